This is an optimization exercise on Yosys and OpenROAD, whose aim is small area, a short achievable clock period and few clock cycles, not a production implementation. At most, simulation tests tie the RTL to the original design; equivalence was not proved. Runs are listed by start time; runs that overlapped did not see each other's results, and the first one shown may already differ from the original design. Some runs may be left out. An edit can pass the tests and still lose a function that they never use. The RTL of runs 2, 4 and 13 was laid out without a check of its function. Power is estimated from default activity; no workload was simulated.

==> run.sh <==
#!/bin/bash
# synth_recipe.tcl (not shown) runs the flow's synth.tcl, then flattens the netlist and writes it again
# the make line also repeats each setting of config.mk as NAME=value (left out here)
make -C /OpenROAD-flow-scripts/flow DESIGN_CONFIG=/design/flow/config.mk WORK_HOME=/design/flow/orfs CLKGATE_MAP_FILE= SYNTH_SCRIPT=/design/flow/synth_recipe.tcl finish
==> config.mk <==
export PLATFORM = sky130hd
export DESIGN_NAME = ysyx_22050058_top
export DESIGN_NICKNAME = ysyx_22050058_top
export VERILOG_FILES = /design/flow/design.v
export SDC_FILE = /design/flow/constraint.sdc
export NUM_CORES = 8
export LEC_CHECK = 0
export CAP_MARGIN = 40
export CELL_PAD_IN_SITES_DETAIL_PLACEMENT = 1
export CELL_PAD_IN_SITES_GLOBAL_PLACEMENT = 1
export CORE_MARGIN = 2
export CORE_UTILIZATION = 30
export PLACE_DENSITY = 0.5
export SLEW_MARGIN = 40
==> constraint.sdc <==
create_clock -name core_clock -period 15.0 [get_ports {clk}]
set_input_delay 3.0000 -clock core_clock [delete_from_list [all_inputs] [get_ports {clk}]]
set_output_delay 3.0000 -clock core_clock [all_outputs]
set_load 0.01 [all_outputs]
==> design.v <==
module ysyx_22050058_mdu #(parameter MK = 4, parameter DK = 2) (
    input  wire        clk,
    input  wire        rst,
    input  wire        start,
    input  wire [2:0]  f3,
    input  wire        w,
    input  wire [63:0] a,
    input  wire [63:0] b,
    output wire        done,
    output wire [63:0] result
);
    reg        act;
    reg [6:0]  cnt;
    reg [65:0] acc;      
    reg [63:0] q;        
    wire is_div = f3[2];
    wire a_sgn_m = (f3[1:0] == 2'b01) | (f3[1:0] == 2'b10);    
    wire b_sgn_m = (f3[1:0] == 2'b01);                          
    wire        d_sgn = ~f3[0];
    wire        d_rem = f3[1];
    wire [63:0] a_d   = w ? {{32{d_sgn & a[31]}}, a[31:0]} : a;
    wire [63:0] b_d   = w ? {{32{d_sgn & b[31]}}, b[31:0]} : b;
    wire        a_neg = d_sgn & a_d[63];
    wire        b_neg = d_sgn & b_d[63];
    wire        b_nz  = |b_d;
    wire [6:0] nsteps = is_div ? (w ? 7'd32 / DK : 7'd64 / DK)
                               : (w ? 7'd32 / MK : 7'd64 / MK);
    wire last = (cnt == nsteps - 7'd1);
    assign done = act & (cnt == nsteps);
    wire signed [64:0] m65 = {a_sgn_m & a[63], a};
    wire negrow = b_sgn_m & ~w & last;
    reg signed [65+MK:0] ms;
    integer j;
    always @(*) begin
        ms = {{MK{acc[65]}}, acc};
        for (j = 0; j < MK; j = j + 1) begin
            if (q[j]) begin
                if (negrow && j == MK - 1) ms = ms - ($signed({{(MK+1){m65[64]}}, m65}) <<< j);
                else                       ms = ms + ($signed({{(MK+1){m65[64]}}, m65}) <<< j);
            end
        end
    end
    wire [65:0] dsub = {2'b11, b_neg ? b_d : ~b_d};
    reg  [63:0] dr;
    reg  [63:0] dq;
    reg  [65:0] dt;
    reg  [64:0] dx;
    integer k;
    always @(*) begin
        dr = acc[63:0];
        dq = q;
        for (k = 0; k < DK; k = k + 1) begin
            dx = {dr, dq[63]};
            dt = {1'b0, dx} + dsub + {65'd0, ~b_neg};
            if (!dt[65]) dr = dt[63:0];
            else         dr = dx[63:0];
            dq = {dq[62:0], ~dt[65]};
        end
    end
    wire [63:0] val = is_div ? (d_rem ? acc[63:0] : q)
                             : (w ? {32'd0, q[63:32]} : ((f3[1:0] == 2'b00) ? q : acc[63:0]));
    wire        neg_res = is_div & (d_rem ? a_neg : ((a_neg ^ b_neg) & b_nz));
    wire [63:0] neg_in  = act ? val : a_d;
    wire [63:0] neg_out = ~neg_in + 64'd1;
    wire [63:0] a_mag   = a_neg ? neg_out : a_d;
    assign result = neg_res ? neg_out : val;
    always @(posedge clk) begin
        if (rst) begin
            act <= 1'b0;
        end else if (start && !act) begin
            act <= 1'b1;
        end else if (done) begin
            act <= 1'b0;
        end
    end
    always @(posedge clk) begin
        if (start && !act) begin
            cnt <= 7'd0;
            acc <= 66'd0;
            q   <= is_div ? (w ? {a_mag[31:0], 32'd0} : a_mag) : b;
        end else if (act && !done) begin
            cnt <= cnt + 7'd1;
            if (is_div) begin
                acc <= {2'b00, dr};
                q   <= dq;
            end else begin
                acc <= ms[65+MK:MK];
                q   <= {ms[MK-1:0], q[63:MK]};
            end
        end
    end
endmodule
module ysyx_22050058_regfile (
    input  wire        clk,
    input  wire        we,
    input  wire [4:0]  waddr,
    input  wire [63:0] wdata,
    input  wire [4:0]  raddr1,
    output wire [63:0] rdata1,
    input  wire [4:0]  raddr2,
    output wire [63:0] rdata2
);
    reg [63:0] gpr [1:31];
    always @(posedge clk) begin
        if (we && waddr != 5'd0)
            gpr[waddr] <= wdata;
    end
    assign rdata1 = (raddr1 == 5'd0) ? 64'd0 : gpr[raddr1];
    assign rdata2 = (raddr2 == 5'd0) ? 64'd0 : gpr[raddr2];
endmodule
module ysyx_22050058_top(
    input   wire            clk,
    input   wire            rst,
    output  wire [63:0]     imem_addr,
    input   wire [63:0]     imem_rdata,
    output  wire            dmem_ren,
    output  wire [63:0]     dmem_raddr,
    input   wire [63:0]     dmem_rdata,
    output  wire            dmem_wen,
    output  wire [63:0]     dmem_waddr,
    output  wire [63:0]     dmem_wdata,
    output  wire [7:0]      dmem_wmask,
    output  wire            halt
);
    localparam [47:0] PC_HI = 48'h0000_0000_8000;
    localparam R_SUM = 4'd0, R_SLT = 4'd1, R_SLTU = 4'd2, R_XOR = 4'd3, R_OR = 4'd4,
               R_AND = 4'd5, R_SLL = 4'd6, R_SRL = 4'd7, R_SRA = 4'd8, R_LOAD = 4'd9,
               R_LINK = 4'd10, R_MDU = 4'd11;
    reg  [15:2] pc_q;
    reg         x_valid;
    reg  [63:0] x_opa, x_opb, x_rs2;
    reg  [15:2] x_alt;
    reg  [4:0]  x_rd;
    reg         x_wen;
    reg  [3:0]  x_res;
    reg         x_w, x_sub, x_ld, x_st, x_br, x_pred, x_jalr, x_md, x_ebreak;
    reg  [2:0]  x_f3;
    wire        x_stall;
    wire        x_redirect;
    wire [15:2] x_target;
    wire [63:0] x_result;
    assign imem_addr = {PC_HI, pc_q, 2'b00};
    wire [31:0] inst = pc_q[2] ? imem_rdata[63:32] : imem_rdata[31:0];
    wire [6:0] opc = inst[6:0];
    wire [4:0] f_rd  = inst[11:7];
    wire [2:0] f_f3  = inst[14:12];
    wire [4:0] f_rs1 = inst[19:15];
    wire [4:0] f_rs2 = inst[24:20];
    wire op_lui   = opc[6:2] == 5'b01101;
    wire op_auipc = opc[6:2] == 5'b00101;
    wire op_jal   = opc[6:2] == 5'b11011;
    wire op_jalr  = opc[6:2] == 5'b11001;
    wire op_br    = opc[6:2] == 5'b11000;
    wire op_ld    = opc[6:2] == 5'b00000;
    wire op_st    = opc[6:2] == 5'b01000;
    wire op_imm   = opc[6:2] == 5'b00100;
    wire op_imm32 = opc[6:2] == 5'b00110;
    wire op_reg   = opc[6:2] == 5'b01100;
    wire op_reg32 = opc[6:2] == 5'b01110;
    wire op_sys   = opc[6:2] == 5'b11100;
    wire [63:0] imm_i = {{52{inst[31]}}, inst[31:20]};
    wire [63:0] imm_s = {{52{inst[31]}}, inst[31:25], inst[11:7]};
    wire [63:0] imm_u = {{32{inst[31]}}, inst[31:12], 12'b0};
    wire [15:2] imm_b = {{4{inst[31]}}, inst[7], inst[30:25], inst[11:9]};
    wire [15:2] imm_j = {inst[15:12], inst[20], inst[30:22]};
    wire [63:0] rf_rdata1, rf_rdata2;
    wire        rf_we = x_valid & x_wen & ~x_stall;
    ysyx_22050058_regfile u_rf (
        .clk(clk),
        .we(rf_we), .waddr(x_rd), .wdata(x_result),
        .raddr1(f_rs1), .rdata1(rf_rdata1),
        .raddr2(f_rs2), .rdata2(rf_rdata2)
    );
    wire byp1 = x_valid & x_wen & (x_rd == f_rs1);
    wire byp2 = x_valid & x_wen & (x_rd == f_rs2);
    wire [63:0] rs1v = byp1 ? x_result : rf_rdata1;
    wire [63:0] rs2v = byp2 ? x_result : rf_rdata2;
    wire        f_take = op_jal | (op_br & inst[31]);
    wire [15:2] f_seq  = pc_q + 14'd1;
    wire [15:2] f_tgt  = pc_q + (op_jal ? imm_j : imm_b);
    wire [15:2] f_next = f_take ? f_tgt : f_seq;
    wire f_md   = (op_reg | op_reg32) & inst[25];
    wire f_wen  = (op_lui | op_auipc | op_jal | op_jalr | op_ld | op_imm | op_imm32 |
                   op_reg | op_reg32) & (f_rd != 5'd0);
    wire f_isub = (op_reg | op_reg32) & ~inst[25] & inst[30] & (f_f3 == 3'b000);
    wire f_slt  = (op_reg & ~inst[25] | op_imm) & (f_f3[2:1] == 2'b01);
    wire f_sub  = f_isub | f_slt | op_br;
    reg [3:0] f_res;
    always @(*) begin
        f_res = R_SUM;
        if (op_jal | op_jalr)            f_res = R_LINK;
        else if (op_ld)                  f_res = R_LOAD;
        else if (f_md)                   f_res = R_MDU;
        else if (op_imm | op_imm32 | op_reg | op_reg32) begin
            case (f_f3)
                3'b001: f_res = R_SLL;
                3'b010: f_res = R_SLT;
                3'b011: f_res = R_SLTU;
                3'b100: f_res = R_XOR;
                3'b101: f_res = inst[30] ? R_SRA : R_SRL;
                3'b110: f_res = R_OR;
                3'b111: f_res = R_AND;
                default: f_res = R_SUM;
            endcase
        end
    end
    wire [63:0] f_opa = op_lui ? 64'd0 : op_auipc ? {PC_HI, pc_q, 2'b00} : rs1v;
    wire [63:0] f_opb = (op_reg | op_reg32 | op_br) ? rs2v :
                        (op_lui | op_auipc)          ? imm_u :
                        op_st                        ? imm_s : imm_i;
    always @(posedge clk) begin
        if (rst) begin
            pc_q    <= 14'd0;
            x_valid <= 1'b0;
        end else if (!x_stall) begin
            pc_q    <= x_redirect ? x_target : f_next;
            x_valid <= ~x_redirect;
        end
    end
    always @(posedge clk) begin
        if (!x_stall) begin
            x_opa    <= f_opa;
            x_opb    <= f_opb;
            x_rs2    <= rs2v;
            x_alt    <= (op_br & ~f_take) ? f_tgt : f_seq;
            x_rd     <= f_rd;
            x_wen    <= f_wen;
            x_res    <= f_res;
            x_w      <= op_imm32 | op_reg32;
            x_sub    <= f_sub;
            x_ld     <= op_ld;
            x_st     <= op_st;
            x_br     <= op_br;
            x_pred   <= f_take;
            x_jalr   <= op_jalr;
            x_md     <= f_md;
            x_ebreak <= op_sys;
            x_f3     <= f_f3;
        end
    end
    wire [63:0] opb_x = x_opb ^ {64{x_sub}};
    wire [64:0] sum65 = {1'b0, x_opa} + {1'b0, opb_x} + {64'd0, x_sub};
    wire [63:0] sum   = sum65[63:0];
    wire        ltu   = ~sum65[64];
    wire        lts   = (x_opa[63] ^ x_opb[63]) ? x_opa[63] : sum[63];
    wire        eq    = (x_opa == x_opb);
    reg br_cond;
    always @(*) begin
        case (x_f3)
            3'b000: br_cond = eq;
            3'b001: br_cond = ~eq;
            3'b100: br_cond = lts;
            3'b101: br_cond = ~lts;
            3'b110: br_cond = ltu;
            default: br_cond = ~ltu;
        endcase
    end
    assign x_redirect = x_valid & ((x_br & (br_cond ^ x_pred)) | x_jalr);
    assign x_target   = x_jalr ? sum[15:2] : x_alt;
    wire        sh_left = (x_res == R_SLL);
    wire [5:0]  shamt   = {x_opb[5] & ~x_w, x_opb[4:0]};
    reg  [63:0] a_rev;
    integer i;
    always @(*) for (i = 0; i < 64; i = i + 1) a_rev[i] = x_opa[63-i];
    wire [63:0] sh_in   = sh_left ? a_rev :
                          x_w ? {{32{(x_res == R_SRA) & x_opa[31]}}, x_opa[31:0]} : x_opa;
    wire        sh_fill = (x_res == R_SRA) & sh_in[63];
    wire [127:0] sh_ext = {{64{sh_fill}}, sh_in};
    wire [63:0] sh_out  = sh_ext >> shamt;
    reg  [63:0] sh_rev;
    always @(*) for (i = 0; i < 64; i = i + 1) sh_rev[i] = sh_out[63-i];
    wire [2:0]  boff  = sum[2:0];
    wire [63:0] ldw   = dmem_rdata >> {boff, 3'b000};
    reg  [63:0] ld_val;
    always @(*) begin
        case (x_f3)
            3'b000: ld_val = {{56{ldw[7]}},  ldw[7:0]};
            3'b001: ld_val = {{48{ldw[15]}}, ldw[15:0]};
            3'b010: ld_val = {{32{ldw[31]}}, ldw[31:0]};
            3'b100: ld_val = {56'd0, ldw[7:0]};
            3'b101: ld_val = {48'd0, ldw[15:0]};
            3'b110: ld_val = {32'd0, ldw[31:0]};
            default: ld_val = ldw;
        endcase
    end
    wire        md_done;
    wire [63:0] md_result;
    ysyx_22050058_mdu u_mdu (
        .clk(clk), .rst(rst),
        .start(x_valid & x_md),
        .f3(x_f3), .w(x_w),
        .a(x_opa), .b(x_opb),
        .done(md_done), .result(md_result)
    );
    reg [63:0] res;
    always @(*) begin
        case (x_res)
            R_SUM:  res = sum;
            R_SLT:  res = {63'd0, lts};
            R_SLTU: res = {63'd0, ltu};
            R_XOR:  res = x_opa ^ x_opb;
            R_OR:   res = x_opa | x_opb;
            R_AND:  res = x_opa & x_opb;
            R_SLL:  res = sh_rev;
            R_SRL, R_SRA: res = sh_out;
            R_LOAD: res = ld_val;
            R_LINK: res = {PC_HI, x_alt, 2'b00};
            default: res = md_result;
        endcase
    end
    assign x_result = x_w ? {{32{res[31]}}, res[31:0]} : res;
    assign x_stall = x_valid & ((x_md & ~md_done) | x_ebreak);
    assign dmem_ren   = x_valid & x_ld;
    assign dmem_raddr = sum;
    assign dmem_wen   = x_valid & x_st;
    assign dmem_waddr = sum;
    assign dmem_wdata = x_rs2;
    assign dmem_wmask = (x_f3[1:0] == 2'b00) ? (8'h01 << boff) :
                        (x_f3[1:0] == 2'b01) ? (8'h03 << boff) :
                        (x_f3[1:0] == 2'b10) ? (8'h0f << boff) : 8'hff;
    assign halt = x_valid & x_ebreak;
endmodule
==> impl_metrics.toml, run 1 <==
[sta]
tns_ns = 0
worst_slack_ns = 1.76
setup_viol = 0
min_period_ns = 13.24
tightest_slew_ns = 1.08
slew-limit-headroom = 0.278
grt_setup_unrepaired = "no"
finalMaxSlewViolations = 0
hold_viol_final = 0
fmax_mhz = 75.5
finalCritPeriodShare = 0.883
fin_worst_skew_ns = 0.108

[setup_path]
cpMostUsedCell = "nand2_1"
crit_path_end_kind = "flip-flop"
cp-start-kind = "flip-flop"
worst_ep_arrival_time_ns = 14.14
r2r_setup_slack_ns = 1.76
crit_required_ns = 15.90
worstSetupPathType = "flip-flop to flip-flop"
cp_max_fo = 7
max_stage_delay_ns = 0.59
crit_path_top_delay_cell = "nor2_1"

[clock_tree]
worstSkewPairLatency_ns = 1.02
post_cts_resized = 0
numCtsBuffers = 303
cts_tree = "done"
cts_setup_buffers = 0
clockBufferDepth = 4
clk_pin_slew_ns = 0.06
clock_sinks = 2365
cts-root-buf = "clkbuf_16"
cts_htree_levels = 5
hold_buffers = 0

[logic_synthesis]
syn-cell-area_um2 = 167000
seq_area_frac_synth = 0.420
synth.distinct_cells = 105
yosysWarningCount = 3
avgSynthCellArea_um2 = 9.03
syn-instance-count = 18511
synth_edf_count = 2276
ys_top_cells_by_area = "edfxtp_1 (41%), nand2_1 (9.5%), nand3_1 (4.9%)"
synthFlopType = "edfxtp_1"
synth_largest_area_cell = "edfxtp_1"
synth_top_area_share = 0.409
synth_seq_cells = 2365
async_flop_share = 0

[die]
core_um2 = 556000
die_w_um = 750
dieArea_um2 = 563000
io_pins = 397
rows = 274
die_h_um = 750
initial_core_util = 0.301

[route]
post_drt_via_cell_ratio = 6.15
vias = 160930
ant_nets = 0
drc = 0
wl_per_cell_um = 38.9
initialDrtViolationCount = 17740
wl_um = 1020000
firstDrtPassIters = 6

[grt]
grt_max_degree = 142
grt-ovfl-total = 0
grt_use_total = 0.349
grt_pass1_wl_um = 1370000
grt_pass1_vias = 157087
antenna_found_initial = 113

[placement]
portBuffers = 342
place_congestion = 1.06
hpwl_um = 713000
dp.cells = 25566
place_ws_ns = 2.09

[cells_and_area]
syn_to_final_growth_pct = 15.3
layoutNonFillerInstCount = 26172
layout.cells.most_common_list = "nand2_1 (4202), edfxtp_1 (2276), nand3_1 (1622), a21oi_1 (1047), nor2_1 (785)"
final_nets = 19183
fill_cells = 63313
layout-drive-gt1-share = 0.111
final_common_cell = "nand2_1"

[worst_hold_path]
hp-class = "flip-flop to flip-flop"

[run]
drv_cap = 0

[status]
status = "timing/DRC/antenna clean"
==> metal layers <==
metal  global-route usage  routed length, um
met5             0.000680                193
met1                0.448             417000
met3               0.0669              75300
met4                0.230              80500
met2                0.536             446000
==> final timing paths <==
path	start	cells past startpoint	to
hold / removal	u_mdu.cnt[1]	2	u_mdu.cnt[1]
setup / recovery	x_opa[11]	45	u_mdu.acc[63]
setup reg to reg	x_opa[11]	45	u_mdu.acc[63]
hold reg to reg	u_mdu.cnt[1]	2	u_mdu.cnt[1]
==> through the flow <==
step / area [um2] / utilization / hold slack, ns
final: 193000 / 0.346 / 0.521
after global routing: 193000 / 0.346 / 0.566
after CTS: 192000 / 0.346 / 0.532
after detailed placement: 183000 / 0.328 / 0.517
after global placement: 181000 / 0.325 / 0.503
after floorplan: 167000 / - / 0.446
==> registers in the layout, indices dropped and copies added, names as in the netlist, 3 cells and up <==
register	cells
x_rd	5
u_mdu.cnt	7
x_alt	14
x_res	4
x_f3	3
u_mdu.acc	66
pc_q	14
x_opa	64
x_rs2	64
u_rf.gpr	1984
u_mdu.q	64
x_opb	64
==> area by class of cell <==
type	instances	area (um2)	area share
multi-input cells	14300	91600	0.475
well taps	7452	9320	0.0484
inverters	357	1360	0.00707
diodes	48	120	0.000623
flip-flops and latches	2365	70100	0.364
clock inverters	178	1770	0.00916
clock buffers	372	7960	0.0413
repair buffers	1100	10400	0.0540
==> critical path, delay by kind of cell, from the launching register on <==
kind	cells	cell delay [ns]
multiplexers	2	0.65
buffers and inverters	1	0.25
flip-flops	1	0.58
AO/OA/AOI/OAI	19	5.56
AND/OR/NAND/NOR	15	3.75
adder cells (fa/ha/maj)	4	1.60
XOR/XNOR	4	0.68
==> cells by family after synthesis <==
logic type,share of synthesized area
xor gates and xnor gates,0.0365
buffers and inverters,0.0458
other,0.0000449
AOI/OAI and AO/OA,0.179
and+or+nand+nor,0.200
muxes,0.0717
DFF,0.420
adders and majority gates,0.0472
==> synthesized netlist by cell type, types with 206 or more instances <==
| cell | number |
|---|---|
| nand2_1 | 4209 |
| edfxtp_1 | 2276 |
| nand3_1 | 1624 |
| clkbuf_1 | 1084 |
| a21oi_1 | 1081 |
| nor2_1 | 844 |
| o21ai_0 | 709 |
| a311oi_1 | 620 |
| ha_1 | 618 |
| xnor2_1 | 422 |
| inv_1 | 343 |
| a21o_1 | 333 |
| mux2i_1 | 326 |
| and3_1 | 290 |
| mux4_2 | 290 |
| a31oi_1 | 284 |
| buf_1 | 276 |
| xor2_1 | 274 |
| a211oi_1 | 208 |
| o211ai_1 | 206 |
Testbench counts, summed over its fixed seeds: cycles 271,989.
Power of run 1 is not shown: default switching activity piles up to over one toggle a cycle in this logic, so the estimate is an artifact.
==> inputs of run 2 (changes only) <==
==> design.v (replaced) <==
module ysyx_22050058_mdu (
    input  wire        clk,
    input  wire        rst,
    input  wire        start,
    input  wire [2:0]  f3_in,
    input  wire        w_in,
    input  wire [4:0]  rd_in,
    input  wire [63:0] a,
    input  wire [63:0] b,
    output wire        busy,
    output wire [4:0]  rd,
    output wire        xhold,
    output wire        sh_req,
    output reg  [63:0] sh_hi,
    output reg  [63:0] sh_lo,
    output reg  [5:0]  sh_amt,
    output wire        sh_rev,
    input  wire [63:0] sh_out,
    output wire        wb,
    output wire [63:0] result
);
    localparam S_IDLE = 3'd0, S_MSTEP = 3'd1, S_DPRE = 3'd2, S_DSTEP = 3'd3, S_DONE = 3'd4;
    reg [2:0]  st;
    reg [4:0]  cnt;      
    reg [3:0]  nst;      
    reg [64:0] acc;      
    reg [63:0] q;        
    reg [64:0] dv;       
    reg [2:0]  f3;
    reg        w;
    reg [4:0]  rd_r;
    reg        an_r, bn_r, bnz_r;
    wire is_div = f3[2];
    wire ld_div = f3_in[2];
    wire sa = ld_div ? ~f3_in[0] : (f3_in[1:0] != 2'b11);
    wire sb = ld_div ? ~f3_in[0] : (f3_in[1:0] == 2'b00) | (f3_in[1:0] == 2'b01);
    wire [63:0] a1 = w_in ? {{32{sa & a[31]}}, a[31:0]} : a;
    wire [63:0] b1 = w_in ? {{32{sb & b[31]}}, b[31:0]} : b;
    wire        an = sa & a1[63];
    wire        bn = sb & b1[63];
    wire [63:0] dval;
    wire [63:0] na_in = (st == S_IDLE) ? a1 : dval;   
    wire [63:0] a_ng  = ~na_in + 64'd1;
    wire [63:0] b_ng  = ~b1 + 64'd1;
    function [4:0] ndig;
        input [63:0] v;
        input        sgn;
        reg [63:0] d;
        integer n;
        begin
            d = sgn ? {v[62:0] ^ {63{v[63]}}, 1'b0} : v;
            ndig = 5'd1;
            for (n = 1; n < 16; n = n + 1)
                if (d[n*4 +: 4] != 4'd0) ndig = n + 1;
        end
    endfunction
    wire [4:0] nda  = ndig(a1, sa);
    wire [4:0] ndb  = ndig(b1, sb);
    wire       swap = (nda < ndb);                
    wire [4:0] ndm  = swap ? nda : ndb;
    wire       mneg = swap ? an : bn;             
    wire [63:0] mc  = swap ? b1 : a1;
    wire        mcs = swap ? sb : sa;
    wire [63:0] mcn = swap ? b_ng : a_ng;
    wire [64:0] mc65 = mneg ? {~(mcs & mc[63]) ^ (mc == 64'd0), mcn} : {mcs & mc[63], mc};
    wire [63:0] mq   = mneg ? (swap ? a_ng : b_ng) : (swap ? a1 : b1);
    wire [68:0] x0 = {{4{acc[64]}}, acc};
    wire [68:0] mx = {{4{dv[64]}}, dv};
    wire [68:0] x1 = q[0] ? mx : 69'd0;
    wire [68:0] x2 = q[1] ? {mx[67:0], 1'b0} : 69'd0;
    wire [68:0] x3 = q[2] ? {mx[66:0], 2'b0} : 69'd0;
    wire [68:0] x4 = q[3] ? {mx[65:0], 3'b0} : 69'd0;
    wire [68:0] s1 = x0 ^ x1 ^ x2;
    wire [68:0] c1 = {(x0[67:0] & x1[67:0]) | (x0[67:0] & x2[67:0]) | (x1[67:0] & x2[67:0]), 1'b0};
    wire [68:0] s2 = s1 ^ c1 ^ x3;
    wire [68:0] c2 = {(s1[67:0] & c1[67:0]) | (s1[67:0] & x3[67:0]) | (c1[67:0] & x3[67:0]), 1'b0};
    wire [68:0] s3 = s2 ^ c2 ^ x4;
    wire [68:0] c3 = {(s2[67:0] & c2[67:0]) | (s2[67:0] & x4[67:0]) | (c2[67:0] & x4[67:0]), 1'b0};
    wire [68:0] ms = s3 + c3;
    function [6:0] clz;
        input [63:0] v;
        integer n;
        begin
            clz = 7'd64;
            for (n = 0; n < 64; n = n + 1)
                if (v[n]) clz = 7'd63 - n[6:0];
        end
    endfunction
    wire [6:0] clz_r  = clz(acc[63:0]);
    wire [6:0] clz_d  = clz(dv[63:0]);
    wire       d_zero = (dv[63:0] == 64'd0);
    wire       d_big  = (clz_d < clz_r);                  
    wire [6:0] nq     = clz_d - clz_r + 7'd1;            
    wire [6:0] nq2    = nq + {6'd0, nq[0]};               
    reg  [63:0] dlow;                                      
    integer m;
    always @(*) begin
        dlow[63] = 1'b0;
        for (m = 62; m >= 0; m = m - 1) dlow[m] = dlow[m+1] | dv[m+1];
    end
    wire       d_pow2 = ~d_zero & ((dv[63:0] & dlow) == 64'd0);
    wire [65:0] t1 = {2'b00, acc[63:0]} - {1'b0, dv};
    wire [63:0] r1 = t1[65] ? acc[63:0] : t1[63:0];
    wire [65:0] t2 = {2'b00, r1} - {2'b00, dv[64:1]};
    wire [63:0] r2 = t2[65] ? r1 : t2[63:0];
    wire mhi = (f3[1:0] != 2'b00);     
    assign sh_req = ((st == S_DPRE) & ~d_zero & ~d_big) | ((st == S_DONE) & ~is_div);
    assign sh_rev = (st == S_DPRE) & ~d_pow2;
    always @(*) begin
        if (st == S_DPRE) begin
            sh_hi  = 64'd0;
            sh_lo  = d_pow2 ? acc[63:0] : dv[63:0];
            sh_amt = d_pow2 ? 6'd63 - clz_d[5:0] : nq2[5:0] - 6'd2;
        end else begin
            sh_hi  = mhi ? {64{acc[64]}} : acc[63:0];
            sh_lo  = mhi ? acc[63:0] : q;
            sh_amt = ~{nst, 2'b11};            
        end
    end
    wire d_rem   = f3[1];
    assign dval  = d_rem ? acc[63:0] : q;
    wire neg_res = d_rem ? an_r : ((an_r ^ bn_r) & bnz_r);
    wire [63:0] res = is_div ? (neg_res ? a_ng : dval) : sh_out;
    assign result = w ? {{32{res[31]}}, res[31:0]} : res;
    assign busy   = (st != S_IDLE);
    assign rd     = rd_r;
    assign wb     = (st == S_DONE) & (rd_r != 5'd0);
    assign xhold  = (st == S_DONE) | ((st == S_DPRE) & ~d_zero & ~d_big);
    always @(posedge clk) begin
        if (rst) begin
            st <= S_IDLE;
        end else begin
            case (st)
                S_IDLE:  if (start) st <= ld_div ? S_DPRE : S_MSTEP;
                S_MSTEP: if (cnt == 5'd1) st <= S_DONE;
                S_DPRE:  st <= (d_zero | d_big | d_pow2) ? S_DONE : S_DSTEP;
                S_DSTEP: if (cnt == 5'd1) st <= S_DONE;
                default: st <= S_IDLE;
            endcase
        end
    end
    always @(posedge clk) begin
        case (st)
            S_IDLE: begin
                f3    <= f3_in;
                w     <= w_in;
                rd_r  <= rd_in;
                an_r  <= an;
                bn_r  <= bn;
                bnz_r <= (b1 != 64'd0);
                if (ld_div) begin
                    acc <= {1'b0, an ? a_ng : a1};
                    dv  <= {1'b0, bn ? b_ng : b1};
                end else begin
                    acc <= 65'd0;
                    dv  <= mc65;
                    q   <= mq;
                    nst <= ndm[3:0] - 4'd1;
                    cnt <= ndm;
                end
            end
            S_MSTEP: begin
                acc <= ms[68:4];
                q   <= {ms[3:0], q[63:4]};
                cnt <= cnt - 5'd1;
            end
            S_DPRE: begin
                q   <= d_zero ? 64'hffff_ffff_ffff_ffff : (d_pow2 & ~d_big) ? sh_out : 64'd0;
                if (d_pow2 & ~d_big) acc <= {1'b0, acc[63:0] & dlow};
                dv  <= {sh_out, 1'b0};
                cnt <= nq2[5:1];
            end
            S_DSTEP: begin
                acc <= {1'b0, r2};
                q   <= {q[61:0], ~t1[65], ~t2[65]};
                dv  <= {2'b00, dv[64:2]};
                cnt <= cnt - 5'd1;
            end
            default: ;
        endcase
    end
endmodule
module ysyx_22050058_regfile (
    input  wire        clk,
    input  wire        we,
    input  wire [4:0]  waddr,
    input  wire [63:0] wdata,
    input  wire [4:0]  raddr1,
    output reg  [63:0] rdata1,
    input  wire [4:0]  raddr2,
    output reg  [63:0] rdata2
);
    reg [63:0] gpr [1:31];
    integer i;
    always @(posedge clk) begin
        if (we && waddr != 5'd0)
            gpr[waddr] <= wdata;
    end
    always @(*) begin
        rdata1 = 64'd0;
        rdata2 = 64'd0;
        for (i = 1; i < 32; i = i + 1) begin
            rdata1 = rdata1 | ({64{raddr1 == i}} & gpr[i]);
            rdata2 = rdata2 | ({64{raddr2 == i}} & gpr[i]);
        end
    end
endmodule
module ysyx_22050058_top(
    input   wire            clk,
    input   wire            rst,
    output  wire [63:0]     imem_addr,
    input   wire [63:0]     imem_rdata,
    output  wire            dmem_ren,
    output  wire [63:0]     dmem_raddr,
    input   wire [63:0]     dmem_rdata,
    output  wire            dmem_wen,
    output  wire [63:0]     dmem_waddr,
    output  wire [63:0]     dmem_wdata,
    output  wire [7:0]      dmem_wmask,
    output  wire            halt
);
    localparam [47:0] PC_HI = 48'h0000_0000_8000;
    localparam R_SUM = 4'd0, R_SLT = 4'd1, R_SLTU = 4'd2, R_XOR = 4'd3, R_OR = 4'd4,
               R_AND = 4'd5, R_SLL = 4'd6, R_SRL = 4'd7, R_SRA = 4'd8, R_LOAD = 4'd9,
               R_LINK = 4'd10;
    reg  [15:2] pc_q;
    reg         x_valid;
    reg  [63:0] x_opa, x_opb, x_rs2;
    reg  [15:2] x_alt;
    reg  [4:0]  x_rd;
    reg         x_wen;
    reg  [3:0]  x_res;
    reg         x_w, x_sub, x_ld, x_st, x_br, x_pred, x_jalr, x_md, x_ebreak, x_auipc;
    reg  [2:0]  x_f3;
    wire        x_stall;
    wire [63:0] sum;
    wire        x_redirect;
    wire [15:2] x_target;
    wire [63:0] x_result;
    assign imem_addr = {PC_HI, pc_q, 2'b00};
    wire [31:0] inst = pc_q[2] ? imem_rdata[63:32] : imem_rdata[31:0];
    wire [6:0] opc = inst[6:0];
    wire [4:0] f_rd  = inst[11:7];
    wire [2:0] f_f3  = inst[14:12];
    wire [4:0] f_rs1 = inst[19:15];
    wire [4:0] f_rs2 = inst[24:20];
    wire op_lui   = opc[6:2] == 5'b01101;
    wire op_auipc = opc[6:2] == 5'b00101;
    wire op_jal   = opc[6:2] == 5'b11011;
    wire op_jalr  = opc[6:2] == 5'b11001;
    wire op_br    = opc[6:2] == 5'b11000;
    wire op_ld    = opc[6:2] == 5'b00000;
    wire op_st    = opc[6:2] == 5'b01000;
    wire op_imm   = opc[6:2] == 5'b00100;
    wire op_imm32 = opc[6:2] == 5'b00110;
    wire op_reg   = opc[6:2] == 5'b01100;
    wire op_reg32 = opc[6:2] == 5'b01110;
    wire op_sys   = opc[6:2] == 5'b11100;
    wire [63:0] imm_i = {{52{inst[31]}}, inst[31:20]};
    wire [63:0] imm_s = {{52{inst[31]}}, inst[31:25], inst[11:7]};
    wire [63:0] imm_u = {{32{inst[31]}}, inst[31:12], 12'b0};
    wire [15:2] imm_b = {{4{inst[31]}}, inst[7], inst[30:25], inst[11:9]};
    wire [15:2] imm_j = {inst[15:12], inst[20], inst[30:22]};
    wire [63:0] rf_rdata1, rf_rdata2;
    wire        md_busy, md_xhold, md_wb;
    wire [4:0]  md_rd;
    wire [63:0] md_result;
    wire        rf_we = (x_valid & x_wen & ~x_stall) | md_wb;
    ysyx_22050058_regfile u_rf (
        .clk(clk),
        .we(rf_we), .waddr(md_wb ? md_rd : x_rd), .wdata(md_wb ? md_result : x_result),
        .raddr1(f_rs1), .rdata1(rf_rdata1),
        .raddr2(f_rs2), .rdata2(rf_rdata2)
    );
    wire byp1 = x_valid & x_wen & (x_rd == f_rs1);
    wire byp2 = x_valid & x_wen & (x_rd == f_rs2);
    wire [63:0] rs1v = byp1 ? x_result : rf_rdata1;
    wire [63:0] rs2v = byp2 ? x_result : rf_rdata2;
    wire        f_take = op_jal | (op_br & (inst[31] | f_f3[0]));
    wire [15:2] f_seq  = pc_q + 14'd1;
    wire [15:2] f_tgt  = pc_q + (op_jal ? imm_j : imm_b);
    wire        f_jpred = op_jalr & x_valid & x_auipc & (x_rd == f_rs1);
    wire [15:0] f_jtgt = sum[15:0] + inst[31:20];
    wire [15:2] f_next = f_jpred ? f_jtgt[15:2] : f_take ? f_tgt : f_seq;
    wire f_md   = (op_reg | op_reg32) & inst[25];
    wire f_wen  = (op_lui | op_auipc | op_jal | op_jalr | op_ld | op_imm | op_imm32 |
                   op_reg | op_reg32) & ~f_md & (f_rd != 5'd0);
    wire f_wr   = f_wen | f_md;
    wire hz_md  = md_busy & (md_rd != 5'd0) &
                  ((f_rs1 == md_rd) | (f_rs2 == md_rd) | (f_wr & (f_rd == md_rd)));
    wire hz_x   = x_valid & x_md & (x_rd != 5'd0) &
                  ((f_rs1 == x_rd) | (f_rs2 == x_rd) | (f_wr & (f_rd == x_rd)));
    wire f_hold = hz_md | hz_x;
    wire f_isub = (op_reg | op_reg32) & ~inst[25] & inst[30] & (f_f3 == 3'b000);
    wire f_slt  = (op_reg & ~inst[25] | op_imm) & (f_f3[2:1] == 2'b01);
    wire f_sub  = f_isub | f_slt | op_br;
    reg [3:0] f_res;
    always @(*) begin
        f_res = R_SUM;
        if (op_jal | op_jalr)            f_res = R_LINK;
        else if (op_ld)                  f_res = R_LOAD;
        else if (op_imm | op_imm32 | op_reg | op_reg32) begin
            case (f_f3)
                3'b001: f_res = R_SLL;
                3'b010: f_res = R_SLT;
                3'b011: f_res = R_SLTU;
                3'b100: f_res = R_XOR;
                3'b101: f_res = inst[30] ? R_SRA : R_SRL;
                3'b110: f_res = R_OR;
                3'b111: f_res = R_AND;
                default: f_res = R_SUM;
            endcase
        end
    end
    wire [63:0] f_opa = op_lui ? 64'd0 : op_auipc ? {PC_HI, pc_q, 2'b00} : rs1v;
    wire [63:0] f_opb = (op_reg | op_reg32 | op_br) ? rs2v :
                        (op_lui | op_auipc)          ? imm_u :
                        op_st                        ? imm_s : imm_i;
    always @(posedge clk) begin
        if (rst) begin
            pc_q    <= 14'd0;
            x_valid <= 1'b0;
        end else if (!x_stall) begin
            if (x_redirect)  pc_q <= x_target;
            else if (!f_hold) pc_q <= f_next;
            x_valid <= ~x_redirect & ~f_hold;
        end
    end
    always @(posedge clk) begin
        if (!x_stall) begin
            x_opa    <= f_opa;
            x_opb    <= f_opb;
            x_rs2    <= rs2v;
            x_alt    <= (op_br & ~f_take) ? f_tgt : f_seq;
            x_rd     <= f_rd;
            x_wen    <= f_wen;
            x_res    <= f_res;
            x_w      <= op_imm32 | op_reg32;
            x_sub    <= f_sub;
            x_ld     <= op_ld;
            x_st     <= op_st;
            x_br     <= op_br;
            x_pred   <= f_take;
            x_jalr   <= op_jalr & ~f_jpred;
            x_auipc  <= op_auipc;
            x_md     <= f_md;
            x_ebreak <= op_sys;
            x_f3     <= f_f3;
        end
    end
    wire [63:0] opb_x = x_opb ^ {64{x_sub}};
    wire [64:0] sum65 = {1'b0, x_opa} + {1'b0, opb_x} + {64'd0, x_sub};
    assign      sum   = sum65[63:0];
    wire        ltu   = ~sum65[64];
    wire        lts   = (x_opa[63] ^ x_opb[63]) ? x_opa[63] : sum[63];
    wire        eq    = (x_opa == x_opb);
    reg br_cond;
    always @(*) begin
        case (x_f3)
            3'b000: br_cond = eq;
            3'b001: br_cond = ~eq;
            3'b100: br_cond = lts;
            3'b101: br_cond = ~lts;
            3'b110: br_cond = ltu;
            default: br_cond = ~ltu;
        endcase
    end
    assign x_redirect = x_valid & ((x_br & (br_cond ^ x_pred)) | x_jalr);
    assign x_target   = x_jalr ? sum[15:2] : x_alt;
    wire        md_sh_req, md_sh_rev;
    wire [63:0] md_sh_hi, md_sh_lo;
    wire [5:0]  md_sh_amt;
    wire        sh_sra  = (x_res == R_SRA);
    wire        sh_rev  = md_sh_req ? md_sh_rev : (x_res == R_SLL);
    wire        sh_sign = sh_sra & (x_w ? x_opa[31] : x_opa[63]);
    wire [63:0] sh_lo0  = md_sh_req ? md_sh_lo :
                          x_w ? {{32{sh_sign}}, x_opa[31:0]} : x_opa;
    wire [63:0] sh_hi   = md_sh_req ? md_sh_hi : {64{sh_sign}};
    wire [5:0]  sh_amt  = md_sh_req ? md_sh_amt : {x_opb[5] & ~x_w, x_opb[4:0]};
    reg  [63:0] sh_lo;
    integer i;
    always @(*) for (i = 0; i < 64; i = i + 1) sh_lo[i] = sh_rev ? sh_lo0[63-i] : sh_lo0[i];
    wire [127:0] sh_cat = {sh_hi, sh_lo} >> sh_amt;
    reg  [63:0] sh_res;
    always @(*) for (i = 0; i < 64; i = i + 1) sh_res[i] = sh_rev ? sh_cat[63-i] : sh_cat[i];
    wire [2:0]  boff  = sum[2:0];
    wire [63:0] ldw   = dmem_rdata >> {boff, 3'b000};
    reg  [63:0] ld_val;
    always @(*) begin
        case (x_f3)
            3'b000: ld_val = {{56{ldw[7]}},  ldw[7:0]};
            3'b001: ld_val = {{48{ldw[15]}}, ldw[15:0]};
            3'b010: ld_val = {{32{ldw[31]}}, ldw[31:0]};
            3'b100: ld_val = {56'd0, ldw[7:0]};
            3'b101: ld_val = {48'd0, ldw[15:0]};
            3'b110: ld_val = {32'd0, ldw[31:0]};
            default: ld_val = ldw;
        endcase
    end
    ysyx_22050058_mdu u_mdu (
        .clk(clk), .rst(rst),
        .start(x_valid & x_md),
        .f3_in(x_f3), .w_in(x_w), .rd_in(x_rd),
        .a(x_opa), .b(x_opb),
        .busy(md_busy), .rd(md_rd), .xhold(md_xhold),
        .sh_req(md_sh_req), .sh_hi(md_sh_hi), .sh_lo(md_sh_lo), .sh_amt(md_sh_amt),
        .sh_rev(md_sh_rev), .sh_out(sh_res),
        .wb(md_wb), .result(md_result)
    );
    reg [63:0] res;
    always @(*) begin
        case (x_res)
            R_SUM:  res = sum;
            R_SLT:  res = {63'd0, lts};
            R_SLTU: res = {63'd0, ltu};
            R_XOR:  res = x_opa ^ x_opb;
            R_OR:   res = x_opa | x_opb;
            R_AND:  res = x_opa & x_opb;
            R_SLL, R_SRL, R_SRA: res = sh_res;
            R_LOAD: res = ld_val;
            default: res = {PC_HI, x_alt, 2'b00};
        endcase
    end
    assign x_result = x_w ? {{32{res[31]}}, res[31:0]} : res;
    assign x_stall = (x_valid & ((x_md & md_busy) | x_ebreak)) | md_xhold;
    assign dmem_ren   = x_valid & x_ld;
    assign dmem_raddr = sum;
    assign dmem_wen   = x_valid & x_st & ~md_xhold;
    assign dmem_waddr = sum;
    assign dmem_wdata = x_rs2;
    assign dmem_wmask = (x_f3[1:0] == 2'b00) ? (8'h01 << boff) :
                        (x_f3[1:0] == 2'b01) ? (8'h03 << boff) :
                        (x_f3[1:0] == 2'b10) ? (8'h0f << boff) : 8'hff;
    assign halt = x_valid & x_ebreak;
endmodule
--- a/config.mk
+++ b/config.mk
@@ -11,4 +11,5 @@
 export CORE_MARGIN = 2
 export CORE_UTILIZATION = 30
 export PLACE_DENSITY = 0.5
+export SETUP_SLACK_MARGIN = 5
 export SLEW_MARGIN = 40
==> impl_metrics.toml, run 2 <==
[sta]
fin_worst_skew_ns = 0.0789
hold_viol_final = 0
tns_ns = 0
finalMaxSlewViolations = 0
min_period_ns = 10.19
finalCritPeriodShare = 0.679
fmax_mhz = 98.2
slew-limit-headroom = 0.265
setup_viol = 0
tightest_slew_ns = 1.10
grt_setup_unrepaired = "yes"
whs_ns = 0.684

[status]
status = "timing/DRC/antenna clean"

[grt]
grt_max_degree = 122
grt_use_total = 0.418
grt-ovfl-total = 0
grt_pass1_wl_um = 1550000
antenna_found_initial = 107
grt_pass1_vias = 158459

[setup_path]
cp_max_fo = 31
cp-start-kind = "flip-flop"
reg2regPathDepth = 42
max_stage_delay_ns = 0.79
r2r_start = "u_mdu.acc[2]"
crit_path_end_kind = "flip-flop"
worst_ep_arrival_time_ns = 10.86
crit_path_top_delay_cell = "nor2_1"
worstSetupPathType = "flip-flop to flip-flop"
r2r_setup_slack_ns = 4.81
cpMostUsedCell = "buf_4"
reg2reg_to = "u_rf.gpr[19][22]"
crit_required_ns = 15.67

[clock_tree]
worstSkewPairLatency_ns = 1.03
cts_tree = "done"
numCtsBuffers = 300
clockBufferDepth = 4
hold_buffers = 0
cts_htree_levels = 5
clk_pin_slew_ns = 0.06
cts-root-buf = "clkbuf_16"
clock_sinks = 2446

[route]
ant_nets = 0
wl_um = 1200000
drc = 0
vias = 167094
wl_per_cell_um = 49.8
initialDrtViolationCount = 27649
post_drt_via_cell_ratio = 6.95
firstDrtPassIters = 10

[die]
core_um2 = 538000
initial_core_util = 0.301
die_w_um = 739
rows = 269
dieArea_um2 = 546000
io_pins = 397
die_h_um = 739

[cells_and_area]
largest_reg_flops = 1984
top_register = "u_rf.gpr"
layout-drive-gt1-share = 0.161
regArea_um2 = 73300
utilization = 0.366
layout.cells.most_common_list = "edfxtp_1 (2428), nand2_1 (1222), a22oi_1 (930), buf_4 (901), nor2_1 (900)"
final_common_cell = "edfxtp_1"
fill_cells = 58930
final_nets = 17336
largestRegisters = "u_rf.gpr (1984), u_mdu.acc (65), u_mdu.dv (65)"
postLayoutCellArea_um2 = 197000
syn_to_final_growth_pct = 21.6
multi_input_area_um2 = 86700

[logic_synthesis]
synth_top_area_share = 0.450
synth_edf_count = 2428
yosysMostFrequentCell = "edfxtp_1"
syn-instance-count = 16007
syn-cell-area_um2 = 162000
yosysWarningCount = 3
ys_top_cells_by_area = "edfxtp_1 (45%), a22oi_1 (4.4%), ha_1 (3.4%)"
synth.distinct_cells = 122
synth_largest_area_cell = "edfxtp_1"
async_flop_share = 0
synth_seq_cells = 2446
seq_area_frac_synth = 0.452
avgSynthCellArea_um2 = 10.1
synth_common_cells = "edfxtp_1 (2428), nand2_1 (1261), nor2_1 (1042)"
synthFlopType = "edfxtp_1"

[worst_hold_path]
hold_path_end = "pc_q[4]"
hp-class = "flip-flop to flip-flop"
min_from = "pc_q[4]"
worstHoldPathCells = 3

[run]
drv_cap = 0

[placement]
portBuffers = 342
place_congestion = 1.08
hpwl_um = 800000
place_area_um2 = 180000
## run 2: kinds of logic after synthesis
group           share of synthesized area
buf+inv                            0.0503
other cells                     0.0000463
mux                                0.0380
flops                               0.452
simple gates                        0.119
fa+ha+maj                          0.0595
xor+xnor                           0.0303
compound gates                      0.251
## run 2: final cells by class
cell class                 instances  area share
multi-input combinational      11643       0.440
sequential                      2446       0.372
timing repair buffer            1542      0.0795
tap                             7181      0.0456
clock buffer                     374      0.0400
inverter                         625      0.0120
clock inverter                   165     0.00956
antenna                           76    0.000966
## run 2: worst max path at each step
stage,from,to,cells after the start
after floorplan,u_mdu.acc[5],u_rf.gpr[17][0],35
after global placement,u_mdu.acc[1],u_rf.gpr[19][3],40
after detailed placement,u_mdu.acc[1],u_rf.gpr[18][12],43
after CTS,u_mdu.acc[2],u_rf.gpr[9][43],45
after global routing,u_mdu.acc[2],u_rf.gpr[19][22],42
final,u_mdu.acc[2],u_rf.gpr[19][22],42
## run 2: what timing repair did
| item | 4_1_cts | 5_1_grt |
|---|---|---|
| resized for setup | 486 | 305 |
| gates cloned | 12 | 11 |
| endpoints found under the setup margin | 3192 | 2257 |
| pin swaps | 111 | 89 |
| setup buffers | 175 | 105 |
## run 2: metrics by stage
step           cells  worst slack (ns)
2_1_floorplan  16055              4.44
5_1_grt        23991              4.83
3_5_place_dp   23122              2.25
6_report       24052              4.81
3_3_place_gp   23066              1.65
4_1_cts        23848              4.79
## run 2: worst max-delay path, delay by kind of cell, from the launching register on
kind / cells / cell delay (ns)
simple gates: 7 / 1.62
mux: 1 / 0.26
fa+ha+maj: 1 / 0.29
buf+inv: 8 / 1.46
flops: 1 / 0.41
compound gates: 25 / 5.67
## run 2: metal layers
metal,track usage,wire [um]
met4,0.341,120000
met5,0.0000874,379
met3,0.111,132000
met1,0.512,442000
met2,0.619,503000
Power of run 2 is left out for the same reason.
==> inputs of run 3 (changes only) <==
--- a/design.v
+++ b/design.v
@@ -19,9 +19,10 @@
     output wire        wb,
     output wire [63:0] result
 );
-    localparam S_IDLE = 3'd0, S_MSTEP = 3'd1, S_DPRE = 3'd2, S_DSTEP = 3'd3, S_DONE = 3'd4;
+    localparam S_IDLE = 3'd0, S_MSTEP = 3'd1, S_DPRE = 3'd2, S_DSH = 3'd3, S_DSTEP = 3'd4,
+               S_DFIN = 3'd5, S_DONE = 3'd6;
     reg [2:0]  st;
-    reg [4:0]  cnt;      
+    reg [6:0]  cnt;      
     reg [3:0]  nst;      
     reg [64:0] acc;      
     reg [63:0] q;        
@@ -30,6 +31,24 @@
     reg        w;
     reg [4:0]  rd_r;
     reg        an_r, bn_r, bnz_r;
+    reg        dpow;     
+    reg [5:0]  damt;     
+    function [63:0] below;
+        input [63:0] v;
+        integer k;
+        begin
+            below = {v[62:0], 1'b0};
+            for (k = 1; k < 64; k = k * 2) below = below | (below << k);
+        end
+    endfunction
+    function [63:0] above;
+        input [63:0] v;
+        integer k;
+        begin
+            above = {1'b0, v[63:1]};
+            for (k = 1; k < 64; k = k * 2) above = above | (above >> k);
+        end
+    endfunction
     wire is_div = f3[2];
     wire ld_div = f3_in[2];
     wire sa = ld_div ? ~f3_in[0] : (f3_in[1:0] != 2'b11);
@@ -40,8 +59,8 @@
     wire        bn = sb & b1[63];
     wire [63:0] dval;
     wire [63:0] na_in = (st == S_IDLE) ? a1 : dval;   
-    wire [63:0] a_ng  = ~na_in + 64'd1;
-    wire [63:0] b_ng  = ~b1 + 64'd1;
+    wire [63:0] a_ng  = na_in ^ below(na_in);
+    wire [63:0] b_ng  = b1 ^ below(b1);
     function [4:0] ndig;
         input [63:0] v;
         input        sgn;
@@ -62,7 +81,7 @@
     wire [63:0] mc  = swap ? b1 : a1;
     wire        mcs = swap ? sb : sa;
     wire [63:0] mcn = swap ? b_ng : a_ng;
-    wire [64:0] mc65 = mneg ? {~(mcs & mc[63]) ^ (mc == 64'd0), mcn} : {mcs & mc[63], mc};
+    wire [64:0] mc65 = mneg ? {(mcs & mc[63]) ^ (mc != 64'd0), mcn} : {mcs & mc[63], mc};
     wire [63:0] mq   = mneg ? (swap ? a_ng : b_ng) : (swap ? a1 : b1);
     wire [68:0] x0 = {{4{acc[64]}}, acc};
     wire [68:0] mx = {{4{dv[64]}}, dv};
@@ -92,25 +111,20 @@
     wire       d_big  = (clz_d < clz_r);                  
     wire [6:0] nq     = clz_d - clz_r + 7'd1;            
     wire [6:0] nq2    = nq + {6'd0, nq[0]};               
-    reg  [63:0] dlow;                                      
-    integer m;
-    always @(*) begin
-        dlow[63] = 1'b0;
-        for (m = 62; m >= 0; m = m - 1) dlow[m] = dlow[m+1] | dv[m+1];
-    end
-    wire       d_pow2 = ~d_zero & ((dv[63:0] & dlow) == 64'd0);
+    wire [63:0] dlow   = above(dv[63:0]);                  
+    wire        d_pow2 = ~d_zero & ((dv[63:0] & dlow) == 64'd0);
     wire [65:0] t1 = {2'b00, acc[63:0]} - {1'b0, dv};
     wire [63:0] r1 = t1[65] ? acc[63:0] : t1[63:0];
     wire [65:0] t2 = {2'b00, r1} - {2'b00, dv[64:1]};
     wire [63:0] r2 = t2[65] ? r1 : t2[63:0];
     wire mhi = (f3[1:0] != 2'b00);     
-    assign sh_req = ((st == S_DPRE) & ~d_zero & ~d_big) | ((st == S_DONE) & ~is_div);
-    assign sh_rev = (st == S_DPRE) & ~d_pow2;
+    assign sh_req = (st == S_DSH) | ((st == S_DONE) & ~is_div);
+    assign sh_rev = (st == S_DSH) & ~dpow;
     always @(*) begin
-        if (st == S_DPRE) begin
+        if (st == S_DSH) begin
             sh_hi  = 64'd0;
-            sh_lo  = d_pow2 ? acc[63:0] : dv[63:0];
-            sh_amt = d_pow2 ? 6'd63 - clz_d[5:0] : nq2[5:0] - 6'd2;
+            sh_lo  = dpow ? acc[63:0] : dv[63:0];
+            sh_amt = damt;
         end else begin
             sh_hi  = mhi ? {64{acc[64]}} : acc[63:0];
             sh_lo  = mhi ? acc[63:0] : q;
@@ -120,21 +134,23 @@
     wire d_rem   = f3[1];
     assign dval  = d_rem ? acc[63:0] : q;
     wire neg_res = d_rem ? an_r : ((an_r ^ bn_r) & bnz_r);
-    wire [63:0] res = is_div ? (neg_res ? a_ng : dval) : sh_out;
+    wire [63:0] res = is_div ? q : sh_out;
     assign result = w ? {{32{res[31]}}, res[31:0]} : res;
     assign busy   = (st != S_IDLE);
     assign rd     = rd_r;
     assign wb     = (st == S_DONE) & (rd_r != 5'd0);
-    assign xhold  = (st == S_DONE) | ((st == S_DPRE) & ~d_zero & ~d_big);
+    assign xhold  = (st == S_DONE) | (st == S_DSH);
     always @(posedge clk) begin
         if (rst) begin
             st <= S_IDLE;
         end else begin
             case (st)
                 S_IDLE:  if (start) st <= ld_div ? S_DPRE : S_MSTEP;
-                S_MSTEP: if (cnt == 5'd1) st <= S_DONE;
-                S_DPRE:  st <= (d_zero | d_big | d_pow2) ? S_DONE : S_DSTEP;
-                S_DSTEP: if (cnt == 5'd1) st <= S_DONE;
+                S_MSTEP: if (cnt == 7'd1) st <= S_DONE;
+                S_DPRE:  st <= (d_zero | d_big) ? S_DFIN : S_DSH;
+                S_DSH:   st <= dpow ? S_DFIN : S_DSTEP;
+                S_DSTEP: if (cnt == 7'd1) st <= S_DFIN;
+                S_DFIN:  st <= S_DONE;
                 default: st <= S_IDLE;
             endcase
         end
@@ -156,25 +172,35 @@
                     dv  <= mc65;
                     q   <= mq;
                     nst <= ndm[3:0] - 4'd1;
-                    cnt <= ndm;
+                    cnt <= {2'd0, ndm};
                 end
             end
             S_MSTEP: begin
                 acc <= ms[68:4];
                 q   <= {ms[3:0], q[63:4]};
-                cnt <= cnt - 5'd1;
+                cnt <= cnt - 7'd1;
             end
             S_DPRE: begin
-                q   <= d_zero ? 64'hffff_ffff_ffff_ffff : (d_pow2 & ~d_big) ? sh_out : 64'd0;
-                if (d_pow2 & ~d_big) acc <= {1'b0, acc[63:0] & dlow};
-                dv  <= {sh_out, 1'b0};
-                cnt <= nq2[5:1];
+                q    <= d_zero ? 64'hffff_ffff_ffff_ffff : 64'd0;
+                dpow <= d_pow2;
+                damt <= d_pow2 ? 6'd63 - clz_d[5:0] : nq[5:0] - 6'd1;
+                cnt  <= nq;
+            end
+            S_DSH: begin
+                if (dpow) begin
+                    q   <= sh_out;
+                    acc <= {1'b0, acc[63:0] & dlow};
+                end
+                dv  <= {1'b0, sh_out};
+            end
+            S_DFIN: begin
+                q   <= neg_res ? a_ng : dval;
             end
             S_DSTEP: begin
-                acc <= {1'b0, r2};
-                q   <= {q[61:0], ~t1[65], ~t2[65]};
-                dv  <= {2'b00, dv[64:2]};
-                cnt <= cnt - 5'd1;
+                acc <= {1'b0, r1};
+                q   <= {q[62:0], ~t1[65]};
+                dv  <= {1'b0, dv[64:1]};
+                cnt <= cnt - 7'd1;
             end
             default: ;
         endcase
==> flow/run.sh (new file) <==
#!/bin/bash
set -euo pipefail
bash standard.sh SETUP_SLACK_MARGIN=9 finish > standard_flow.log 2>&1
==> standard.sh (new file) <==
#!/bin/bash
# synth_recipe.tcl (not shown) runs the flow's synth.tcl, then flattens the netlist and writes it again
# the make line also repeats each setting of config.mk as NAME=value (left out here)
make -C /OpenROAD-flow-scripts/flow DESIGN_CONFIG=/design/flow/config.mk WORK_HOME=/design/flow/orfs CLKGATE_MAP_FILE= SYNTH_SCRIPT=/design/flow/synth_recipe.tcl "${@:-finish}"
--- a/config.mk
+++ b/config.mk
@@ -9,7 +9,6 @@
 export CELL_PAD_IN_SITES_DETAIL_PLACEMENT = 1
 export CELL_PAD_IN_SITES_GLOBAL_PLACEMENT = 1
 export CORE_MARGIN = 2
-export CORE_UTILIZATION = 30
-export PLACE_DENSITY = 0.5
-export SETUP_SLACK_MARGIN = 5
+export CORE_UTILIZATION = 50
+export PLACE_DENSITY = 0.65
 export SLEW_MARGIN = 40
removed: run.sh
==> impl_metrics.toml, run 3 <==
[status]
status = "aborted with a tool error"
stop_stage = "global routing"
error_line = "[ERROR GRT-0116] Global routing finished with congestion. Check the congestion regions in the DRC Viewer."

[die]
die_w_um = 567
io_pins = 397
initial_core_util = 0.503
die_h_um = 567
rows = 206

[logic_synthesis]
synth_seq_cells = 2455
synth_common_cells = "edfxtp_1 (2437), nand2_1 (1251), clkbuf_1 (944)"
yosysWarningCount = 3
ys_top_cells_by_area = "edfxtp_1 (46%), a221oi_1 (4.0%), a22o_1 (3.4%)"
synthFlopType = "edfxtp_1"
synth.distinct_cells = 121
yosysMostFrequentCell = "edfxtp_1"
syn-cell-area_um2 = 158000
synth_largest_area_cell = "edfxtp_1"
async_flop_share = 0
synth_edf_count = 2437
synth_top_area_share = 0.462
avgSynthCellArea_um2 = 10.4
seq_area_frac_synth = 0.464
syn-instance-count = 15297

[grt]
grt_max_degree = 108
grt_use_total = 0.794
grt_pass1_vias = 195330
grt-ovfl-total = 182
grt_pass1_wl_um = 1790000

[clock_tree]
cts_htree_levels = 5
cts-root-buf = "clkbuf_16"
clock_sinks = 2455
hold_buffers = 0
clockBufferDepth = 4
numCtsBuffers = 273

[placement]
place_area_um2 = 171000
hpwl_um = 718000
place_congestion = 1.19
portBuffers = 342
[run 3: changes by cell type after synthesis, moves of 47 or more]
cell / before / now
a21o_1: 217 / 160
nand3_1: 531 / 475
mux2i_1: 417 / 281
o221ai_1: 122 / 75
a21oi_1: 950 / 797
a22oi_1: 954 / 679
ha_1: 446 / 382
nor2_1: 1042 / 905
o21ai_0: 828 / 702
a22o_1: 481 / 622
a221oi_1: 551 / 726
[run 3: how the worst max path moves through the flow]
stage / start / end / slack [ns]
4_1_cts: x_sub / dmem_waddr[62] / 7.18
3_3_place_gp: x_f3[2] / u_mdu.q[31] / 6.10
3_5_place_dp: x_sub / dmem_waddr[57] / 6.13
2_1_floorplan: u_mdu.st[2] / u_rf.gpr[20][0] / 4.96
[run 3: repair_timing]
action / in CTS
endpoints found under the setup margin: 2781
pin swaps: 283
cloned: 78
setup buffers: 460
gates resized for setup: 1772
[run 3: kinds of logic after synthesis]
family / count (synthesis) / share of synthesized area
xor+xnor: 511 / 0.0283
compound gates: 5358 / 0.250
flops: 2455 / 0.464
other cells: 2 / 0.0000474
fa+ha+maj: 586 / 0.0558
mux: 426 / 0.0312
buf+inv: 1961 / 0.0506
simple gates: 3998 / 0.120
[run 3: stage by stage]
| step | hold slack, ns | std cells | setup WS (ns) | util |
|---|---|---|---|---|
| after floorplan | 0.421 | 15345 | 4.96 | - |
| after global placement | 0.604 | 19191 | 6.10 | 0.536 |
| after detailed placement | 0.625 | 19226 | 6.13 | 0.542 |
| after CTS | 0.634 | 20252 | 7.18 | 0.607 |
[run 3: layer usage]
metal	overflow	track usage
met1	3	0.807
met2	72	0.923
met3	10	0.679
met4	94	0.754
met5	3	0.404
Testbench counts for the RTL of run 3, summed over its fixed seeds: cycles 154,478.
==> inputs of run 4 (changes only) <==
--- a/design.v
+++ b/design.v
@@ -10,6 +10,8 @@
     output wire        busy,
     output wire [4:0]  rd,
     output wire        xhold,
+    input  wire        kill_in,      
+    output reg         killed,
     output wire        sh_req,
     output reg  [63:0] sh_hi,
     output reg  [63:0] sh_lo,
@@ -138,12 +140,15 @@
     assign result = w ? {{32{res[31]}}, res[31:0]} : res;
     assign busy   = (st != S_IDLE);
     assign rd     = rd_r;
-    assign wb     = (st == S_DONE) & (rd_r != 5'd0);
+    assign wb     = (st == S_DONE) & (rd_r != 5'd0) & ~killed;
     assign xhold  = (st == S_DONE) | (st == S_DSH);
     always @(posedge clk) begin
         if (rst) begin
-            st <= S_IDLE;
+            st     <= S_IDLE;
+            killed <= 1'b0;
         end else begin
+            if (st == S_IDLE) killed <= 1'b0;
+            else if (kill_in) killed <= 1'b1;
             case (st)
                 S_IDLE:  if (start) st <= ld_div ? S_DPRE : S_MSTEP;
                 S_MSTEP: if (cnt == 7'd1) st <= S_DONE;
@@ -288,7 +293,7 @@
     wire [15:2] imm_b = {{4{inst[31]}}, inst[7], inst[30:25], inst[11:9]};
     wire [15:2] imm_j = {inst[15:12], inst[20], inst[30:22]};
     wire [63:0] rf_rdata1, rf_rdata2;
-    wire        md_busy, md_xhold, md_wb;
+    wire        md_busy, md_xhold, md_wb, md_kill;
     wire [4:0]  md_rd;
     wire [63:0] md_result;
     wire        rf_we = (x_valid & x_wen & ~x_stall) | md_wb;
@@ -311,11 +316,13 @@
     wire f_md   = (op_reg | op_reg32) & inst[25];
     wire f_wen  = (op_lui | op_auipc | op_jal | op_jalr | op_ld | op_imm | op_imm32 |
                    op_reg | op_reg32) & ~f_md & (f_rd != 5'd0);
-    wire f_wr   = f_wen | f_md;
-    wire hz_md  = md_busy & (md_rd != 5'd0) &
-                  ((f_rs1 == md_rd) | (f_rs2 == md_rd) | (f_wr & (f_rd == md_rd)));
+    wire f_use1 = ~(op_lui | op_auipc | op_jal);
+    wire f_use2 = op_reg | op_reg32 | op_br | op_st;
+    wire x_wr_md = x_valid & x_wen & (x_rd == md_rd);      
+    wire hz_md  = md_busy & ~md_kill & ~x_wr_md & (md_rd != 5'd0) &
+                  ((f_use1 & (f_rs1 == md_rd)) | (f_use2 & (f_rs2 == md_rd)));
     wire hz_x   = x_valid & x_md & (x_rd != 5'd0) &
-                  ((f_rs1 == x_rd) | (f_rs2 == x_rd) | (f_wr & (f_rd == x_rd)));
+                  ((f_use1 & (f_rs1 == x_rd)) | (f_use2 & (f_rs2 == x_rd)));
     wire f_hold = hz_md | hz_x;
     wire f_isub = (op_reg | op_reg32) & ~inst[25] & inst[30] & (f_f3 == 3'b000);
     wire f_slt  = (op_reg & ~inst[25] | op_imm) & (f_f3[2:1] == 2'b01);
@@ -429,6 +436,7 @@
         .f3_in(x_f3), .w_in(x_w), .rd_in(x_rd),
         .a(x_opa), .b(x_opb),
         .busy(md_busy), .rd(md_rd), .xhold(md_xhold),
+        .kill_in(x_wr_md & ~x_stall), .killed(md_kill),
         .sh_req(md_sh_req), .sh_hi(md_sh_hi), .sh_lo(md_sh_lo), .sh_amt(md_sh_amt),
         .sh_rev(md_sh_rev), .sh_out(sh_res),
         .wb(md_wb), .result(md_result)
==> impl_metrics.toml, run 4 <==
[status]
status = "aborted with a tool error"
stop_stage = "global routing"
error_line = "[ERROR GRT-0116] Global routing finished with congestion. Check the congestion regions in the DRC Viewer."

[logic_synthesis]
synth_top_area_share = 0.457
ys_top_cells_by_area = "edfxtp_1 (46%), a221oi_1 (4.0%), a22oi_1 (3.7%)"
synth_seq_cells = 2456
synth_largest_area_cell = "edfxtp_1"
async_flop_share = 0
synth.distinct_cells = 128
yosysWarningCount = 3
syn-instance-count = 15590
syn-cell-area_um2 = 160000
yosysMostFrequentCell = "edfxtp_1"
synthFlopType = "edfxtp_1"
synth_common_cells = "edfxtp_1 (2437), nand2_1 (1174), nor2_1 (982)"
synth_edf_count = 2437
seq_area_frac_synth = 0.459
avgSynthCellArea_um2 = 10.3

[die]
io_pins = 397
die_w_um = 570
rows = 207
initial_core_util = 0.503
die_h_um = 570

[placement]
hpwl_um = 763000
portBuffers = 342
dp.cells = 19600
place_area_um2 = 173000
place_congestion = 1.17

[grt]
grt-ovfl-total = 4641
grt_max_degree = 93
grt_pass1_wl_um = 2120000
grt_use_total = 0.931
grt_pass1_vias = 221115

[clock_tree]
hold_buffers = 0
numCtsBuffers = 272
clockBufferDepth = 4
cts_htree_levels = 5
cts-root-buf = "clkbuf_16"
clock_sinks = 2456
## run 4: cell types whose count changed after synthesis, moves of 35 or more
cell      delta
a22oi_1    +104
mux2i_1     +86
nand2_1     -77
nor2_1      +77
o21ai_0     +71
a21oi_1     +57
o211ai_1    -56
nand3_1     -52
a22o_1      -42
a211oi_1    +39
o22ai_1     +37
o21a_1      +35
## run 4: cell families after synthesis
kind of cell / count (synthesis) / synth area share
buf+inv: 1983 / 0.0516
mux: 505 / 0.0337
compound gates: 5578 / 0.253
flops: 2456 / 0.459
fa+ha+maj: 585 / 0.0552
simple gates: 3996 / 0.120
xor+xnor: 485 / 0.0265
other cells: 2 / 0.0000469
## run 4: worst max-delay path by stage
stage | to | cells past startpoint | slack (ns) | from
2_1_floorplan | u_rf.gpr[25][0] | 8 | 5.21 | u_mdu.st[1]
4_1_cts | dmem_raddr[57] | 17 | 7.09 | x_sub
3_3_place_gp | dmem_raddr[61] | 17 | 5.60 | x_sub
3_5_place_dp | dmem_raddr[61] | 17 | 5.67 | x_sub
## run 4: through the flow
stage,hold slack [ns],worst slack (ns),utilization
global placement,0.543,5.60,0.537
detailed placement,0.526,5.67,0.542
floorplan,0.421,5.21,-
CTS,0.558,7.09,0.612
## run 4: timing repair
action / in CTS
buffers inserted: 523
setup endpoints to repair: 3015
pin swaps: 310
gates cloned: 91
resized for setup: 1938
## run 4: per-layer routing
| layer | overflow | track usage |
|---|---|---|
| met5 | 121 | 0.779 |
| met4 | 1355 | 0.944 |
| met3 | 676 | 0.870 |
| met2 | 1905 | 1.00 |
| met1 | 584 | 0.918 |
==> inputs of run 5 (changes only) <==
==> design.v (replaced) <==
module ysyx_22050058_mdu #(parameter MK = 4) (
    input  wire        clk,
    input  wire        rst,
    input  wire        start,
    input  wire [2:0]  f3_in,
    input  wire        w_in,
    input  wire [4:0]  rd_in,
    input  wire [63:0] a,
    input  wire [63:0] b,
    output wire        busy,
    output wire [4:0]  rd,
    output wire        xhold_sh,     
    output wire        xhold_wb,     
    input  wire        kill_in,      
    output reg         killed,
    output reg         sh_req,
    output reg         sh_rev,
    output reg  [5:0]  sh_amt,
    output reg         sh_lo_acc,
    output reg         sh_lo_q,
    output reg         sh_lo_dv,
    output reg         sh_hi_acc,
    output reg         sh_hi_sgn,
    output wire [64:0] acc_o,
    output wire [63:0] q_o,
    output wire [63:0] dv_o,
    input  wire [63:0] sh_out,
    output wire        wb,
    output wire [63:0] result
);
    localparam S_IDLE = 3'd0, S_MSTEP = 3'd1, S_DPRE = 3'd2, S_DSH = 3'd3, S_DSTEP = 3'd4,
               S_FIN = 3'd5, S_DONE = 3'd6;
    reg [2:0]  st;
    reg [6:0]  cnt;      
    localparam ND = 64 / MK;           
    reg [5:0]  nst;      
    reg [64:0] acc;      
    reg [63:0] q;        
    reg [64:0] dv;       
    reg [2:0]  f3;
    reg        w;
    reg [4:0]  rd_r;
    reg        an_r, bn_r, bnz_r;
    reg        dpow;     
    function [63:0] below;
        input [63:0] v;
        integer k;
        begin
            below = {v[62:0], 1'b0};
            for (k = 1; k < 64; k = k * 2) below = below | (below << k);
        end
    endfunction
    function [63:0] above;
        input [63:0] v;
        integer k;
        begin
            above = {1'b0, v[63:1]};
            for (k = 1; k < 64; k = k * 2) above = above | (above >> k);
        end
    endfunction
    wire is_div = f3[2];
    wire ld_div = f3_in[2];
    wire sa = ld_div ? ~f3_in[0] : (f3_in[1:0] != 2'b11);
    wire sb = ld_div ? ~f3_in[0] : (f3_in[1:0] == 2'b00) | (f3_in[1:0] == 2'b01);
    wire [63:0] a1 = w_in ? {{32{sa & a[31]}}, a[31:0]} : a;
    wire [63:0] b1 = w_in ? {{32{sb & b[31]}}, b[31:0]} : b;
    wire        an = sa & a1[63];
    wire        bn = sb & b1[63];
    wire [63:0] dval;
    wire [63:0] na_in = (st == S_IDLE) ? a1 : dval;   
    wire [63:0] a_ng  = na_in ^ below(na_in);
    wire [63:0] b_ng  = b1 ^ below(b1);
    function [6:0] ndig;
        input [63:0] v;
        input        sgn;
        reg [63:0] d;
        integer n;
        begin
            d = sgn ? {v[62:0] ^ {63{v[63]}}, 1'b0} : v;
            ndig = 7'd1;
            for (n = 1; n < ND; n = n + 1)
                if (d[n*MK +: MK] != {MK{1'b0}}) ndig = n + 1;
        end
    endfunction
    wire [6:0] nda  = ndig(a1, sa);
    wire [6:0] ndb  = ndig(b1, sb);
    wire       swap = (nda < ndb);                
    wire [6:0] ndm  = swap ? nda : ndb;
    wire       mneg = swap ? an : bn;             
    wire [63:0] mc  = swap ? b1 : a1;
    wire        mcs = swap ? sb : sa;
    wire [63:0] mcn = swap ? b_ng : a_ng;
    wire [64:0] mc65 = mneg ? {(mcs & mc[63]) ^ (mc != 64'd0), mcn} : {mcs & mc[63], mc};
    wire [63:0] mq   = mneg ? (swap ? a_ng : b_ng) : (swap ? a1 : b1);
    localparam MW = 65 + MK;
    reg [MW-1:0] cs_s, cs_c, cs_x, cs_t;
    integer j;
    always @(*) begin
        cs_s = {{MK{acc[64]}}, acc};
        cs_c = {MW{1'b0}};
        for (j = 0; j < MK; j = j + 1) begin
            cs_x = q[j] ? ({{MK{dv[64]}}, dv} << j) : {MW{1'b0}};
            cs_t = cs_s ^ cs_c ^ cs_x;
            cs_c = ((cs_s & cs_c) | (cs_s & cs_x) | (cs_c & cs_x)) << 1;
            cs_s = cs_t;
        end
    end
    wire          mstep = (st == S_MSTEP);
    wire [MW-1:0] ad_a  = mstep ? cs_s : {{(MW-64){1'b0}}, acc[63:0]};
    wire [MW-1:0] ad_b  = mstep ? cs_c : ~{{(MW-65){1'b0}}, dv};
    wire [MW-1:0] ms    = ad_a + ad_b + {{(MW-1){1'b0}}, ~mstep};
    function [6:0] clz;
        input [63:0] v;
        integer n;
        begin
            clz = 7'd64;
            for (n = 0; n < 64; n = n + 1)
                if (v[n]) clz = 7'd63 - n[6:0];
        end
    endfunction
    wire [6:0] clz_r  = clz(acc[63:0]);
    wire [6:0] clz_d  = clz(dv[63:0]);
    wire       d_zero = (dv[63:0] == 64'd0);
    wire       d_big  = (clz_d < clz_r);                  
    wire [6:0] nq     = clz_d - clz_r + 7'd1;            
    wire [63:0] dlow   = above(dv[63:0]);                  
    wire        d_pow2 = ~d_zero & ((dv[63:0] & dlow) == 64'd0);
    wire        t1n = ms[MW-1];                           
    wire [63:0] r1 = t1n ? acc[63:0] : ms[63:0];
    wire mhi = (f3[1:0] != 2'b00);     
    assign acc_o = acc;
    assign q_o   = q;
    assign dv_o  = dv[63:0];
    wire d_rem   = f3[1];
    assign dval  = d_rem ? acc[63:0] : q;
    wire neg_res = d_rem ? an_r : ((an_r ^ bn_r) & bnz_r);
    assign result = w ? {{32{q[31]}}, q[31:0]} : q;
    assign busy   = (st != S_IDLE);
    assign rd     = rd_r;
    assign wb     = (st == S_DONE) & (rd_r != 5'd0) & ~killed;
    assign xhold_sh = sh_req;
    assign xhold_wb = (st == S_DONE);
    wire m_fin = (st == S_MSTEP) & (cnt == 7'd1);             
    wire d_sh  = (st == S_DPRE) & ~d_zero & ~d_big;           
    always @(posedge clk) begin
        if (m_fin) sh_amt <= 6'd0 - MK * (nst + 6'd1);         
        else       sh_amt <= d_pow2 ? 6'd63 - clz_d[5:0] : nq[5:0] - 6'd1;
    end
    always @(posedge clk) begin
        if (rst) begin
            st     <= S_IDLE;
            killed <= 1'b0;
            sh_req    <= 1'b0;
            sh_rev    <= 1'b0;
            sh_lo_acc <= 1'b0;
            sh_lo_q   <= 1'b0;
            sh_lo_dv  <= 1'b0;
            sh_hi_acc <= 1'b0;
            sh_hi_sgn <= 1'b0;
        end else begin
            sh_req    <= m_fin | d_sh;
            sh_rev    <= d_sh & ~d_pow2;
            sh_lo_acc <= (m_fin & mhi) | (d_sh & d_pow2);
            sh_lo_q   <= m_fin & ~mhi;
            sh_lo_dv  <= d_sh & ~d_pow2;
            sh_hi_acc <= m_fin & ~mhi;
            sh_hi_sgn <= m_fin & mhi;
            if (st == S_IDLE) killed <= 1'b0;
            else if (kill_in) killed <= 1'b1;
            case (st)
                S_IDLE:  if (start) st <= ld_div ? S_DPRE : S_MSTEP;
                S_MSTEP: if (cnt == 7'd1) st <= S_FIN;
                S_DPRE:  st <= (d_zero | d_big) ? S_FIN : S_DSH;
                S_DSH:   st <= dpow ? S_FIN : S_DSTEP;
                S_DSTEP: if (cnt == 7'd1) st <= S_FIN;
                S_FIN:  st <= S_DONE;
                default: st <= S_IDLE;
            endcase
        end
    end
    always @(posedge clk) begin
        case (st)
            S_IDLE: begin
                f3    <= f3_in;
                w     <= w_in;
                rd_r  <= rd_in;
                an_r  <= an;
                bn_r  <= bn;
                bnz_r <= (b1 != 64'd0);
                if (ld_div) begin
                    acc <= {1'b0, an ? a_ng : a1};
                    dv  <= {1'b0, bn ? b_ng : b1};
                end else begin
                    acc <= 65'd0;
                    dv  <= mc65;
                    q   <= mq;
                    nst <= ndm[5:0] - 6'd1;
                    cnt <= ndm;
                end
            end
            S_MSTEP: begin
                acc <= ms[MW-1:MK];
                q   <= {ms[MK-1:0], q[63:MK]};
                cnt <= cnt - 7'd1;
            end
            S_DPRE: begin
                q    <= d_zero ? 64'hffff_ffff_ffff_ffff : 64'd0;
                dpow <= d_pow2;
                cnt  <= nq;
            end
            S_DSH: begin
                if (dpow) begin
                    q   <= sh_out;
                    acc <= {1'b0, acc[63:0] & dlow};
                end
                dv  <= {1'b0, sh_out};
            end
            S_FIN: begin
                q   <= is_div ? (neg_res ? a_ng : dval) : sh_out;
            end
            S_DSTEP: begin
                acc <= {1'b0, r1};
                q   <= {q[62:0], ~t1n};
                dv  <= {1'b0, dv[64:1]};
                cnt <= cnt - 7'd1;
            end
            default: ;
        endcase
    end
endmodule
module ysyx_22050058_regfile (
    input  wire        clk,
    input  wire        we,
    input  wire [4:0]  waddr,
    input  wire [63:0] wdata,
    input  wire [4:0]  raddr1,
    output reg  [63:0] rdata1,
    input  wire [4:0]  raddr2,
    output reg  [63:0] rdata2
);
    reg [63:0] gpr [1:31];
    integer i;
    always @(posedge clk) begin
        if (we && waddr != 5'd0)
            gpr[waddr] <= wdata;
    end
    always @(*) begin
        rdata1 = 64'd0;
        rdata2 = 64'd0;
        for (i = 1; i < 32; i = i + 1) begin
            rdata1 = rdata1 | ({64{raddr1 == i}} & gpr[i]);
            rdata2 = rdata2 | ({64{raddr2 == i}} & gpr[i]);
        end
    end
endmodule
module ysyx_22050058_ifu (
    input  wire [15:2] pc,
    input  wire [63:0] imem_rdata,
    input  wire        d_valid,
    input  wire [31:0] d_ir,
    input  wire [15:2] d_pc,
    input  wire        flip,      
    output wire [31:0] ir,
    output wire [15:2] next,
    output wire [15:2] alt,       
    output wire        take,
    output wire        hint,      
    output wire        jpred
);
    assign ir = pc[2] ? imem_rdata[63:32] : imem_rdata[31:0];
    wire is_jal  = ir[6:2] == 5'b11011;
    wire is_jalr = ir[6:2] == 5'b11001;
    wire is_br   = ir[6:2] == 5'b11000;
    wire [15:2] immb = {{4{ir[31]}}, ir[7], ir[30:25], ir[11:9]};
    wire [15:2] immj = {ir[15:12], ir[20], ir[30:22]};
    wire [15:2] seq  = pc + 14'd1;
    wire [15:2] tgtb = pc + immb;
    wire [15:2] tgtj = pc + immj;
    wire        d_auipc = d_ir[6:2] == 5'b00101;
    wire [15:0] tgtr = {d_pc, 2'b00} + {d_ir[15:12], 12'd0} + {{4{ir[31]}}, ir[31:20]};
    assign hint = ir[31] | ir[12];
    wire take_b = is_br & (hint ^ flip);
    assign take  = is_jal | take_b;
    assign jpred = is_jalr & d_valid & d_auipc & (d_ir[11:7] == ir[19:15]) & (d_ir[11:7] != 5'd0);
    assign next  = jpred ? tgtr[15:2] : is_jal ? tgtj : take_b ? tgtb : seq;
    assign alt   = (is_br & ~take_b) ? tgtb : seq;
endmodule
module ysyx_22050058_bht (
    input  wire        clk,
    input  wire        rst,
    input  wire [4:0]  ridx,
    output wire        flip,
    input  wire        upd,
    input  wire [4:0]  widx,
    input  wire        agree
);
    reg [1:0] cnt [0:31];
    integer i;
    always @(posedge clk) begin
        if (rst) begin
            for (i = 0; i < 32; i = i + 1) cnt[i] <= 2'b01;
        end else if (upd) begin
            if (agree) begin
                if (cnt[widx] != 2'b00) cnt[widx] <= cnt[widx] - 2'b01;
            end else begin
                if (cnt[widx] != 2'b11) cnt[widx] <= cnt[widx] + 2'b01;
            end
        end
    end
    assign flip = cnt[ridx][1];
endmodule
module ysyx_22050058_dec (
    input  wire [31:0] ir,
    output wire [4:0]  rd,
    output wire [4:0]  rs1,
    output wire [4:0]  rs2,
    output wire [2:0]  f3,
    output wire        wen,        
    output wire        md,
    output wire        use1,       
    output wire        use2,       
    output wire        sub,        
    output reg  [3:0]  res_sel,
    output wire        w,
    output wire        ld,
    output wire        st,
    output wire        br,
    output wire        jalr,
    output wire        ebreak,
    output wire        opa_zero,
    output wire        opa_pc,
    output wire        opb_rs2,
    output wire        mem,        
    output wire        shift,      
    output wire [63:0] imm
);
    localparam R_SUM = 4'd0, R_SLT = 4'd1, R_SLTU = 4'd2, R_XOR = 4'd3, R_OR = 4'd4,
               R_AND = 4'd5, R_SLL = 4'd6, R_SRL = 4'd7, R_SRA = 4'd8, R_LOAD = 4'd9,
               R_LINK = 4'd10;
    wire [4:0] op = ir[6:2];
    wire op_lui   = op == 5'b01101;
    wire op_auipc = op == 5'b00101;
    wire op_jal   = op == 5'b11011;
    wire op_jalr  = op == 5'b11001;
    wire op_br    = op == 5'b11000;
    wire op_ld    = op == 5'b00000;
    wire op_st    = op == 5'b01000;
    wire op_imm   = op == 5'b00100;
    wire op_imm32 = op == 5'b00110;
    wire op_reg   = op == 5'b01100;
    wire op_reg32 = op == 5'b01110;
    wire op_sys   = op == 5'b11100;
    assign rd  = ir[11:7];
    assign rs1 = ir[19:15];
    assign rs2 = ir[24:20];
    assign f3  = ir[14:12];
    assign md   = (op_reg | op_reg32) & ir[25];
    assign wen  = (op_lui | op_auipc | op_jal | op_jalr | op_ld | op_imm | op_imm32 |
                   op_reg | op_reg32) & ~md & (rd != 5'd0);
    assign use1 = ~(op_lui | op_auipc | op_jal);
    assign use2 = op_reg | op_reg32 | op_br | op_st;
    wire isub   = (op_reg | op_reg32) & ~ir[25] & ir[30] & (f3 == 3'b000);
    wire slt    = (op_reg & ~ir[25] | op_imm) & (f3[2:1] == 2'b01);
    assign sub  = isub | slt | op_br;
    assign w    = op_imm32 | op_reg32;
    assign ld   = op_ld;
    assign st   = op_st;
    assign br   = op_br;
    assign jalr = op_jalr;
    assign ebreak = op_sys;
    assign opa_zero = op_lui;
    assign opa_pc   = op_auipc;
    assign opb_rs2  = op_reg | op_reg32 | op_br | op_st;
    assign mem      = op_ld | op_st;
    assign shift    = (op_imm | op_imm32 | op_reg | op_reg32) & ~md & (f3[1:0] == 2'b01);
    assign imm = (op_lui | op_auipc) ? {{32{ir[31]}}, ir[31:12], 12'b0} :
                 op_st               ? {{52{ir[31]}}, ir[31:25], ir[11:7]} :
                                       {{52{ir[31]}}, ir[31:20]};
    always @(*) begin
        res_sel = R_SUM;
        if (op_jal | op_jalr)            res_sel = R_LINK;
        else if (op_ld)                  res_sel = R_LOAD;
        else if (op_imm | op_imm32 | op_reg | op_reg32) begin
            case (f3)
                3'b001: res_sel = R_SLL;
                3'b010: res_sel = R_SLT;
                3'b011: res_sel = R_SLTU;
                3'b100: res_sel = R_XOR;
                3'b101: res_sel = ir[30] ? R_SRA : R_SRL;
                3'b110: res_sel = R_OR;
                3'b111: res_sel = R_AND;
                default: res_sel = R_SUM;
            endcase
        end
    end
endmodule
module ysyx_22050058_opsel (
    input  wire [63:0] rf1,
    input  wire [63:0] rf2,
    input  wire [63:0] xres,
    input  wire        byp1,
    input  wire        byp2,
    input  wire        opa_zero,
    input  wire        opa_pc,
    input  wire [63:0] pcv,
    input  wire        opb_rs2,
    input  wire        mem,
    input  wire        sub,
    input  wire [63:0] imm,
    output wire [63:0] opa,
    output wire [63:0] opb
);
    wire [63:0] inv = {64{sub}};
    wire [63:0] addr = rf1 + imm;
    wire [63:0] opa_base = mem ? addr : opa_zero ? 64'd0 : opa_pc ? pcv : rf1;
    wire [63:0] opb_base = (opb_rs2 ? rf2 : imm) ^ inv;
    assign opa  = (byp1 & ~opa_zero & ~opa_pc & ~mem) ? xres : opa_base;
    assign opb  = (byp2 & opb_rs2) ? (xres ^ inv) : opb_base;
endmodule
module ysyx_22050058_alu (
    input  wire [63:0] opa,
    input  wire [63:0] opb,
    input  wire        cin,
    input  wire [3:0]  res_sel,
    input  wire        w,
    input  wire [2:0]  f3,
    input  wire [15:2] alt,
    input  wire        md_sh_req,
    input  wire        md_sh_rev,
    input  wire [5:0]  md_sh_amt,
    input  wire        md_lo_acc,
    input  wire        md_lo_q,
    input  wire        md_lo_dv,
    input  wire        md_hi_acc,
    input  wire        md_hi_sgn,
    input  wire [64:0] md_acc,
    input  wire [63:0] md_q,
    input  wire [63:0] md_dv,
    output wire [63:0] sum,
    output reg         br_cond,
    output wire [63:0] sh_res_o,
    output wire [63:0] alu_res
);
    localparam [47:0] PC_HI = 48'h0000_0000_8000;
    localparam R_SUM = 4'd0, R_SLT = 4'd1, R_SLTU = 4'd2, R_XOR = 4'd3, R_OR = 4'd4,
               R_AND = 4'd5, R_SLL = 4'd6, R_SRL = 4'd7, R_SRA = 4'd8, R_LOAD = 4'd9,
               R_LINK = 4'd10;
    wire [64:0] sum65 = {1'b0, opa} + {1'b0, opb} + {64'd0, cin};
    assign      sum   = sum65[63:0];
    wire        ltu   = ~sum65[64];
    wire        lts   = (opa[63] == opb[63]) ? opa[63] : sum[63];
    wire        eq    = &(opa ^ opb);
    always @(*) begin
        case (f3)
            3'b000: br_cond = eq;
            3'b001: br_cond = ~eq;
            3'b100: br_cond = lts;
            3'b101: br_cond = ~lts;
            3'b110: br_cond = ltu;
            default: br_cond = ~ltu;
        endcase
    end
    wire        own     = ~md_sh_req;
    wire        sh_sra  = (res_sel == R_SRA);
    wire        sh_rev  = md_sh_req ? md_sh_rev : (res_sel == R_SLL);
    wire        sh_sign = sh_sra & (w ? opa[31] : opa[63]);
    wire [63:0] sh_lo0  = ({64{own & ~w}} & opa) |
                          ({64{own & w}} & {{32{sh_sign}}, opa[31:0]}) |
                          ({64{md_lo_acc}} & md_acc[63:0]) |
                          ({64{md_lo_q}} & md_q) |
                          ({64{md_lo_dv}} & md_dv);
    wire [63:0] sh_hi   = ({64{own & sh_sign}}) |
                          ({64{md_hi_acc}} & md_acc[63:0]) |
                          ({64{md_hi_sgn & md_acc[64]}});
    wire [5:0]  sh_amt  = md_sh_req ? md_sh_amt : {opb[5] & ~w, opb[4:0]};
    reg  [63:0] sh_lo;
    integer i;
    always @(*) for (i = 0; i < 64; i = i + 1) sh_lo[i] = sh_rev ? sh_lo0[63-i] : sh_lo0[i];
    wire [127:0] sh_cat = {sh_hi, sh_lo} >> sh_amt;
    reg  [63:0] sh_res;
    always @(*) for (i = 0; i < 64; i = i + 1) sh_res[i] = sh_rev ? sh_cat[63-i] : sh_cat[i];
    assign sh_res_o = sh_res;
    reg [63:0] res;
    always @(*) begin
        case (res_sel)
            R_SUM:  res = sum;
            R_SLT:  res = {63'd0, lts};
            R_SLTU: res = {63'd0, ltu};
            R_XOR:  res = opa ^ opb;
            R_OR:   res = opa | opb;
            R_AND:  res = opa & opb;
            R_SLL, R_SRL, R_SRA: res = sh_res;
            default: res = {PC_HI, alt, 2'b00};
        endcase
    end
    assign alu_res = w ? {{32{res[31]}}, res[31:0]} : res;
endmodule
module ysyx_22050058_lsu (
    input  wire [63:0] dmem_rdata,
    input  wire [2:0]  boff,
    input  wire [2:0]  f3,
    input  wire        is_ld,
    input  wire [63:0] alu_res,
    output wire [63:0] result,
    output wire [7:0]  wmask
);
    wire [63:0] ldw = dmem_rdata >> {boff, 3'b000};
    reg  [63:0] ld_val;
    always @(*) begin
        case (f3)
            3'b000: ld_val = {{56{ldw[7]}},  ldw[7:0]};
            3'b001: ld_val = {{48{ldw[15]}}, ldw[15:0]};
            3'b010: ld_val = {{32{ldw[31]}}, ldw[31:0]};
            3'b100: ld_val = {56'd0, ldw[7:0]};
            3'b101: ld_val = {48'd0, ldw[15:0]};
            3'b110: ld_val = {32'd0, ldw[31:0]};
            default: ld_val = ldw;
        endcase
    end
    assign result = is_ld ? ld_val : alu_res;
    assign wmask  = (f3[1:0] == 2'b00) ? (8'h01 << boff) :
                    (f3[1:0] == 2'b01) ? (8'h03 << boff) :
                    (f3[1:0] == 2'b10) ? (8'h0f << boff) : 8'hff;
endmodule
module ysyx_22050058_top(
    input   wire            clk,
    input   wire            rst,
    output  wire [63:0]     imem_addr,
    input   wire [63:0]     imem_rdata,
    output  wire            dmem_ren,
    output  wire [63:0]     dmem_raddr,
    input   wire [63:0]     dmem_rdata,
    output  wire            dmem_wen,
    output  wire [63:0]     dmem_waddr,
    output  wire [63:0]     dmem_wdata,
    output  wire [7:0]      dmem_wmask,
    output  wire            halt
);
    localparam [47:0] PC_HI = 48'h0000_0000_8000;
    reg  [15:2] pc_q;
    reg         d_valid;
    reg  [31:0] d_ir;
    reg  [15:2] d_pc;
    reg  [15:2] d_alt;       
    reg         d_pred;      
    reg         d_jpred;     
    reg         d_hint;      
    reg  [4:0]  d_bidx;      
    reg         x_valid;
    reg  [63:0] x_opa, x_opb;      
    reg  [15:2] x_alt;
    reg  [4:0]  x_rd;
    reg         x_wen;
    reg  [3:0]  x_res;
    reg         x_w, x_sub, x_ld, x_st, x_br, x_pred, x_jalr, x_md, x_ebreak, x_sh;
    reg  [2:0]  x_f3;
    reg         x_hint;
    reg  [4:0]  x_bidx;
    wire        x_stall;
    wire        x_redirect;
    wire [15:2] x_target;
    wire [63:0] x_result;
    wire [31:0] f_ir;
    wire [15:2] f_next, f_alt;
    wire        f_take, f_jpred, f_hint, f_flip;
    assign imem_addr = {PC_HI, pc_q, 2'b00};
    ysyx_22050058_ifu u_ifu (
        .pc(pc_q), .imem_rdata(imem_rdata),
        .d_valid(d_valid), .d_ir(d_ir), .d_pc(d_pc), .flip(f_flip),
        .ir(f_ir), .next(f_next), .alt(f_alt), .take(f_take), .hint(f_hint), .jpred(f_jpred)
    );
    wire [4:0]  d_rd, d_rs1, d_rs2;
    wire [2:0]  d_f3;
    wire        d_wen, d_md, d_use1, d_use2, d_sub, d_w, d_ld, d_st, d_br, d_jalr, d_ebreak;
    wire        d_opa_zero, d_opa_pc, d_opb_rs2, d_mem, d_shift;
    wire [3:0]  d_res;
    wire [63:0] d_imm;
    ysyx_22050058_dec u_dec (
        .ir(d_ir), .rd(d_rd), .rs1(d_rs1), .rs2(d_rs2), .f3(d_f3),
        .wen(d_wen), .md(d_md), .use1(d_use1), .use2(d_use2), .sub(d_sub),
        .res_sel(d_res), .w(d_w), .ld(d_ld), .st(d_st), .br(d_br), .jalr(d_jalr),
        .ebreak(d_ebreak), .opa_zero(d_opa_zero), .opa_pc(d_opa_pc),
        .opb_rs2(d_opb_rs2), .mem(d_mem), .shift(d_shift), .imm(d_imm)
    );
    wire [63:0] rf_rdata1, rf_rdata2;
    wire        md_busy, md_xh_sh, md_xh_wb, md_wb, md_kill;
    wire [4:0]  md_rd;
    wire [63:0] md_result;
    wire        rf_we = (x_valid & x_wen & ~x_stall) | md_wb;
    ysyx_22050058_regfile u_rf (
        .clk(clk),
        .we(rf_we), .waddr(md_wb ? md_rd : x_rd), .wdata(md_wb ? md_result : x_result),
        .raddr1(d_rs1), .rdata1(rf_rdata1),
        .raddr2(d_rs2), .rdata2(rf_rdata2)
    );
    wire byp1 = x_valid & x_wen & (x_rd == d_rs1);
    wire byp2 = x_valid & x_wen & (x_rd == d_rs2);
    wire [63:0] d_opa, d_opb;
    ysyx_22050058_opsel u_opsel (
        .rf1(rf_rdata1), .rf2(rf_rdata2), .xres(x_result), .byp1(byp1), .byp2(byp2),
        .opa_zero(d_opa_zero), .opa_pc(d_opa_pc), .pcv({PC_HI, d_pc, 2'b00}),
        .opb_rs2(d_opb_rs2), .mem(d_mem), .sub(d_sub), .imm(d_imm),
        .opa(d_opa), .opb(d_opb)
    );
    wire x_wr_md = x_valid & x_wen & (x_rd == md_rd);      
    wire hz_md  = md_busy & ~md_kill & ~x_wr_md & (md_rd != 5'd0) &
                  ((d_use1 & (d_rs1 == md_rd)) | (d_use2 & (d_rs2 == md_rd)));
    wire hz_x   = x_valid & x_md & (x_rd != 5'd0) &
                  ((d_use1 & (d_rs1 == x_rd)) | (d_use2 & (d_rs2 == x_rd)));
    wire hz_agu = d_mem & x_valid & x_wen & (x_rd == d_rs1);
    wire d_hold = d_valid & (hz_md | hz_x | hz_agu);
    always @(posedge clk) begin
        if (rst) begin
            pc_q    <= 14'd0;
            d_valid <= 1'b0;
            x_valid <= 1'b0;
        end else if (!x_stall) begin
            if (x_redirect) begin
                pc_q    <= x_target;
                d_valid <= 1'b0;
                x_valid <= 1'b0;
            end else if (d_hold) begin
                x_valid <= 1'b0;
            end else begin
                pc_q    <= f_next;
                d_valid <= 1'b1;
                x_valid <= d_valid;
            end
        end
    end
    always @(posedge clk) begin
        if (!x_stall && !d_hold) begin
            d_ir    <= f_ir;
            d_pc    <= pc_q;
            d_alt   <= f_alt;
            d_pred  <= f_take;
            d_jpred <= f_jpred;
            d_hint  <= f_hint;
            d_bidx  <= pc_q[6:2];
        end
    end
    always @(posedge clk) begin
        if (!x_stall) begin
            x_opa    <= d_opa;
            x_opb    <= d_opb;
            x_alt    <= d_alt;
            x_rd     <= d_rd;
            x_wen    <= d_wen;
            x_res    <= d_res;
            x_w      <= d_w;
            x_sub    <= d_sub;
            x_ld     <= d_ld;
            x_st     <= d_st;
            x_br     <= d_br;
            x_pred   <= d_pred;
            x_jalr   <= d_jalr & ~d_jpred;
            x_md     <= d_md;
            x_ebreak <= d_ebreak;
            x_f3     <= d_f3;
            x_sh     <= d_shift;
            x_hint   <= d_hint;
            x_bidx   <= d_bidx;
        end
    end
    wire        md_sh_req, md_sh_rev, md_lo_acc, md_lo_q, md_lo_dv, md_hi_acc, md_hi_sgn;
    wire [5:0]  md_sh_amt;
    wire [64:0] md_acc;
    wire [63:0] md_q, md_dv;
    wire [63:0] sum, sh_res, alu_res;
    wire        br_cond;
    ysyx_22050058_alu u_alu (
        .opa(x_opa), .opb(x_opb), .cin(x_sub), .res_sel(x_res), .w(x_w), .f3(x_f3),
        .alt(x_alt),
        .md_sh_req(md_sh_req), .md_sh_rev(md_sh_rev), .md_sh_amt(md_sh_amt),
        .md_lo_acc(md_lo_acc), .md_lo_q(md_lo_q), .md_lo_dv(md_lo_dv),
        .md_hi_acc(md_hi_acc), .md_hi_sgn(md_hi_sgn),
        .md_acc(md_acc), .md_q(md_q), .md_dv(md_dv),
        .sum(sum), .br_cond(br_cond), .sh_res_o(sh_res), .alu_res(alu_res)
    );
    assign x_redirect = x_valid & ((x_br & (br_cond ^ x_pred)) | x_jalr);
    ysyx_22050058_bht u_bht (
        .clk(clk), .rst(rst),
        .ridx(pc_q[6:2]), .flip(f_flip),
        .upd(x_valid & x_br & ~x_stall), .widx(x_bidx), .agree(br_cond == x_hint)
    );
    assign x_target   = x_jalr ? sum[15:2] : x_alt;
    wire [7:0] wmask;
    ysyx_22050058_lsu u_lsu (
        .dmem_rdata(dmem_rdata), .boff(x_opa[2:0]), .f3(x_f3), .is_ld(x_ld),
        .alu_res(alu_res), .result(x_result), .wmask(wmask)
    );
    ysyx_22050058_mdu u_mdu (
        .clk(clk), .rst(rst),
        .start(x_valid & x_md),
        .f3_in(x_f3), .w_in(x_w), .rd_in(x_rd),
        .a(x_opa), .b(x_opb),
        .busy(md_busy), .rd(md_rd), .xhold_sh(md_xh_sh), .xhold_wb(md_xh_wb),
        .kill_in(x_wr_md & ~x_stall), .killed(md_kill),
        .sh_req(md_sh_req), .sh_rev(md_sh_rev), .sh_amt(md_sh_amt),
        .sh_lo_acc(md_lo_acc), .sh_lo_q(md_lo_q), .sh_lo_dv(md_lo_dv),
        .sh_hi_acc(md_hi_acc), .sh_hi_sgn(md_hi_sgn),
        .acc_o(md_acc), .q_o(md_q), .dv_o(md_dv), .sh_out(sh_res),
        .wb(md_wb), .result(md_result)
    );
    wire md_stall  = x_valid & ((md_xh_sh & x_sh) | (md_xh_wb & x_wen));
    assign x_stall = (x_valid & ((x_md & md_busy) | x_ebreak)) | md_stall;
    assign dmem_ren   = x_valid & x_ld;
    assign dmem_raddr = x_opa;
    assign dmem_wen   = x_valid & x_st;
    assign dmem_waddr = x_opa;
    assign dmem_wdata = x_opb;
    assign dmem_wmask = wmask;
    assign halt = x_valid & x_ebreak;
endmodule
==> run.sh (new file) <==
#!/bin/bash
# synth_recipe.tcl (not shown) runs the flow's synth.tcl, then flattens the netlist and writes it again
# the make line also repeats each setting of config.mk as NAME=value (left out here)
make -C /OpenROAD-flow-scripts/flow DESIGN_CONFIG=/design/flow/config.mk WORK_HOME=/design/flow/orfs CLKGATE_MAP_FILE= SYNTH_SCRIPT=/design/flow/synth_recipe.tcl finish
--- a/config.mk
+++ b/config.mk
@@ -9,6 +9,9 @@
 export CELL_PAD_IN_SITES_DETAIL_PLACEMENT = 1
 export CELL_PAD_IN_SITES_GLOBAL_PLACEMENT = 1
 export CORE_MARGIN = 2
-export CORE_UTILIZATION = 50
-export PLACE_DENSITY = 0.65
+export CORE_UTILIZATION = 35
+export PLACE_DENSITY = 0.55
+export SETUP_SLACK_MARGIN = 5
 export SLEW_MARGIN = 40
+export SYNTH_HIERARCHICAL = 1
+export SYNTH_MINIMUM_KEEP_SIZE = 0
removed: flow/run.sh
removed: standard.sh
==> impl_metrics.toml, run 5 <==
[cells_and_area]
final_nets = 18440
layout.cells.most_common_list = "edfxtp_1 (2498), nand2_1 (1480), nor2_1 (1205), a22oi_1 (1144), a21oi_1 (973)"
largest_reg_flops = 1984
largestRegisters = "u_rf.gpr (1984), u_mdu.acc (65), u_mdu.dv (65)"
syn_to_final_growth_pct = 13.6
top_register = "u_rf.gpr"
fill_cells = 55524
layout-drive-gt1-share = 0.127
final_common_cell = "edfxtp_1"

[setup_path]
crit_path_end_kind = "flip-flop"
crit_end = "u_mdu.dv[35]"
reg2reg_to = "u_mdu.dv[35]"
worst_ep_arrival_time_ns = 10.14
r2r_start = "x_w"
cp_max_fo = 92
startpoint = "x_w"
cp-start-kind = "flip-flop"
crit_required_ns = 15.69
worstSetupPathType = "flip-flop to flip-flop"
r2r_setup_slack_ns = 5.55
reg2regPathDepth = 22

[sta]
finalCritPeriodShare = 0.630
slew-limit-headroom = 0.246
finalMaxSlewViolations = 0
min_period_ns = 9.45
setup_viol = 0
grt_setup_unrepaired = "no"
tns_ns = 0
hold_viol_final = 0
tightest_slew_ns = 1.13
fin_worst_skew_ns = 0.0830
fmax_mhz = 106

[grt]
grt-ovfl-total = 0
grt_pass1_vias = 168279
grt_max_degree = 125
antenna_found_initial = 226
grt_use_total = 0.474
grt_pass1_wl_um = 1630000

[route]
ant_nets = 0
wl_um = 1260000
firstDrtPassIters = 10
drc = 0
initialDrtViolationCount = 31542
vias = 180536
post_drt_via_cell_ratio = 7.26
wl_per_cell_um = 50.5

[logic_synthesis]
syn-cell-area_um2 = 177000
syn-instance-count = 17730
yosysWarningCount = 13
avgSynthCellArea_um2 = 9.98

[clock_tree]
hold_buffers = 0
clk_pin_slew_ns = 0.07
clockBufferDepth = 4
worstSkewPairLatency_ns = 1.04
cts_htree_levels = 5
numCtsBuffers = 304
cts-root-buf = "clkbuf_16"
cts_setup_buffers = 0
post_cts_resized = 0
cts_tree = "done"
clock_sinks = 2529

[placement]
place_congestion = 1.07
portBuffers = 342
hpwl_um = 856000

[die]
core_um2 = 505000
rows = 261
io_pins = 397
die_h_um = 715
initial_core_util = 0.351
die_w_um = 715
dieArea_um2 = 511000

[run]
drv_cap = 0

[worst_hold_path]
hp-class = "flip-flop to flip-flop"

[status]
status = "timing/DRC/antenna clean"
==> run 5: metal layers <==
layer  track usage  vias up  part of all wire
li1              -    68177                 -
met1         0.554    91746              0.35
met2         0.674    15648              0.41
met3         0.171     4883              0.13
met4         0.439       82              0.11
met5       0.00255        -           0.00057
==> run 5: how the worst min path moves through the flow <==
stage              start   endpoint  slack, ns  cells past startpoint
3_5_place_dp   d_alt[15]  x_alt[15]       0.41                      0
4_1_cts           d_hint     x_hint       0.39                      0
5_1_grt           d_hint     x_hint       0.41                      0
2_1_floorplan  d_alt[10]  x_alt[10]       0.40                      0
6_report          d_hint     x_hint       0.38                      0
3_3_place_gp    d_alt[8]   x_alt[8]       0.40                      0
==> run 5: worst max-delay path, stage by stage (launching register included) <==
cell and delay [ns]:
edfxtp_1 0.37, buf_12 0.37, buf_4 0.63, and2_0 0.58, o21ai_4 0.10, buf_4 0.30, inv_2 0.53, buf_4 0.64
nand3_1 0.14, o31a_1 0.31, nor2_1 0.18, nand2_1 0.12, a31oi_1 0.19, o21ai_0 0.26, ha_1 0.33, or4_1 0.55
a2111o_1 0.61, nand3_2 0.15, buf_4 0.57, nand2_2 0.64, buf_6 0.47, mux2i_1 0.21, o221ai_1 0.57
==> run 5: layout make-up <==
| cell class | count | area (um2) | area share |
|---|---|---|---|
| clock inverters | 183 | 1970 | 0.00980 |
| multi-input cells | 12988 | 92900 | 0.462 |
| repair buffers | 1242 | 11300 | 0.0561 |
| diodes | 214 | 536 | 0.00266 |
| inverters | 631 | 2380 | 0.0119 |
| clock buffers | 368 | 7960 | 0.0396 |
| flip-flops and latches | 2529 | 75700 | 0.376 |
| well taps | 6706 | 8390 | 0.0417 |
==> run 5: metrics by stage <==
stage / hold WS [ns] / util / std cells / instance area, um2 / setup slack (ns)
2_1_floorplan: 0.400 / - / 17828 / 177000 / 6.64
3_3_place_gp: 0.402 / 0.374 / 24016 / 189000 / 5.58
3_5_place_dp: 0.406 / 0.377 / 24070 / 190000 / 5.62
4_1_cts: 0.391 / 0.396 / 24621 / 200000 / 5.54
5_1_grt: 0.406 / 0.398 / 24698 / 201000 / 5.42
6_report: 0.380 / 0.398 / 24861 / 201000 / 5.55
Testbench counts for the RTL of run 5, summed over its fixed seeds: cycles 152,103.
Power of run 5 is not shown: the default activity estimate is doubtful for this run.
==> inputs of run 6 (changes only) <==
--- a/design.v
+++ b/design.v
@@ -8,9 +8,11 @@
     input  wire [63:0] a,
     input  wire [63:0] b,
     output wire        busy,
+    output wire        accept,       
+    output wire        ready,        
     output wire [4:0]  rd,
     output wire        xhold_sh,     
-    output wire        xhold_wb,     
+    input  wire        port_free,    
     input  wire        kill_in,      
     output reg         killed,
     output reg         sh_req,
@@ -28,9 +30,9 @@
     output wire        wb,
     output wire [63:0] result
 );
-    localparam S_IDLE = 3'd0, S_MSTEP = 3'd1, S_DPRE = 3'd2, S_DSH = 3'd3, S_DSTEP = 3'd4,
-               S_FIN = 3'd5, S_DONE = 3'd6;
-    reg [2:0]  st;
+    localparam S_IDLE = 4'd0, S_MSTEP = 4'd1, S_MCOR = 4'd2, S_DNEG = 4'd3, S_DPRE = 4'd4,
+               S_DSH = 4'd5, S_DSTEP = 4'd6, S_FIN = 4'd7, S_DONE = 4'd8, S_DCOR = 4'd9;
+    reg [3:0]  st;
     reg [6:0]  cnt;      
     localparam ND = 64 / MK;           
     reg [5:0]  nst;      
@@ -41,6 +43,7 @@
     reg        w;
     reg [4:0]  rd_r;
     reg        an_r, bn_r, bnz_r;
+    reg        mneg_r;   
     reg        dpow;     
     function [63:0] below;
         input [63:0] v;
@@ -67,9 +70,8 @@
     wire        an = sa & a1[63];
     wire        bn = sb & b1[63];
     wire [63:0] dval;
-    wire [63:0] na_in = (st == S_IDLE) ? a1 : dval;   
-    wire [63:0] a_ng  = na_in ^ below(na_in);
-    wire [63:0] b_ng  = b1 ^ below(b1);
+    wire [63:0] ng_in = (st == S_FIN) ? dval : q;
+    wire [63:0] ng    = ng_in ^ below(ng_in);
     function [6:0] ndig;
         input [63:0] v;
         input        sgn;
@@ -86,12 +88,9 @@
     wire [6:0] ndb  = ndig(b1, sb);
     wire       swap = (nda < ndb);                
     wire [6:0] ndm  = swap ? nda : ndb;
-    wire       mneg = swap ? an : bn;             
+    wire       mneg = swap ? an : bn;
     wire [63:0] mc  = swap ? b1 : a1;
     wire        mcs = swap ? sb : sa;
-    wire [63:0] mcn = swap ? b_ng : a_ng;
-    wire [64:0] mc65 = mneg ? {(mcs & mc[63]) ^ (mc != 64'd0), mcn} : {mcs & mc[63], mc};
-    wire [63:0] mq   = mneg ? (swap ? a_ng : b_ng) : (swap ? a1 : b1);
     localparam MW = 65 + MK;
     reg [MW-1:0] cs_s, cs_c, cs_x, cs_t;
     integer j;
@@ -106,9 +105,10 @@
         end
     end
     wire          mstep = (st == S_MSTEP);
-    wire [MW-1:0] ad_a  = mstep ? cs_s : {{(MW-64){1'b0}}, acc[63:0]};
-    wire [MW-1:0] ad_b  = mstep ? cs_c : ~{{(MW-65){1'b0}}, dv};
-    wire [MW-1:0] ms    = ad_a + ad_b + {{(MW-1){1'b0}}, ~mstep};
+    wire          dadd  = acc[64] & ((st == S_DSTEP) | (st == S_DCOR));
+    wire [MW-1:0] ad_a  = mstep ? cs_s : {{MK{acc[64]}}, acc};
+    wire [MW-1:0] ad_b  = mstep ? cs_c : ({{MK{dv[64]}}, dv} ^ {MW{~dadd}});
+    wire [MW-1:0] ms    = ad_a + ad_b + {{(MW-1){1'b0}}, ~mstep & ~dadd};
     function [6:0] clz;
         input [63:0] v;
         integer n;
@@ -126,7 +126,6 @@
     wire [63:0] dlow   = above(dv[63:0]);                  
     wire        d_pow2 = ~d_zero & ((dv[63:0] & dlow) == 64'd0);
     wire        t1n = ms[MW-1];                           
-    wire [63:0] r1 = t1n ? acc[63:0] : ms[63:0];
     wire mhi = (f3[1:0] != 2'b00);     
     assign acc_o = acc;
     assign q_o   = q;
@@ -136,12 +135,15 @@
     wire neg_res = d_rem ? an_r : ((an_r ^ bn_r) & bnz_r);
     assign result = w ? {{32{q[31]}}, q[31:0]} : q;
     assign busy   = (st != S_IDLE);
+    assign accept = (st == S_IDLE) | (st == S_DONE);
+    wire   load   = start & accept;
+    assign ready  = (st == S_DONE);
     assign rd     = rd_r;
-    assign wb     = (st == S_DONE) & (rd_r != 5'd0) & ~killed;
+    assign wb     = (st == S_DONE) & (rd_r != 5'd0) & ~killed & port_free;
     assign xhold_sh = sh_req;
-    assign xhold_wb = (st == S_DONE);
-    wire m_fin = (st == S_MSTEP) & (cnt == 7'd1);             
-    wire d_sh  = (st == S_DPRE) & ~d_zero & ~d_big;           
+    wire m_last = (st == S_MSTEP) & (cnt == 7'd1);
+    wire m_fin  = (m_last & ~mneg_r) | (st == S_MCOR);       
+    wire d_sh   = (st == S_DPRE) & ~d_zero & ~d_big;         
     always @(posedge clk) begin
         if (m_fin) sh_amt <= 6'd0 - MK * (nst + 6'd1);         
         else       sh_amt <= d_pow2 ? 6'd63 - clz_d[5:0] : nq[5:0] - 6'd1;
@@ -165,44 +167,57 @@
             sh_lo_dv  <= d_sh & ~d_pow2;
             sh_hi_acc <= m_fin & ~mhi;
             sh_hi_sgn <= m_fin & mhi;
-            if (st == S_IDLE) killed <= 1'b0;
+            if (load) killed <= 1'b0;
             else if (kill_in) killed <= 1'b1;
-            case (st)
-                S_IDLE:  if (start) st <= ld_div ? S_DPRE : S_MSTEP;
-                S_MSTEP: if (cnt == 7'd1) st <= S_FIN;
+            if (load) st <= ld_div ? ((an | bn) ? S_DNEG : S_DPRE) : S_MSTEP;
+            else case (st)
+                S_IDLE:  ;
+                S_MSTEP: if (cnt == 7'd1) st <= mneg_r ? S_MCOR : S_FIN;
+                S_MCOR:  st <= S_FIN;
+                S_DNEG:  st <= S_DPRE;
                 S_DPRE:  st <= (d_zero | d_big) ? S_FIN : S_DSH;
                 S_DSH:   st <= dpow ? S_FIN : S_DSTEP;
-                S_DSTEP: if (cnt == 7'd1) st <= S_FIN;
-                S_FIN:  st <= S_DONE;
+                S_DSTEP: if (cnt == 7'd1) st <= t1n ? S_DCOR : S_FIN;
+                S_DCOR:  st <= S_FIN;
+                S_FIN:   st <= S_DONE;
+                S_DONE:  if (port_free | killed | (rd_r == 5'd0)) st <= S_IDLE;
                 default: st <= S_IDLE;
             endcase
         end
     end
     always @(posedge clk) begin
-        case (st)
-            S_IDLE: begin
-                f3    <= f3_in;
-                w     <= w_in;
-                rd_r  <= rd_in;
-                an_r  <= an;
-                bn_r  <= bn;
-                bnz_r <= (b1 != 64'd0);
-                if (ld_div) begin
-                    acc <= {1'b0, an ? a_ng : a1};
-                    dv  <= {1'b0, bn ? b_ng : b1};
-                end else begin
-                    acc <= 65'd0;
-                    dv  <= mc65;
-                    q   <= mq;
-                    nst <= ndm[5:0] - 6'd1;
-                    cnt <= ndm;
-                end
+        if (load) begin
+            f3    <= f3_in;
+            w     <= w_in;
+            rd_r  <= rd_in;
+            an_r  <= an;
+            bn_r  <= bn;
+            bnz_r <= (b1 != 64'd0);
+            if (ld_div) begin
+                acc <= (an | bn) ? 65'd0 : {1'b0, a1};
+                q   <= a1;
+                dv  <= {1'b0, b1};
+            end else begin
+                acc    <= 65'd0;
+                dv     <= {mcs & mc[63], mc};
+                q      <= swap ? a1 : b1;
+                mneg_r <= mneg;
+                nst    <= ndm[5:0] - 6'd1;
+                cnt    <= ndm;
             end
+        end else case (st)
             S_MSTEP: begin
                 acc <= ms[MW-1:MK];
                 q   <= {ms[MK-1:0], q[63:MK]};
                 cnt <= cnt - 7'd1;
             end
+            S_MCOR: begin
+                acc <= ms[64:0];
+            end
+            S_DNEG: begin
+                acc <= {1'b0, an_r ? ng : q};
+                if (bn_r) dv <= {1'b0, ms[63:0]};
+            end
             S_DPRE: begin
                 q    <= d_zero ? 64'hffff_ffff_ffff_ffff : 64'd0;
                 dpow <= d_pow2;
@@ -216,14 +231,17 @@
                 dv  <= {1'b0, sh_out};
             end
             S_FIN: begin
-                q   <= is_div ? (neg_res ? a_ng : dval) : sh_out;
+                q   <= is_div ? (neg_res ? ng : dval) : sh_out;
             end
             S_DSTEP: begin
-                acc <= {1'b0, r1};
+                acc <= ms[64:0];
                 q   <= {q[62:0], ~t1n};
-                dv  <= {1'b0, dv[64:1]};
+                if (cnt != 7'd1) dv <= {1'b0, dv[64:1]};
                 cnt <= cnt - 7'd1;
             end
+            S_DCOR: begin
+                acc <= ms[64:0];
+            end
             default: ;
         endcase
     end
@@ -233,9 +251,9 @@
     input  wire        we,
     input  wire [4:0]  waddr,
     input  wire [63:0] wdata,
-    input  wire [4:0]  raddr1,
+    input  wire [31:0] rsel1,
     output reg  [63:0] rdata1,
-    input  wire [4:0]  raddr2,
+    input  wire [31:0] rsel2,
     output reg  [63:0] rdata2
 );
     reg [63:0] gpr [1:31];
@@ -248,8 +266,8 @@
         rdata1 = 64'd0;
         rdata2 = 64'd0;
         for (i = 1; i < 32; i = i + 1) begin
-            rdata1 = rdata1 | ({64{raddr1 == i}} & gpr[i]);
-            rdata2 = rdata2 | ({64{raddr2 == i}} & gpr[i]);
+            rdata1 = rdata1 | ({64{rsel1[i]}} & gpr[i]);
+            rdata2 = rdata2 | ({64{rsel2[i]}} & gpr[i]);
         end
     end
 endmodule
@@ -400,20 +418,30 @@
     input  wire [63:0] xres,
     input  wire        byp1,
     input  wire        byp2,
+    input  wire [63:0] mdres,      
+    input  wire        mbyp1,
+    input  wire        mbyp2,
     input  wire        opa_zero,
     input  wire        opa_pc,
     input  wire [63:0] pcv,
     input  wire        opb_rs2,
     input  wire        mem,
     input  wire        sub,
+    input  wire [2:0]  f3,
     input  wire [63:0] imm,
     output wire [63:0] opa,
-    output wire [63:0] opb
+    output wire [63:0] opb,
+    output wire [7:0]  wmask       
 );
     wire [63:0] inv = {64{sub}};
     wire [63:0] addr = rf1 + imm;
-    wire [63:0] opa_base = mem ? addr : opa_zero ? 64'd0 : opa_pc ? pcv : rf1;
-    wire [63:0] opb_base = (opb_rs2 ? rf2 : imm) ^ inv;
+    assign wmask = (f3[1:0] == 2'b00) ? (8'h01 << addr[2:0]) :
+                   (f3[1:0] == 2'b01) ? (8'h03 << addr[2:0]) :
+                   (f3[1:0] == 2'b10) ? (8'h0f << addr[2:0]) : 8'hff;
+    wire [63:0] r1 = mbyp1 ? mdres : rf1;
+    wire [63:0] r2 = mbyp2 ? mdres : rf2;
+    wire [63:0] opa_base = mem ? addr : opa_zero ? 64'd0 : opa_pc ? pcv : r1;
+    wire [63:0] opb_base = (opb_rs2 ? r2 : imm) ^ inv;
     assign opa  = (byp1 & ~opa_zero & ~opa_pc & ~mem) ? xres : opa_base;
     assign opb  = (byp2 & opb_rs2) ? (xres ^ inv) : opb_base;
 endmodule
@@ -480,20 +508,21 @@
     reg  [63:0] sh_res;
     always @(*) for (i = 0; i < 64; i = i + 1) sh_res[i] = sh_rev ? sh_cat[63-i] : sh_cat[i];
     assign sh_res_o = sh_res;
+    wire        slt_bit = ((res_sel == R_SLT) & lts) | ((res_sel == R_SLTU) & ltu);
     reg [63:0] res;
     always @(*) begin
         case (res_sel)
             R_SUM:  res = sum;
-            R_SLT:  res = {63'd0, lts};
-            R_SLTU: res = {63'd0, ltu};
             R_XOR:  res = opa ^ opb;
             R_OR:   res = opa | opb;
             R_AND:  res = opa & opb;
             R_SLL, R_SRL, R_SRA: res = sh_res;
+            R_SLT, R_SLTU: res = 64'd0;
             default: res = {PC_HI, alt, 2'b00};
         endcase
     end
-    assign alu_res = w ? {{32{res[31]}}, res[31:0]} : res;
+    wire [63:0] res_w = w ? {{32{res[31]}}, res[31:0]} : res;
+    assign alu_res = {res_w[63:1], res_w[0] | slt_bit};
 endmodule
 module ysyx_22050058_lsu (
     input  wire [63:0] dmem_rdata,
@@ -501,8 +530,7 @@
     input  wire [2:0]  f3,
     input  wire        is_ld,
     input  wire [63:0] alu_res,
-    output wire [63:0] result,
-    output wire [7:0]  wmask
+    output wire [63:0] result
 );
     wire [63:0] ldw = dmem_rdata >> {boff, 3'b000};
     reg  [63:0] ld_val;
@@ -518,9 +546,6 @@
         endcase
     end
     assign result = is_ld ? ld_val : alu_res;
-    assign wmask  = (f3[1:0] == 2'b00) ? (8'h01 << boff) :
-                    (f3[1:0] == 2'b01) ? (8'h03 << boff) :
-                    (f3[1:0] == 2'b10) ? (8'h0f << boff) : 8'hff;
 endmodule
 module ysyx_22050058_top(
     input   wire            clk,
@@ -544,16 +569,19 @@
     reg  [15:2] d_alt;       
     reg         d_pred;      
     reg         d_jpred;     
+    reg  [31:0] d_rsel1, d_rsel2;    
     reg         d_hint;      
     reg  [4:0]  d_bidx;      
     reg         x_valid;
-    reg  [63:0] x_opa, x_opb;      
+    reg  [63:0] x_opa, x_opb;
+    reg  [63:0] x_addr, x_wdata;   
     reg  [15:2] x_alt;
     reg  [4:0]  x_rd;
     reg         x_wen;
     reg  [3:0]  x_res;
     reg         x_w, x_sub, x_ld, x_st, x_br, x_pred, x_jalr, x_md, x_ebreak, x_sh;
     reg  [2:0]  x_f3;
+    reg  [7:0]  x_wmask;
     reg         x_hint;
     reg  [4:0]  x_bidx;
     wire        x_stall;
@@ -583,28 +611,32 @@
         .opb_rs2(d_opb_rs2), .mem(d_mem), .shift(d_shift), .imm(d_imm)
     );
     wire [63:0] rf_rdata1, rf_rdata2;
-    wire        md_busy, md_xh_sh, md_xh_wb, md_wb, md_kill;
+    wire        md_busy, md_accept, md_ready, md_xh_sh, md_wb, md_kill;
     wire [4:0]  md_rd;
     wire [63:0] md_result;
     wire        rf_we = (x_valid & x_wen & ~x_stall) | md_wb;
     ysyx_22050058_regfile u_rf (
         .clk(clk),
         .we(rf_we), .waddr(md_wb ? md_rd : x_rd), .wdata(md_wb ? md_result : x_result),
-        .raddr1(d_rs1), .rdata1(rf_rdata1),
-        .raddr2(d_rs2), .rdata2(rf_rdata2)
+        .rsel1(d_rsel1), .rdata1(rf_rdata1),
+        .rsel2(d_rsel2), .rdata2(rf_rdata2)
     );
     wire byp1 = x_valid & x_wen & (x_rd == d_rs1);
     wire byp2 = x_valid & x_wen & (x_rd == d_rs2);
     wire [63:0] d_opa, d_opb;
+    wire [7:0]  d_wmask;
     ysyx_22050058_opsel u_opsel (
         .rf1(rf_rdata1), .rf2(rf_rdata2), .xres(x_result), .byp1(byp1), .byp2(byp2),
+        .mdres(md_result), .mbyp1(md_m1 & md_ready), .mbyp2(md_m2 & md_ready),
         .opa_zero(d_opa_zero), .opa_pc(d_opa_pc), .pcv({PC_HI, d_pc, 2'b00}),
-        .opb_rs2(d_opb_rs2), .mem(d_mem), .sub(d_sub), .imm(d_imm),
-        .opa(d_opa), .opb(d_opb)
+        .opb_rs2(d_opb_rs2), .mem(d_mem), .sub(d_sub), .f3(d_f3), .imm(d_imm),
+        .opa(d_opa), .opb(d_opb), .wmask(d_wmask)
     );
     wire x_wr_md = x_valid & x_wen & (x_rd == md_rd);      
-    wire hz_md  = md_busy & ~md_kill & ~x_wr_md & (md_rd != 5'd0) &
-                  ((d_use1 & (d_rs1 == md_rd)) | (d_use2 & (d_rs2 == md_rd)));
+    wire md_live = md_busy & ~md_kill & ~x_wr_md & (md_rd != 5'd0);
+    wire md_m1   = md_live & (d_rs1 == md_rd);
+    wire md_m2   = md_live & (d_rs2 == md_rd);
+    wire hz_md   = (d_use1 & md_m1 & (~md_ready | d_mem)) | (d_use2 & md_m2 & ~md_ready);
     wire hz_x   = x_valid & x_md & (x_rd != 5'd0) &
                   ((d_use1 & (d_rs1 == x_rd)) | (d_use2 & (d_rs2 == x_rd)));
     wire hz_agu = d_mem & x_valid & x_wen & (x_rd == d_rs1);
@@ -631,6 +663,8 @@
     always @(posedge clk) begin
         if (!x_stall && !d_hold) begin
             d_ir    <= f_ir;
+            d_rsel1 <= 32'd1 << f_ir[19:15];
+            d_rsel2 <= 32'd1 << f_ir[24:20];
             d_pc    <= pc_q;
             d_alt   <= f_alt;
             d_pred  <= f_take;
@@ -640,6 +674,10 @@
         end
     end
     always @(posedge clk) begin
+        if (!x_stall && d_mem) x_addr  <= d_opa;
+        if (!x_stall && d_st)  x_wdata <= d_opb;
+    end
+    always @(posedge clk) begin
         if (!x_stall) begin
             x_opa    <= d_opa;
             x_opb    <= d_opb;
@@ -657,6 +695,7 @@
             x_md     <= d_md;
             x_ebreak <= d_ebreak;
             x_f3     <= d_f3;
+            x_wmask  <= d_wmask;
             x_sh     <= d_shift;
             x_hint   <= d_hint;
             x_bidx   <= d_bidx;
@@ -684,17 +723,16 @@
         .upd(x_valid & x_br & ~x_stall), .widx(x_bidx), .agree(br_cond == x_hint)
     );
     assign x_target   = x_jalr ? sum[15:2] : x_alt;
-    wire [7:0] wmask;
     ysyx_22050058_lsu u_lsu (
-        .dmem_rdata(dmem_rdata), .boff(x_opa[2:0]), .f3(x_f3), .is_ld(x_ld),
-        .alu_res(alu_res), .result(x_result), .wmask(wmask)
+        .dmem_rdata(dmem_rdata), .boff(x_addr[2:0]), .f3(x_f3), .is_ld(x_ld),
+        .alu_res(alu_res), .result(x_result)
     );
     ysyx_22050058_mdu u_mdu (
         .clk(clk), .rst(rst),
         .start(x_valid & x_md),
         .f3_in(x_f3), .w_in(x_w), .rd_in(x_rd),
         .a(x_opa), .b(x_opb),
-        .busy(md_busy), .rd(md_rd), .xhold_sh(md_xh_sh), .xhold_wb(md_xh_wb),
+        .busy(md_busy), .accept(md_accept), .ready(md_ready), .rd(md_rd), .xhold_sh(md_xh_sh), .port_free(~(x_valid & x_wen) | x_stall),
         .kill_in(x_wr_md & ~x_stall), .killed(md_kill),
         .sh_req(md_sh_req), .sh_rev(md_sh_rev), .sh_amt(md_sh_amt),
         .sh_lo_acc(md_lo_acc), .sh_lo_q(md_lo_q), .sh_lo_dv(md_lo_dv),
@@ -702,13 +740,13 @@
         .acc_o(md_acc), .q_o(md_q), .dv_o(md_dv), .sh_out(sh_res),
         .wb(md_wb), .result(md_result)
     );
-    wire md_stall  = x_valid & ((md_xh_sh & x_sh) | (md_xh_wb & x_wen));
-    assign x_stall = (x_valid & ((x_md & md_busy) | x_ebreak)) | md_stall;
+    wire md_stall  = x_valid & md_xh_sh & x_sh;
+    assign x_stall = (x_valid & ((x_md & ~md_accept) | x_ebreak)) | md_stall;
     assign dmem_ren   = x_valid & x_ld;
-    assign dmem_raddr = x_opa;
+    assign dmem_raddr = x_addr;
     assign dmem_wen   = x_valid & x_st;
-    assign dmem_waddr = x_opa;
-    assign dmem_wdata = x_opb;
-    assign dmem_wmask = wmask;
+    assign dmem_waddr = x_addr;
+    assign dmem_wdata = x_wdata;
+    assign dmem_wmask = x_wmask;
     assign halt = x_valid & x_ebreak;
 endmodule
==> flow/run.sh (new file) <==
#!/bin/bash
set -euo pipefail
bash standard.sh SETUP_SLACK_MARGIN=12 finish > standard_flow.log 2>&1
==> standard.sh (new file) <==
#!/bin/bash
# synth_recipe.tcl (not shown) runs the flow's synth.tcl, then flattens the netlist and writes it again
# the make line also repeats each setting of config.mk as NAME=value (left out here)
make -C /OpenROAD-flow-scripts/flow DESIGN_CONFIG=/design/flow/config.mk WORK_HOME=/design/flow/orfs CLKGATE_MAP_FILE= SYNTH_SCRIPT=/design/flow/synth_recipe.tcl "${@:-finish}"
==> config.mk (replaced) <==
export PLATFORM = sky130hd
export DESIGN_NAME = ysyx_22050058_top
export DESIGN_NICKNAME = ysyx_22050058_top
export VERILOG_FILES = /design/flow/design.v
export SDC_FILE = /design/flow/constraint.sdc
export NUM_CORES = 8
export LEC_CHECK = 0
export CAP_MARGIN = 20
export CELL_PAD_IN_SITES_DETAIL_PLACEMENT = 1
export CELL_PAD_IN_SITES_GLOBAL_PLACEMENT = 1
export CORE_MARGIN = 2
export CORE_UTILIZATION = 40
export CTS_CLUSTER_DIAMETER = 60
export CTS_CLUSTER_SIZE = 20
export PLACE_DENSITY = 0.6
export SLEW_MARGIN = 20
export SYNTH_HIERARCHICAL = 1
export SYNTH_MINIMUM_KEEP_SIZE = 0
export TNS_END_PERCENT = 0
removed: run.sh
==> impl_metrics.toml, run 6 <==
[route]
wl_um = 1070000
initialDrtViolationCount = 26001
vias = 170066
post_drt_via_cell_ratio = 7.26
drc = 0
firstDrtPassIters = 10
ant_nets = 0
wl_per_cell_um = 45.7

[clock_tree]
clock_sinks = 2729
numCtsBuffers = 296
worstSkewPairLatency_ns = 1.03
cts_tree = "done"
cts-root-buf = "clkbuf_16"
clk_pin_slew_ns = 0.07
cts_htree_levels = 5
clockBufferDepth = 4

[cells_and_area]
layout.cells.most_common_list = "edfxtp_1 (2697), a22oi_1 (1631), nand2_1 (1408), nor2_1 (1085), a21oi_1 (850)"
final_common_cell = "edfxtp_1"
postLayoutCellArea_um2 = 203000
final_nets = 17946
largestRegisters = "u_rf.gpr (1984), u_mdu.acc (65), u_mdu.dv (65)"
syn_to_final_growth_pct = 14.0
largest_reg_flops = 1984
top_register = "u_rf.gpr"
layout-drive-gt1-share = 0.140

[power_and_ir_drop]
power_switching_mw = 19.8
sequentialPowerShare = 0.301
swShare = 0.489
vdd_drop_max_mv = 0.159
power.share.clock = 0.195
p_leak_nw = 70.1
p_per_area_nw_per_um2 = 200
p_int_mw = 20.7
power_frac_comb = 0.504

[grt]
grtUsageMet2 = 0.675
grt-ovfl-total = 0
antenna_found_initial = 90
grt_use_met1 = 0.551
grt-busiest-layer = "met2"
grt_pass1_vias = 163939
grt_use_met3 = 0.129
grt_use_total = 0.459
grt_pass1_wl_um = 1430000
grt_max_degree = 89

[setup_path]
worst-path-buf-inv = 4
cp_max_fo = 31
crit_chain = "buf_12, buf_12, clkbuf_16, buf_4, a22o_1, a221oi_2, a32oi_2, o22ai_1, nor2_1, o21ai_1, a21oi_1, o21ai_1, o211ai_1, a21o_1, nor2_1, a21oi_1, mux2_2"
reg2regPathDepth = 17
reg2reg_to = "u_rf.gpr[6][44]"
crit_required_ns = 15.60
cp-start-kind = "flip-flop"
cp_top_family = "compound AO/OA/AOI/OAI gates"
worst_ep_arrival_time_ns = 7.41
r2r_start = "u_mdu.q[0]"
crit_path_end_kind = "flip-flop"
crit_path_top_delay_cell = "o21ai_1"
crit_cells = 17
r2r_setup_slack_ns = 8.19
max_stage_delay_ns = 0.79
worstSetupPathType = "flip-flop to flip-flop"

[sta]
finalCritPeriodShare = 0.454
setup_viol = 0
slew-limit-headroom = 0.0947
finalMaxSlewViolations = 0
min_period_ns = 6.81
worst_slack_ns = 8.19
fmax_mhz = 147
fin_worst_skew_ns = 0.0950
tns_ns = 0
hold_viol_final = 0
grt_setup_unrepaired = "yes"
tightest_slew_ns = 1.34

[die]
die_w_um = 671
die_h_um = 671
rows = 244
io_pins = 397
dieArea_um2 = 450000
core_um2 = 442000
initial_core_util = 0.402

[placement]
place_area_um2 = 187000
portBuffers = 342
hpwl_um = 734000
place_congestion = 1.13
place_ws_ns = 6.54

[worst_hold_path]
min_from = "d_alt[6]"
worstHoldPathCells = 0
hold_path_end = "x_alt[6]"
hp-class = "flip-flop to flip-flop"

[logic_synthesis]
syn-instance-count = 17260
avgSynthCellArea_um2 = 10.3
syn-cell-area_um2 = 178000
yosysWarningCount = 13

[run]
drv_cap = 0

[status]
status = "timing/DRC/antenna clean"
-- run 6: changes by cell type in the layout (fill, tap and decap cells not counted), moves of 105 or more --
| cell | delta |
|---|---|
| a22oi_1 | +487 |
| mux2i_1 | -385 |
| and3_1 | -253 |
| edfxtp_1 | +199 |
| diode_2 | -147 |
| o22ai_1 | -143 |
| a21oi_1 | -123 |
| xor2_1 | -123 |
| nor2_1 | -120 |
| a221oi_2 | +115 |
| o221ai_1 | -114 |
| mux2_2 | -105 |
-- run 6: area by class of cell --
| type | count | area, um2 |
|---|---|---|
| well taps | 5904 | 7390 |
| inverters | 598 | 2250 |
| repair buffers | 1215 | 11100 |
| diodes | 67 | 168 |
| clock buffers | 327 | 7620 |
| multi-input cells | 12367 | 89800 |
| flip-flops and latches | 2729 | 81700 |
| clock inverters | 215 | 2680 |
| fillers | 47869 | 239000 |
-- run 6: timing repair --
item / CTS / global route
pin swaps: 89 / 45
endpoints found under the setup margin: 5453 / 5442
cloned: 11 / 2
hold buffers: 0 / 0
gates resized for setup: 558 / 52
endpoints found under the hold margin: 0 / 0
setup buffers: 134 / 43
-- run 6: power by group through the flow --
stage / combinational (mW) / sequential, mW / clock [mW]
after global placement: 17.7 / 12.3 / 0
after floorplan: 9.51 / 11.8 / 0
after CTS: 18.9 / 12.1 / 7.93
after detailed placement: 17.8 / 12.3 / 0
final: 20.5 / 12.2 / 7.92
after global routing: 20.5 / 12.2 / 8.20
-- run 6: worst max path at each step --
stage               slack, ns           start          endpoint
CTS                      8.85      u_mdu.q[0]        u_mdu.q[0]
finish                   8.19      u_mdu.q[0]   u_rf.gpr[6][44]
global placement         6.60    u_mdu.sh_req  u_rf.gpr[18][61]
global route             8.31      u_mdu.q[0]        u_mdu.q[0]
detailed placement       6.54    u_mdu.sh_req  u_rf.gpr[18][61]
floorplan                9.49  imem_rdata[22]          pc_q[14]
-- run 6: per-stage QoR --
stage,cells,power (mW),hold slack [ns],utilization
floorplan,17358,21.3,0.400,-
global placement,22605,30.0,0.403,0.424
detailed placement,22611,30.2,0.408,0.424
CTS,23298,39.0,0.358,0.456
global route,23364,40.9,0.381,0.458
finish,23422,40.6,0.380,0.458
-- run 6: layer usage --
| layer | part of all wire | routed length, um |
|---|---|---|
| met5 | 0.00043 | 461 |
| met4 | 0.11 | 115000 |
| met3 | 0.11 | 120000 |
| met2 | 0.42 | 453000 |
| met1 | 0.36 | 383000 |
Testbench counts for the RTL of run 6, summed over its fixed seeds: cycles 147,581.
==> inputs of run 7 (changes only) <==
--- a/config.mk
+++ b/config.mk
@@ -10,8 +10,6 @@
 export CELL_PAD_IN_SITES_GLOBAL_PLACEMENT = 1
 export CORE_MARGIN = 2
 export CORE_UTILIZATION = 40
-export CTS_CLUSTER_DIAMETER = 60
-export CTS_CLUSTER_SIZE = 20
 export PLACE_DENSITY = 0.6
 export SLEW_MARGIN = 20
 export SYNTH_HIERARCHICAL = 1
==> impl_metrics.toml, run 7 <==
[cells_and_area]
final_common_cell = "edfxtp_1"
top_register = "u_rf.gpr"
final_nets = 17991
layout-drive-gt1-share = 0.139
layoutNonFillerInstCount = 23475
largest_reg_flops = 1984
postLayoutCellArea_um2 = 203000
layout.cells.most_common_list = "edfxtp_1 (2697), a22oi_1 (1630), nand2_1 (1405), nor2_1 (1082), a21oi_1 (840)"
syn_to_final_growth_pct = 14.1
largestRegisters = "u_rf.gpr (1984), u_mdu.acc (65), u_mdu.dv (65)"

[clock_tree]
hold_buffers = 0
numCtsBuffers = 313
clk_pin_slew_ns = 0.07
cts_tree = "done"
clock_sinks = 2729
cts-root-buf = "clkbuf_16"
cts_htree_levels = 5
clockBufferDepth = 4
worstSkewPairLatency_ns = 1.01

[grt]
antenna_found_initial = 94
grt-ovfl-total = 0
grt_use_total = 0.459
grt_pass1_wl_um = 1430000
grt_pass1_vias = 164154
grt_max_degree = 89

[sta]
finalCritPeriodShare = 0.446
whs_ns = 0.415
fin_worst_skew_ns = 0.0871
hold_viol_final = 0
min_period_ns = 6.69
setup_viol = 0
tightest_slew_ns = 1.34
finalMaxSlewViolations = 0
tns_ns = 0
slew-limit-headroom = 0.0941
grt_setup_unrepaired = "yes"
fmax_mhz = 149

[power_and_ir_drop]
p_per_area_nw_per_um2 = 199
vdd_drop_max_mv = 0.151
p_leak_nw = 70.3
fin_total_pwr_mw = 40.5

[placement]
place_congestion = 1.13
portBuffers = 342
dp.cells = 22611
hpwl_um = 734000
place_area_um2 = 187000

[route]
wl_um = 1070000
drc = 0
firstDrtPassIters = 27
ant_nets = 0
post_drt_via_cell_ratio = 7.24
initialDrtViolationCount = 26237
wl_per_cell_um = 45.7
vias = 170067

[setup_path]
max_stage_delay_ns = 1.14
cp-start-kind = "flip-flop"
crit_path_end_kind = "flip-flop"
crit_path_top_delay_cell = "o31ai_2"
worst_ep_arrival_time_ns = 7.38
crit_chain = "buf_4, o31ai_2, mux2i_1, mux2i_1, mux2i_1, a211oi_2, a311oi_1, a221oi_2, nand2_1, nand2_2, a221oi_1, nor2_2, nor2_1, a21oi_1, mux2_2"
crit_required_ns = 15.69
worstSetupPathType = "flip-flop to flip-flop"
cpMostUsedCell = "mux2i_1"
cp_max_fo = 31

[die]
io_pins = 397
die_h_um = 671
core_um2 = 442000
rows = 244
initial_core_util = 0.402
die_w_um = 671
dieArea_um2 = 450000

[worst_hold_path]
hp-class = "flip-flop to flip-flop"

[logic_synthesis]
syn-instance-count = 17260
yosysWarningCount = 13
avgSynthCellArea_um2 = 10.3
syn-cell-area_um2 = 178000

[status]
status = "timing/DRC/antenna clean"

[run]
drv_cap = 0
## run 7: cell types whose count changed in the layout (fill, tap and decap cells not counted), sizes merged
cell      before  now
inv          676  611
buf          865  891
clkinvlp      27    8
bufinv        20   22
diode         67   70
clkbuf       331  401
clkinv        90  126
## run 7: worst max-delay path, delay by kind of cell, from the launching register on
kind / cells / cell delay [ns]
AO/OA/AOI/OAI: 6 / 2.82
buffers and inverters: 1 / 0.34
flip-flops: 1 / 0.46
multiplexers: 4 / 1.78
AND/OR/NAND/NOR: 4 / 0.91
## run 7: per-layer routing
metal  vias up  share of wire  GRT usage
li1      66937              -          -
met1     87090           0.36      0.552
met2     12434           0.42      0.676
met3      3557           0.11      0.127
met4        49           0.11      0.403
met5         -        0.00070    0.00330
## run 7: what timing repair did
item | 4_1_cts | 5_1_grt
pin swaps | 110 | 60
setup buffers | 160 | 42
endpoints found under the setup margin | 5449 | 5433
resized for setup | 606 | 92
cloned | 13 | 1
## run 7: where the power goes
part / switching (mW) / total (mW) / leakage [nW] / internal [mW]
clock network: 3.40 / 7.69 / 4.81 / 4.29
logic: 15.3 / 20.6 / 40.2 / 5.23
registers: 0.818 / 12.2 / 25.3 / 11.4
total: 19.6 / 40.5 / 70.3 / 20.9
## run 7: final timing paths
| path | from | to | slack (ns) | cells past startpoint |
|---|---|---|---|---|
| max | u_mdu.sh_req | u_rf.gpr[25][5] | 8.31 | 15 |
| max reg2reg | u_mdu.sh_req | u_rf.gpr[25][5] | 8.31 | 15 |
| min | d_alt[9] | x_alt[9] | 0.42 | 0 |
| min reg2reg | d_alt[9] | x_alt[9] | 0.42 | 0 |
## run 7: metrics by stage
step                      worst slack, ns  utilization
after global routing                 8.55        0.459
after global placement               6.60        0.424
final                                8.31        0.459
after detailed placement             6.54        0.424
after floorplan                      9.49            -
after CTS                            8.87        0.456
## run 7: final cells by class
| cell class | instances | area (um2) |
|---|---|---|
| Timing Repair Buffer | 1243 | 11500 |
| Antenna cell | 70 | 175 |
| Tap cell | 5904 | 7390 |
| Clock buffer | 395 | 8240 |
| Inverter | 598 | 2260 |
| Clock inverter | 169 | 1620 |
| Sequential cell | 2729 | 81600 |
| Multi-Input combinational cell | 12367 | 90100 |
| Fill cell | 47915 | 239000 |
==> inputs of run 8 (changes only) <==
--- a/design.v
+++ b/design.v
@@ -306,17 +306,17 @@
 module ysyx_22050058_bht (
     input  wire        clk,
     input  wire        rst,
-    input  wire [4:0]  ridx,
+    input  wire [3:0]  ridx,
     output wire        flip,
     input  wire        upd,
-    input  wire [4:0]  widx,
+    input  wire [3:0]  widx,
     input  wire        agree
 );
-    reg [1:0] cnt [0:31];
+    reg [1:0] cnt [0:15];
     integer i;
     always @(posedge clk) begin
         if (rst) begin
-            for (i = 0; i < 32; i = i + 1) cnt[i] <= 2'b01;
+            for (i = 0; i < 16; i = i + 1) cnt[i] <= 2'b01;
         end else if (upd) begin
             if (agree) begin
                 if (cnt[widx] != 2'b00) cnt[widx] <= cnt[widx] - 2'b01;
@@ -571,10 +571,9 @@
     reg         d_jpred;     
     reg  [31:0] d_rsel1, d_rsel2;    
     reg         d_hint;      
-    reg  [4:0]  d_bidx;      
+    reg  [3:0]  d_bidx;      
     reg         x_valid;
-    reg  [63:0] x_opa, x_opb;
-    reg  [63:0] x_addr, x_wdata;   
+    reg  [63:0] x_opa, x_opb;      
     reg  [15:2] x_alt;
     reg  [4:0]  x_rd;
     reg         x_wen;
@@ -583,7 +582,7 @@
     reg  [2:0]  x_f3;
     reg  [7:0]  x_wmask;
     reg         x_hint;
-    reg  [4:0]  x_bidx;
+    reg  [3:0]  x_bidx;
     wire        x_stall;
     wire        x_redirect;
     wire [15:2] x_target;
@@ -670,14 +669,10 @@
             d_pred  <= f_take;
             d_jpred <= f_jpred;
             d_hint  <= f_hint;
-            d_bidx  <= pc_q[6:2];
+            d_bidx  <= pc_q[5:2];
         end
     end
     always @(posedge clk) begin
-        if (!x_stall && d_mem) x_addr  <= d_opa;
-        if (!x_stall && d_st)  x_wdata <= d_opb;
-    end
-    always @(posedge clk) begin
         if (!x_stall) begin
             x_opa    <= d_opa;
             x_opb    <= d_opb;
@@ -719,12 +714,12 @@
     assign x_redirect = x_valid & ((x_br & (br_cond ^ x_pred)) | x_jalr);
     ysyx_22050058_bht u_bht (
         .clk(clk), .rst(rst),
-        .ridx(pc_q[6:2]), .flip(f_flip),
+        .ridx(pc_q[5:2]), .flip(f_flip),
         .upd(x_valid & x_br & ~x_stall), .widx(x_bidx), .agree(br_cond == x_hint)
     );
     assign x_target   = x_jalr ? sum[15:2] : x_alt;
     ysyx_22050058_lsu u_lsu (
-        .dmem_rdata(dmem_rdata), .boff(x_addr[2:0]), .f3(x_f3), .is_ld(x_ld),
+        .dmem_rdata(dmem_rdata), .boff(x_opa[2:0]), .f3(x_f3), .is_ld(x_ld),
         .alu_res(alu_res), .result(x_result)
     );
     ysyx_22050058_mdu u_mdu (
@@ -743,10 +738,10 @@
     wire md_stall  = x_valid & md_xh_sh & x_sh;
     assign x_stall = (x_valid & ((x_md & ~md_accept) | x_ebreak)) | md_stall;
     assign dmem_ren   = x_valid & x_ld;
-    assign dmem_raddr = x_addr;
+    assign dmem_raddr = x_opa;
     assign dmem_wen   = x_valid & x_st;
-    assign dmem_waddr = x_addr;
-    assign dmem_wdata = x_wdata;
+    assign dmem_waddr = x_opa;
+    assign dmem_wdata = x_opb;
     assign dmem_wmask = x_wmask;
     assign halt = x_valid & x_ebreak;
 endmodule
--- a/config.mk
+++ b/config.mk
@@ -10,6 +10,8 @@
 export CELL_PAD_IN_SITES_GLOBAL_PLACEMENT = 1
 export CORE_MARGIN = 2
 export CORE_UTILIZATION = 40
+export CTS_CLUSTER_DIAMETER = 60
+export CTS_CLUSTER_SIZE = 20
 export PLACE_DENSITY = 0.6
 export SLEW_MARGIN = 20
 export SYNTH_HIERARCHICAL = 1
==> impl_metrics.toml, run 8 <==
[status]
status = "timing/DRC/antenna clean"

[cells_and_area]
layout-drive-gt1-share = 0.136
final_nets = 17678
largest_reg_flops = 1984
top_register = "u_rf.gpr"
largestRegisters = "u_rf.gpr (1984), u_mdu.acc (65), u_mdu.dv (65)"
syn_to_final_growth_pct = 13.8
final_common_cell = "edfxtp_1"
layout.cells.most_common_list = "edfxtp_1 (2536), a22oi_1 (1630), nand2_1 (1424), nor2_1 (1086), a21oi_1 (844)"
postLayoutCellArea_um2 = 196000
utilization = 0.458

[sta]
tightest_slew_ns = 1.38
min_period_ns = 6.80
finalCritPeriodShare = 0.453
grt_setup_unrepaired = "yes"
finalMaxSlewViolations = 0
slew-limit-headroom = 0.0789
hold_viol_final = 0
fin_worst_skew_ns = 0.0886
setup_viol = 0
worst_slack_ns = 8.20
tns_ns = 0
fmax_mhz = 147

[power_and_ir_drop]
p_leak_nw = 68.3
power.share.clock = 0.186
fin_total_pwr_mw = 40.6
p_int_mw = 20.4
sequentialPowerShare = 0.281
swShare = 0.497
vdd_drop_max_mv = 0.221
power_switching_mw = 20.2
power_frac_comb = 0.533
p_per_area_nw_per_um2 = 207

[die]
core_um2 = 428000
die_h_um = 660
die_w_um = 660
initial_core_util = 0.402
rows = 240
io_pins = 397
dieArea_um2 = 436000

[clock_tree]
clockBufferDepth = 4
clock_sinks = 2568
cts_tree = "done"
cts-root-buf = "clkbuf_16"
cts_htree_levels = 5
numCtsBuffers = 282
worstSkewPairLatency_ns = 1.06
clk_pin_slew_ns = 0.07

[worst_hold_path]
worstHoldPathCells = 0
min_from = "d_pred"
hold_path_end = "x_pred"
hp-class = "flip-flop to flip-flop"

[setup_path]
cp-start-kind = "flip-flop"
cp_max_fo = 31
crit_path_end_kind = "flip-flop"
worstSetupPathType = "flip-flop to flip-flop"
r2r_start = "u_mdu.sh_lo_acc"
crit_chain = "buf_6, buf_6, a222oi_1, a21boi_2, a32oi_4, a22o_1, or2_1, nor2_1, o22ai_2, nand2b_1, a31oi_2, o21ai_1, a21o_1, nor2_1, a21oi_2, mux2_2"
r2r_setup_slack_ns = 8.20
reg2reg_to = "u_rf.gpr[12][22]"
worst_ep_arrival_time_ns = 7.52
max_stage_delay_ns = 1.12
crit_path_top_delay_cell = "o21ai_1"
crit_required_ns = 15.72
reg2regPathDepth = 16

[route]
post_drt_via_cell_ratio = 7.27
topRoutingLayerUsed = "met5"
wl_met2_um = 458000
ant_nets = 0
vias = 166903
initialDrtViolationCount = 25000
drc = 0
wl_per_cell_um = 46.6
firstDrtPassIters = 9
wl_um = 1070000
dr_wl_met3_um = 115000
wl_met1_um = 383000

[placement]
portBuffers = 342
hpwl_um = 747000
place_ws_ns = 6.46
place_area_um2 = 182000
place_congestion = 1.10

[grt]
grt_max_degree = 89
grt_pass1_vias = 160261
grt-ovfl-total = 0
grt_pass1_wl_um = 1420000
antenna_found_initial = 104
grt_use_total = 0.474

[logic_synthesis]
yosysWarningCount = 13
syn-cell-area_um2 = 172000
avgSynthCellArea_um2 = 10.1
syn-instance-count = 16992

[run]
drv_cap = 0
[run 8: routing by layer]
metal,global-route usage,vias up
li1,-,65849
met1,0.566,85070
met2,0.706,12331
met3,0.124,3625
met4,0.413,28
met5,0.000332,-
[run 8: what timing repair did]
action                     in CTS  in global routing
hold buffers                    0                  0
cloned                          5                  5
resized for setup             385                171
pin swaps                      44                 57
buffers inserted               99                 58
setup endpoints to repair    5143               5145
[run 8: layout make-up]
type | count | area (um2)
inverter | 598 | 2260
clock inverter | 211 | 2610
clock buffer | 307 | 7240
timing repair buffer | 1223 | 10900
antenna | 89 | 223
sequential | 2568 | 76800
tap | 5687 | 7120
fill | 46403 | 232000
multi-input combinational | 12266 | 88800
[run 8: how the worst max path moves through the flow]
stage | startpoint | to | slack [ns]
after floorplan | u_mdu.st[1] | d_alt[10] | 1.35
after global placement | u_mdu.sh_req | u_rf.gpr[24][54] | 6.44
after detailed placement | u_mdu.sh_req | u_rf.gpr[24][54] | 6.46
after CTS | u_mdu.q[0] | u_mdu.q[0] | 8.69
after global routing | u_mdu.q[0] | u_mdu.st[1] | 8.50
final | u_mdu.sh_lo_acc | u_rf.gpr[12][22] | 8.20
[run 8: through the flow]
step | hold slack (ns) | cells
finish | 0.423 | 22949
global placement | 0.401 | 22162
global route | 0.431 | 22887
CTS | 0.423 | 22789
detailed placement | 0.409 | 22167
floorplan | 0.400 | 17090
[run 8: power by group through the flow]
stage	Clock [mW]	Combinational [mW]	Sequential, mW
3_5_place_dp	0	19.1	11.7
2_1_floorplan	0	9.66	11.3
6_report	7.58	21.7	11.4
3_3_place_gp	0	18.9	11.7
4_1_cts	7.59	20.0	11.4
5_1_grt	7.84	21.7	11.4
[run 8: worst max-delay path: cells and delay by family, from the launching register on]
family | cells | cell delay [ns]
AOI/OAI and AO/OA | 9 | 3.84
buffers and inverters | 2 | 0.72
muxes | 1 | 0.68
DFF | 1 | 0.61
and+or+nand+nor | 4 | 0.54
Testbench counts for the RTL of run 8, summed over its fixed seeds: cycles 148,123.
==> inputs of run 9 (changes only) <==
--- a/config.mk
+++ b/config.mk
@@ -5,7 +5,7 @@
 export SDC_FILE = /design/flow/constraint.sdc
 export NUM_CORES = 8
 export LEC_CHECK = 0
-export CAP_MARGIN = 20
+export CAP_MARGIN = 10
 export CELL_PAD_IN_SITES_DETAIL_PLACEMENT = 1
 export CELL_PAD_IN_SITES_GLOBAL_PLACEMENT = 1
 export CORE_MARGIN = 2
@@ -13,7 +13,7 @@
 export CTS_CLUSTER_DIAMETER = 60
 export CTS_CLUSTER_SIZE = 20
 export PLACE_DENSITY = 0.6
-export SLEW_MARGIN = 20
+export SLEW_MARGIN = 10
 export SYNTH_HIERARCHICAL = 1
 export SYNTH_MINIMUM_KEEP_SIZE = 0
 export TNS_END_PERCENT = 0
==> impl_metrics.toml, run 9 <==
[die]
die_h_um = 660
io_pins = 397
core_um2 = 428000
dieArea_um2 = 436000
initial_core_util = 0.402
rows = 240
die_w_um = 660

[route]
drc = 0
firstDrtPassIters = 11
wl_per_cell_um = 46.7
wl_um = 1070000
initialDrtViolationCount = 25168
post_drt_via_cell_ratio = 7.30
ant_nets = 0
vias = 167421

[placement]
portBuffers = 342
place_congestion = 1.10
place_area_um2 = 182000
hpwl_um = 746000

[logic_synthesis]
yosysWarningCount = 13
avgSynthCellArea_um2 = 10.1
syn-instance-count = 16992
syn-cell-area_um2 = 172000

[clock_tree]
cts-root-buf = "clkbuf_16"
clk_pin_slew_ns = 0.07
hold_buffers = 0
numCtsBuffers = 284
worstSkewPairLatency_ns = 1.01
clock_sinks = 2568
cts_htree_levels = 5
cts_tree = "done"
clockBufferDepth = 4

[sta]
finalCritPeriodShare = 0.448
fin_worst_skew_ns = 0.0837
tns_ns = 0
grt_setup_unrepaired = "yes"
slew-limit-headroom = -0.872
tightest_slew_ns = 2.78
fmax_mhz = 149
finalMaxSlewViolations = 9
whs_ns = 0.424
hold_viol_final = 0
min_period_ns = 6.73
setup_viol = 0

[cells_and_area]
regArea_um2 = 76800
multi_input_area_um2 = 88800
final_nets = 17691
postLayoutCellArea_um2 = 196000
fill_cells = 46532
largest_reg_flops = 1984
largestRegisters = "u_rf.gpr (1984), u_mdu.acc (65), u_mdu.dv (65)"
layout-drive-gt1-share = 0.138
top_register = "u_rf.gpr"
syn_to_final_growth_pct = 13.9
layout.cells.most_common_list = "edfxtp_1 (2536), a22oi_1 (1630), nand2_1 (1422), nor2_1 (1087), a21oi_1 (840)"
final_common_cell = "edfxtp_1"

[setup_path]
worstSetupPathType = "flip-flop to flip-flop"
crit_required_ns = 15.71
worst_ep_arrival_time_ns = 7.43
cp-start-kind = "flip-flop"
cp_max_fo = 43
crit_path_end_kind = "flip-flop"

[power_and_ir_drop]
p_leak_nw = 68.4
p_per_area_nw_per_um2 = 207
vdd_drop_max_mv = 0.155

[grt]
grt_max_degree = 89
grt_pass1_wl_um = 1420000
grt_pass1_vias = 160435
antenna_found_initial = 102
grt-ovfl-total = 0
grt_use_total = 0.473

[status]
so_faults = "max-capacitance violations, max-slew violations"
status = "failed layout checks"

[worst_hold_path]
hp-class = "flip-flop to flip-flop"

[run]
drv_cap = 2
==> run 9: where the power goes <==
| part | internal (mW) | switching [mW] |
|---|---|---|
| clock | 3.93 | 3.61 |
| combinational | 5.63 | 16.1 |
| sequential | 10.8 | 0.650 |
==> run 9: worst paths after layout <==
kind | end | from | cells past startpoint | slack (ns)
min reg2reg | x_pred | d_pred | 0 | 0.42
max reg2reg | x_opb[8] | u_mdu.sh_req | 19 | 8.27
min | x_pred | d_pred | 0 | 0.42
max | x_opb[8] | u_mdu.sh_req | 19 | 8.27
==> run 9: through the flow <==
step            util  std cells  total power [mW]  worst slack [ns]
2_1_floorplan      -      17090              21.0              1.35
5_1_grt        0.458      22885              40.9              8.46
3_3_place_gp   0.424      22162              30.6              6.44
4_1_cts        0.454      22791              38.9              8.69
3_5_place_dp   0.424      22162              30.8              6.45
6_report       0.458      22940              40.7              8.27
==> run 9: layout make-up <==
| type | count | area share |
|---|---|---|
| diodes | 62 | 0.000791 |
| well taps | 5687 | 0.0363 |
| flip-flops and latches | 2568 | 0.392 |
| multi-input cells | 12267 | 0.453 |
| clock buffers | 302 | 0.0366 |
| clock inverters | 223 | 0.0140 |
| repair buffers | 1233 | 0.0564 |
| inverters | 598 | 0.0115 |
==> run 9: timing repair <==
item	in CTS	in global routing
setup endpoints to repair	5144	5149
gates resized for setup	377	218
buffers inserted	100	71
pin swaps	42	79
gates cloned	4	9
==> run 9: layer usage <==
layer / GRT usage / part of all wire
met1: 0.567 / 0.36
met2: 0.705 / 0.43
met3: 0.121 / 0.11
met4: 0.415 / 0.11
met5: 0.00144 / 0.00032
==> run 9: worst max-delay path, cell delays in order (launching register included) <==
cell	delay, ns
dfxtp_4	0.47
buf_6	0.38
mux2i_4	0.30
buf_6	0.36
buf_6	0.40
nand2_2	0.41
o22ai_1	0.42
a211oi_4	0.07
buf_4	0.22
a221oi_4	0.47
mux2i_1	0.30
o211ai_2	0.51
mux2_4	0.45
nand2_1	0.10
a31oi_1	0.48
o22a_1	0.39
nand2_1	0.08
o21ai_0	0.20
mux2i_1	0.17
xnor2_1	0.15
==> inputs of run 10 (changes only) <==
==> config.mk (replaced) <==
export PLATFORM = sky130hd
export DESIGN_NAME = ysyx_22050058_top
export DESIGN_NICKNAME = ysyx_22050058_top
export VERILOG_FILES = /design/flow/design.v
export SDC_FILE = /design/flow/constraint.sdc
export NUM_CORES = 8
export LEC_CHECK = 0
export CAP_MARGIN = 20
export CELL_PAD_IN_SITES_DETAIL_PLACEMENT = 1
export CELL_PAD_IN_SITES_GLOBAL_PLACEMENT = 1
export CORE_MARGIN = 2
export CORE_UTILIZATION = 35
export CTS_CLUSTER_DIAMETER = 60
export CTS_CLUSTER_SIZE = 20
export PLACE_DENSITY = 0.55
export SLEW_MARGIN = 20
export SYNTH_HIERARCHICAL = 1
export SYNTH_MINIMUM_KEEP_SIZE = 0
export TNS_END_PERCENT = 0
==> impl_metrics.toml, run 10 <==
[grt]
grt_pass1_vias = 159540
grt_use_total = 0.415
grt_pass1_wl_um = 1430000
antenna_found_initial = 100
grt-ovfl-total = 0
grt_max_degree = 147

[run]
drv_cap = 0

[placement]
hpwl_um = 744000
place_congestion = 1.05
portBuffers = 342

[route]
wl_um = 1070000
wl_per_cell_um = 45.3
drc = 0
firstDrtPassIters = 10
initialDrtViolationCount = 22679
post_drt_via_cell_ratio = 6.91
ant_nets = 0
vias = 163558

[sta]
grt_setup_unrepaired = "yes"
finalMaxSlewViolations = 0
setup_viol = 0
fin_worst_skew_ns = 0.0858
min_period_ns = 6.37
tns_ns = 0
finalCritPeriodShare = 0.425
hold_viol_final = 0
slew-limit-headroom = 0.101
fmax_mhz = 157
tightest_slew_ns = 1.31

[clock_tree]
cts_htree_levels = 5
numCtsBuffers = 280
clockBufferDepth = 4
clk_pin_slew_ns = 0.07
cts_tree = "done"
worstSkewPairLatency_ns = 1.02
clock_sinks = 2568
cts-root-buf = "clkbuf_16"
hold_buffers = 0

[cells_and_area]
top_register = "u_rf.gpr"
largestRegisters = "u_rf.gpr (1984), u_mdu.acc (65), u_mdu.dv (65)"
final_nets = 17676
utilization = 0.403
syn_to_final_growth_pct = 14.6
final_common_cell = "edfxtp_1"
layout-drive-gt1-share = 0.135
largest_reg_flops = 1984
layout.cells.most_common_list = "edfxtp_1 (2536), a22oi_1 (1627), nand2_1 (1433), nor2_1 (1087), a21oi_1 (844)"

[die]
die_h_um = 705
initial_core_util = 0.351
io_pins = 397
core_um2 = 490000
rows = 257
dieArea_um2 = 498000
die_w_um = 705

[power_and_ir_drop]
power_switching_mw = 20.3
vdd_drop_max_mv = 0.133
power.share.clock = 0.187
p_leak_nw = 68.5
swShare = 0.496
power_frac_comb = 0.538
p_per_area_nw_per_um2 = 208
p_int_mw = 20.7
sequentialPowerShare = 0.274

[setup_path]
r2r_start = "u_mdu.dv[4]"
crit_end = "u_mdu.sh_amt[5]"
crit_required_ns = 15.88
worst_ep_arrival_time_ns = 7.25
reg2regPathDepth = 20
cp_max_fo = 6
startpoint = "u_mdu.dv[4]"
cp-start-kind = "flip-flop"
r2r_setup_slack_ns = 8.63
crit_path_end_kind = "flip-flop"
reg2reg_to = "u_mdu.sh_amt[5]"
worstSetupPathType = "flip-flop to flip-flop"

[logic_synthesis]
syn-instance-count = 16992
yosysWarningCount = 13
avgSynthCellArea_um2 = 10.1
syn-cell-area_um2 = 172000

[status]
status = "timing/DRC/antenna clean"

[worst_hold_path]
hp-class = "flip-flop to flip-flop"
run 10: power by group through the flow:
| stage | logic (mW) | registers (mW) | clock network (mW) |
|---|---|---|---|
| after floorplan | 9.66 | 11.3 | 0 |
| after global placement | 19.5 | 11.5 | 0 |
| after detailed placement | 19.6 | 11.5 | 0 |
| after CTS | 20.8 | 11.2 | 7.74 |
| after global routing | 22.3 | 11.2 | 7.98 |
| final | 22.1 | 11.3 | 7.69 |
run 10: through the flow:
stage / total power, mW / setup slack, ns / cells / hold WS (ns) / cell area (um2)
after floorplan: 21.0 / 1.35 / 17090 / 0.400 / 173000
after detailed placement: 31.1 / 6.55 / 22933 / 0.406 / 183000
after global routing: 41.5 / 8.65 / 23647 / 0.427 / 197000
after global placement: 31.0 / 6.76 / 22925 / 0.404 / 182000
final: 41.0 / 8.63 / 23681 / 0.416 / 197000
after CTS: 39.8 / 8.91 / 23591 / 0.416 / 196000
run 10: final cells by class:
cell class	count	area [um2]
antenna	39	97.6
clock inverter	209	2740
clock buffer	303	7210
sequential	2568	76800
timing repair buffer	1226	11300
inverter	598	2260
fill	53628	293000
multi-input combinational	12263	88700
tap	6475	8100
run 10: how the worst min path moves through the flow:
stage | slack [ns] | endpoint | startpoint | cells past startpoint
after floorplan | 0.40 | x_alt[10] | d_alt[10] | 0
after global placement | 0.40 | x_hint | d_hint | 0
after detailed placement | 0.41 | x_pred | d_pred | 0
after CTS | 0.42 | x_alt[7] | d_alt[7] | 0
after global routing | 0.43 | x_alt[13] | d_alt[13] | 0
final | 0.42 | x_alt[7] | d_alt[7] | 0
run 10: critical path: stages (launching register included):
cell and delay, ns:
edfxtp_1 0.48, buf_4 0.24, buf_4 0.19, or4_1 0.59, a21oi_1 0.21, o21bai_1 0.14, a21boi_0 0.26, o21ai_0 0.27
a21boi_0 0.71, o21ai_0 0.31, a21oi_1 0.21, o21a_1 0.47, ha_1 0.37, ha_1 0.30, a21o_1 0.18, a21oi_1 0.25
xnor2_1 0.20, nor3b_1 0.30, xnor2_1 0.09, mux2_1 0.34, a21oi_1 0.17
run 10: per-layer routing:
layer,routed length [um],global-route usage,vias up
met5,434,0,-
li1,-,-,65764
met3,107000,0.107,2855
met4,100000,0.317,34
met2,469000,0.635,10042
met1,398000,0.500,84863
run 10: what timing repair did:
action / in CTS / in global routing
pin swaps: 86 / 50
setup buffers: 134 / 42
gates resized for setup: 503 / 99
gates cloned: 12 / 3
setup endpoints to repair: 5190 / 5194
==> inputs of run 11 (changes only) <==
--- a/config.mk
+++ b/config.mk
@@ -9,10 +9,10 @@
 export CELL_PAD_IN_SITES_DETAIL_PLACEMENT = 1
 export CELL_PAD_IN_SITES_GLOBAL_PLACEMENT = 1
 export CORE_MARGIN = 2
-export CORE_UTILIZATION = 35
+export CORE_UTILIZATION = 30
 export CTS_CLUSTER_DIAMETER = 60
 export CTS_CLUSTER_SIZE = 20
-export PLACE_DENSITY = 0.55
+export PLACE_DENSITY = 0.5
 export SLEW_MARGIN = 20
 export SYNTH_HIERARCHICAL = 1
 export SYNTH_MINIMUM_KEEP_SIZE = 0
==> impl_metrics.toml, run 11 <==
[grt]
grt_max_degree = 85
grt_pass1_vias = 159799
antenna_found_initial = 103
grt_pass1_wl_um = 1440000
grt_use_total = 0.359
grt-ovfl-total = 0

[sta]
fmax_mhz = 157
finalCritPeriodShare = 0.425
slew-limit-headroom = 0.0698
min_period_ns = 6.38
tns_ns = 0
grt_setup_unrepaired = "yes"
worst_slack_ns = 8.62
setup_viol = 0
tightest_slew_ns = 1.38
hold_viol_final = 0
fin_worst_skew_ns = 0.109
whs_ns = 0.403
finalMaxSlewViolations = 0

[cells_and_area]
layout.cells.most_common_list = "edfxtp_1 (2536), a22oi_1 (1627), nand2_1 (1428), nor2_1 (1082), a21oi_1 (841)"
layout-drive-gt1-share = 0.143
final_nets = 17772
syn_to_final_growth_pct = 16.2
final_common_cell = "edfxtp_1"
top_register = "u_rf.gpr"
layoutNonFillerInstCount = 24895
largest_reg_flops = 1984
largestRegisters = "u_rf.gpr (1984), u_mdu.acc (65), u_mdu.dv (65)"
fill_cells = 63157

[setup_path]
worst_ep_arrival_time_ns = 7.06
crit_path_top_delay_cell = "nor2_1"
crit_chain = "mux2i_4, buf_6, nand2_1, nor2_1, a22oi_1, o211ai_1, buf_4, nor2_1, a211oi_1, a31oi_1, mux2i_1, buf_4, nand2_1, a31oi_1, o22a_1, nand2_1, o21ai_0, mux2i_1, xnor2_1"
startpoint = "u_mdu.sh_req"
reg2regPathDepth = 19
r2r_start = "u_mdu.sh_req"
worst-path-buf-inv = 3
cp-start-kind = "flip-flop"
crit_path_end_kind = "flip-flop"
max_stage_delay_ns = 0.81
cp_max_fo = 40
worstSetupPathType = "flip-flop to flip-flop"
cp_top_family = "simple AND/OR/NAND/NOR gates"
reg2reg_to = "x_opb[10]"
r2r_setup_slack_ns = 8.62
cpMostUsedCell = "nand2_1"
crit_required_ns = 15.68

[clock_tree]
clk_pin_slew_ns = 0.07
cts_htree_levels = 5
cts-root-buf = "clkbuf_16"
hold_buffers = 0
worstSkewPairLatency_ns = 1.05
clock_sinks = 2568
clockBufferDepth = 4
numCtsBuffers = 306
cts_tree = "done"

[logic_synthesis]
syn-instance-count = 16992
yosysWarningCount = 13
avgSynthCellArea_um2 = 10.1
syn-cell-area_um2 = 172000

[die]
rows = 278
dieArea_um2 = 580000
core_um2 = 573000
io_pins = 397
die_w_um = 762
initial_core_util = 0.301
die_h_um = 762

[route]
initialDrtViolationCount = 21575
vias = 162304
wl_um = 1090000
ant_nets = 0
wl_per_cell_um = 43.7
drc = 0
firstDrtPassIters = 10
post_drt_via_cell_ratio = 6.52

[worst_hold_path]
hp-class = "flip-flop to flip-flop"
worstHoldPathCells = 0
min_from = "d_pred"
hold_path_end = "x_pred"

[placement]
place_ws_ns = 6.15
place_congestion = 1.01
portBuffers = 342
hpwl_um = 765000
dp.cells = 24052

[status]
status = "timing/DRC/antenna clean"

[power_and_ir_drop]
p_per_area_nw_per_um2 = 208
p_leak_nw = 69.2
vdd_drop_max_mv = 0.207

[run]
drv_cap = 0
-- run 11: area by class of cell --
| cell class | count | area, um2 | area share |
|---|---|---|---|
| diodes | 46 | 115 | 0.000575 |
| inverters | 598 | 2260 | 0.0113 |
| clock inverters | 228 | 2670 | 0.0133 |
| flip-flops and latches | 2568 | 76800 | 0.384 |
| repair buffers | 1288 | 11900 | 0.0596 |
| multi-input cells | 12271 | 89000 | 0.445 |
| well taps | 7560 | 9460 | 0.0473 |
| clock buffers | 336 | 7930 | 0.0396 |
-- run 11: power by group --
part	total (mW)	switching, mW	internal (mW)
Clock	8.02	3.64	4.38
Sequential	11.2	0.467	10.8
Combinational	22.4	16.6	5.85
-- run 11: metal layers --
metal  GRT usage  up-vias  routed length, um  part of all wire
li1            -    66008                  -                 -
met1       0.440    84637             418000              0.38
met2       0.562     9044             481000              0.44
met3      0.0811     2573              95500             0.088
met4       0.249       42              92100             0.085
met5           0        -                738           0.00068
-- run 11: worst max-delay path by stage --
stage	end	slack, ns	cells after the start
final	x_opb[10]	8.62	19
after global placement	u_rf.gpr[12][46]	6.00	16
after global routing	u_mdu.acc[64]	8.74	26
after detailed placement	u_rf.gpr[7][1]	6.15	16
after CTS	u_mdu.st[2]	9.00	26
after floorplan	d_alt[10]	1.35	5
-- run 11: stage by stage --
| step | util | instance area, um2 | power (mW) |
|---|---|---|---|
| 5_1_grt | 0.349 | 200000 | 42.3 |
| 3_3_place_gp | 0.321 | 184000 | 31.3 |
| 3_5_place_dp | 0.322 | 184000 | 31.4 |
| 6_report | 0.350 | 200000 | 41.7 |
| 2_1_floorplan | - | 173000 | 21.0 |
| 4_1_cts | 0.349 | 200000 | 40.6 |
-- run 11: what timing repair did --
action,CTS,global route
endpoints found under the hold margin,0,0
cloned,23,1
setup buffers,196,8
resized for setup,623,28
setup endpoints to repair,5171,5178
pin swaps,126,16
-- run 11: worst register-to-register path, stage by stage, from the launching register on --
cell and delay [ns]:
dfxtp_4 0.54, mux2i_4 0.30, buf_6 0.40, nand2_1 0.88, nor2_1 0.83, a22oi_1 0.22
o211ai_1 0.17, buf_4 0.25, nor2_1 0.07, a211oi_1 0.25, a31oi_1 0.15, mux2i_1 0.24
buf_4 0.32, nand2_1 0.12, a31oi_1 0.47, o22a_1 0.29, nand2_1 0.07, o21ai_0 0.10
mux2i_1 0.18, xnor2_1 0.22
==> inputs of run 12 (changes only) <==
--- a/config.mk
+++ b/config.mk
@@ -6,13 +6,13 @@
 export NUM_CORES = 8
 export LEC_CHECK = 0
 export CAP_MARGIN = 20
-export CELL_PAD_IN_SITES_DETAIL_PLACEMENT = 1
-export CELL_PAD_IN_SITES_GLOBAL_PLACEMENT = 1
+export CELL_PAD_IN_SITES_DETAIL_PLACEMENT = 0
+export CELL_PAD_IN_SITES_GLOBAL_PLACEMENT = 0
 export CORE_MARGIN = 2
-export CORE_UTILIZATION = 30
+export CORE_UTILIZATION = 35
 export CTS_CLUSTER_DIAMETER = 60
 export CTS_CLUSTER_SIZE = 20
-export PLACE_DENSITY = 0.5
+export PLACE_DENSITY = 0.55
 export SLEW_MARGIN = 20
 export SYNTH_HIERARCHICAL = 1
 export SYNTH_MINIMUM_KEEP_SIZE = 0
==> impl_metrics.toml, run 12 <==
[setup_path]
worst-path-buf-inv = 2
crit_path_end_kind = "flip-flop"
cp_top_family = "compound AO/OA/AOI/OAI gates"
crit_required_ns = 15.73
worst_ep_arrival_time_ns = 7.31
crit_chain = "buf_12, a222oi_1, a21boi_4, a32o_2, buf_4, o22ai_1, a221oi_4, a222oi_1, and2_1, a22oi_2, o21ai_0, nor2_1, nor2_2, a221o_1, nor2_1, a21oi_2, mux2_4"
cp_max_fo = 42
cp-start-kind = "flip-flop"
max_stage_delay_ns = 1.17
crit_path_top_delay_cell = "a222oi_1"
worstSetupPathType = "flip-flop to flip-flop"

[power_and_ir_drop]
power_frac_comb = 0.550
power.share.clock = 0.169
swShare = 0.499
vdd_drop_max_mv = 0.156
p_per_area_nw_per_um2 = 204
sequentialPowerShare = 0.280
p_int_mw = 20.1
p_leak_nw = 67.9
power_switching_mw = 20.0

[die]
core_um2 = 490000
rows = 257
die_h_um = 705
initial_core_util = 0.351
die_w_um = 705
dieArea_um2 = 498000
io_pins = 397

[sta]
finalCritPeriodShare = 0.439
fmax_mhz = 152
grt_setup_unrepaired = "yes"
hold_viol_final = 0
fin_worst_skew_ns = 0.0937
slew-limit-headroom = 0.0579
tns_ns = 0
min_period_ns = 6.59
finalMaxSlewViolations = 0
tightest_slew_ns = 1.40
worst_slack_ns = 8.41
setup_viol = 0

[cells_and_area]
largestRegisters = "u_rf.gpr (1984), u_mdu.acc (65), u_mdu.dv (65)"
utilization = 0.400
largest_reg_flops = 1984
postLayoutCellArea_um2 = 196000
top_register = "u_rf.gpr"
syn_to_final_growth_pct = 13.9
final_nets = 17672
final_common_cell = "edfxtp_1"
fill_cells = 48028
layout.cells.most_common_list = "edfxtp_1 (2536), a22oi_1 (1630), nand2_1 (1428), nor2_1 (1090), a21oi_1 (840)"
layout-drive-gt1-share = 0.136

[placement]
portBuffers = 342
hpwl_um = 694000
place_congestion = 1.07
place_area_um2 = 182000
place_ws_ns = 6.54

[clock_tree]
numCtsBuffers = 242
clockBufferDepth = 4
cts_htree_levels = 4
hold_buffers = 0
worstSkewPairLatency_ns = 1.05
clk_pin_slew_ns = 0.09
cts-root-buf = "clkbuf_16"
clock_sinks = 2568
cts_tree = "done"

[route]
vias = 162648
initialDrtViolationCount = 26292
post_drt_via_cell_ratio = 6.87
wl_um = 986000
firstDrtPassIters = 10
drc = 0
wl_per_cell_um = 41.6
ant_nets = 0

[logic_synthesis]
syn-cell-area_um2 = 172000
syn-instance-count = 16992
yosysWarningCount = 13
avgSynthCellArea_um2 = 10.1

[grt]
grt-busiest-layer = "met2"
grt_use_total = 0.378
grt-ovfl-total = 0
grtUsageMet2 = 0.556
antenna_found_initial = 109
grt_use_met3 = 0.137
grt_pass1_vias = 151209
grt_pass1_wl_um = 1310000
grt_use_met1 = 0.451
grt_max_degree = 110

[worst_hold_path]
hp-class = "flip-flop to flip-flop"

[status]
status = "timing/DRC/antenna clean"

[run]
drv_cap = 0
run 12: final timing paths:
kind,start,end,slack (ns),cells after the start
worst max-delay path,u_mdu.sh_lo_q,u_rf.gpr[20][29],8.41,17
worst min-delay path,d_alt[7],x_alt[7],0.42,0
worst max register to register,u_mdu.sh_lo_q,u_rf.gpr[20][29],8.41,17
worst min register to register,d_alt[7],x_alt[7],0.42,0
run 12: routing by layer:
layer / vias up / share of wire
met4: 64 / 0.093
met5: - / 0.00076
met2: 12260 / 0.42
met3: 3145 / 0.13
li1: 65795 / -
met1: 81384 / 0.36
run 12: timing repair:
item | 4_1_cts | 5_1_grt
setup buffers | 150 | 71
hold endpoints to repair | 0 | 0
pin swaps | 94 | 84
setup endpoints to repair | 5212 | 5233
resized for setup | 465 | 162
cloned | 13 | 4
run 12: layout make-up:
| type | instances | area (um2) | area share |
|---|---|---|---|
| Clock inverter | 198 | 2460 | 0.0126 |
| Timing Repair Buffer | 1258 | 11200 | 0.0573 |
| Multi-Input combinational cell | 12265 | 89000 | 0.454 |
| Antenna cell | 60 | 150 | 0.000766 |
| Tap cell | 6475 | 8100 | 0.0413 |
| Clock buffer | 254 | 6150 | 0.0314 |
| Sequential cell | 2568 | 76800 | 0.392 |
| Inverter | 598 | 2260 | 0.0115 |
run 12: worst register-to-register path: cells and delay by family, from the launching register on:
family | cells | cell delay, ns
mux | 1 | 0.48
simple gates | 4 | 0.76
flops | 1 | 0.42
buf+inv | 2 | 0.39
compound gates | 10 | 4.23
run 12: power groups by stage:
stage	registers [mW]	logic, mW	clock network, mW
6_report	11.2	22.0	6.79
5_1_grt	11.2	22.2	7.07
4_1_cts	11.2	20.3	6.82
3_5_place_dp	11.5	19.1	0
3_3_place_gp	11.5	19.1	0
2_1_floorplan	11.3	9.66	0
run 12: stage by stage:
step | power [mW] | instances | hold slack (ns)
after floorplan | 21.0 | 17090 | 0.400
after global placement | 30.6 | 22913 | 0.403
after detailed placement | 30.6 | 22915 | 0.405
after CTS | 38.4 | 23530 | 0.420
after global routing | 40.5 | 23631 | 0.427
final | 40.1 | 23676 | 0.421
==> inputs of run 13 (changes only) <==
--- a/design.v
+++ b/design.v
@@ -92,13 +92,17 @@
     wire [63:0] mc  = swap ? b1 : a1;
     wire        mcs = swap ? sb : sa;
     localparam MW = 65 + MK;
-    reg [MW-1:0] cs_s, cs_c, cs_x, cs_t;
+    reg [MW-1:0] cs_s, cs_c, cs_x, cs_t, cs_m;
     integer j;
     always @(*) begin
+        cs_m = {{MK{dv[64]}}, dv};
+        cs_x = q[0] ? cs_m : {MW{1'b0}};
+        cs_t = q[1] ? (cs_m << 1) : {MW{1'b0}};
         cs_s = {{MK{acc[64]}}, acc};
-        cs_c = {MW{1'b0}};
-        for (j = 0; j < MK; j = j + 1) begin
-            cs_x = q[j] ? ({{MK{dv[64]}}, dv} << j) : {MW{1'b0}};
+        cs_c = ((cs_s & cs_x) | (cs_s & cs_t) | (cs_x & cs_t)) << 1;
+        cs_s = cs_s ^ cs_x ^ cs_t;
+        for (j = 2; j < MK; j = j + 1) begin
+            cs_x = q[j] ? (cs_m << j) : {MW{1'b0}};
             cs_t = cs_s ^ cs_c ^ cs_x;
             cs_c = ((cs_s & cs_c) | (cs_s & cs_x) | (cs_c & cs_x)) << 1;
             cs_s = cs_t;
@@ -111,11 +115,23 @@
     wire [MW-1:0] ms    = ad_a + ad_b + {{(MW-1){1'b0}}, ~mstep & ~dadd};
     function [6:0] clz;
         input [63:0] v;
-        integer n;
+        reg [6:0] c [0:63];
+        reg       z [0:63];
+        integer lv, g;
         begin
-            clz = 7'd64;
-            for (n = 0; n < 64; n = n + 1)
-                if (v[n]) clz = 7'd63 - n[6:0];
+            for (g = 0; g < 64; g = g + 1) begin
+                z[g] = ~v[63-g];
+                c[g] = {6'd0, ~v[63-g]};
+            end
+            for (lv = 0; lv < 6; lv = lv + 1) begin
+                for (g = 0; g < 32; g = g + 1) begin
+                    if (g < (32 >> lv)) begin
+                        c[g] = z[2*g] ? ((7'd1 << lv) + c[2*g+1]) : c[2*g];
+                        z[g] = z[2*g] & z[2*g+1];
+                    end
+                end
+            end
+            clz = c[0];
         end
     endfunction
     wire [6:0] clz_r  = clz(acc[63:0]);
--- a/config.mk
+++ b/config.mk
@@ -6,8 +6,8 @@
 export NUM_CORES = 8
 export LEC_CHECK = 0
 export CAP_MARGIN = 20
-export CELL_PAD_IN_SITES_DETAIL_PLACEMENT = 0
-export CELL_PAD_IN_SITES_GLOBAL_PLACEMENT = 0
+export CELL_PAD_IN_SITES_DETAIL_PLACEMENT = 1
+export CELL_PAD_IN_SITES_GLOBAL_PLACEMENT = 1
 export CORE_MARGIN = 2
 export CORE_UTILIZATION = 35
 export CTS_CLUSTER_DIAMETER = 60
==> impl_metrics.toml, run 13 <==
[status]
status = "timing/DRC/antenna clean"

[die]
io_pins = 397
rows = 257
core_um2 = 489000
die_w_um = 704
die_h_um = 704
initial_core_util = 0.351
dieArea_um2 = 496000

[logic_synthesis]
yosysWarningCount = 17
avgSynthCellArea_um2 = 10.2
syn-instance-count = 16758
syn-cell-area_um2 = 172000

[sta]
slew-limit-headroom = 0.111
finalMaxSlewViolations = 0
finalCritPeriodShare = 0.421
setup_viol = 0
tns_ns = 0
min_period_ns = 6.31
hold_viol_final = 0
fin_worst_skew_ns = 0.0797
fmax_mhz = 158
tightest_slew_ns = 1.33
grt_setup_unrepaired = "yes"

[setup_path]
worst-path-buf-inv = 2
max_stage_delay_ns = 0.92
cp_max_fo = 26
r2r_setup_slack_ns = 8.69
cp_top_family = "compound AO/OA/AOI/OAI gates"
crit_chain = "buf_6, a222oi_1, o31ai_4, buf_12, mux2i_1, mux2i_1, mux2i_1, a211oi_1, a311oi_2, a221oi_4, nand2_1, nand2_4, a221oi_1, nor2_2, nor2_1, a21oi_1, nand2_1, o21ai_0, mux2i_1, xnor2_1"
cp-start-kind = "flip-flop"
reg2reg_to = "x_opb[5]"
crit_path_top_delay_cell = "a222oi_1"
worst_ep_arrival_time_ns = 7.03
cpMostUsedCell = "mux2i_1"
reg2regPathDepth = 20
crit_path_end_kind = "flip-flop"
r2r_start = "u_mdu.sh_lo_acc"
worstSetupPathType = "flip-flop to flip-flop"
crit_required_ns = 15.72

[power_and_ir_drop]
sequentialPowerShare = 0.232
swShare = 0.533
vdd_drop_max_mv = 0.172
power_frac_comb = 0.625
p_leak_nw = 68.9
power.share.clock = 0.143
p_per_area_nw_per_um2 = 269
fin_total_pwr_mw = 53.4
power_switching_mw = 28.4
p_int_mw = 24.9

[cells_and_area]
largestRegisters = "u_rf.gpr (1984), u_mdu.acc (65), u_mdu.dv (65)"
largest_reg_flops = 1984
top_register = "u_rf.gpr"
layout.cells.most_common_list = "edfxtp_1 (2536), a22oi_1 (1646), nand2_1 (1229), nor2_1 (1114), a21oi_1 (802)"
syn_to_final_growth_pct = 15.6
final_common_cell = "edfxtp_1"
layout-drive-gt1-share = 0.150
final_nets = 17457

[route]
ant_nets = 0
wl_per_cell_um = 45.3
vias = 162185
wl_um = 1070000
initialDrtViolationCount = 22564
firstDrtPassIters = 10
post_drt_via_cell_ratio = 6.88
drc = 0

[placement]
portBuffers = 342
place_congestion = 1.05
hpwl_um = 756000

[grt]
antenna_found_initial = 106
grt_pass1_wl_um = 1410000
grt_max_degree = 129
grt_pass1_vias = 156769
grt-ovfl-total = 0
grt_use_total = 0.412

[run]
drv_cap = 0

[worst_hold_path]
worstHoldPathCells = 0
min_from = "d_alt[5]"
hold_path_end = "x_alt[5]"
hp-class = "flip-flop to flip-flop"

[clock_tree]
cts_htree_levels = 5
clockBufferDepth = 4
cts-root-buf = "clkbuf_16"
worstSkewPairLatency_ns = 1.00
hold_buffers = 0
clock_sinks = 2568
clk_pin_slew_ns = 0.08
cts_tree = "done"
numCtsBuffers = 283
## run 13: routing by layer
layer | vias to the layer above | share of wire | track usage | routed length [um]
met4 | 38 | 0.097 | 0.325 | 103000
met2 | 10138 | 0.43 | 0.625 | 462000
li1 | 65301 | - | - | -
met5 | - | 0.00022 | 0 | 231
met1 | 83884 | 0.38 | 0.510 | 401000
met3 | 2824 | 0.094 | 0.0871 | 99900
## run 13: worst max path at each step
stage	start	end	slack, ns	depth (start not counted)
after global placement	u_mdu.sh_req	u_rf.gpr[2][61]	6.31	20
after floorplan	u_mdu.st[2]	d_alt[10]	1.35	5
after detailed placement	u_mdu.sh_req	u_rf.gpr[1][61]	6.34	20
after global routing	u_mdu.q[0]	u_mdu.q[0]	8.83	26
after CTS	u_mdu.q[0]	u_mdu.q[0]	8.98	26
final	u_mdu.sh_lo_acc	x_opb[5]	8.69	20
## run 13: stage by stage
step / cell area (um2) / worst slack (ns) / util / instances / hold slack [ns]
6_report: 198000 / 8.69 / 0.405 / 23561 / 0.403
5_1_grt: 198000 / 8.83 / 0.405 / 23520 / 0.417
4_1_cts: 196000 / 8.98 / 0.401 / 23422 / 0.403
3_5_place_dp: 182000 / 6.34 / 0.372 / 22738 / 0.408
3_3_place_gp: 182000 / 6.31 / 0.372 / 22736 / 0.401
2_1_floorplan: 172000 / 1.35 / - / 16856 / 0.400
## run 13: timing repair
item / 4_1_cts / 5_1_grt
cloned: 12 / 7
pin swaps: 88 / 85
gates resized for setup: 574 / 228
endpoints found under the setup margin: 5106 / 5111
buffers inserted: 150 / 61
## run 13: power groups by stage
stage	sequential [mW]	combinational, mW	clock, mW
4_1_cts	12.4	31.1	7.68
3_3_place_gp	12.7	29.1	0
3_5_place_dp	12.7	29.2	0
5_1_grt	12.4	33.9	7.92
6_report	12.4	33.3	7.63
2_1_floorplan	12.3	14.9	0
## run 13: final cells by class
type	instances	area, um2
fill	53211	291000
multi-input combinational	12105	89200
sequential	2568	76800
timing repair buffer	1280	12000
tap	6475	8100
clock buffer	299	7250
clock inverter	223	2710
inverter	542	2070
antenna	69	173
==> inputs of run 14 (changes only) <==
--- a/design.v
+++ b/design.v
@@ -329,15 +329,23 @@
     input  wire        agree
 );
     reg [1:0] cnt [0:15];
+    reg       upd_q, agree_q;
+    reg [3:0] widx_q;
     integer i;
     always @(posedge clk) begin
         if (rst) begin
+            upd_q <= 1'b0;
             for (i = 0; i < 16; i = i + 1) cnt[i] <= 2'b01;
-        end else if (upd) begin
-            if (agree) begin
-                if (cnt[widx] != 2'b00) cnt[widx] <= cnt[widx] - 2'b01;
-            end else begin
-                if (cnt[widx] != 2'b11) cnt[widx] <= cnt[widx] + 2'b01;
+        end else begin
+            upd_q   <= upd;
+            agree_q <= agree;
+            widx_q  <= widx;
+            if (upd_q) begin
+                if (agree_q) begin
+                    if (cnt[widx_q] != 2'b00) cnt[widx_q] <= cnt[widx_q] - 2'b01;
+                end else begin
+                    if (cnt[widx_q] != 2'b11) cnt[widx_q] <= cnt[widx_q] + 2'b01;
+                end
             end
         end
     end
==> impl_metrics.toml, run 14 <==
[worst_hold_path]
worstHoldPathCells = 0
min_from = "d_alt[14]"
hp-class = "flip-flop to flip-flop"

[sta]
slew-limit-headroom = 0.116
setup_viol = 0
min_period_ns = 6.25
tightest_slew_ns = 1.32
fmax_mhz = 160
finalMaxSlewViolations = 0
tns_ns = 0
grt_setup_unrepaired = "yes"
finalCritPeriodShare = 0.416
fin_worst_skew_ns = 0.0822
hold_viol_final = 0

[power_and_ir_drop]
p_per_area_nw_per_um2 = 266
sequentialPowerShare = 0.235
vdd_drop_max_mv = 0.186
power.share.clock = 0.144
power_switching_mw = 27.9
power_frac_comb = 0.620
p_int_mw = 24.8
swShare = 0.530
fin_total_pwr_mw = 52.7
p_leak_nw = 68.7

[cells_and_area]
top_register = "u_rf.gpr"
final_nets = 17453
syn_to_final_growth_pct = 15.1
layout.cells.most_common_list = "edfxtp_1 (2541), a22oi_1 (1643), nand2_1 (1219), nor2_1 (1136), a21oi_1 (806)"
largestRegisters = "u_rf.gpr (1984), u_mdu.acc (65), u_mdu.dv (65)"
layout-drive-gt1-share = 0.147
final_common_cell = "edfxtp_1"
largest_reg_flops = 1984

[grt]
grt_pass1_vias = 157403
grt_max_degree = 124
antenna_found_initial = 94
grt_pass1_wl_um = 1390000
grt_use_total = 0.404
grt-ovfl-total = 0

[setup_path]
r2r_setup_slack_ns = 8.75
worstSetupPathType = "flip-flop to flip-flop"
crit_required_ns = 15.71
crit_path_top_delay_cell = "a21oi_4"
reg2regPathDepth = 18
startpoint = "x_w"
cp_max_fo = 50
max_stage_delay_ns = 0.52
cp-start-kind = "flip-flop"
crit_path_end_kind = "flip-flop"
r2r_start = "x_w"
worst_ep_arrival_time_ns = 6.96
crit_chain = "clkbuf_8, buf_16, nand3b_2, o22ai_2, clkbuf_8, o32ai_2, buf_4, o21ai_2, o22ai_1, nor4_4, nand2_1, o21ai_1, o21ai_2, a21oi_4, a221o_1, nor2_1, a21oi_1, mux2_4"

[logic_synthesis]
yosysWarningCount = 17
avgSynthCellArea_um2 = 10.2
syn-instance-count = 16765
syn-cell-area_um2 = 172000

[clock_tree]
worstSkewPairLatency_ns = 1.01
numCtsBuffers = 284
cts_htree_levels = 5
clk_pin_slew_ns = 0.07
clock_sinks = 2578
clockBufferDepth = 4
cts-root-buf = "clkbuf_16"
cts_tree = "done"

[die]
die_h_um = 705
core_um2 = 489000
dieArea_um2 = 497000
io_pins = 397
rows = 257
die_w_um = 705
initial_core_util = 0.351

[run]
drv_cap = 0

[route]
post_drt_via_cell_ratio = 6.89
drc = 0
initialDrtViolationCount = 22164
vias = 162322
ant_nets = 0
wl_per_cell_um = 44.5
wl_um = 1050000
firstDrtPassIters = 9

[placement]
place_congestion = 1.08
hpwl_um = 731000
portBuffers = 342

[status]
status = "timing/DRC/antenna clean"
-- run 14: final timing paths --
check / end
setup / recovery: u_rf.gpr[9][1]
hold / removal: x_alt[14]
setup reg to reg: u_rf.gpr[9][1]
hold reg to reg: x_alt[14]
-- run 14: timing repair --
action                     in CTS  in global routing
resized for setup             629                113
hold buffers                    0                  0
pin swaps                     113                 62
buffers inserted              170                 40
gates cloned                   16                  8
setup endpoints to repair    5124               5130
-- run 14: layout make-up --
type / instances / area [um2]
clock inverter: 207 / 2500
clock buffer: 315 / 7410
inverter: 542 / 2050
multi-input combinational: 12104 / 88900
timing repair buffer: 1266 / 11700
sequential: 2578 / 77100
tap: 6475 / 8100
antenna: 59 / 148
fill: 53431 / 292000
-- run 14: worst max-delay path, delay by kind of cell (launching register included) --
family,cells,cell delay (ns)
AO/OA/AOI/OAI,9,2.66
buffers and inverters,4,1.26
AND/OR/NAND/NOR,4,1.01
multiplexers,1,0.51
flip-flops,1,0.35
-- run 14: power groups by stage --
| stage | logic (mW) | registers [mW] | clock network, mW |
|---|---|---|---|
| after global placement | 28.5 | 12.7 | 0 |
| after floorplan | 14.8 | 12.3 | 0 |
| after CTS | 30.5 | 12.4 | 7.66 |
| after global routing | 33.1 | 12.4 | 7.90 |
| final | 32.7 | 12.4 | 7.60 |
| after detailed placement | 28.6 | 12.7 | 0 |
-- run 14: metal layers --
metal  track usage  up-vias  routed length (um)
li1              -    65222                   -
met1         0.499    83561              397000
met2         0.609    10565              450000
met3         0.102     2916              106000
met4         0.303       58               95400
met5             0        -                 397
-- run 14: metrics by stage --
| stage | worst slack [ns] | utilization | instance area, um2 | hold WS [ns] | instances |
|---|---|---|---|---|---|
| 3_3_place_gp | 6.49 | 0.372 | 182000 | 0.402 | 22724 |
| 6_report | 8.75 | 0.404 | 198000 | 0.382 | 23546 |
| 3_5_place_dp | 6.46 | 0.372 | 182000 | 0.405 | 22727 |
| 2_1_floorplan | 1.35 | - | 172000 | 0.400 | 16863 |
| 4_1_cts | 9.12 | 0.402 | 197000 | 0.373 | 23435 |
| 5_1_grt | 8.88 | 0.404 | 198000 | 0.396 | 23498 |
Testbench counts for the RTL of run 14, summed over its fixed seeds: cycles 148,103.
==> inputs of run 15 (changes only) <==
--- a/design.v
+++ b/design.v
@@ -193,7 +193,7 @@
                 S_DNEG:  st <= S_DPRE;
                 S_DPRE:  st <= (d_zero | d_big) ? S_FIN : S_DSH;
                 S_DSH:   st <= dpow ? S_FIN : S_DSTEP;
-                S_DSTEP: if (cnt == 7'd1) st <= t1n ? S_DCOR : S_FIN;
+                S_DSTEP: if (cnt == 7'd1) st <= S_DCOR;
                 S_DCOR:  st <= S_FIN;
                 S_FIN:   st <= S_DONE;
                 S_DONE:  if (port_free | killed | (rd_r == 5'd0)) st <= S_IDLE;
@@ -256,7 +256,7 @@
                 cnt <= cnt - 7'd1;
             end
             S_DCOR: begin
-                acc <= ms[64:0];
+                if (acc[64]) acc <= ms[64:0];       
             end
             default: ;
         endcase
==> impl_metrics.toml, run 15 <==
[logic_synthesis]
avgSynthCellArea_um2 = 10.2
syn-instance-count = 16812
yosysWarningCount = 17
syn-cell-area_um2 = 172000

[cells_and_area]
fill_cells = 53170
syn_to_final_growth_pct = 16.4
largest_reg_flops = 1984
top_register = "u_rf.gpr"
final_common_cell = "edfxtp_1"
layout.cells.most_common_list = "edfxtp_1 (2541), a22oi_1 (1634), nand2_1 (1265), nor2_1 (1106), buf_4 (825)"
largestRegisters = "u_rf.gpr (1984), u_mdu.acc (65), u_mdu.dv (65)"
layout-drive-gt1-share = 0.156
final_nets = 17579

[sta]
slew-limit-headroom = 0.0938
min_period_ns = 6.21
setup_viol = 0
tns_ns = 0
finalCritPeriodShare = 0.414
tightest_slew_ns = 1.35
grt_setup_unrepaired = "yes"
fin_worst_skew_ns = 0.0950
finalMaxSlewViolations = 0
fmax_mhz = 161
hold_viol_final = 0

[route]
vias = 163196
wl_um = 1070000
firstDrtPassIters = 9
initialDrtViolationCount = 23415
ant_nets = 0
post_drt_via_cell_ratio = 6.90
wl_per_cell_um = 45.2
drc = 0

[setup_path]
cp_max_fo = 22
crit_required_ns = 15.70
crit_path_end_kind = "flip-flop"
crit_chain = "nand4bb_2, o22ai_4, buf_6, o32ai_2, buf_4, o21ai_2, mux2i_1, o22ai_4, a22oi_2, buf_4, a221oi_4, a21o_4, a221oi_1, nor2_1, o22a_1, nand2_1, o21ai_0, mux2i_1, xnor2_1"
crit_path_top_delay_cell = "nand4bb_2"
worstSetupPathType = "flip-flop to flip-flop"
max_stage_delay_ns = 0.66
worst_ep_arrival_time_ns = 6.90
reg2regPathDepth = 19
cp-start-kind = "flip-flop"

[clock_tree]
clock_sinks = 2578
numCtsBuffers = 296
cts_tree = "done"
worstSkewPairLatency_ns = 1.02
clk_pin_slew_ns = 0.07
cts_htree_levels = 5
cts-root-buf = "clkbuf_16"
clockBufferDepth = 4

[worst_hold_path]
worstHoldPathCells = 0
hp-class = "flip-flop to flip-flop"

[grt]
grt_pass1_wl_um = 1420000
grt_max_degree = 125
grt_pass1_vias = 158630
antenna_found_initial = 117
grt-ovfl-total = 0
grt_use_total = 0.413

[die]
initial_core_util = 0.351
io_pins = 397
rows = 257
dieArea_um2 = 497000
core_um2 = 489000
die_h_um = 705
die_w_um = 705

[status]
status = "timing/DRC/antenna clean"

[placement]
portBuffers = 342
place_congestion = 1.13
hpwl_um = 738000

[run]
drv_cap = 0
run 15: cell type report:
class | count | area [um2] | share of cell area
Multi-Input combinational cell | 12125 | 89300 | 0.447
Clock buffer | 317 | 7640 | 0.0382
Sequential cell | 2578 | 77100 | 0.385
Timing Repair Buffer | 1341 | 12800 | 0.0641
Clock inverter | 223 | 2780 | 0.0139
Tap cell | 6475 | 8100 | 0.0405
Inverter | 560 | 2150 | 0.0107
Antenna cell | 35 | 87.6 | 0.000438
run 15: final timing paths:
path,from,to,slack [ns]
worst min register to register,d_hint,x_hint,0.41
worst max register to register,x_res[3],x_opb[9],8.79
worst min-delay path,d_hint,x_hint,0.41
worst max-delay path,x_res[3],x_opb[9],8.79
run 15: metal layers:
metal,up-vias,share of wire,global-route usage
met5,-,0.00029,0
met4,42,0.093,0.312
met3,2838,0.10,0.111
met2,10295,0.44,0.633
met1,84546,0.37,0.496
li1,65475,-,-
run 15: critical path, delay by kind of cell (launching register included):
family	cells	cell delay, ns
AND/OR/NAND/NOR	3	1.13
multiplexers	2	0.42
flip-flops	1	0.52
AO/OA/AOI/OAI	10	2.89
buffers and inverters	3	0.76
XOR/XNOR	1	0.16
run 15: what timing repair did:
item / CTS / global route
endpoints found under the setup margin: 5070 / 5101
gates resized for setup: 681 / 170
setup buffers: 213 / 90
pin swaps: 117 / 85
hold buffers: 0 / 0
cloned: 11 / 6
run 15: stage by stage:
step	hold WS, ns	instances	worst slack (ns)	cell area (um2)	util
finish	0.407	23654	8.79	200000	0.409
global route	0.422	23623	8.95	200000	0.408
CTS	0.408	23516	9.13	198000	0.405
detailed placement	0.406	22752	6.45	182000	0.372
global placement	0.403	22745	6.49	182000	0.372
floorplan	0.400	16910	1.34	172000	-
Testbench counts for the RTL of run 15, summed over its fixed seeds: cycles 148,266.
Power of run 15 is not shown: the default activity estimate is doubtful for this run.

==> static timing again, ports no longer ideal <==
In the flow no input, the clock included, has a driving cell. The finished layouts below were timed again as built, in two steps. Step 1 (the two cells are an assumption about what drives the block):
set clk [get_ports {clk}]
set_driving_cell -lib_cell sky130_fd_sc_hd__clkbuf_16 $clk
set_driving_cell -lib_cell sky130_fd_sc_hd__buf_2 [delete_from_list [all_inputs] $clk]
Step 2 also shifts input and output timing later by t, the mid clock arrival at the registers, as if the neighbouring blocks saw the same clock. Slacks: ideal / step 1 / step 2; pairs: ideal / step 1.
| run | t (ns) | setup slack, ns | worst register clock-pin slew, ns |
|---|---|---|---|
| run 1 | 1.091 | 1.758 / 1.758 / 1.758 | 0.08 / 0.08 |
| run 2 | 1.114 | 4.813 / 4.813 / 4.813 | 0.07 / 0.07 |
| run 5 | 1.119 | 5.546 / 5.546 / 5.546 | 0.10 / 0.10 |
| run 6 | 1.111 | 8.190 / 8.190 / 7.473 | 0.09 / 0.09 |
| run 7 | 1.087 | 8.308 / 8.308 / 7.498 | 0.07 / 0.07 |
| run 8 | 1.113 | 8.204 / 8.204 / 7.354 | 0.09 / 0.09 |
| run 9 | 1.095 | 8.273 / 8.273 / 7.591 | 0.08 / 0.08 |
| run 10 | 1.101 | 8.629 / 8.629 / 7.710 | 0.09 / 0.09 |
| run 11 | 1.113 | 8.620 / 8.620 / 7.742 | 0.08 / 0.08 |
| run 12 | 1.127 | 8.413 / 8.413 / 7.636 | 0.09 / 0.09 |
| run 13 | 1.082 | 8.688 / 8.688 / 7.905 | 0.09 / 0.09 |
| run 14 | 1.099 | 8.753 / 8.753 / 8.020 | 0.08 / 0.08 |
| run 15 | 1.096 | 8.795 / 8.795 / 8.057 | 0.08 / 0.08 |
For run 10, which loses most, drivers alone change the setup slack by 0.000 ns; drivers and shift together by -0.919 ns.
